Source: an optimization exercise on an open RTL-to-GDS flow (aim: small area). Production flows keep margins and buffers that such runs may drop. Where RTL was checked, it was by simulation tests only, not by an equivalence proof against the original. Order is by start time. A run may have started before the one above it ended, and the first run may already hold edits. The series may have gaps, and a smaller design here may also do less where the tests do not look. The RTL of run 2 was laid out without a check of its function.

File: config.mk
export PLATFORM = sky130hd
export DESIGN_NAME = FNDCounter
export DESIGN_NICKNAME = FNDCounter
export VERILOG_FILES = /design/flow/design.v
export SDC_FILE = /design/flow/constraint.sdc
export NUM_CORES = 4
export LEC_CHECK = 0
export CAP_MARGIN = 20
export CORE_MARGIN = 2
export CORE_UTILIZATION = 40
export SLEW_MARGIN = 20
File: constraint.sdc
create_clock -name core_clock -period 150.0 [get_ports {clk}]
set_input_delay 30.0000 -clock core_clock [delete_from_list [all_inputs] [get_ports {clk}]]
set_output_delay 30.0000 -clock core_clock [all_outputs]
set_load 0.01 [all_outputs]
File: design.v
`timescale 1ns / 1ps
module BCDDecoder(bcd, seg);
    input [3:0] bcd;
    output reg [6:0] seg;
    always @(bcd) begin
        case (bcd)
            0: seg = 7'b000_0001;
            1: seg = 7'b100_1111;
            2: seg = 7'b001_0010;
            3: seg = 7'b000_0110;
            4: seg = 7'b100_1100;
            5: seg = 7'b010_0100;
            6: seg = 7'b010_0000;
            7: seg = 7'b000_1111;
            8: seg = 7'b000_0000;
            9: seg = 7'b000_0100;
            default: seg = 7'b111_1111;  
        endcase        
    end
endmodule
`timescale 1ns / 1ps
module Counter24 #(parameter RATE = 1000000)(sysclk, rstn, ovf);
    input sysclk;
    input rstn;
    output reg ovf;
    reg [23:0] cnt;
    always @(posedge sysclk or negedge rstn) begin
        if (!rstn) begin
            cnt <= 0;
            ovf <= 0;
        end
        else begin
            if (cnt == RATE) begin
                ovf <= 1;
                cnt <= 0;
            end
            else begin
                ovf <= 0;
                cnt <= cnt + 1;
            end
        end
    end
endmodule
`timescale 1ns / 1ps
module FNDCounter(clk, rstn, clksel, ld, ld_val, seg, an);
    input clk;
    input rstn;
    input clksel;
    input ld;            
    input [31:0] ld_val;
    output [6:0] seg;    
    output reg [7:0] an; 
    reg [31:0] fndcnt;   
    reg [2:0]  fndsel;   
    reg [3:0] bcd;
    wire fndovf;
    wire fndovf1;
    wire fndovf2;
    wire refreshovf;
    Counter24                  fctr1(clk, rstn, fndovf1);    
    Counter24 #(.RATE(500000)) fctr2(clk, rstn, fndovf2);    
    Counter24 #(.RATE(125000)) rctr(clk, rstn, refreshovf);  
    BCDDecoder dec(bcd, seg);
    assign fndovf = (clksel) ? fndovf2 : fndovf1;
    always @(*) begin
        case (fndsel) 
            3'b000: begin
                an = 8'b1111_1110;
                bcd = fndcnt % 10;
            end
            3'b001: begin
                an = 8'b1111_1101;
                bcd = (fndcnt / 10) % 10;
            end
            3'b010: begin
                an = 8'b1111_1011;
                bcd = (fndcnt / 100) % 10;
            end
            3'b011: begin
                an = 8'b1111_0111;
                bcd = (fndcnt / 1000) % 10;
            end
            3'b100: begin
                an = 8'b1110_1111;
                bcd = (fndcnt / 10000) % 10;
            end
            3'b101: begin
                an = 8'b1101_1111;
                bcd = (fndcnt / 100000) % 10;
            end
            3'b110: begin
                an = 8'b1011_1111;
                bcd = (fndcnt / 1000000) % 10;
            end
            3'b111: begin
                an = 8'b0111_1111;
                bcd = (fndcnt / 10000000) % 10;
            end
            default: begin
                an = 8'b1111_1110;
                bcd = fndcnt % 10;
            end
        endcase
    end
    always @(posedge clk or negedge rstn) begin
        if (!rstn) begin
            fndcnt <= 0;
        end
        else begin
            if (ld)
                fndcnt <= ld_val;
            else if (fndovf)
                fndcnt <= fndcnt + 1;
        end
    end
    always @(posedge clk or negedge rstn) begin
        if (!rstn) begin
            fndsel <= 0;
        end
        else begin
            if (refreshovf)
                fndsel <= fndsel + 1;
        end
    end
endmodule
File: run.sh
#!/bin/bash
# synth_recipe.tcl (not shown) runs the flow's synth.tcl, then flattens the netlist and writes it again
# the make line also repeats each setting of config.mk as NAME=value (left out here)
make -C /OpenROAD-flow-scripts/flow DESIGN_CONFIG=/design/flow/config.mk WORK_HOME=/design/flow/orfs CLKGATE_MAP_FILE= SYNTH_SCRIPT=/design/flow/synth_recipe.tcl finish
==> flow_metrics.py, run 1 <==
metrics = {
    "run_status": {
        "status": "complete, no violations",
    },
    "synth": {
        "synth.area.top_cells": "ha_1 17%, dfrtp_1 8.8%, nand2_1 5.4%, xnor2_1 5.3%, nor2_1 4.7%",
        "synth_top_area_cell": "ha_1",
        "synth.net_count": 4785,
        "avgSynthCellArea_um2": 7.291,
        "synth_edf_count": 0,
        "synth-seq-area-share_pct": 8.758,
        "yosysTopAreaCellShare_pct": 17.44,
        "netlist-cell-type-count": 123,
        "synth.ff_latch_count": 110,
        "synthCells": 4311,
        "syn_area_um2": 31430,
        "yosys_warnings": 5,
        "async_reset_ff_share_pct": 100.0,
        "ys.flop_type": "dfrtp_1",
    },
    "floorplan": {
        "die_w_um": 284.3,
        "io_pins": 51,
        "die_h_um": 284.3,
        "core_um2": 77590,
        "start_util_pct": 40.51,
        "die_area_um2": 80840,
        "rows": 102,
    },
    "setup_path": {
        "reg2reg_slack_ns": 146.65,
        "cp-start-kind": "flop",
        "r2r-start": "fndcnt[9]",
        "cp-end-kind": "output port",
        "crit_family": "compound AO/OA/AOI/OAI gates",
        "slowest_stage": "o211a_1",
        "cpMostUsedCell": "o21a_1",
        "timing.rr.end": "fndcnt[31]",
        "timing.critical_path.buf_inv": 22,
        "crit_path_max_fanout": 36,
        "worstPathRequired_ns": 120.00,
        "crit_arrival_ns": 93.71,
        "crit_type": "reg2out",
        "cpPeakStageDelay_ns": 0.86,
        "r2r_cells": 14,
    },
    "layout": {
        "syn_to_final_growth_pct": 5.995,
        "drive_gt1_share_pct": 6.631,
        "nets": 4737,
        "multi_input_area_um2": 27710,
        "num-fill-cells": 8129,
        "register_area_um2": 2753,
        "final_cell_mix": "445 x nand2_1, 438 x ha_1, 388 x nor2_1, 262 x a21oi_1, 245 x nor3_1",
        "layout_commonest_cell": "nand2_1",
    },
    "worst_hold_path": {
        "hold_path_class": "reg2reg",
        "hp-start": "rctr.cnt[23]",
        "whs_path_depth": 1,
        "min_to": "rctr.cnt[23]",
    },
    "grt": {
        "grt_max_degree": 67,
        "antenna_found_initial": 1,
        "gr-total-overflow": 0,
        "grt_pass1_vias": 29230,
        "grtUsageTotal_pct": 22.72,
        "grt_pass1_wl_mm": 154.4,
    },
    "timing": {
        "whs_ns": 0.4810,
        "tns_ns": 0,
        "drv_slew": 0,
        "hold_viol": 0,
        "rsz0062_at_grt": "no",
        "maxSlewHeadroom_pct": 28.54,
        "worst_slew_pin_slew_ns": 1.042,
        "setup_viol": 0,
        "max_freq_mhz": 8.083,
        "post-route-period-util_pct": 82.48,
        "clock_skew_ns": 0.01889,
        "finalCriticalPeriod_ns": 123.71,
    },
    "clocking": {
        "cts_tree": "built",
        "worstSkewPairLatency_ns": 0.38,
        "postCtsSetupBuffers": 0,
        "cts_buffer_depth": 2,
        "clk_pin_slew_worst_paths_ns": 0.09,
        "cts_resized": 0,
        "cts_made_buffers": 9,
        "hold_buffers": 0,
        "root_buffer": "clkbuf_16",
        "cts_max_level": 3,
        "cts.sinks": 110,
    },
    "route": {
        "wl_per_cell_um": 17.89,
        "viasPerCell": 6.016,
        "via_count": 31940,
        "drc": 0,
        "top_layer": "met4",
        "met3_length_mm": 4.206,
        "wl_met2_mm": 41.86,
        "postRouteAntennaNets": 0,
        "drt_iter0_drc": 2433,
        "totalWireLength_mm": 94.99,
        "dr.pass1.iters": 6,
        "wl_met1_mm": 47.30,
    },
    "placement": {
        "io_buffer_count": 50,
        "post-dp-hpwl_mm": 73.60,
        "routabilityCongestion": 0.9152,
    },
    "job": {
        "cap_violations": 0,
    },
}
## metrics by stage
stage | setup WS, ns | area (um2) | util (%) | cells
6_report | 26.29 | 33320 | 42.94 | 5309
3_5_place_dp | 27.84 | 33000 | 42.53 | 5292
2_1_floorplan | 33.22 | 31430 | - | 4311
3_3_place_gp | 30.26 | 33000 | 42.53 | 5292
5_1_grt | 17.79 | 33310 | 42.93 | 5308
4_1_cts | 27.10 | 33310 | 42.93 | 5308
## per-layer routing
layer	vias to the layer above	GRT usage [%]
li1	16180	-
met1	14940	32.99
met2	724	36.80
met3	96	1.958
met4	0	3.789
met5	-	0
## synth_stat cells, types with 38 or more instances
| library cell | count |
|---|---|
| a21o_1 | 121 |
| a21oi_1 | 265 |
| and2_1 | 44 |
| and3_1 | 63 |
| clkbuf_1 | 110 |
| dfrtp_1 | 110 |
| ha_1 | 438 |
| inv_1 | 117 |
| mux2_2 | 91 |
| mux2i_1 | 50 |
| nand2_1 | 448 |
| nand2b_1 | 43 |
| nand3_1 | 109 |
| nand4_1 | 81 |
| nor2_1 | 392 |
| nor2b_1 | 51 |
| nor3_1 | 245 |
| o21a_1 | 193 |
| o21ai_0 | 221 |
| o31ai_1 | 125 |
| or3_1 | 38 |
| xnor2_1 | 190 |
| xor2_1 | 119 |
## flip-flops by register name, summed over array words and instances (netlist names)
| signal | count |
|---|---|
| fctr1.cnt | 24 |
| fndsel | 3 |
| fndcnt | 32 |
| fctr2.cnt | 24 |
| fctr1.ovf | 1 |
| rctr.ovf | 1 |
| fctr2.ovf | 1 |
| rctr.cnt | 24 |
## how the worst max path moves through the flow
| stage | cells past startpoint | start | slack, ns | to |
|---|---|---|---|---|
| 2_1_floorplan | 450 | fndsel[0] | 33.22 | seg[3] |
| 3_3_place_gp | 407 | fndsel[2] | 30.26 | seg[3] |
| 3_5_place_dp | 406 | fndsel[2] | 27.84 | seg[3] |
| 4_1_cts | 406 | fndsel[2] | 27.10 | seg[3] |
| 5_1_grt | 407 | fndsel[2] | 17.79 | seg[3] |
| 6_report | 407 | fndsel[2] | 26.29 | seg[3] |
## layout make-up
type	instances	share of cell area (%)
timing repair buffer	90	2.381
multi-input combinational	3932	83.16
inverter	120	1.352
tap	1040	3.906
sequential	110	8.262
antenna	1	0.007511
clock buffer	9	0.6760
clock inverter	7	0.2554
## kinds of logic (layout without fill, tap and decap cells)
kind of cell               Yosys count  count (layout)  share of synthesized area, %
other                                0               1                             0
adders and majority gates          440             440                         17.50
AOI/OAI and AO/OA                 1363            1363                         30.56
muxes                              148             148                         5.187
DFF                                110             110                         8.758
and+or+nand+nor                   1672            1672                         26.02
buffers and inverters              269             226                         3.364
xor gates and xnor gates           309             309                         8.610
Power of run 1 is left out: the tool's default activity adds up to more than one toggle a clock period on the data nets, which glitch-free logic cannot reach.
==> run 2, diff against run 1 <==
==> design.v (replaced) <==
`timescale 1ns / 1ps
module BCDDecoder(n, an, seg);
    input [31:0] n;
    input [7:0] an;       
    output [6:0] seg;
    wire [2:0] m1_0 = {2'b00, n[31]};
    wire [2:0] m2_0 = {~((m1_0[0]&m1_0[1]&n[30]) | ~((m1_0[0]&n[30])|m1_0[1])), ~((m1_0[0]&n[30]) | ~((m1_0[2]&n[30])|m1_0[0])), ~((m1_0[0]&n[30]) | ~(m1_0[0]|m1_0[2]|n[30]) | m1_0[1])};
    wire [2:0] m3_0 = {~((m2_0[0]&m2_0[1]&n[29]) | ~((m2_0[0]&n[29])|m2_0[1])), ~((m2_0[0]&n[29]) | ~((m2_0[2]&n[29])|m2_0[0])), ~((m2_0[0]&n[29]) | ~(m2_0[0]|m2_0[2]|n[29]) | m2_0[1])};
    wire c3_0 = ((m2_0[1]&n[29])|m2_0[2]);
    wire [2:0] m4_0 = {~((m3_0[0]&m3_0[1]&n[28]) | ~((m3_0[0]&n[28])|m3_0[1])), ~((m3_0[0]&n[28]) | ~((m3_0[2]&n[28])|m3_0[0])), ~((m3_0[0]&n[28]) | ~(m3_0[0]|m3_0[2]|n[28]) | m3_0[1])};
    wire c4_0 = ((m3_0[1]&n[28])|m3_0[2]);
    wire [2:0] m4_1 = {2'b00, c3_0};
    wire [2:0] m5_0 = {~((m4_0[0]&m4_0[1]&n[27]) | ~((m4_0[0]&n[27])|m4_0[1])), ~((m4_0[0]&n[27]) | ~((m4_0[2]&n[27])|m4_0[0])), ~((m4_0[0]&n[27]) | ~(m4_0[0]|m4_0[2]|n[27]) | m4_0[1])};
    wire c5_0 = ((m4_0[1]&n[27])|m4_0[2]);
    wire [2:0] m5_1 = {~((m4_1[0]&m4_1[1]&c4_0) | ~((m4_1[0]&c4_0)|m4_1[1])), ~((m4_1[0]&c4_0) | ~((m4_1[2]&c4_0)|m4_1[0])), ~((m4_1[0]&c4_0) | ~(m4_1[0]|m4_1[2]|c4_0) | m4_1[1])};
    wire [2:0] m6_0 = {~((m5_0[0]&m5_0[1]&n[26]) | ~((m5_0[0]&n[26])|m5_0[1])), ~((m5_0[0]&n[26]) | ~((m5_0[2]&n[26])|m5_0[0])), ~((m5_0[0]&n[26]) | ~(m5_0[0]|m5_0[2]|n[26]) | m5_0[1])};
    wire c6_0 = ((m5_0[1]&n[26])|m5_0[2]);
    wire [2:0] m6_1 = {~((m5_1[0]&m5_1[1]&c5_0) | ~((m5_1[0]&c5_0)|m5_1[1])), ~((m5_1[0]&c5_0) | ~((m5_1[2]&c5_0)|m5_1[0])), ~((m5_1[0]&c5_0) | ~(m5_1[0]|m5_1[2]|c5_0) | m5_1[1])};
    wire c6_1 = ((m5_1[1]&c5_0)|m5_1[2]);
    wire [2:0] m7_0 = {~((m6_0[0]&m6_0[1]&n[25]) | ~((m6_0[0]&n[25])|m6_0[1])), ~((m6_0[0]&n[25]) | ~((m6_0[2]&n[25])|m6_0[0])), ~((m6_0[0]&n[25]) | ~(m6_0[0]|m6_0[2]|n[25]) | m6_0[1])};
    wire c7_0 = ((m6_0[1]&n[25])|m6_0[2]);
    wire [2:0] m7_1 = {~((m6_1[0]&m6_1[1]&c6_0) | ~((m6_1[0]&c6_0)|m6_1[1])), ~((m6_1[0]&c6_0) | ~((m6_1[2]&c6_0)|m6_1[0])), ~((m6_1[0]&c6_0) | ~(m6_1[0]|m6_1[2]|c6_0) | m6_1[1])};
    wire c7_1 = ((m6_1[1]&c6_0)|m6_1[2]);
    wire [2:0] m7_2 = {2'b00, c6_1};
    wire [2:0] m8_0 = {~((m7_0[0]&m7_0[1]&n[24]) | ~((m7_0[0]&n[24])|m7_0[1])), ~((m7_0[0]&n[24]) | ~((m7_0[2]&n[24])|m7_0[0])), ~((m7_0[0]&n[24]) | ~(m7_0[0]|m7_0[2]|n[24]) | m7_0[1])};
    wire c8_0 = ((m7_0[1]&n[24])|m7_0[2]);
    wire [2:0] m8_1 = {~((m7_1[0]&m7_1[1]&c7_0) | ~((m7_1[0]&c7_0)|m7_1[1])), ~((m7_1[0]&c7_0) | ~((m7_1[2]&c7_0)|m7_1[0])), ~((m7_1[0]&c7_0) | ~(m7_1[0]|m7_1[2]|c7_0) | m7_1[1])};
    wire c8_1 = ((m7_1[1]&c7_0)|m7_1[2]);
    wire [2:0] m8_2 = {~((m7_2[0]&m7_2[1]&c7_1) | ~((m7_2[0]&c7_1)|m7_2[1])), ~((m7_2[0]&c7_1) | ~((m7_2[2]&c7_1)|m7_2[0])), ~((m7_2[0]&c7_1) | ~(m7_2[0]|m7_2[2]|c7_1) | m7_2[1])};
    wire [2:0] m9_0 = {~((m8_0[0]&m8_0[1]&n[23]) | ~((m8_0[0]&n[23])|m8_0[1])), ~((m8_0[0]&n[23]) | ~((m8_0[2]&n[23])|m8_0[0])), ~((m8_0[0]&n[23]) | ~(m8_0[0]|m8_0[2]|n[23]) | m8_0[1])};
    wire c9_0 = ((m8_0[1]&n[23])|m8_0[2]);
    wire [2:0] m9_1 = {~((m8_1[0]&m8_1[1]&c8_0) | ~((m8_1[0]&c8_0)|m8_1[1])), ~((m8_1[0]&c8_0) | ~((m8_1[2]&c8_0)|m8_1[0])), ~((m8_1[0]&c8_0) | ~(m8_1[0]|m8_1[2]|c8_0) | m8_1[1])};
    wire c9_1 = ((m8_1[1]&c8_0)|m8_1[2]);
    wire [2:0] m9_2 = {~((m8_2[0]&m8_2[1]&c8_1) | ~((m8_2[0]&c8_1)|m8_2[1])), ~((m8_2[0]&c8_1) | ~((m8_2[2]&c8_1)|m8_2[0])), ~((m8_2[0]&c8_1) | ~(m8_2[0]|m8_2[2]|c8_1) | m8_2[1])};
    wire c9_2 = ((m8_2[1]&c8_1)|m8_2[2]);
    wire [2:0] m10_0 = {~((m9_0[0]&m9_0[1]&n[22]) | ~((m9_0[0]&n[22])|m9_0[1])), ~((m9_0[0]&n[22]) | ~((m9_0[2]&n[22])|m9_0[0])), ~((m9_0[0]&n[22]) | ~(m9_0[0]|m9_0[2]|n[22]) | m9_0[1])};
    wire c10_0 = ((m9_0[1]&n[22])|m9_0[2]);
    wire [2:0] m10_1 = {~((m9_1[0]&m9_1[1]&c9_0) | ~((m9_1[0]&c9_0)|m9_1[1])), ~((m9_1[0]&c9_0) | ~((m9_1[2]&c9_0)|m9_1[0])), ~((m9_1[0]&c9_0) | ~(m9_1[0]|m9_1[2]|c9_0) | m9_1[1])};
    wire c10_1 = ((m9_1[1]&c9_0)|m9_1[2]);
    wire [2:0] m10_2 = {~((m9_2[0]&m9_2[1]&c9_1) | ~((m9_2[0]&c9_1)|m9_2[1])), ~((m9_2[0]&c9_1) | ~((m9_2[2]&c9_1)|m9_2[0])), ~((m9_2[0]&c9_1) | ~(m9_2[0]|m9_2[2]|c9_1) | m9_2[1])};
    wire c10_2 = ((m9_2[1]&c9_1)|m9_2[2]);
    wire [2:0] m10_3 = {2'b00, c9_2};
    wire [2:0] m11_0 = {~((m10_0[0]&m10_0[1]&n[21]) | ~((m10_0[0]&n[21])|m10_0[1])), ~((m10_0[0]&n[21]) | ~((m10_0[2]&n[21])|m10_0[0])), ~((m10_0[0]&n[21]) | ~(m10_0[0]|m10_0[2]|n[21]) | m10_0[1])};
    wire c11_0 = ((m10_0[1]&n[21])|m10_0[2]);
    wire [2:0] m11_1 = {~((m10_1[0]&m10_1[1]&c10_0) | ~((m10_1[0]&c10_0)|m10_1[1])), ~((m10_1[0]&c10_0) | ~((m10_1[2]&c10_0)|m10_1[0])), ~((m10_1[0]&c10_0) | ~(m10_1[0]|m10_1[2]|c10_0) | m10_1[1])};
    wire c11_1 = ((m10_1[1]&c10_0)|m10_1[2]);
    wire [2:0] m11_2 = {~((m10_2[0]&m10_2[1]&c10_1) | ~((m10_2[0]&c10_1)|m10_2[1])), ~((m10_2[0]&c10_1) | ~((m10_2[2]&c10_1)|m10_2[0])), ~((m10_2[0]&c10_1) | ~(m10_2[0]|m10_2[2]|c10_1) | m10_2[1])};
    wire c11_2 = ((m10_2[1]&c10_1)|m10_2[2]);
    wire [2:0] m11_3 = {~((m10_3[0]&m10_3[1]&c10_2) | ~((m10_3[0]&c10_2)|m10_3[1])), ~((m10_3[0]&c10_2) | ~((m10_3[2]&c10_2)|m10_3[0])), ~((m10_3[0]&c10_2) | ~(m10_3[0]|m10_3[2]|c10_2) | m10_3[1])};
    wire [2:0] m12_0 = {~((m11_0[0]&m11_0[1]&n[20]) | ~((m11_0[0]&n[20])|m11_0[1])), ~((m11_0[0]&n[20]) | ~((m11_0[2]&n[20])|m11_0[0])), ~((m11_0[0]&n[20]) | ~(m11_0[0]|m11_0[2]|n[20]) | m11_0[1])};
    wire c12_0 = ((m11_0[1]&n[20])|m11_0[2]);
    wire [2:0] m12_1 = {~((m11_1[0]&m11_1[1]&c11_0) | ~((m11_1[0]&c11_0)|m11_1[1])), ~((m11_1[0]&c11_0) | ~((m11_1[2]&c11_0)|m11_1[0])), ~((m11_1[0]&c11_0) | ~(m11_1[0]|m11_1[2]|c11_0) | m11_1[1])};
    wire c12_1 = ((m11_1[1]&c11_0)|m11_1[2]);
    wire [2:0] m12_2 = {~((m11_2[0]&m11_2[1]&c11_1) | ~((m11_2[0]&c11_1)|m11_2[1])), ~((m11_2[0]&c11_1) | ~((m11_2[2]&c11_1)|m11_2[0])), ~((m11_2[0]&c11_1) | ~(m11_2[0]|m11_2[2]|c11_1) | m11_2[1])};
    wire c12_2 = ((m11_2[1]&c11_1)|m11_2[2]);
    wire [2:0] m12_3 = {~((m11_3[0]&m11_3[1]&c11_2) | ~((m11_3[0]&c11_2)|m11_3[1])), ~((m11_3[0]&c11_2) | ~((m11_3[2]&c11_2)|m11_3[0])), ~((m11_3[0]&c11_2) | ~(m11_3[0]|m11_3[2]|c11_2) | m11_3[1])};
    wire [2:0] m13_0 = {~((m12_0[0]&m12_0[1]&n[19]) | ~((m12_0[0]&n[19])|m12_0[1])), ~((m12_0[0]&n[19]) | ~((m12_0[2]&n[19])|m12_0[0])), ~((m12_0[0]&n[19]) | ~(m12_0[0]|m12_0[2]|n[19]) | m12_0[1])};
    wire c13_0 = ((m12_0[1]&n[19])|m12_0[2]);
    wire [2:0] m13_1 = {~((m12_1[0]&m12_1[1]&c12_0) | ~((m12_1[0]&c12_0)|m12_1[1])), ~((m12_1[0]&c12_0) | ~((m12_1[2]&c12_0)|m12_1[0])), ~((m12_1[0]&c12_0) | ~(m12_1[0]|m12_1[2]|c12_0) | m12_1[1])};
    wire c13_1 = ((m12_1[1]&c12_0)|m12_1[2]);
    wire [2:0] m13_2 = {~((m12_2[0]&m12_2[1]&c12_1) | ~((m12_2[0]&c12_1)|m12_2[1])), ~((m12_2[0]&c12_1) | ~((m12_2[2]&c12_1)|m12_2[0])), ~((m12_2[0]&c12_1) | ~(m12_2[0]|m12_2[2]|c12_1) | m12_2[1])};
    wire c13_2 = ((m12_2[1]&c12_1)|m12_2[2]);
    wire [2:0] m13_3 = {~((m12_3[0]&m12_3[1]&c12_2) | ~((m12_3[0]&c12_2)|m12_3[1])), ~((m12_3[0]&c12_2) | ~((m12_3[2]&c12_2)|m12_3[0])), ~((m12_3[0]&c12_2) | ~(m12_3[0]|m12_3[2]|c12_2) | m12_3[1])};
    wire c13_3 = ((m12_3[1]&c12_2)|m12_3[2]);
    wire [2:0] m14_0 = {~((m13_0[0]&m13_0[1]&n[18]) | ~((m13_0[0]&n[18])|m13_0[1])), ~((m13_0[0]&n[18]) | ~((m13_0[2]&n[18])|m13_0[0])), ~((m13_0[0]&n[18]) | ~(m13_0[0]|m13_0[2]|n[18]) | m13_0[1])};
    wire c14_0 = ((m13_0[1]&n[18])|m13_0[2]);
    wire [2:0] m14_1 = {~((m13_1[0]&m13_1[1]&c13_0) | ~((m13_1[0]&c13_0)|m13_1[1])), ~((m13_1[0]&c13_0) | ~((m13_1[2]&c13_0)|m13_1[0])), ~((m13_1[0]&c13_0) | ~(m13_1[0]|m13_1[2]|c13_0) | m13_1[1])};
    wire c14_1 = ((m13_1[1]&c13_0)|m13_1[2]);
    wire [2:0] m14_2 = {~((m13_2[0]&m13_2[1]&c13_1) | ~((m13_2[0]&c13_1)|m13_2[1])), ~((m13_2[0]&c13_1) | ~((m13_2[2]&c13_1)|m13_2[0])), ~((m13_2[0]&c13_1) | ~(m13_2[0]|m13_2[2]|c13_1) | m13_2[1])};
    wire c14_2 = ((m13_2[1]&c13_1)|m13_2[2]);
    wire [2:0] m14_3 = {~((m13_3[0]&m13_3[1]&c13_2) | ~((m13_3[0]&c13_2)|m13_3[1])), ~((m13_3[0]&c13_2) | ~((m13_3[2]&c13_2)|m13_3[0])), ~((m13_3[0]&c13_2) | ~(m13_3[0]|m13_3[2]|c13_2) | m13_3[1])};
    wire c14_3 = ((m13_3[1]&c13_2)|m13_3[2]);
    wire [2:0] m14_4 = {2'b00, c13_3};
    wire [2:0] m15_0 = {~((m14_0[0]&m14_0[1]&n[17]) | ~((m14_0[0]&n[17])|m14_0[1])), ~((m14_0[0]&n[17]) | ~((m14_0[2]&n[17])|m14_0[0])), ~((m14_0[0]&n[17]) | ~(m14_0[0]|m14_0[2]|n[17]) | m14_0[1])};
    wire c15_0 = ((m14_0[1]&n[17])|m14_0[2]);
    wire [2:0] m15_1 = {~((m14_1[0]&m14_1[1]&c14_0) | ~((m14_1[0]&c14_0)|m14_1[1])), ~((m14_1[0]&c14_0) | ~((m14_1[2]&c14_0)|m14_1[0])), ~((m14_1[0]&c14_0) | ~(m14_1[0]|m14_1[2]|c14_0) | m14_1[1])};
    wire c15_1 = ((m14_1[1]&c14_0)|m14_1[2]);
    wire [2:0] m15_2 = {~((m14_2[0]&m14_2[1]&c14_1) | ~((m14_2[0]&c14_1)|m14_2[1])), ~((m14_2[0]&c14_1) | ~((m14_2[2]&c14_1)|m14_2[0])), ~((m14_2[0]&c14_1) | ~(m14_2[0]|m14_2[2]|c14_1) | m14_2[1])};
    wire c15_2 = ((m14_2[1]&c14_1)|m14_2[2]);
    wire [2:0] m15_3 = {~((m14_3[0]&m14_3[1]&c14_2) | ~((m14_3[0]&c14_2)|m14_3[1])), ~((m14_3[0]&c14_2) | ~((m14_3[2]&c14_2)|m14_3[0])), ~((m14_3[0]&c14_2) | ~(m14_3[0]|m14_3[2]|c14_2) | m14_3[1])};
    wire c15_3 = ((m14_3[1]&c14_2)|m14_3[2]);
    wire [2:0] m15_4 = {~((m14_4[0]&m14_4[1]&c14_3) | ~((m14_4[0]&c14_3)|m14_4[1])), ~((m14_4[0]&c14_3) | ~((m14_4[2]&c14_3)|m14_4[0])), ~((m14_4[0]&c14_3) | ~(m14_4[0]|m14_4[2]|c14_3) | m14_4[1])};
    wire [2:0] m16_0 = {~((m15_0[0]&m15_0[1]&n[16]) | ~((m15_0[0]&n[16])|m15_0[1])), ~((m15_0[0]&n[16]) | ~((m15_0[2]&n[16])|m15_0[0])), ~((m15_0[0]&n[16]) | ~(m15_0[0]|m15_0[2]|n[16]) | m15_0[1])};
    wire c16_0 = ((m15_0[1]&n[16])|m15_0[2]);
    wire [2:0] m16_1 = {~((m15_1[0]&m15_1[1]&c15_0) | ~((m15_1[0]&c15_0)|m15_1[1])), ~((m15_1[0]&c15_0) | ~((m15_1[2]&c15_0)|m15_1[0])), ~((m15_1[0]&c15_0) | ~(m15_1[0]|m15_1[2]|c15_0) | m15_1[1])};
    wire c16_1 = ((m15_1[1]&c15_0)|m15_1[2]);
    wire [2:0] m16_2 = {~((m15_2[0]&m15_2[1]&c15_1) | ~((m15_2[0]&c15_1)|m15_2[1])), ~((m15_2[0]&c15_1) | ~((m15_2[2]&c15_1)|m15_2[0])), ~((m15_2[0]&c15_1) | ~(m15_2[0]|m15_2[2]|c15_1) | m15_2[1])};
    wire c16_2 = ((m15_2[1]&c15_1)|m15_2[2]);
    wire [2:0] m16_3 = {~((m15_3[0]&m15_3[1]&c15_2) | ~((m15_3[0]&c15_2)|m15_3[1])), ~((m15_3[0]&c15_2) | ~((m15_3[2]&c15_2)|m15_3[0])), ~((m15_3[0]&c15_2) | ~(m15_3[0]|m15_3[2]|c15_2) | m15_3[1])};
    wire c16_3 = ((m15_3[1]&c15_2)|m15_3[2]);
    wire [2:0] m16_4 = {~((m15_4[0]&m15_4[1]&c15_3) | ~((m15_4[0]&c15_3)|m15_4[1])), ~((m15_4[0]&c15_3) | ~((m15_4[2]&c15_3)|m15_4[0])), ~((m15_4[0]&c15_3) | ~(m15_4[0]|m15_4[2]|c15_3) | m15_4[1])};
    wire c16_4 = ((m15_4[1]&c15_3)|m15_4[2]);
    wire [2:0] m17_0 = {~((m16_0[0]&m16_0[1]&n[15]) | ~((m16_0[0]&n[15])|m16_0[1])), ~((m16_0[0]&n[15]) | ~((m16_0[2]&n[15])|m16_0[0])), ~((m16_0[0]&n[15]) | ~(m16_0[0]|m16_0[2]|n[15]) | m16_0[1])};
    wire c17_0 = ((m16_0[1]&n[15])|m16_0[2]);
    wire [2:0] m17_1 = {~((m16_1[0]&m16_1[1]&c16_0) | ~((m16_1[0]&c16_0)|m16_1[1])), ~((m16_1[0]&c16_0) | ~((m16_1[2]&c16_0)|m16_1[0])), ~((m16_1[0]&c16_0) | ~(m16_1[0]|m16_1[2]|c16_0) | m16_1[1])};
    wire c17_1 = ((m16_1[1]&c16_0)|m16_1[2]);
    wire [2:0] m17_2 = {~((m16_2[0]&m16_2[1]&c16_1) | ~((m16_2[0]&c16_1)|m16_2[1])), ~((m16_2[0]&c16_1) | ~((m16_2[2]&c16_1)|m16_2[0])), ~((m16_2[0]&c16_1) | ~(m16_2[0]|m16_2[2]|c16_1) | m16_2[1])};
    wire c17_2 = ((m16_2[1]&c16_1)|m16_2[2]);
    wire [2:0] m17_3 = {~((m16_3[0]&m16_3[1]&c16_2) | ~((m16_3[0]&c16_2)|m16_3[1])), ~((m16_3[0]&c16_2) | ~((m16_3[2]&c16_2)|m16_3[0])), ~((m16_3[0]&c16_2) | ~(m16_3[0]|m16_3[2]|c16_2) | m16_3[1])};
    wire c17_3 = ((m16_3[1]&c16_2)|m16_3[2]);
    wire [2:0] m17_4 = {~((m16_4[0]&m16_4[1]&c16_3) | ~((m16_4[0]&c16_3)|m16_4[1])), ~((m16_4[0]&c16_3) | ~((m16_4[2]&c16_3)|m16_4[0])), ~((m16_4[0]&c16_3) | ~(m16_4[0]|m16_4[2]|c16_3) | m16_4[1])};
    wire c17_4 = ((m16_4[1]&c16_3)|m16_4[2]);
    wire [2:0] m17_5 = {2'b00, c16_4};
    wire [2:0] m18_0 = {~((m17_0[0]&m17_0[1]&n[14]) | ~((m17_0[0]&n[14])|m17_0[1])), ~((m17_0[0]&n[14]) | ~((m17_0[2]&n[14])|m17_0[0])), ~((m17_0[0]&n[14]) | ~(m17_0[0]|m17_0[2]|n[14]) | m17_0[1])};
    wire c18_0 = ((m17_0[1]&n[14])|m17_0[2]);
    wire [2:0] m18_1 = {~((m17_1[0]&m17_1[1]&c17_0) | ~((m17_1[0]&c17_0)|m17_1[1])), ~((m17_1[0]&c17_0) | ~((m17_1[2]&c17_0)|m17_1[0])), ~((m17_1[0]&c17_0) | ~(m17_1[0]|m17_1[2]|c17_0) | m17_1[1])};
    wire c18_1 = ((m17_1[1]&c17_0)|m17_1[2]);
    wire [2:0] m18_2 = {~((m17_2[0]&m17_2[1]&c17_1) | ~((m17_2[0]&c17_1)|m17_2[1])), ~((m17_2[0]&c17_1) | ~((m17_2[2]&c17_1)|m17_2[0])), ~((m17_2[0]&c17_1) | ~(m17_2[0]|m17_2[2]|c17_1) | m17_2[1])};
    wire c18_2 = ((m17_2[1]&c17_1)|m17_2[2]);
    wire [2:0] m18_3 = {~((m17_3[0]&m17_3[1]&c17_2) | ~((m17_3[0]&c17_2)|m17_3[1])), ~((m17_3[0]&c17_2) | ~((m17_3[2]&c17_2)|m17_3[0])), ~((m17_3[0]&c17_2) | ~(m17_3[0]|m17_3[2]|c17_2) | m17_3[1])};
    wire c18_3 = ((m17_3[1]&c17_2)|m17_3[2]);
    wire [2:0] m18_4 = {~((m17_4[0]&m17_4[1]&c17_3) | ~((m17_4[0]&c17_3)|m17_4[1])), ~((m17_4[0]&c17_3) | ~((m17_4[2]&c17_3)|m17_4[0])), ~((m17_4[0]&c17_3) | ~(m17_4[0]|m17_4[2]|c17_3) | m17_4[1])};
    wire c18_4 = ((m17_4[1]&c17_3)|m17_4[2]);
    wire [2:0] m18_5 = {~((m17_5[0]&m17_5[1]&c17_4) | ~((m17_5[0]&c17_4)|m17_5[1])), ~((m17_5[0]&c17_4) | ~((m17_5[2]&c17_4)|m17_5[0])), ~((m17_5[0]&c17_4) | ~(m17_5[0]|m17_5[2]|c17_4) | m17_5[1])};
    wire [2:0] m19_0 = {~((m18_0[0]&m18_0[1]&n[13]) | ~((m18_0[0]&n[13])|m18_0[1])), ~((m18_0[0]&n[13]) | ~((m18_0[2]&n[13])|m18_0[0])), ~((m18_0[0]&n[13]) | ~(m18_0[0]|m18_0[2]|n[13]) | m18_0[1])};
    wire c19_0 = ((m18_0[1]&n[13])|m18_0[2]);
    wire [2:0] m19_1 = {~((m18_1[0]&m18_1[1]&c18_0) | ~((m18_1[0]&c18_0)|m18_1[1])), ~((m18_1[0]&c18_0) | ~((m18_1[2]&c18_0)|m18_1[0])), ~((m18_1[0]&c18_0) | ~(m18_1[0]|m18_1[2]|c18_0) | m18_1[1])};
    wire c19_1 = ((m18_1[1]&c18_0)|m18_1[2]);
    wire [2:0] m19_2 = {~((m18_2[0]&m18_2[1]&c18_1) | ~((m18_2[0]&c18_1)|m18_2[1])), ~((m18_2[0]&c18_1) | ~((m18_2[2]&c18_1)|m18_2[0])), ~((m18_2[0]&c18_1) | ~(m18_2[0]|m18_2[2]|c18_1) | m18_2[1])};
    wire c19_2 = ((m18_2[1]&c18_1)|m18_2[2]);
    wire [2:0] m19_3 = {~((m18_3[0]&m18_3[1]&c18_2) | ~((m18_3[0]&c18_2)|m18_3[1])), ~((m18_3[0]&c18_2) | ~((m18_3[2]&c18_2)|m18_3[0])), ~((m18_3[0]&c18_2) | ~(m18_3[0]|m18_3[2]|c18_2) | m18_3[1])};
    wire c19_3 = ((m18_3[1]&c18_2)|m18_3[2]);
    wire [2:0] m19_4 = {~((m18_4[0]&m18_4[1]&c18_3) | ~((m18_4[0]&c18_3)|m18_4[1])), ~((m18_4[0]&c18_3) | ~((m18_4[2]&c18_3)|m18_4[0])), ~((m18_4[0]&c18_3) | ~(m18_4[0]|m18_4[2]|c18_3) | m18_4[1])};
    wire c19_4 = ((m18_4[1]&c18_3)|m18_4[2]);
    wire [2:0] m19_5 = {~((m18_5[0]&m18_5[1]&c18_4) | ~((m18_5[0]&c18_4)|m18_5[1])), ~((m18_5[0]&c18_4) | ~((m18_5[2]&c18_4)|m18_5[0])), ~((m18_5[0]&c18_4) | ~(m18_5[0]|m18_5[2]|c18_4) | m18_5[1])};
    wire c19_5 = ((m18_5[1]&c18_4)|m18_5[2]);
    wire [2:0] m20_0 = {~((m19_0[0]&m19_0[1]&n[12]) | ~((m19_0[0]&n[12])|m19_0[1])), ~((m19_0[0]&n[12]) | ~((m19_0[2]&n[12])|m19_0[0])), ~((m19_0[0]&n[12]) | ~(m19_0[0]|m19_0[2]|n[12]) | m19_0[1])};
    wire c20_0 = ((m19_0[1]&n[12])|m19_0[2]);
    wire [2:0] m20_1 = {~((m19_1[0]&m19_1[1]&c19_0) | ~((m19_1[0]&c19_0)|m19_1[1])), ~((m19_1[0]&c19_0) | ~((m19_1[2]&c19_0)|m19_1[0])), ~((m19_1[0]&c19_0) | ~(m19_1[0]|m19_1[2]|c19_0) | m19_1[1])};
    wire c20_1 = ((m19_1[1]&c19_0)|m19_1[2]);
    wire [2:0] m20_2 = {~((m19_2[0]&m19_2[1]&c19_1) | ~((m19_2[0]&c19_1)|m19_2[1])), ~((m19_2[0]&c19_1) | ~((m19_2[2]&c19_1)|m19_2[0])), ~((m19_2[0]&c19_1) | ~(m19_2[0]|m19_2[2]|c19_1) | m19_2[1])};
    wire c20_2 = ((m19_2[1]&c19_1)|m19_2[2]);
    wire [2:0] m20_3 = {~((m19_3[0]&m19_3[1]&c19_2) | ~((m19_3[0]&c19_2)|m19_3[1])), ~((m19_3[0]&c19_2) | ~((m19_3[2]&c19_2)|m19_3[0])), ~((m19_3[0]&c19_2) | ~(m19_3[0]|m19_3[2]|c19_2) | m19_3[1])};
    wire c20_3 = ((m19_3[1]&c19_2)|m19_3[2]);
    wire [2:0] m20_4 = {~((m19_4[0]&m19_4[1]&c19_3) | ~((m19_4[0]&c19_3)|m19_4[1])), ~((m19_4[0]&c19_3) | ~((m19_4[2]&c19_3)|m19_4[0])), ~((m19_4[0]&c19_3) | ~(m19_4[0]|m19_4[2]|c19_3) | m19_4[1])};
    wire c20_4 = ((m19_4[1]&c19_3)|m19_4[2]);
    wire [2:0] m20_5 = {~((m19_5[0]&m19_5[1]&c19_4) | ~((m19_5[0]&c19_4)|m19_5[1])), ~((m19_5[0]&c19_4) | ~((m19_5[2]&c19_4)|m19_5[0])), ~((m19_5[0]&c19_4) | ~(m19_5[0]|m19_5[2]|c19_4) | m19_5[1])};
    wire c20_5 = ((m19_5[1]&c19_4)|m19_5[2]);
    wire [2:0] m20_6 = {2'b00, c19_5};
    wire [2:0] m21_0 = {~((m20_0[0]&m20_0[1]&n[11]) | ~((m20_0[0]&n[11])|m20_0[1])), ~((m20_0[0]&n[11]) | ~((m20_0[2]&n[11])|m20_0[0])), ~((m20_0[0]&n[11]) | ~(m20_0[0]|m20_0[2]|n[11]) | m20_0[1])};
    wire c21_0 = ((m20_0[1]&n[11])|m20_0[2]);
    wire [2:0] m21_1 = {~((m20_1[0]&m20_1[1]&c20_0) | ~((m20_1[0]&c20_0)|m20_1[1])), ~((m20_1[0]&c20_0) | ~((m20_1[2]&c20_0)|m20_1[0])), ~((m20_1[0]&c20_0) | ~(m20_1[0]|m20_1[2]|c20_0) | m20_1[1])};
    wire c21_1 = ((m20_1[1]&c20_0)|m20_1[2]);
    wire [2:0] m21_2 = {~((m20_2[0]&m20_2[1]&c20_1) | ~((m20_2[0]&c20_1)|m20_2[1])), ~((m20_2[0]&c20_1) | ~((m20_2[2]&c20_1)|m20_2[0])), ~((m20_2[0]&c20_1) | ~(m20_2[0]|m20_2[2]|c20_1) | m20_2[1])};
    wire c21_2 = ((m20_2[1]&c20_1)|m20_2[2]);
    wire [2:0] m21_3 = {~((m20_3[0]&m20_3[1]&c20_2) | ~((m20_3[0]&c20_2)|m20_3[1])), ~((m20_3[0]&c20_2) | ~((m20_3[2]&c20_2)|m20_3[0])), ~((m20_3[0]&c20_2) | ~(m20_3[0]|m20_3[2]|c20_2) | m20_3[1])};
    wire c21_3 = ((m20_3[1]&c20_2)|m20_3[2]);
    wire [2:0] m21_4 = {~((m20_4[0]&m20_4[1]&c20_3) | ~((m20_4[0]&c20_3)|m20_4[1])), ~((m20_4[0]&c20_3) | ~((m20_4[2]&c20_3)|m20_4[0])), ~((m20_4[0]&c20_3) | ~(m20_4[0]|m20_4[2]|c20_3) | m20_4[1])};
    wire c21_4 = ((m20_4[1]&c20_3)|m20_4[2]);
    wire [2:0] m21_5 = {~((m20_5[0]&m20_5[1]&c20_4) | ~((m20_5[0]&c20_4)|m20_5[1])), ~((m20_5[0]&c20_4) | ~((m20_5[2]&c20_4)|m20_5[0])), ~((m20_5[0]&c20_4) | ~(m20_5[0]|m20_5[2]|c20_4) | m20_5[1])};
    wire c21_5 = ((m20_5[1]&c20_4)|m20_5[2]);
    wire [2:0] m21_6 = {~((m20_6[0]&m20_6[1]&c20_5) | ~((m20_6[0]&c20_5)|m20_6[1])), ~((m20_6[0]&c20_5) | ~((m20_6[2]&c20_5)|m20_6[0])), ~((m20_6[0]&c20_5) | ~(m20_6[0]|m20_6[2]|c20_5) | m20_6[1])};
    wire [2:0] m22_0 = {~((m21_0[0]&m21_0[1]&n[10]) | ~((m21_0[0]&n[10])|m21_0[1])), ~((m21_0[0]&n[10]) | ~((m21_0[2]&n[10])|m21_0[0])), ~((m21_0[0]&n[10]) | ~(m21_0[0]|m21_0[2]|n[10]) | m21_0[1])};
    wire c22_0 = ((m21_0[1]&n[10])|m21_0[2]);
    wire [2:0] m22_1 = {~((m21_1[0]&m21_1[1]&c21_0) | ~((m21_1[0]&c21_0)|m21_1[1])), ~((m21_1[0]&c21_0) | ~((m21_1[2]&c21_0)|m21_1[0])), ~((m21_1[0]&c21_0) | ~(m21_1[0]|m21_1[2]|c21_0) | m21_1[1])};
    wire c22_1 = ((m21_1[1]&c21_0)|m21_1[2]);
    wire [2:0] m22_2 = {~((m21_2[0]&m21_2[1]&c21_1) | ~((m21_2[0]&c21_1)|m21_2[1])), ~((m21_2[0]&c21_1) | ~((m21_2[2]&c21_1)|m21_2[0])), ~((m21_2[0]&c21_1) | ~(m21_2[0]|m21_2[2]|c21_1) | m21_2[1])};
    wire c22_2 = ((m21_2[1]&c21_1)|m21_2[2]);
    wire [2:0] m22_3 = {~((m21_3[0]&m21_3[1]&c21_2) | ~((m21_3[0]&c21_2)|m21_3[1])), ~((m21_3[0]&c21_2) | ~((m21_3[2]&c21_2)|m21_3[0])), ~((m21_3[0]&c21_2) | ~(m21_3[0]|m21_3[2]|c21_2) | m21_3[1])};
    wire c22_3 = ((m21_3[1]&c21_2)|m21_3[2]);
    wire [2:0] m22_4 = {~((m21_4[0]&m21_4[1]&c21_3) | ~((m21_4[0]&c21_3)|m21_4[1])), ~((m21_4[0]&c21_3) | ~((m21_4[2]&c21_3)|m21_4[0])), ~((m21_4[0]&c21_3) | ~(m21_4[0]|m21_4[2]|c21_3) | m21_4[1])};
    wire c22_4 = ((m21_4[1]&c21_3)|m21_4[2]);
    wire [2:0] m22_5 = {~((m21_5[0]&m21_5[1]&c21_4) | ~((m21_5[0]&c21_4)|m21_5[1])), ~((m21_5[0]&c21_4) | ~((m21_5[2]&c21_4)|m21_5[0])), ~((m21_5[0]&c21_4) | ~(m21_5[0]|m21_5[2]|c21_4) | m21_5[1])};
    wire c22_5 = ((m21_5[1]&c21_4)|m21_5[2]);
    wire [2:0] m22_6 = {~((m21_6[0]&m21_6[1]&c21_5) | ~((m21_6[0]&c21_5)|m21_6[1])), ~((m21_6[0]&c21_5) | ~((m21_6[2]&c21_5)|m21_6[0])), ~((m21_6[0]&c21_5) | ~(m21_6[0]|m21_6[2]|c21_5) | m21_6[1])};
    wire [2:0] m23_0 = {~((m22_0[0]&m22_0[1]&n[9]) | ~((m22_0[0]&n[9])|m22_0[1])), ~((m22_0[0]&n[9]) | ~((m22_0[2]&n[9])|m22_0[0])), ~((m22_0[0]&n[9]) | ~(m22_0[0]|m22_0[2]|n[9]) | m22_0[1])};
    wire c23_0 = ((m22_0[1]&n[9])|m22_0[2]);
    wire [2:0] m23_1 = {~((m22_1[0]&m22_1[1]&c22_0) | ~((m22_1[0]&c22_0)|m22_1[1])), ~((m22_1[0]&c22_0) | ~((m22_1[2]&c22_0)|m22_1[0])), ~((m22_1[0]&c22_0) | ~(m22_1[0]|m22_1[2]|c22_0) | m22_1[1])};
    wire c23_1 = ((m22_1[1]&c22_0)|m22_1[2]);
    wire [2:0] m23_2 = {~((m22_2[0]&m22_2[1]&c22_1) | ~((m22_2[0]&c22_1)|m22_2[1])), ~((m22_2[0]&c22_1) | ~((m22_2[2]&c22_1)|m22_2[0])), ~((m22_2[0]&c22_1) | ~(m22_2[0]|m22_2[2]|c22_1) | m22_2[1])};
    wire c23_2 = ((m22_2[1]&c22_1)|m22_2[2]);
    wire [2:0] m23_3 = {~((m22_3[0]&m22_3[1]&c22_2) | ~((m22_3[0]&c22_2)|m22_3[1])), ~((m22_3[0]&c22_2) | ~((m22_3[2]&c22_2)|m22_3[0])), ~((m22_3[0]&c22_2) | ~(m22_3[0]|m22_3[2]|c22_2) | m22_3[1])};
    wire c23_3 = ((m22_3[1]&c22_2)|m22_3[2]);
    wire [2:0] m23_4 = {~((m22_4[0]&m22_4[1]&c22_3) | ~((m22_4[0]&c22_3)|m22_4[1])), ~((m22_4[0]&c22_3) | ~((m22_4[2]&c22_3)|m22_4[0])), ~((m22_4[0]&c22_3) | ~(m22_4[0]|m22_4[2]|c22_3) | m22_4[1])};
    wire c23_4 = ((m22_4[1]&c22_3)|m22_4[2]);
    wire [2:0] m23_5 = {~((m22_5[0]&m22_5[1]&c22_4) | ~((m22_5[0]&c22_4)|m22_5[1])), ~((m22_5[0]&c22_4) | ~((m22_5[2]&c22_4)|m22_5[0])), ~((m22_5[0]&c22_4) | ~(m22_5[0]|m22_5[2]|c22_4) | m22_5[1])};
    wire c23_5 = ((m22_5[1]&c22_4)|m22_5[2]);
    wire [2:0] m23_6 = {~((m22_6[0]&m22_6[1]&c22_5) | ~((m22_6[0]&c22_5)|m22_6[1])), ~((m22_6[0]&c22_5) | ~((m22_6[2]&c22_5)|m22_6[0])), ~((m22_6[0]&c22_5) | ~(m22_6[0]|m22_6[2]|c22_5) | m22_6[1])};
    wire c23_6 = ((m22_6[1]&c22_5)|m22_6[2]);
    wire [2:0] m24_0 = {~((m23_0[0]&m23_0[1]&n[8]) | ~((m23_0[0]&n[8])|m23_0[1])), ~((m23_0[0]&n[8]) | ~((m23_0[2]&n[8])|m23_0[0])), ~((m23_0[0]&n[8]) | ~(m23_0[0]|m23_0[2]|n[8]) | m23_0[1])};
    wire c24_0 = ((m23_0[1]&n[8])|m23_0[2]);
    wire [2:0] m24_1 = {~((m23_1[0]&m23_1[1]&c23_0) | ~((m23_1[0]&c23_0)|m23_1[1])), ~((m23_1[0]&c23_0) | ~((m23_1[2]&c23_0)|m23_1[0])), ~((m23_1[0]&c23_0) | ~(m23_1[0]|m23_1[2]|c23_0) | m23_1[1])};
    wire c24_1 = ((m23_1[1]&c23_0)|m23_1[2]);
    wire [2:0] m24_2 = {~((m23_2[0]&m23_2[1]&c23_1) | ~((m23_2[0]&c23_1)|m23_2[1])), ~((m23_2[0]&c23_1) | ~((m23_2[2]&c23_1)|m23_2[0])), ~((m23_2[0]&c23_1) | ~(m23_2[0]|m23_2[2]|c23_1) | m23_2[1])};
    wire c24_2 = ((m23_2[1]&c23_1)|m23_2[2]);
    wire [2:0] m24_3 = {~((m23_3[0]&m23_3[1]&c23_2) | ~((m23_3[0]&c23_2)|m23_3[1])), ~((m23_3[0]&c23_2) | ~((m23_3[2]&c23_2)|m23_3[0])), ~((m23_3[0]&c23_2) | ~(m23_3[0]|m23_3[2]|c23_2) | m23_3[1])};
    wire c24_3 = ((m23_3[1]&c23_2)|m23_3[2]);
    wire [2:0] m24_4 = {~((m23_4[0]&m23_4[1]&c23_3) | ~((m23_4[0]&c23_3)|m23_4[1])), ~((m23_4[0]&c23_3) | ~((m23_4[2]&c23_3)|m23_4[0])), ~((m23_4[0]&c23_3) | ~(m23_4[0]|m23_4[2]|c23_3) | m23_4[1])};
    wire c24_4 = ((m23_4[1]&c23_3)|m23_4[2]);
    wire [2:0] m24_5 = {~((m23_5[0]&m23_5[1]&c23_4) | ~((m23_5[0]&c23_4)|m23_5[1])), ~((m23_5[0]&c23_4) | ~((m23_5[2]&c23_4)|m23_5[0])), ~((m23_5[0]&c23_4) | ~(m23_5[0]|m23_5[2]|c23_4) | m23_5[1])};
    wire c24_5 = ((m23_5[1]&c23_4)|m23_5[2]);
    wire [2:0] m24_6 = {~((m23_6[0]&m23_6[1]&c23_5) | ~((m23_6[0]&c23_5)|m23_6[1])), ~((m23_6[0]&c23_5) | ~((m23_6[2]&c23_5)|m23_6[0])), ~((m23_6[0]&c23_5) | ~(m23_6[0]|m23_6[2]|c23_5) | m23_6[1])};
    wire c24_6 = ((m23_6[1]&c23_5)|m23_6[2]);
    wire [2:0] m24_7 = {2'b00, c23_6};
    wire [2:0] m25_0 = {~((m24_0[0]&m24_0[1]&n[7]) | ~((m24_0[0]&n[7])|m24_0[1])), ~((m24_0[0]&n[7]) | ~((m24_0[2]&n[7])|m24_0[0])), ~((m24_0[0]&n[7]) | ~(m24_0[0]|m24_0[2]|n[7]) | m24_0[1])};
    wire c25_0 = ((m24_0[1]&n[7])|m24_0[2]);
    wire [2:0] m25_1 = {~((m24_1[0]&m24_1[1]&c24_0) | ~((m24_1[0]&c24_0)|m24_1[1])), ~((m24_1[0]&c24_0) | ~((m24_1[2]&c24_0)|m24_1[0])), ~((m24_1[0]&c24_0) | ~(m24_1[0]|m24_1[2]|c24_0) | m24_1[1])};
    wire c25_1 = ((m24_1[1]&c24_0)|m24_1[2]);
    wire [2:0] m25_2 = {~((m24_2[0]&m24_2[1]&c24_1) | ~((m24_2[0]&c24_1)|m24_2[1])), ~((m24_2[0]&c24_1) | ~((m24_2[2]&c24_1)|m24_2[0])), ~((m24_2[0]&c24_1) | ~(m24_2[0]|m24_2[2]|c24_1) | m24_2[1])};
    wire c25_2 = ((m24_2[1]&c24_1)|m24_2[2]);
    wire [2:0] m25_3 = {~((m24_3[0]&m24_3[1]&c24_2) | ~((m24_3[0]&c24_2)|m24_3[1])), ~((m24_3[0]&c24_2) | ~((m24_3[2]&c24_2)|m24_3[0])), ~((m24_3[0]&c24_2) | ~(m24_3[0]|m24_3[2]|c24_2) | m24_3[1])};
    wire c25_3 = ((m24_3[1]&c24_2)|m24_3[2]);
    wire [2:0] m25_4 = {~((m24_4[0]&m24_4[1]&c24_3) | ~((m24_4[0]&c24_3)|m24_4[1])), ~((m24_4[0]&c24_3) | ~((m24_4[2]&c24_3)|m24_4[0])), ~((m24_4[0]&c24_3) | ~(m24_4[0]|m24_4[2]|c24_3) | m24_4[1])};
    wire c25_4 = ((m24_4[1]&c24_3)|m24_4[2]);
    wire [2:0] m25_5 = {~((m24_5[0]&m24_5[1]&c24_4) | ~((m24_5[0]&c24_4)|m24_5[1])), ~((m24_5[0]&c24_4) | ~((m24_5[2]&c24_4)|m24_5[0])), ~((m24_5[0]&c24_4) | ~(m24_5[0]|m24_5[2]|c24_4) | m24_5[1])};
    wire c25_5 = ((m24_5[1]&c24_4)|m24_5[2]);
    wire [2:0] m25_6 = {~((m24_6[0]&m24_6[1]&c24_5) | ~((m24_6[0]&c24_5)|m24_6[1])), ~((m24_6[0]&c24_5) | ~((m24_6[2]&c24_5)|m24_6[0])), ~((m24_6[0]&c24_5) | ~(m24_6[0]|m24_6[2]|c24_5) | m24_6[1])};
    wire c25_6 = ((m24_6[1]&c24_5)|m24_6[2]);
    wire [2:0] m25_7 = {~((m24_7[0]&m24_7[1]&c24_6) | ~((m24_7[0]&c24_6)|m24_7[1])), ~((m24_7[0]&c24_6) | ~((m24_7[2]&c24_6)|m24_7[0])), ~((m24_7[0]&c24_6) | ~(m24_7[0]|m24_7[2]|c24_6) | m24_7[1])};
    wire [2:0] m26_0 = {~((m25_0[0]&m25_0[1]&n[6]) | ~((m25_0[0]&n[6])|m25_0[1])), ~((m25_0[0]&n[6]) | ~((m25_0[2]&n[6])|m25_0[0])), ~((m25_0[0]&n[6]) | ~(m25_0[0]|m25_0[2]|n[6]) | m25_0[1])};
    wire c26_0 = ((m25_0[1]&n[6])|m25_0[2]);
    wire [2:0] m26_1 = {~((m25_1[0]&m25_1[1]&c25_0) | ~((m25_1[0]&c25_0)|m25_1[1])), ~((m25_1[0]&c25_0) | ~((m25_1[2]&c25_0)|m25_1[0])), ~((m25_1[0]&c25_0) | ~(m25_1[0]|m25_1[2]|c25_0) | m25_1[1])};
    wire c26_1 = ((m25_1[1]&c25_0)|m25_1[2]);
    wire [2:0] m26_2 = {~((m25_2[0]&m25_2[1]&c25_1) | ~((m25_2[0]&c25_1)|m25_2[1])), ~((m25_2[0]&c25_1) | ~((m25_2[2]&c25_1)|m25_2[0])), ~((m25_2[0]&c25_1) | ~(m25_2[0]|m25_2[2]|c25_1) | m25_2[1])};
    wire c26_2 = ((m25_2[1]&c25_1)|m25_2[2]);
    wire [2:0] m26_3 = {~((m25_3[0]&m25_3[1]&c25_2) | ~((m25_3[0]&c25_2)|m25_3[1])), ~((m25_3[0]&c25_2) | ~((m25_3[2]&c25_2)|m25_3[0])), ~((m25_3[0]&c25_2) | ~(m25_3[0]|m25_3[2]|c25_2) | m25_3[1])};
    wire c26_3 = ((m25_3[1]&c25_2)|m25_3[2]);
    wire [2:0] m26_4 = {~((m25_4[0]&m25_4[1]&c25_3) | ~((m25_4[0]&c25_3)|m25_4[1])), ~((m25_4[0]&c25_3) | ~((m25_4[2]&c25_3)|m25_4[0])), ~((m25_4[0]&c25_3) | ~(m25_4[0]|m25_4[2]|c25_3) | m25_4[1])};
    wire c26_4 = ((m25_4[1]&c25_3)|m25_4[2]);
    wire [2:0] m26_5 = {~((m25_5[0]&m25_5[1]&c25_4) | ~((m25_5[0]&c25_4)|m25_5[1])), ~((m25_5[0]&c25_4) | ~((m25_5[2]&c25_4)|m25_5[0])), ~((m25_5[0]&c25_4) | ~(m25_5[0]|m25_5[2]|c25_4) | m25_5[1])};
    wire c26_5 = ((m25_5[1]&c25_4)|m25_5[2]);
    wire [2:0] m26_6 = {~((m25_6[0]&m25_6[1]&c25_5) | ~((m25_6[0]&c25_5)|m25_6[1])), ~((m25_6[0]&c25_5) | ~((m25_6[2]&c25_5)|m25_6[0])), ~((m25_6[0]&c25_5) | ~(m25_6[0]|m25_6[2]|c25_5) | m25_6[1])};
    wire c26_6 = ((m25_6[1]&c25_5)|m25_6[2]);
    wire [2:0] m26_7 = {~((m25_7[0]&m25_7[1]&c25_6) | ~((m25_7[0]&c25_6)|m25_7[1])), ~((m25_7[0]&c25_6) | ~((m25_7[2]&c25_6)|m25_7[0])), ~((m25_7[0]&c25_6) | ~(m25_7[0]|m25_7[2]|c25_6) | m25_7[1])};
    wire c26_7 = ((m25_7[1]&c25_6)|m25_7[2]);
    wire [2:0] m27_0 = {~((m26_0[0]&m26_0[1]&n[5]) | ~((m26_0[0]&n[5])|m26_0[1])), ~((m26_0[0]&n[5]) | ~((m26_0[2]&n[5])|m26_0[0])), ~((m26_0[0]&n[5]) | ~(m26_0[0]|m26_0[2]|n[5]) | m26_0[1])};
    wire c27_0 = ((m26_0[1]&n[5])|m26_0[2]);
    wire [2:0] m27_1 = {~((m26_1[0]&m26_1[1]&c26_0) | ~((m26_1[0]&c26_0)|m26_1[1])), ~((m26_1[0]&c26_0) | ~((m26_1[2]&c26_0)|m26_1[0])), ~((m26_1[0]&c26_0) | ~(m26_1[0]|m26_1[2]|c26_0) | m26_1[1])};
    wire c27_1 = ((m26_1[1]&c26_0)|m26_1[2]);
    wire [2:0] m27_2 = {~((m26_2[0]&m26_2[1]&c26_1) | ~((m26_2[0]&c26_1)|m26_2[1])), ~((m26_2[0]&c26_1) | ~((m26_2[2]&c26_1)|m26_2[0])), ~((m26_2[0]&c26_1) | ~(m26_2[0]|m26_2[2]|c26_1) | m26_2[1])};
    wire c27_2 = ((m26_2[1]&c26_1)|m26_2[2]);
    wire [2:0] m27_3 = {~((m26_3[0]&m26_3[1]&c26_2) | ~((m26_3[0]&c26_2)|m26_3[1])), ~((m26_3[0]&c26_2) | ~((m26_3[2]&c26_2)|m26_3[0])), ~((m26_3[0]&c26_2) | ~(m26_3[0]|m26_3[2]|c26_2) | m26_3[1])};
    wire c27_3 = ((m26_3[1]&c26_2)|m26_3[2]);
    wire [2:0] m27_4 = {~((m26_4[0]&m26_4[1]&c26_3) | ~((m26_4[0]&c26_3)|m26_4[1])), ~((m26_4[0]&c26_3) | ~((m26_4[2]&c26_3)|m26_4[0])), ~((m26_4[0]&c26_3) | ~(m26_4[0]|m26_4[2]|c26_3) | m26_4[1])};
    wire c27_4 = ((m26_4[1]&c26_3)|m26_4[2]);
    wire [2:0] m27_5 = {~((m26_5[0]&m26_5[1]&c26_4) | ~((m26_5[0]&c26_4)|m26_5[1])), ~((m26_5[0]&c26_4) | ~((m26_5[2]&c26_4)|m26_5[0])), ~((m26_5[0]&c26_4) | ~(m26_5[0]|m26_5[2]|c26_4) | m26_5[1])};
    wire c27_5 = ((m26_5[1]&c26_4)|m26_5[2]);
    wire [2:0] m27_6 = {~((m26_6[0]&m26_6[1]&c26_5) | ~((m26_6[0]&c26_5)|m26_6[1])), ~((m26_6[0]&c26_5) | ~((m26_6[2]&c26_5)|m26_6[0])), ~((m26_6[0]&c26_5) | ~(m26_6[0]|m26_6[2]|c26_5) | m26_6[1])};
    wire c27_6 = ((m26_6[1]&c26_5)|m26_6[2]);
    wire [2:0] m27_7 = {~((m26_7[0]&m26_7[1]&c26_6) | ~((m26_7[0]&c26_6)|m26_7[1])), ~((m26_7[0]&c26_6) | ~((m26_7[2]&c26_6)|m26_7[0])), ~((m26_7[0]&c26_6) | ~(m26_7[0]|m26_7[2]|c26_6) | m26_7[1])};
    wire c27_7 = ((m26_7[1]&c26_6)|m26_7[2]);
    wire [2:0] m28_0 = {~((m27_0[0]&m27_0[1]&n[4]) | ~((m27_0[0]&n[4])|m27_0[1])), ~((m27_0[0]&n[4]) | ~((m27_0[2]&n[4])|m27_0[0])), ~((m27_0[0]&n[4]) | ~(m27_0[0]|m27_0[2]|n[4]) | m27_0[1])};
    wire c28_0 = ((m27_0[1]&n[4])|m27_0[2]);
    wire [2:0] m28_1 = {~((m27_1[0]&m27_1[1]&c27_0) | ~((m27_1[0]&c27_0)|m27_1[1])), ~((m27_1[0]&c27_0) | ~((m27_1[2]&c27_0)|m27_1[0])), ~((m27_1[0]&c27_0) | ~(m27_1[0]|m27_1[2]|c27_0) | m27_1[1])};
    wire c28_1 = ((m27_1[1]&c27_0)|m27_1[2]);
    wire [2:0] m28_2 = {~((m27_2[0]&m27_2[1]&c27_1) | ~((m27_2[0]&c27_1)|m27_2[1])), ~((m27_2[0]&c27_1) | ~((m27_2[2]&c27_1)|m27_2[0])), ~((m27_2[0]&c27_1) | ~(m27_2[0]|m27_2[2]|c27_1) | m27_2[1])};
    wire c28_2 = ((m27_2[1]&c27_1)|m27_2[2]);
    wire [2:0] m28_3 = {~((m27_3[0]&m27_3[1]&c27_2) | ~((m27_3[0]&c27_2)|m27_3[1])), ~((m27_3[0]&c27_2) | ~((m27_3[2]&c27_2)|m27_3[0])), ~((m27_3[0]&c27_2) | ~(m27_3[0]|m27_3[2]|c27_2) | m27_3[1])};
    wire c28_3 = ((m27_3[1]&c27_2)|m27_3[2]);
    wire [2:0] m28_4 = {~((m27_4[0]&m27_4[1]&c27_3) | ~((m27_4[0]&c27_3)|m27_4[1])), ~((m27_4[0]&c27_3) | ~((m27_4[2]&c27_3)|m27_4[0])), ~((m27_4[0]&c27_3) | ~(m27_4[0]|m27_4[2]|c27_3) | m27_4[1])};
    wire c28_4 = ((m27_4[1]&c27_3)|m27_4[2]);
    wire [2:0] m28_5 = {~((m27_5[0]&m27_5[1]&c27_4) | ~((m27_5[0]&c27_4)|m27_5[1])), ~((m27_5[0]&c27_4) | ~((m27_5[2]&c27_4)|m27_5[0])), ~((m27_5[0]&c27_4) | ~(m27_5[0]|m27_5[2]|c27_4) | m27_5[1])};
    wire c28_5 = ((m27_5[1]&c27_4)|m27_5[2]);
    wire [2:0] m28_6 = {~((m27_6[0]&m27_6[1]&c27_5) | ~((m27_6[0]&c27_5)|m27_6[1])), ~((m27_6[0]&c27_5) | ~((m27_6[2]&c27_5)|m27_6[0])), ~((m27_6[0]&c27_5) | ~(m27_6[0]|m27_6[2]|c27_5) | m27_6[1])};
    wire c28_6 = ((m27_6[1]&c27_5)|m27_6[2]);
    wire [2:0] m28_7 = {~((m27_7[0]&m27_7[1]&c27_6) | ~((m27_7[0]&c27_6)|m27_7[1])), ~((m27_7[0]&c27_6) | ~((m27_7[2]&c27_6)|m27_7[0])), ~((m27_7[0]&c27_6) | ~(m27_7[0]|m27_7[2]|c27_6) | m27_7[1])};
    wire c28_7 = ((m27_7[1]&c27_6)|m27_7[2]);
    wire [2:0] m29_0 = {~((m28_0[0]&m28_0[1]&n[3]) | ~((m28_0[0]&n[3])|m28_0[1])), ~((m28_0[0]&n[3]) | ~((m28_0[2]&n[3])|m28_0[0])), ~((m28_0[0]&n[3]) | ~(m28_0[0]|m28_0[2]|n[3]) | m28_0[1])};
    wire c29_0 = ((m28_0[1]&n[3])|m28_0[2]);
    wire [2:0] m29_1 = {~((m28_1[0]&m28_1[1]&c28_0) | ~((m28_1[0]&c28_0)|m28_1[1])), ~((m28_1[0]&c28_0) | ~((m28_1[2]&c28_0)|m28_1[0])), ~((m28_1[0]&c28_0) | ~(m28_1[0]|m28_1[2]|c28_0) | m28_1[1])};
    wire c29_1 = ((m28_1[1]&c28_0)|m28_1[2]);
    wire [2:0] m29_2 = {~((m28_2[0]&m28_2[1]&c28_1) | ~((m28_2[0]&c28_1)|m28_2[1])), ~((m28_2[0]&c28_1) | ~((m28_2[2]&c28_1)|m28_2[0])), ~((m28_2[0]&c28_1) | ~(m28_2[0]|m28_2[2]|c28_1) | m28_2[1])};
    wire c29_2 = ((m28_2[1]&c28_1)|m28_2[2]);
    wire [2:0] m29_3 = {~((m28_3[0]&m28_3[1]&c28_2) | ~((m28_3[0]&c28_2)|m28_3[1])), ~((m28_3[0]&c28_2) | ~((m28_3[2]&c28_2)|m28_3[0])), ~((m28_3[0]&c28_2) | ~(m28_3[0]|m28_3[2]|c28_2) | m28_3[1])};
    wire c29_3 = ((m28_3[1]&c28_2)|m28_3[2]);
    wire [2:0] m29_4 = {~((m28_4[0]&m28_4[1]&c28_3) | ~((m28_4[0]&c28_3)|m28_4[1])), ~((m28_4[0]&c28_3) | ~((m28_4[2]&c28_3)|m28_4[0])), ~((m28_4[0]&c28_3) | ~(m28_4[0]|m28_4[2]|c28_3) | m28_4[1])};
    wire c29_4 = ((m28_4[1]&c28_3)|m28_4[2]);
    wire [2:0] m29_5 = {~((m28_5[0]&m28_5[1]&c28_4) | ~((m28_5[0]&c28_4)|m28_5[1])), ~((m28_5[0]&c28_4) | ~((m28_5[2]&c28_4)|m28_5[0])), ~((m28_5[0]&c28_4) | ~(m28_5[0]|m28_5[2]|c28_4) | m28_5[1])};
    wire c29_5 = ((m28_5[1]&c28_4)|m28_5[2]);
    wire [2:0] m29_6 = {~((m28_6[0]&m28_6[1]&c28_5) | ~((m28_6[0]&c28_5)|m28_6[1])), ~((m28_6[0]&c28_5) | ~((m28_6[2]&c28_5)|m28_6[0])), ~((m28_6[0]&c28_5) | ~(m28_6[0]|m28_6[2]|c28_5) | m28_6[1])};
    wire c29_6 = ((m28_6[1]&c28_5)|m28_6[2]);
    wire [2:0] m29_7 = {~((m28_7[0]&m28_7[1]&c28_6) | ~((m28_7[0]&c28_6)|m28_7[1])), ~((m28_7[0]&c28_6) | ~((m28_7[2]&c28_6)|m28_7[0])), ~((m28_7[0]&c28_6) | ~(m28_7[0]|m28_7[2]|c28_6) | m28_7[1])};
    wire c29_7 = ((m28_7[1]&c28_6)|m28_7[2]);
    wire [2:0] m30_0 = {~((m29_0[0]&m29_0[1]&n[2]) | ~((m29_0[0]&n[2])|m29_0[1])), ~((m29_0[0]&n[2]) | ~((m29_0[2]&n[2])|m29_0[0])), ~((m29_0[0]&n[2]) | ~(m29_0[0]|m29_0[2]|n[2]) | m29_0[1])};
    wire c30_0 = ((m29_0[1]&n[2])|m29_0[2]);
    wire [2:0] m30_1 = {~((m29_1[0]&m29_1[1]&c29_0) | ~((m29_1[0]&c29_0)|m29_1[1])), ~((m29_1[0]&c29_0) | ~((m29_1[2]&c29_0)|m29_1[0])), ~((m29_1[0]&c29_0) | ~(m29_1[0]|m29_1[2]|c29_0) | m29_1[1])};
    wire c30_1 = ((m29_1[1]&c29_0)|m29_1[2]);
    wire [2:0] m30_2 = {~((m29_2[0]&m29_2[1]&c29_1) | ~((m29_2[0]&c29_1)|m29_2[1])), ~((m29_2[0]&c29_1) | ~((m29_2[2]&c29_1)|m29_2[0])), ~((m29_2[0]&c29_1) | ~(m29_2[0]|m29_2[2]|c29_1) | m29_2[1])};
    wire c30_2 = ((m29_2[1]&c29_1)|m29_2[2]);
    wire [2:0] m30_3 = {~((m29_3[0]&m29_3[1]&c29_2) | ~((m29_3[0]&c29_2)|m29_3[1])), ~((m29_3[0]&c29_2) | ~((m29_3[2]&c29_2)|m29_3[0])), ~((m29_3[0]&c29_2) | ~(m29_3[0]|m29_3[2]|c29_2) | m29_3[1])};
    wire c30_3 = ((m29_3[1]&c29_2)|m29_3[2]);
    wire [2:0] m30_4 = {~((m29_4[0]&m29_4[1]&c29_3) | ~((m29_4[0]&c29_3)|m29_4[1])), ~((m29_4[0]&c29_3) | ~((m29_4[2]&c29_3)|m29_4[0])), ~((m29_4[0]&c29_3) | ~(m29_4[0]|m29_4[2]|c29_3) | m29_4[1])};
    wire c30_4 = ((m29_4[1]&c29_3)|m29_4[2]);
    wire [2:0] m30_5 = {~((m29_5[0]&m29_5[1]&c29_4) | ~((m29_5[0]&c29_4)|m29_5[1])), ~((m29_5[0]&c29_4) | ~((m29_5[2]&c29_4)|m29_5[0])), ~((m29_5[0]&c29_4) | ~(m29_5[0]|m29_5[2]|c29_4) | m29_5[1])};
    wire c30_5 = ((m29_5[1]&c29_4)|m29_5[2]);
    wire [2:0] m30_6 = {~((m29_6[0]&m29_6[1]&c29_5) | ~((m29_6[0]&c29_5)|m29_6[1])), ~((m29_6[0]&c29_5) | ~((m29_6[2]&c29_5)|m29_6[0])), ~((m29_6[0]&c29_5) | ~(m29_6[0]|m29_6[2]|c29_5) | m29_6[1])};
    wire c30_6 = ((m29_6[1]&c29_5)|m29_6[2]);
    wire [2:0] m30_7 = {~((m29_7[0]&m29_7[1]&c29_6) | ~((m29_7[0]&c29_6)|m29_7[1])), ~((m29_7[0]&c29_6) | ~((m29_7[2]&c29_6)|m29_7[0])), ~((m29_7[0]&c29_6) | ~(m29_7[0]|m29_7[2]|c29_6) | m29_7[1])};
    wire c30_7 = ((m29_7[1]&c29_6)|m29_7[2]);
    wire [2:0] m31_0 = {~((m30_0[0]&m30_0[1]&n[1]) | ~((m30_0[0]&n[1])|m30_0[1])), ~((m30_0[0]&n[1]) | ~((m30_0[2]&n[1])|m30_0[0])), ~((m30_0[0]&n[1]) | ~(m30_0[0]|m30_0[2]|n[1]) | m30_0[1])};
    wire c31_0 = ((m30_0[1]&n[1])|m30_0[2]);
    wire [2:0] m31_1 = {~((m30_1[0]&m30_1[1]&c30_0) | ~((m30_1[0]&c30_0)|m30_1[1])), ~((m30_1[0]&c30_0) | ~((m30_1[2]&c30_0)|m30_1[0])), ~((m30_1[0]&c30_0) | ~(m30_1[0]|m30_1[2]|c30_0) | m30_1[1])};
    wire c31_1 = ((m30_1[1]&c30_0)|m30_1[2]);
    wire [2:0] m31_2 = {~((m30_2[0]&m30_2[1]&c30_1) | ~((m30_2[0]&c30_1)|m30_2[1])), ~((m30_2[0]&c30_1) | ~((m30_2[2]&c30_1)|m30_2[0])), ~((m30_2[0]&c30_1) | ~(m30_2[0]|m30_2[2]|c30_1) | m30_2[1])};
    wire c31_2 = ((m30_2[1]&c30_1)|m30_2[2]);
    wire [2:0] m31_3 = {~((m30_3[0]&m30_3[1]&c30_2) | ~((m30_3[0]&c30_2)|m30_3[1])), ~((m30_3[0]&c30_2) | ~((m30_3[2]&c30_2)|m30_3[0])), ~((m30_3[0]&c30_2) | ~(m30_3[0]|m30_3[2]|c30_2) | m30_3[1])};
    wire c31_3 = ((m30_3[1]&c30_2)|m30_3[2]);
    wire [2:0] m31_4 = {~((m30_4[0]&m30_4[1]&c30_3) | ~((m30_4[0]&c30_3)|m30_4[1])), ~((m30_4[0]&c30_3) | ~((m30_4[2]&c30_3)|m30_4[0])), ~((m30_4[0]&c30_3) | ~(m30_4[0]|m30_4[2]|c30_3) | m30_4[1])};
    wire c31_4 = ((m30_4[1]&c30_3)|m30_4[2]);
    wire [2:0] m31_5 = {~((m30_5[0]&m30_5[1]&c30_4) | ~((m30_5[0]&c30_4)|m30_5[1])), ~((m30_5[0]&c30_4) | ~((m30_5[2]&c30_4)|m30_5[0])), ~((m30_5[0]&c30_4) | ~(m30_5[0]|m30_5[2]|c30_4) | m30_5[1])};
    wire c31_5 = ((m30_5[1]&c30_4)|m30_5[2]);
    wire [2:0] m31_6 = {~((m30_6[0]&m30_6[1]&c30_5) | ~((m30_6[0]&c30_5)|m30_6[1])), ~((m30_6[0]&c30_5) | ~((m30_6[2]&c30_5)|m30_6[0])), ~((m30_6[0]&c30_5) | ~(m30_6[0]|m30_6[2]|c30_5) | m30_6[1])};
    wire c31_6 = ((m30_6[1]&c30_5)|m30_6[2]);
    wire [2:0] m31_7 = {~((m30_7[0]&m30_7[1]&c30_6) | ~((m30_7[0]&c30_6)|m30_7[1])), ~((m30_7[0]&c30_6) | ~((m30_7[2]&c30_6)|m30_7[0])), ~((m30_7[0]&c30_6) | ~(m30_7[0]|m30_7[2]|c30_6) | m30_7[1])};
    wire c31_7 = ((m30_7[1]&c30_6)|m30_7[2]);
    wire [3:0] dsel;
    assign dsel[0] = (~an[0] & m31_0[0]) | (~an[1] & m31_1[0]) | (~an[2] & m31_2[0]) | (~an[3] & m31_3[0]) | (~an[4] & m31_4[0]) | (~an[5] & m31_5[0]) | (~an[6] & m31_6[0]) | (~an[7] & m31_7[0]);
    assign dsel[1] = (~an[0] & m31_0[1]) | (~an[1] & m31_1[1]) | (~an[2] & m31_2[1]) | (~an[3] & m31_3[1]) | (~an[4] & m31_4[1]) | (~an[5] & m31_5[1]) | (~an[6] & m31_6[1]) | (~an[7] & m31_7[1]);
    assign dsel[2] = (~an[0] & m31_0[2]) | (~an[1] & m31_1[2]) | (~an[2] & m31_2[2]) | (~an[3] & m31_3[2]) | (~an[4] & m31_4[2]) | (~an[5] & m31_5[2]) | (~an[6] & m31_6[2]) | (~an[7] & m31_7[2]);
    assign dsel[3] = (~an[0] & n[0]) | (~an[1] & c31_0) | (~an[2] & c31_1) | (~an[3] & c31_2) | (~an[4] & c31_3) | (~an[5] & c31_4) | (~an[6] & c31_5) | (~an[7] & c31_6);
    reg [6:0] segr;
    assign seg = segr;
    always @(*) begin
        case ({dsel[3], dsel[2:0]})
            4'd0: segr = 7'b0000001;
            4'd1: segr = 7'b0010010;
            4'd2: segr = 7'b1001001;
            4'd3: segr = 7'b1001100;
            4'd4: segr = 7'b0100000;
            4'd5: segr = 7'b0110010;
            4'd6: segr = 7'b0000000;
            4'd7: segr = 7'b0000100;
            4'd8: segr = 7'b1001111;
            4'd9: segr = 7'b0000110;
            4'd10: segr = 7'b1101101;
            4'd11: segr = 7'b0100100;
            4'd12: segr = 7'b0001111;
            4'd13: segr = 7'b0000111;
            4'd14: segr = 7'b0000100;
            4'd15: segr = 7'b0000100;
        endcase
    end
endmodule
`timescale 1ns / 1ps
module Counter24 #(
    parameter W    = 20,
    parameter TAP  = 17,
    parameter JBIT = 19,
    parameter [W-1:0] TVAL = 0,
    parameter [W-1:0] IVAL = 0
)(sysclk, rstn, ovf);
    input sysclk;
    input rstn;
    output ovf;
    reg [W-1:0] cnt;
    assign ovf = (cnt == TVAL);
    wire [W-1:0] nxt = {cnt[W-2:0], cnt[W-1] ^ cnt[TAP-1]};
    always @(posedge sysclk or negedge rstn) begin
        if (!rstn)
            cnt <= IVAL;
        else
            cnt <= nxt ^ ({{(W-1){1'b0}}, ovf} << JBIT);
    end
endmodule
`timescale 1ns / 1ps
module FNDCounter(clk, rstn, clksel, ld, ld_val, seg, an);
    input clk;
    input rstn;
    input clksel;
    input ld;            
    input [31:0] ld_val;
    output [6:0] seg;    
    output [7:0] an;     
    reg [31:0] fndcnt;   
    reg [2:0]  fndsel;   
    wire fndovf1, fndovf2, refreshovf;
    Counter24 #(.W(20), .TAP(17), .JBIT(19), .TVAL(20'h71d94), .IVAL(20'h31d94)) fctr1(clk, rstn, fndovf1);
    Counter24 #(.W(19), .TAP(7),  .JBIT(3),  .TVAL(19'h28284), .IVAL(19'h28280)) fctr2(clk, rstn, fndovf2);
    Counter24 #(.W(17), .TAP(14), .JBIT(0),  .TVAL(17'h15c38), .IVAL(17'h05c38)) rctr(clk, rstn, refreshovf);
    BCDDecoder dec(.n(fndcnt), .an(an), .seg(seg));
    wire fndovf = clksel ? fndovf2 : fndovf1;
    assign an = ~(8'b1 << fndsel);
    always @(posedge clk or negedge rstn) begin
        if (!rstn)
            fndcnt <= 0;
        else if (ld)
            fndcnt <= ld_val;
        else if (fndovf)
            fndcnt <= fndcnt + 1;
    end
    always @(posedge clk or negedge rstn) begin
        if (!rstn)
            fndsel <= 0;
        else if (refreshovf)
            fndsel <= fndsel + 1;
    end
endmodule
==> flow/run.sh (new file) <==
#!/bin/bash
bash standard.sh > standard.log 2>&1
==> standard.sh (new file) <==
#!/bin/bash
# synth_recipe.tcl (not shown) runs the flow's synth.tcl, then flattens the netlist and writes it again
# the make line also repeats each setting of config.mk as NAME=value (left out here)
make -C /OpenROAD-flow-scripts/flow DESIGN_CONFIG=/design/flow/config.mk WORK_HOME=/design/flow/orfs CLKGATE_MAP_FILE= SYNTH_SCRIPT=/design/flow/synth_recipe.tcl "${@:-finish}"
--- a/config.mk
+++ b/config.mk
@@ -5,6 +5,7 @@
 export SDC_FILE = /design/flow/constraint.sdc
 export NUM_CORES = 4
 export LEC_CHECK = 0
+export ABC_AREA = 1
 export CAP_MARGIN = 20
 export CORE_MARGIN = 2
 export CORE_UTILIZATION = 40
removed: run.sh
==> run 2 against run 1 <==
Net effect: core utilization increased by 1.3 points; worst hold slack got worse by 0.11 ns; critical path depth decreased by 328; via count decreased by 53%; critical path type unchanged; maximum frequency increased to 3.0 times the previous value; still clean on timing, DRC and antenna; synthesized area decreased by 53%; sequential share of layout area increased by 5.9 points; sequential cell count decreased by 19; highest routed layer unchanged; final cell count decreased by 41%; routed wire length decreased by 68%; first-iteration DRC count decreased by 79%.
==> flow_metrics.py, run 2 <==
metrics = {
    "run_status": {
        "status": "complete, no violations",
    },
    "synth": {
        "synthCells": 2601,
        "synth.area.top_cells": "nand2_1 19%, nand3_1 15%, dfrtp_1 12%, nand2_2 8.2%, inv_1 8.0%",
        "synth_edf_count": 0,
        "synth-seq-area-share_pct": 15.43,
        "synth.net_count": 2676,
        "netlist-cell-type-count": 45,
        "synth_top_area_cell": "nand2_1",
        "synth_common_cells": "764 x nand2_1, 459 x nand3_1, 317 x inv_1",
        "synth.ff_latch_count": 91,
        "yosys_warnings": 5,
        "async_reset_ff_share_pct": 100.0,
        "yosysTopAreaCellShare_pct": 19.22,
        "yosysMostFrequentCell": "nand2_1",
        "avgSynthCellArea_um2": 5.738,
        "ys.flop_type": "dfrtp_1",
        "syn_area_um2": 14920,
    },
    "floorplan": {
        "die_w_um": 197.2,
        "start_util_pct": 40.67,
        "core_um2": 36700,
        "rows": 70,
        "die_area_um2": 38870,
        "die_h_um": 197.2,
        "io_pins": 51,
    },
    "grt": {
        "grtUsageTotal_pct": 16.37,
        "grt_pass1_vias": 13850,
        "grt_pass1_wl_mm": 56.70,
        "grt_max_degree": 65,
        "gr-total-overflow": 0,
        "antenna_found_initial": 0,
    },
    "timing": {
        "max_freq_mhz": 24.64,
        "clock_skew_ns": 0.01564,
        "setup_viol": 0,
        "post-route-period-util_pct": 27.06,
        "drv_slew": 0,
        "maxSlewHeadroom_pct": 29.65,
        "finalCriticalPeriod_ns": 40.59,
        "rsz0062_at_grt": "no",
        "tns_ns": 0,
        "worst_slew_pin_slew_ns": 1.052,
        "hold_viol": 0,
    },
    "layout": {
        "antennaDiodeCount": 0,
        "drive_gt1_share_pct": 22.16,
        "nets": 2715,
        "final_cell_mix": "763 x nand2_1, 459 x nand3_1, 316 x inv_1, 197 x nand2_2, 145 x inv_2",
        "reg_top3": "fndcnt x32, fctr1.cnt x20, fctr2.cnt x19",
        "fin_cells": 3113,
        "syn_to_final_growth_pct": 8.711,
        "layout_commonest_cell": "nand2_1",
        "largest_reg_flops": 32,
        "regMostFlops": "fndcnt",
        "num-fill-cells": 3919,
    },
    "clocking": {
        "worstSkewPairLatency_ns": 0.36,
        "cts.sinks": 91,
        "cts_tree": "built",
        "root_buffer": "clkbuf_16",
        "cts_resized": 0,
        "cts_max_level": 3,
        "cts_buffer_depth": 2,
        "postCtsSetupBuffers": 0,
        "hold_buffers": 0,
        "clk_pin_slew_worst_paths_ns": 0.08,
        "cts_made_buffers": 9,
    },
    "route": {
        "drt_iter0_drc": 504,
        "drc": 0,
        "postRouteAntennaNets": 0,
        "dr.pass1.iters": 5,
        "totalWireLength_mm": 30.71,
        "via_count": 15050,
        "wl_per_cell_um": 9.866,
        "viasPerCell": 4.833,
    },
    "setup_path": {
        "crit_path_max_fanout": 4,
        "cp-end-kind": "output port",
        "crit_type": "reg2out",
        "cp-start-kind": "flop",
        "crit_arrival_ns": 10.59,
        "cpMostUsedCell": "nand2_1",
        "slowest_stage": "clkdlybuf4s50_1",
        "cpPeakStageDelay_ns": 0.53,
        "reg2reg_slack_ns": 145.93,
        "worstPathRequired_ns": 120.00,
    },
    "worst_hold_path": {
        "hold_path_class": "reg2reg",
    },
    "placement": {
        "post-dp-hpwl_mm": 25.89,
        "placed_cells": 3097,
        "routabilityCongestion": 0.7987,
        "io_buffer_count": 50,
    },
    "job": {
        "cap_violations": 0,
    },
}
[run 2: cell types whose count changed in the layout (fill, tap and decap cells not counted), moves of 123 or more]
cell / previous run / this run
nor2_1: 388 / 114
o21a_1: 193 / 2
a21oi_1: 262 / 35
nand2_2: 3 / 197
inv_2: 5 / 145
o31ai_1: 125 / 2
nand2_1: 445 / 763
nor3_1: 245 / 10
ha_1: 438 / 39
nand3_1: 109 / 459
inv_1: 115 / 316
xnor2_1: 190 / 2
o21ai_0: 220 / 42
[run 2: layout make-up]
| class | count | area (um2) | share of cell area [%] |
|---|---|---|---|
| Tap cell | 468 | 585.6 | 3.609 |
| Inverter | 466 | 1752 | 10.80 |
| Sequential cell | 91 | 2302 | 14.19 |
| Clock inverter | 7 | 80.08 | 0.4936 |
| Multi-Input combinational cell | 2020 | 10770 | 66.36 |
| Timing Repair Buffer | 52 | 513.0 | 3.162 |
| Clock buffer | 9 | 225.2 | 1.388 |
[run 2: cells by family after synthesis]
family	share of synthesized area [%]
simple gates	60.97
buf+inv	12.45
compound gates	6.581
flops	15.43
fa+ha+maj	3.270
xor+xnor	1.232
mux	0.07545
[run 2: through the flow]
stage	instance area (um2)	setup slack (ns)	hold slack, ns	utilization [%]
after detailed placement	15920	109.75	0.3571	43.38
after CTS	16220	109.32	0.3655	44.21
after global placement	15920	110.12	0.3552	43.38
final	16220	109.41	0.3666	44.21
after floorplan	14920	111.37	0.3464	-
after global routing	16220	107.85	0.3696	44.21
[run 2: worst paths after layout]
path	start	endpoint	cells past startpoint
max	fndcnt[31]	seg[6]	79
min	fctr1.cnt[7]	fctr1.cnt[8]	0
max reg2reg	fndcnt[1]	fndcnt[30]	16
min reg2reg	fctr1.cnt[7]	fctr1.cnt[8]	0
max in group asynchronous	rstn	fndcnt[19]	2
min in group asynchronous	rstn	rctr.cnt[15]	1
[run 2: worst max-delay path: cells and delay by family (launching register included)]
family                   cells  cell delay [ns]
adder cells (fa/ha/maj)      8             2.41
flip-flops                   1             0.41
buffers and inverters       18             1.79
AO/OA/AOI/OAI                6             1.47
AND/OR/NAND/NOR             47             4.11
[run 2: layer usage]
metal	global-route usage, %	wire, um	up-vias
met2	30.56	14980	121
met1	20.46	14870	6553
met4	2.785	376	0
met3	1.759	487	29
met5	0	0	-
li1	-	-	8342
Power of run 2 is left out for the same reason.
==> run 3, diff against run 2 <==
==> design.v (replaced) <==
`timescale 1ns / 1ps
module BCDDecoder(n, an, seg);
    input [31:0] n;
    input [7:0] an;       
    output [6:0] seg;
    function [3:0] f;
        input [2:0] m;
        input l;
        begin
            f[0] = ~((m[0] & l) | ~(m[0] | m[2] | l) | m[1]);
            f[1] = ~((m[0] & l) | ~((m[2] & l) | m[0]));
            f[2] = ~((m[0] & m[1] & l) | ~((m[0] & l) | m[1]));
            f[3] = (m[1] & l) | m[2];
        end
    endfunction
    wire [2:0] m1_0 = {2'b00, n[31]};
    wire [2:0] m2_0;
    wire m2_0_h;
    assign {m2_0_h, m2_0} = f(m1_0, n[30]);
    wire [2:0] m3_0;
    wire c3_0;
    assign {c3_0, m3_0} = f(m2_0, n[29]);
    wire [2:0] m4_0;
    wire c4_0;
    assign {c4_0, m4_0} = f(m3_0, n[28]);
    wire [2:0] m4_1 = {2'b00, c3_0};
    wire [2:0] m5_0;
    wire c5_0;
    assign {c5_0, m5_0} = f(m4_0, n[27]);
    wire [2:0] m5_1;
    wire m5_1_h;
    assign {m5_1_h, m5_1} = f(m4_1, c4_0);
    wire [2:0] m6_0;
    wire c6_0;
    assign {c6_0, m6_0} = f(m5_0, n[26]);
    wire [2:0] m6_1;
    wire c6_1;
    assign {c6_1, m6_1} = f(m5_1, c5_0);
    wire [2:0] m7_0;
    wire c7_0;
    assign {c7_0, m7_0} = f(m6_0, n[25]);
    wire [2:0] m7_1;
    wire c7_1;
    assign {c7_1, m7_1} = f(m6_1, c6_0);
    wire [2:0] m7_2 = {2'b00, c6_1};
    wire [2:0] m8_0;
    wire c8_0;
    assign {c8_0, m8_0} = f(m7_0, n[24]);
    wire [2:0] m8_1;
    wire c8_1;
    assign {c8_1, m8_1} = f(m7_1, c7_0);
    wire [2:0] m8_2;
    wire m8_2_h;
    assign {m8_2_h, m8_2} = f(m7_2, c7_1);
    wire [2:0] m9_0;
    wire c9_0;
    assign {c9_0, m9_0} = f(m8_0, n[23]);
    wire [2:0] m9_1;
    wire c9_1;
    assign {c9_1, m9_1} = f(m8_1, c8_0);
    wire [2:0] m9_2;
    wire c9_2;
    assign {c9_2, m9_2} = f(m8_2, c8_1);
    wire [2:0] m10_0;
    wire c10_0;
    assign {c10_0, m10_0} = f(m9_0, n[22]);
    wire [2:0] m10_1;
    wire c10_1;
    assign {c10_1, m10_1} = f(m9_1, c9_0);
    wire [2:0] m10_2;
    wire c10_2;
    assign {c10_2, m10_2} = f(m9_2, c9_1);
    wire [2:0] m10_3 = {2'b00, c9_2};
    wire [2:0] m11_0;
    wire c11_0;
    assign {c11_0, m11_0} = f(m10_0, n[21]);
    wire [2:0] m11_1;
    wire c11_1;
    assign {c11_1, m11_1} = f(m10_1, c10_0);
    wire [2:0] m11_2;
    wire c11_2;
    assign {c11_2, m11_2} = f(m10_2, c10_1);
    wire [2:0] m11_3;
    wire m11_3_h;
    assign {m11_3_h, m11_3} = f(m10_3, c10_2);
    wire [2:0] m12_0;
    wire c12_0;
    assign {c12_0, m12_0} = f(m11_0, n[20]);
    wire [2:0] m12_1;
    wire c12_1;
    assign {c12_1, m12_1} = f(m11_1, c11_0);
    wire [2:0] m12_2;
    wire c12_2;
    assign {c12_2, m12_2} = f(m11_2, c11_1);
    wire [2:0] m12_3;
    wire m12_3_h;
    assign {m12_3_h, m12_3} = f(m11_3, c11_2);
    wire [2:0] m13_0;
    wire c13_0;
    assign {c13_0, m13_0} = f(m12_0, n[19]);
    wire [2:0] m13_1;
    wire c13_1;
    assign {c13_1, m13_1} = f(m12_1, c12_0);
    wire [2:0] m13_2;
    wire c13_2;
    assign {c13_2, m13_2} = f(m12_2, c12_1);
    wire [2:0] m13_3;
    wire c13_3;
    assign {c13_3, m13_3} = f(m12_3, c12_2);
    wire [2:0] m14_0;
    wire c14_0;
    assign {c14_0, m14_0} = f(m13_0, n[18]);
    wire [2:0] m14_1;
    wire c14_1;
    assign {c14_1, m14_1} = f(m13_1, c13_0);
    wire [2:0] m14_2;
    wire c14_2;
    assign {c14_2, m14_2} = f(m13_2, c13_1);
    wire [2:0] m14_3;
    wire c14_3;
    assign {c14_3, m14_3} = f(m13_3, c13_2);
    wire [2:0] m14_4 = {2'b00, c13_3};
    wire [2:0] m15_0;
    wire c15_0;
    assign {c15_0, m15_0} = f(m14_0, n[17]);
    wire [2:0] m15_1;
    wire c15_1;
    assign {c15_1, m15_1} = f(m14_1, c14_0);
    wire [2:0] m15_2;
    wire c15_2;
    assign {c15_2, m15_2} = f(m14_2, c14_1);
    wire [2:0] m15_3;
    wire c15_3;
    assign {c15_3, m15_3} = f(m14_3, c14_2);
    wire [2:0] m15_4;
    wire m15_4_h;
    assign {m15_4_h, m15_4} = f(m14_4, c14_3);
    wire [2:0] m16_0;
    wire c16_0;
    assign {c16_0, m16_0} = f(m15_0, n[16]);
    wire [2:0] m16_1;
    wire c16_1;
    assign {c16_1, m16_1} = f(m15_1, c15_0);
    wire [2:0] m16_2;
    wire c16_2;
    assign {c16_2, m16_2} = f(m15_2, c15_1);
    wire [2:0] m16_3;
    wire c16_3;
    assign {c16_3, m16_3} = f(m15_3, c15_2);
    wire [2:0] m16_4;
    wire c16_4;
    assign {c16_4, m16_4} = f(m15_4, c15_3);
    wire [2:0] m17_0;
    wire c17_0;
    assign {c17_0, m17_0} = f(m16_0, n[15]);
    wire [2:0] m17_1;
    wire c17_1;
    assign {c17_1, m17_1} = f(m16_1, c16_0);
    wire [2:0] m17_2;
    wire c17_2;
    assign {c17_2, m17_2} = f(m16_2, c16_1);
    wire [2:0] m17_3;
    wire c17_3;
    assign {c17_3, m17_3} = f(m16_3, c16_2);
    wire [2:0] m17_4;
    wire c17_4;
    assign {c17_4, m17_4} = f(m16_4, c16_3);
    wire [2:0] m17_5 = {2'b00, c16_4};
    wire [2:0] m18_0;
    wire c18_0;
    assign {c18_0, m18_0} = f(m17_0, n[14]);
    wire [2:0] m18_1;
    wire c18_1;
    assign {c18_1, m18_1} = f(m17_1, c17_0);
    wire [2:0] m18_2;
    wire c18_2;
    assign {c18_2, m18_2} = f(m17_2, c17_1);
    wire [2:0] m18_3;
    wire c18_3;
    assign {c18_3, m18_3} = f(m17_3, c17_2);
    wire [2:0] m18_4;
    wire c18_4;
    assign {c18_4, m18_4} = f(m17_4, c17_3);
    wire [2:0] m18_5;
    wire m18_5_h;
    assign {m18_5_h, m18_5} = f(m17_5, c17_4);
    wire [2:0] m19_0;
    wire c19_0;
    assign {c19_0, m19_0} = f(m18_0, n[13]);
    wire [2:0] m19_1;
    wire c19_1;
    assign {c19_1, m19_1} = f(m18_1, c18_0);
    wire [2:0] m19_2;
    wire c19_2;
    assign {c19_2, m19_2} = f(m18_2, c18_1);
    wire [2:0] m19_3;
    wire c19_3;
    assign {c19_3, m19_3} = f(m18_3, c18_2);
    wire [2:0] m19_4;
    wire c19_4;
    assign {c19_4, m19_4} = f(m18_4, c18_3);
    wire [2:0] m19_5;
    wire c19_5;
    assign {c19_5, m19_5} = f(m18_5, c18_4);
    wire [2:0] m20_0;
    wire c20_0;
    assign {c20_0, m20_0} = f(m19_0, n[12]);
    wire [2:0] m20_1;
    wire c20_1;
    assign {c20_1, m20_1} = f(m19_1, c19_0);
    wire [2:0] m20_2;
    wire c20_2;
    assign {c20_2, m20_2} = f(m19_2, c19_1);
    wire [2:0] m20_3;
    wire c20_3;
    assign {c20_3, m20_3} = f(m19_3, c19_2);
    wire [2:0] m20_4;
    wire c20_4;
    assign {c20_4, m20_4} = f(m19_4, c19_3);
    wire [2:0] m20_5;
    wire c20_5;
    assign {c20_5, m20_5} = f(m19_5, c19_4);
    wire [2:0] m20_6 = {2'b00, c19_5};
    wire [2:0] m21_0;
    wire c21_0;
    assign {c21_0, m21_0} = f(m20_0, n[11]);
    wire [2:0] m21_1;
    wire c21_1;
    assign {c21_1, m21_1} = f(m20_1, c20_0);
    wire [2:0] m21_2;
    wire c21_2;
    assign {c21_2, m21_2} = f(m20_2, c20_1);
    wire [2:0] m21_3;
    wire c21_3;
    assign {c21_3, m21_3} = f(m20_3, c20_2);
    wire [2:0] m21_4;
    wire c21_4;
    assign {c21_4, m21_4} = f(m20_4, c20_3);
    wire [2:0] m21_5;
    wire c21_5;
    assign {c21_5, m21_5} = f(m20_5, c20_4);
    wire [2:0] m21_6;
    wire m21_6_h;
    assign {m21_6_h, m21_6} = f(m20_6, c20_5);
    wire [2:0] m22_0;
    wire c22_0;
    assign {c22_0, m22_0} = f(m21_0, n[10]);
    wire [2:0] m22_1;
    wire c22_1;
    assign {c22_1, m22_1} = f(m21_1, c21_0);
    wire [2:0] m22_2;
    wire c22_2;
    assign {c22_2, m22_2} = f(m21_2, c21_1);
    wire [2:0] m22_3;
    wire c22_3;
    assign {c22_3, m22_3} = f(m21_3, c21_2);
    wire [2:0] m22_4;
    wire c22_4;
    assign {c22_4, m22_4} = f(m21_4, c21_3);
    wire [2:0] m22_5;
    wire c22_5;
    assign {c22_5, m22_5} = f(m21_5, c21_4);
    wire [2:0] m22_6;
    wire m22_6_h;
    assign {m22_6_h, m22_6} = f(m21_6, c21_5);
    wire [2:0] m23_0;
    wire c23_0;
    assign {c23_0, m23_0} = f(m22_0, n[9]);
    wire [2:0] m23_1;
    wire c23_1;
    assign {c23_1, m23_1} = f(m22_1, c22_0);
    wire [2:0] m23_2;
    wire c23_2;
    assign {c23_2, m23_2} = f(m22_2, c22_1);
    wire [2:0] m23_3;
    wire c23_3;
    assign {c23_3, m23_3} = f(m22_3, c22_2);
    wire [2:0] m23_4;
    wire c23_4;
    assign {c23_4, m23_4} = f(m22_4, c22_3);
    wire [2:0] m23_5;
    wire c23_5;
    assign {c23_5, m23_5} = f(m22_5, c22_4);
    wire [2:0] m23_6;
    wire c23_6;
    assign {c23_6, m23_6} = f(m22_6, c22_5);
    wire [2:0] m24_0;
    wire c24_0;
    assign {c24_0, m24_0} = f(m23_0, n[8]);
    wire [2:0] m24_1;
    wire c24_1;
    assign {c24_1, m24_1} = f(m23_1, c23_0);
    wire [2:0] m24_2;
    wire c24_2;
    assign {c24_2, m24_2} = f(m23_2, c23_1);
    wire [2:0] m24_3;
    wire c24_3;
    assign {c24_3, m24_3} = f(m23_3, c23_2);
    wire [2:0] m24_4;
    wire c24_4;
    assign {c24_4, m24_4} = f(m23_4, c23_3);
    wire [2:0] m24_5;
    wire c24_5;
    assign {c24_5, m24_5} = f(m23_5, c23_4);
    wire [2:0] m24_6;
    wire c24_6;
    assign {c24_6, m24_6} = f(m23_6, c23_5);
    wire [2:0] m24_7 = {2'b00, c23_6};
    wire [2:0] m25_0;
    wire c25_0;
    assign {c25_0, m25_0} = f(m24_0, n[7]);
    wire [2:0] m25_1;
    wire c25_1;
    assign {c25_1, m25_1} = f(m24_1, c24_0);
    wire [2:0] m25_2;
    wire c25_2;
    assign {c25_2, m25_2} = f(m24_2, c24_1);
    wire [2:0] m25_3;
    wire c25_3;
    assign {c25_3, m25_3} = f(m24_3, c24_2);
    wire [2:0] m25_4;
    wire c25_4;
    assign {c25_4, m25_4} = f(m24_4, c24_3);
    wire [2:0] m25_5;
    wire c25_5;
    assign {c25_5, m25_5} = f(m24_5, c24_4);
    wire [2:0] m25_6;
    wire c25_6;
    assign {c25_6, m25_6} = f(m24_6, c24_5);
    wire [2:0] m25_7;
    wire m25_7_h;
    assign {m25_7_h, m25_7} = f(m24_7, c24_6);
    wire [2:0] m26_0;
    wire c26_0;
    assign {c26_0, m26_0} = f(m25_0, n[6]);
    wire [2:0] m26_1;
    wire c26_1;
    assign {c26_1, m26_1} = f(m25_1, c25_0);
    wire [2:0] m26_2;
    wire c26_2;
    assign {c26_2, m26_2} = f(m25_2, c25_1);
    wire [2:0] m26_3;
    wire c26_3;
    assign {c26_3, m26_3} = f(m25_3, c25_2);
    wire [2:0] m26_4;
    wire c26_4;
    assign {c26_4, m26_4} = f(m25_4, c25_3);
    wire [2:0] m26_5;
    wire c26_5;
    assign {c26_5, m26_5} = f(m25_5, c25_4);
    wire [2:0] m26_6;
    wire c26_6;
    assign {c26_6, m26_6} = f(m25_6, c25_5);
    wire [2:0] m26_7;
    wire c26_7;
    assign {c26_7, m26_7} = f(m25_7, c25_6);
    wire [2:0] m27_0;
    wire c27_0;
    assign {c27_0, m27_0} = f(m26_0, n[5]);
    wire [2:0] m27_1;
    wire c27_1;
    assign {c27_1, m27_1} = f(m26_1, c26_0);
    wire [2:0] m27_2;
    wire c27_2;
    assign {c27_2, m27_2} = f(m26_2, c26_1);
    wire [2:0] m27_3;
    wire c27_3;
    assign {c27_3, m27_3} = f(m26_3, c26_2);
    wire [2:0] m27_4;
    wire c27_4;
    assign {c27_4, m27_4} = f(m26_4, c26_3);
    wire [2:0] m27_5;
    wire c27_5;
    assign {c27_5, m27_5} = f(m26_5, c26_4);
    wire [2:0] m27_6;
    wire c27_6;
    assign {c27_6, m27_6} = f(m26_6, c26_5);
    wire [2:0] m27_7;
    wire c27_7;
    assign {c27_7, m27_7} = f(m26_7, c26_6);
    wire [2:0] m28_0;
    wire c28_0;
    assign {c28_0, m28_0} = f(m27_0, n[4]);
    wire [2:0] m28_1;
    wire c28_1;
    assign {c28_1, m28_1} = f(m27_1, c27_0);
    wire [2:0] m28_2;
    wire c28_2;
    assign {c28_2, m28_2} = f(m27_2, c27_1);
    wire [2:0] m28_3;
    wire c28_3;
    assign {c28_3, m28_3} = f(m27_3, c27_2);
    wire [2:0] m28_4;
    wire c28_4;
    assign {c28_4, m28_4} = f(m27_4, c27_3);
    wire [2:0] m28_5;
    wire c28_5;
    assign {c28_5, m28_5} = f(m27_5, c27_4);
    wire [2:0] m28_6;
    wire c28_6;
    assign {c28_6, m28_6} = f(m27_6, c27_5);
    wire [2:0] m28_7;
    wire c28_7;
    assign {c28_7, m28_7} = f(m27_7, c27_6);
    wire [2:0] m29_0;
    wire c29_0;
    assign {c29_0, m29_0} = f(m28_0, n[3]);
    wire [2:0] m29_1;
    wire c29_1;
    assign {c29_1, m29_1} = f(m28_1, c28_0);
    wire [2:0] m29_2;
    wire c29_2;
    assign {c29_2, m29_2} = f(m28_2, c28_1);
    wire [2:0] m29_3;
    wire c29_3;
    assign {c29_3, m29_3} = f(m28_3, c28_2);
    wire [2:0] m29_4;
    wire c29_4;
    assign {c29_4, m29_4} = f(m28_4, c28_3);
    wire [2:0] m29_5;
    wire c29_5;
    assign {c29_5, m29_5} = f(m28_5, c28_4);
    wire [2:0] m29_6;
    wire c29_6;
    assign {c29_6, m29_6} = f(m28_6, c28_5);
    wire [2:0] m29_7;
    wire c29_7;
    assign {c29_7, m29_7} = f(m28_7, c28_6);
    wire [2:0] m30_0;
    wire c30_0;
    assign {c30_0, m30_0} = f(m29_0, n[2]);
    wire [2:0] m30_1;
    wire c30_1;
    assign {c30_1, m30_1} = f(m29_1, c29_0);
    wire [2:0] m30_2;
    wire c30_2;
    assign {c30_2, m30_2} = f(m29_2, c29_1);
    wire [2:0] m30_3;
    wire c30_3;
    assign {c30_3, m30_3} = f(m29_3, c29_2);
    wire [2:0] m30_4;
    wire c30_4;
    assign {c30_4, m30_4} = f(m29_4, c29_3);
    wire [2:0] m30_5;
    wire c30_5;
    assign {c30_5, m30_5} = f(m29_5, c29_4);
    wire [2:0] m30_6;
    wire c30_6;
    assign {c30_6, m30_6} = f(m29_6, c29_5);
    wire [2:0] m30_7;
    wire c30_7;
    assign {c30_7, m30_7} = f(m29_7, c29_6);
    wire [2:0] m31_0;
    wire c31_0;
    assign {c31_0, m31_0} = f(m30_0, n[1]);
    wire [2:0] m31_1;
    wire c31_1;
    assign {c31_1, m31_1} = f(m30_1, c30_0);
    wire [2:0] m31_2;
    wire c31_2;
    assign {c31_2, m31_2} = f(m30_2, c30_1);
    wire [2:0] m31_3;
    wire c31_3;
    assign {c31_3, m31_3} = f(m30_3, c30_2);
    wire [2:0] m31_4;
    wire c31_4;
    assign {c31_4, m31_4} = f(m30_4, c30_3);
    wire [2:0] m31_5;
    wire c31_5;
    assign {c31_5, m31_5} = f(m30_5, c30_4);
    wire [2:0] m31_6;
    wire c31_6;
    assign {c31_6, m31_6} = f(m30_6, c30_5);
    wire [2:0] m31_7;
    wire c31_7;
    assign {c31_7, m31_7} = f(m30_7, c30_6);
    wire [3:0] dsel;
    assign dsel[0] = (~an[0] & m31_0[0]) | (~an[1] & m31_1[0]) | (~an[2] & m31_2[0]) | (~an[3] & m31_3[0]) | (~an[4] & m31_4[0]) | (~an[5] & m31_5[0]) | (~an[6] & m31_6[0]) | (~an[7] & m31_7[0]);
    assign dsel[1] = (~an[0] & m31_0[1]) | (~an[1] & m31_1[1]) | (~an[2] & m31_2[1]) | (~an[3] & m31_3[1]) | (~an[4] & m31_4[1]) | (~an[5] & m31_5[1]) | (~an[6] & m31_6[1]) | (~an[7] & m31_7[1]);
    assign dsel[2] = (~an[0] & m31_0[2]) | (~an[1] & m31_1[2]) | (~an[2] & m31_2[2]) | (~an[3] & m31_3[2]) | (~an[4] & m31_4[2]) | (~an[5] & m31_5[2]) | (~an[6] & m31_6[2]) | (~an[7] & m31_7[2]);
    assign dsel[3] = (~an[0] & n[0]) | (~an[1] & c31_0) | (~an[2] & c31_1) | (~an[3] & c31_2) | (~an[4] & c31_3) | (~an[5] & c31_4) | (~an[6] & c31_5) | (~an[7] & c31_6);
    reg [6:0] segr;
    assign seg = segr;
    always @(*) begin
        case ({dsel[3], dsel[2:0]})
            4'd0: segr = 7'b0000001;
            4'd1: segr = 7'b0010010;
            4'd2: segr = 7'b1001001;
            4'd3: segr = 7'b1001100;
            4'd4: segr = 7'b0100000;
            4'd5: segr = 7'b0110010;
            4'd6: segr = 7'b0000000;
            4'd7: segr = 7'b0000100;
            4'd8: segr = 7'b1001111;
            4'd9: segr = 7'b0000110;
            4'd10: segr = 7'b1101101;
            4'd11: segr = 7'b0100100;
            4'd12: segr = 7'b0001111;
            4'd13: segr = 7'b0000111;
            4'd14: segr = 7'b0000100;
            4'd15: segr = 7'b0000100;
        endcase
    end
endmodule
`timescale 1ns / 1ps
module Counter24 #(
    parameter W    = 20,
    parameter TAP  = 17,
    parameter JBIT = 19,
    parameter [W-1:0] TVAL = 0,
    parameter [W-1:0] IVAL = 0
)(sysclk, rstn, ovf);
    input sysclk;
    input rstn;
    output ovf;
    reg [W-1:0] cnt;
    assign ovf = (cnt == TVAL);
    wire [W-1:0] nxt = {cnt[W-2:0], cnt[W-1] ^ cnt[TAP-1]};
    always @(posedge sysclk or negedge rstn) begin
        if (!rstn)
            cnt <= IVAL;
        else
            cnt <= nxt ^ ({{(W-1){1'b0}}, ovf} << JBIT);
    end
endmodule
`timescale 1ns / 1ps
module FNDCounter(clk, rstn, clksel, ld, ld_val, seg, an);
    input clk;
    input rstn;
    input clksel;
    input ld;            
    input [31:0] ld_val;
    output [6:0] seg;    
    output [7:0] an;     
    reg [31:0] fndcnt;   
    reg [2:0]  fndsel;   
    wire fndovf1, fndovf2, refreshovf;
    Counter24 #(.W(20), .TAP(17), .JBIT(19), .TVAL(20'h71d94), .IVAL(20'h31d94)) fctr1(clk, rstn, fndovf1);
    Counter24 #(.W(19), .TAP(7),  .JBIT(3),  .TVAL(19'h28284), .IVAL(19'h28280)) fctr2(clk, rstn, fndovf2);
    Counter24 #(.W(17), .TAP(14), .JBIT(0),  .TVAL(17'h15c38), .IVAL(17'h05c38)) rctr(clk, rstn, refreshovf);
    BCDDecoder dec(.n(fndcnt), .an(an), .seg(seg));
    wire fndovf = clksel ? fndovf2 : fndovf1;
    assign an = ~(8'b1 << fndsel);
    always @(posedge clk or negedge rstn) begin
        if (!rstn)
            fndcnt <= 0;
        else if (ld)
            fndcnt <= ld_val;
        else if (fndovf)
            fndcnt <= fndcnt + 1;
    end
    always @(posedge clk or negedge rstn) begin
        if (!rstn)
            fndsel <= 0;
        else if (refreshovf)
            fndsel <= fndsel + 1;
    end
endmodule
==> flow/run.sh (replaced) <==
#!/bin/bash
# Layout flow: the standard flow, except that
#  - synthesis maps the logic with an area-only ABC script (flow/abc_area.script)
#    in place of ORFS's abc_area.script, which sizes cells up for speed;
#  - ports are buffered with sky130_fd_sc_hd__buf_1.
# Synthesis itself is ORFS's (synth_recipe.tcl), so registers keep their names and cells.
set -euo pipefail
W=$(pwd)
rm -rf "$W/scripts_custom"
cp -r "$FLOW_HOME/scripts" "$W/scripts_custom"
cp "$W/flow/abc_area.script" "$W/scripts_custom/abc_area.script"
bash standard.sh synth "SCRIPTS_DIR=$W/scripts_custom" > "$W/synth.log" 2>&1
bash standard.sh finish "BUFFER_PORTS_ARGS=-buffer_cell sky130_fd_sc_hd__buf_1" > "$W/finish.log" 2>&1
==> flow/abc_area.script (new file) <==
strash
dc2
dch -f
amap
topo
--- a/config.mk
+++ b/config.mk
@@ -9,4 +9,5 @@
 export CAP_MARGIN = 20
 export CORE_MARGIN = 2
 export CORE_UTILIZATION = 40
+export CTS_BUF_LIST = sky130_fd_sc_hd__clkbuf_8
 export SLEW_MARGIN = 20
==> run 3 against run 2 <==
Net effect: still clean; worst setup slack lost 3.4 ns; routed wire length shrank 27%; final area shrank 34%; worst hold slack lost 0.0035 ns; sequential share of layout area grew 7.5 points; non-clock buffer count grew 2; sequential cell count is the same; final cell count shrank 35%.
==> flow_metrics.py, run 3 <==
metrics = {
    "layout": {
        "drive_gt1_share_pct": 2.549,
        "final_area_um2": 10640,
        "final_cell_mix": "427 x nor2_1, 244 x o21ai_0, 213 x a21oi_1, 189 x clkinv_1, 150 x nand2_1",
        "largest_reg_flops": 32,
        "antennaDiodeCount": 0,
        "syn_to_final_growth_pct": 8.472,
        "reg_top3": "fndcnt x32, fctr1.cnt x20, fctr2.cnt x19",
        "regMostFlops": "fndcnt",
        "nets": 1757,
        "layout_commonest_cell": "nor2_1",
    },
    "timing": {
        "rsz0062_at_grt": "no",
        "clock_skew_ns": 0.01206,
        "maxSlewHeadroom_pct": 41.64,
        "post-route-period-util_pct": 29.31,
        "hold_viol": 0,
        "fin_ws_ns": 106.03,
        "tns_ns": 0,
        "drv_slew": 0,
        "finalCriticalPeriod_ns": 43.97,
        "max_freq_mhz": 22.74,
        "setup_viol": 0,
        "worst_slew_pin_slew_ns": 0.8700,
    },
    "setup_path": {
        "cp-start-kind": "flop",
        "cpMostUsedCell": "o21ai_0",
        "cp-end-kind": "output port",
        "crit_arrival_ns": 13.97,
        "crit_path_max_fanout": 5,
        "r2r_cells": 23,
        "reg2reg_slack_ns": 145.76,
        "slowest_stage": "a2111oi_0",
        "cpPeakStageDelay_ns": 0.44,
        "worstPathRequired_ns": 120.00,
        "crit_type": "reg2out",
    },
    "grt": {
        "grtUsageTotal_pct": 17.62,
        "grt_pass1_wl_mm": 39.66,
        "gr-total-overflow": 0,
        "grt_max_degree": 55,
        "antenna_found_initial": 0,
        "grt_pass1_vias": 9485,
    },
    "synth": {
        "synth_common_cells": "427 x nor2_1, 244 x o21ai_0, 213 x a21oi_1",
        "avgSynthCellArea_um2": 6.065,
        "ys.flop_type": "dfrtp_1",
        "netlist-cell-type-count": 45,
        "yosys_warnings": 5,
        "syn_area_um2": 9807,
        "async_reset_ff_share_pct": 100.0,
        "synth_edf_count": 0,
        "synth.net_count": 1692,
        "synth.ff_latch_count": 91,
        "yosysMostFrequentCell": "nor2_1",
        "synth-seq-area-share_pct": 23.48,
        "synth.area.top_cells": "dfrtp_1 18%, nor2_1 16%, o21ai_0 12%, a21oi_1 11%, clkinv_1 7.2%",
        "yosysTopAreaCellShare_pct": 18.12,
        "synthCells": 1617,
        "synth_top_area_cell": "dfrtp_1",
    },
    "clocking": {
        "cts_resized": 0,
        "hold_buffers": 0,
        "cts.sinks": 91,
        "cts_tree": "built",
        "cts_max_level": 3,
        "clk_pin_slew_worst_paths_ns": 0.09,
        "cts_buffer_depth": 2,
        "root_buffer": "clkbuf_8",
        "postCtsSetupBuffers": 0,
        "cts_made_buffers": 9,
        "worstSkewPairLatency_ns": 0.37,
    },
    "route": {
        "viasPerCell": 5.164,
        "totalWireLength_mm": 22.29,
        "via_count": 10380,
        "dr.pass1.iters": 5,
        "wl_per_cell_um": 11.08,
        "drt_iter0_drc": 558,
        "postRouteAntennaNets": 0,
        "drc": 0,
    },
    "worst_hold_path": {
        "hold_path_class": "reg2reg",
        "whs_path_depth": 0,
    },
    "floorplan": {
        "core_um2": 24180,
        "die_h_um": 160.6,
        "io_pins": 51,
        "rows": 57,
        "die_area_um2": 25790,
        "start_util_pct": 40.56,
        "die_w_um": 160.6,
    },
    "placement": {
        "dp_slack_ns": 106.58,
        "placed_area_um2": 10440,
        "io_buffer_count": 50,
        "routabilityCongestion": 0.8204,
        "post-dp-hpwl_mm": 17.87,
    },
    "run_status": {
        "status": "complete, no violations",
    },
    "job": {
        "cap_violations": 0,
    },
}
[run 3: cell types whose count changed in the layout (fill, tap and decap cells not counted), sizes merged, moves of 170 or more]
cell and delta:
nand2 -857, inv -462, a21oi +170, clkinv +184, nor2 +230, o21ai +174
nand3 -483
[run 3: final cells by class]
class                   count  area [um2]
fillers                  2561       13540
clock buffers              10       137.6
multi-input cells        1337        6802
clock inverters             6       58.81
repair buffers             54       222.7
flip-flops and latches     91        2302
well taps                 324       405.4
inverters                 189       709.4
[run 3: path summary, 6_finish.rpt]
check | start | endpoint
worst max-delay path | fndcnt[31] | seg[3]
worst min-delay path | rctr.cnt[4] | rctr.cnt[5]
worst max register to register | fndcnt[4] | fndcnt[31]
worst min register to register | rctr.cnt[4] | rctr.cnt[5]
max in group asynchronous | rstn | fctr2.cnt[4]
min in group asynchronous | rstn | fctr1.cnt[1]
[run 3: critical path, delay by kind of cell, from the launching register on]
kind,cells,cell delay (ns)
AO/OA/AOI/OAI,29,7.65
adder cells (fa/ha/maj),2,0.61
buffers and inverters,11,1.34
flip-flops,1,0.43
AND/OR/NAND/NOR,28,3.56
[run 3: cell families (layout without fill, tap and decap cells)]
family | Yosys count | after routing | share of synthesized area, %
and+or+nand+nor | 687 | 687 | 28.85
AOI/OAI and AO/OA | 611 | 611 | 35.47
buffers and inverters | 189 | 259 | 7.234
DFF | 91 | 91 | 23.48
adders and majority gates | 39 | 39 | 4.976
[run 3: per-layer routing]
metal,vias to the layer above,GRT usage [%],wire [um]
li1,5723,-,-
met1,4545,22.56,11060
met2,99,32.27,10510
met3,17,2.144,536
met4,0,2.826,184
met5,-,0,0
[run 3: metrics by stage]
stage	instances	util, %	hold slack [ns]
2_1_floorplan	1617	-	0.3464
3_3_place_gp	1995	43.19	0.3552
3_5_place_dp	1995	43.19	0.3538
4_1_cts	2011	44.00	0.3679
5_1_grt	2011	44.00	0.3715
6_report	2011	44.00	0.3631
Power of run 3 is left out for the same reason.
==> run 4, diff against run 3 <==
==> design.v (replaced) <==
`timescale 1ns / 1ps
module BCDDecoder(n, an, seg);
    input [31:0] n;
    input [7:0] an;
    output [6:0] seg;
    function [3:0] fa;
        input [2:0] m;
        input l;
        begin
            fa[0] = ~((m[0] | l) & ~((m[0] & m[2] & l) | m[1]));
            fa[1] = ~(l ? m[0] : m[2]);
            fa[2] = ~(~(m[0] | l) ^ m[1]);
            fa[3] = ~((m[0] | m[1]) & ~((m[0] | l) & m[2]));
        end
    endfunction
    function [3:0] fb;
        input [2:0] m;
        input l;
        begin
            fb[0] = ~((m[0] | l) & ~((m[0] & m[2] & l) | m[1]));
            fb[1] = ~(l ? m[0] : m[2]);
            fb[2] = ~(~(m[0] | l) ^ m[1]);
            fb[3] = ~((m[0] | m[1]) & ~((m[0] | l) & m[2]));
        end
    endfunction
    wire [2:0] m1_0;
    wire m1_0_h;
    assign {m1_0_h, m1_0} = fb(3'd3, n[31]);
    wire [2:0] m2_0;
    wire m2_0_h;
    assign {m2_0_h, m2_0} = fa(m1_0, n[30]);
    wire [2:0] m3_0;
    wire c3_0;
    assign {c3_0, m3_0} = fb(m2_0, n[29]);
    wire [2:0] m4_0;
    wire c4_0;
    assign {c4_0, m4_0} = fa(m3_0, n[28]);
    wire [2:0] m4_1;
    wire m4_1_h;
    assign {m4_1_h, m4_1} = fa(3'd3, c3_0);
    wire [2:0] m5_0;
    wire c5_0;
    assign {c5_0, m5_0} = fb(m4_0, n[27]);
    wire [2:0] m5_1;
    wire m5_1_h;
    assign {m5_1_h, m5_1} = fb(m4_1, c4_0);
    wire [2:0] m6_0;
    wire c6_0;
    assign {c6_0, m6_0} = fa(m5_0, n[26]);
    wire [2:0] m6_1;
    wire c6_1;
    assign {c6_1, m6_1} = fa(m5_1, c5_0);
    wire [2:0] m7_0;
    wire c7_0;
    assign {c7_0, m7_0} = fb(m6_0, n[25]);
    wire [2:0] m7_1;
    wire c7_1;
    assign {c7_1, m7_1} = fb(m6_1, c6_0);
    wire [2:0] m7_2;
    wire m7_2_h;
    assign {m7_2_h, m7_2} = fb(3'd3, c6_1);
    wire [2:0] m8_0;
    wire c8_0;
    assign {c8_0, m8_0} = fa(m7_0, n[24]);
    wire [2:0] m8_1;
    wire c8_1;
    assign {c8_1, m8_1} = fa(m7_1, c7_0);
    wire [2:0] m8_2;
    wire m8_2_h;
    assign {m8_2_h, m8_2} = fa(m7_2, c7_1);
    wire [2:0] m9_0;
    wire c9_0;
    assign {c9_0, m9_0} = fb(m8_0, n[23]);
    wire [2:0] m9_1;
    wire c9_1;
    assign {c9_1, m9_1} = fb(m8_1, c8_0);
    wire [2:0] m9_2;
    wire c9_2;
    assign {c9_2, m9_2} = fb(m8_2, c8_1);
    wire [2:0] m10_0;
    wire c10_0;
    assign {c10_0, m10_0} = fa(m9_0, n[22]);
    wire [2:0] m10_1;
    wire c10_1;
    assign {c10_1, m10_1} = fa(m9_1, c9_0);
    wire [2:0] m10_2;
    wire c10_2;
    assign {c10_2, m10_2} = fa(m9_2, c9_1);
    wire [2:0] m10_3;
    wire m10_3_h;
    assign {m10_3_h, m10_3} = fa(3'd3, c9_2);
    wire [2:0] m11_0;
    wire c11_0;
    assign {c11_0, m11_0} = fb(m10_0, n[21]);
    wire [2:0] m11_1;
    wire c11_1;
    assign {c11_1, m11_1} = fb(m10_1, c10_0);
    wire [2:0] m11_2;
    wire c11_2;
    assign {c11_2, m11_2} = fb(m10_2, c10_1);
    wire [2:0] m11_3;
    wire m11_3_h;
    assign {m11_3_h, m11_3} = fb(m10_3, c10_2);
    wire [2:0] m12_0;
    wire c12_0;
    assign {c12_0, m12_0} = fa(m11_0, n[20]);
    wire [2:0] m12_1;
    wire c12_1;
    assign {c12_1, m12_1} = fa(m11_1, c11_0);
    wire [2:0] m12_2;
    wire c12_2;
    assign {c12_2, m12_2} = fa(m11_2, c11_1);
    wire [2:0] m12_3;
    wire m12_3_h;
    assign {m12_3_h, m12_3} = fa(m11_3, c11_2);
    wire [2:0] m13_0;
    wire c13_0;
    assign {c13_0, m13_0} = fb(m12_0, n[19]);
    wire [2:0] m13_1;
    wire c13_1;
    assign {c13_1, m13_1} = fb(m12_1, c12_0);
    wire [2:0] m13_2;
    wire c13_2;
    assign {c13_2, m13_2} = fb(m12_2, c12_1);
    wire [2:0] m13_3;
    wire c13_3;
    assign {c13_3, m13_3} = fb(m12_3, c12_2);
    wire [2:0] m14_0;
    wire c14_0;
    assign {c14_0, m14_0} = fa(m13_0, n[18]);
    wire [2:0] m14_1;
    wire c14_1;
    assign {c14_1, m14_1} = fa(m13_1, c13_0);
    wire [2:0] m14_2;
    wire c14_2;
    assign {c14_2, m14_2} = fa(m13_2, c13_1);
    wire [2:0] m14_3;
    wire c14_3;
    assign {c14_3, m14_3} = fa(m13_3, c13_2);
    wire [2:0] m14_4;
    wire m14_4_h;
    assign {m14_4_h, m14_4} = fa(3'd3, c13_3);
    wire [2:0] m15_0;
    wire c15_0;
    assign {c15_0, m15_0} = fb(m14_0, n[17]);
    wire [2:0] m15_1;
    wire c15_1;
    assign {c15_1, m15_1} = fb(m14_1, c14_0);
    wire [2:0] m15_2;
    wire c15_2;
    assign {c15_2, m15_2} = fb(m14_2, c14_1);
    wire [2:0] m15_3;
    wire c15_3;
    assign {c15_3, m15_3} = fb(m14_3, c14_2);
    wire [2:0] m15_4;
    wire m15_4_h;
    assign {m15_4_h, m15_4} = fb(m14_4, c14_3);
    wire [2:0] m16_0;
    wire c16_0;
    assign {c16_0, m16_0} = fa(m15_0, n[16]);
    wire [2:0] m16_1;
    wire c16_1;
    assign {c16_1, m16_1} = fa(m15_1, c15_0);
    wire [2:0] m16_2;
    wire c16_2;
    assign {c16_2, m16_2} = fa(m15_2, c15_1);
    wire [2:0] m16_3;
    wire c16_3;
    assign {c16_3, m16_3} = fa(m15_3, c15_2);
    wire [2:0] m16_4;
    wire c16_4;
    assign {c16_4, m16_4} = fa(m15_4, c15_3);
    wire [2:0] m17_0;
    wire c17_0;
    assign {c17_0, m17_0} = fb(m16_0, n[15]);
    wire [2:0] m17_1;
    wire c17_1;
    assign {c17_1, m17_1} = fb(m16_1, c16_0);
    wire [2:0] m17_2;
    wire c17_2;
    assign {c17_2, m17_2} = fb(m16_2, c16_1);
    wire [2:0] m17_3;
    wire c17_3;
    assign {c17_3, m17_3} = fb(m16_3, c16_2);
    wire [2:0] m17_4;
    wire c17_4;
    assign {c17_4, m17_4} = fb(m16_4, c16_3);
    wire [2:0] m17_5;
    wire m17_5_h;
    assign {m17_5_h, m17_5} = fb(3'd3, c16_4);
    wire [2:0] m18_0;
    wire c18_0;
    assign {c18_0, m18_0} = fa(m17_0, n[14]);
    wire [2:0] m18_1;
    wire c18_1;
    assign {c18_1, m18_1} = fa(m17_1, c17_0);
    wire [2:0] m18_2;
    wire c18_2;
    assign {c18_2, m18_2} = fa(m17_2, c17_1);
    wire [2:0] m18_3;
    wire c18_3;
    assign {c18_3, m18_3} = fa(m17_3, c17_2);
    wire [2:0] m18_4;
    wire c18_4;
    assign {c18_4, m18_4} = fa(m17_4, c17_3);
    wire [2:0] m18_5;
    wire m18_5_h;
    assign {m18_5_h, m18_5} = fa(m17_5, c17_4);
    wire [2:0] m19_0;
    wire c19_0;
    assign {c19_0, m19_0} = fb(m18_0, n[13]);
    wire [2:0] m19_1;
    wire c19_1;
    assign {c19_1, m19_1} = fb(m18_1, c18_0);
    wire [2:0] m19_2;
    wire c19_2;
    assign {c19_2, m19_2} = fb(m18_2, c18_1);
    wire [2:0] m19_3;
    wire c19_3;
    assign {c19_3, m19_3} = fb(m18_3, c18_2);
    wire [2:0] m19_4;
    wire c19_4;
    assign {c19_4, m19_4} = fb(m18_4, c18_3);
    wire [2:0] m19_5;
    wire c19_5;
    assign {c19_5, m19_5} = fb(m18_5, c18_4);
    wire [2:0] m20_0;
    wire c20_0;
    assign {c20_0, m20_0} = fa(m19_0, n[12]);
    wire [2:0] m20_1;
    wire c20_1;
    assign {c20_1, m20_1} = fa(m19_1, c19_0);
    wire [2:0] m20_2;
    wire c20_2;
    assign {c20_2, m20_2} = fa(m19_2, c19_1);
    wire [2:0] m20_3;
    wire c20_3;
    assign {c20_3, m20_3} = fa(m19_3, c19_2);
    wire [2:0] m20_4;
    wire c20_4;
    assign {c20_4, m20_4} = fa(m19_4, c19_3);
    wire [2:0] m20_5;
    wire c20_5;
    assign {c20_5, m20_5} = fa(m19_5, c19_4);
    wire [2:0] m20_6;
    wire m20_6_h;
    assign {m20_6_h, m20_6} = fa(3'd3, c19_5);
    wire [2:0] m21_0;
    wire c21_0;
    assign {c21_0, m21_0} = fb(m20_0, n[11]);
    wire [2:0] m21_1;
    wire c21_1;
    assign {c21_1, m21_1} = fb(m20_1, c20_0);
    wire [2:0] m21_2;
    wire c21_2;
    assign {c21_2, m21_2} = fb(m20_2, c20_1);
    wire [2:0] m21_3;
    wire c21_3;
    assign {c21_3, m21_3} = fb(m20_3, c20_2);
    wire [2:0] m21_4;
    wire c21_4;
    assign {c21_4, m21_4} = fb(m20_4, c20_3);
    wire [2:0] m21_5;
    wire c21_5;
    assign {c21_5, m21_5} = fb(m20_5, c20_4);
    wire [2:0] m21_6;
    wire m21_6_h;
    assign {m21_6_h, m21_6} = fb(m20_6, c20_5);
    wire [2:0] m22_0;
    wire c22_0;
    assign {c22_0, m22_0} = fa(m21_0, n[10]);
    wire [2:0] m22_1;
    wire c22_1;
    assign {c22_1, m22_1} = fa(m21_1, c21_0);
    wire [2:0] m22_2;
    wire c22_2;
    assign {c22_2, m22_2} = fa(m21_2, c21_1);
    wire [2:0] m22_3;
    wire c22_3;
    assign {c22_3, m22_3} = fa(m21_3, c21_2);
    wire [2:0] m22_4;
    wire c22_4;
    assign {c22_4, m22_4} = fa(m21_4, c21_3);
    wire [2:0] m22_5;
    wire c22_5;
    assign {c22_5, m22_5} = fa(m21_5, c21_4);
    wire [2:0] m22_6;
    wire m22_6_h;
    assign {m22_6_h, m22_6} = fa(m21_6, c21_5);
    wire [2:0] m23_0;
    wire c23_0;
    assign {c23_0, m23_0} = fb(m22_0, n[9]);
    wire [2:0] m23_1;
    wire c23_1;
    assign {c23_1, m23_1} = fb(m22_1, c22_0);
    wire [2:0] m23_2;
    wire c23_2;
    assign {c23_2, m23_2} = fb(m22_2, c22_1);
    wire [2:0] m23_3;
    wire c23_3;
    assign {c23_3, m23_3} = fb(m22_3, c22_2);
    wire [2:0] m23_4;
    wire c23_4;
    assign {c23_4, m23_4} = fb(m22_4, c22_3);
    wire [2:0] m23_5;
    wire c23_5;
    assign {c23_5, m23_5} = fb(m22_5, c22_4);
    wire [2:0] m23_6;
    wire c23_6;
    assign {c23_6, m23_6} = fb(m22_6, c22_5);
    wire [2:0] m24_0;
    wire c24_0;
    assign {c24_0, m24_0} = fa(m23_0, n[8]);
    wire [2:0] m24_1;
    wire c24_1;
    assign {c24_1, m24_1} = fa(m23_1, c23_0);
    wire [2:0] m24_2;
    wire c24_2;
    assign {c24_2, m24_2} = fa(m23_2, c23_1);
    wire [2:0] m24_3;
    wire c24_3;
    assign {c24_3, m24_3} = fa(m23_3, c23_2);
    wire [2:0] m24_4;
    wire c24_4;
    assign {c24_4, m24_4} = fa(m23_4, c23_3);
    wire [2:0] m24_5;
    wire c24_5;
    assign {c24_5, m24_5} = fa(m23_5, c23_4);
    wire [2:0] m24_6;
    wire c24_6;
    assign {c24_6, m24_6} = fa(m23_6, c23_5);
    wire [2:0] m24_7;
    wire m24_7_h;
    assign {m24_7_h, m24_7} = fa(3'd3, c23_6);
    wire [2:0] m25_0;
    wire c25_0;
    assign {c25_0, m25_0} = fb(m24_0, n[7]);
    wire [2:0] m25_1;
    wire c25_1;
    assign {c25_1, m25_1} = fb(m24_1, c24_0);
    wire [2:0] m25_2;
    wire c25_2;
    assign {c25_2, m25_2} = fb(m24_2, c24_1);
    wire [2:0] m25_3;
    wire c25_3;
    assign {c25_3, m25_3} = fb(m24_3, c24_2);
    wire [2:0] m25_4;
    wire c25_4;
    assign {c25_4, m25_4} = fb(m24_4, c24_3);
    wire [2:0] m25_5;
    wire c25_5;
    assign {c25_5, m25_5} = fb(m24_5, c24_4);
    wire [2:0] m25_6;
    wire c25_6;
    assign {c25_6, m25_6} = fb(m24_6, c24_5);
    wire [2:0] m25_7;
    wire m25_7_h;
    assign {m25_7_h, m25_7} = fb(m24_7, c24_6);
    wire [2:0] m26_0;
    wire c26_0;
    assign {c26_0, m26_0} = fa(m25_0, n[6]);
    wire [2:0] m26_1;
    wire c26_1;
    assign {c26_1, m26_1} = fa(m25_1, c25_0);
    wire [2:0] m26_2;
    wire c26_2;
    assign {c26_2, m26_2} = fa(m25_2, c25_1);
    wire [2:0] m26_3;
    wire c26_3;
    assign {c26_3, m26_3} = fa(m25_3, c25_2);
    wire [2:0] m26_4;
    wire c26_4;
    assign {c26_4, m26_4} = fa(m25_4, c25_3);
    wire [2:0] m26_5;
    wire c26_5;
    assign {c26_5, m26_5} = fa(m25_5, c25_4);
    wire [2:0] m26_6;
    wire c26_6;
    assign {c26_6, m26_6} = fa(m25_6, c25_5);
    wire [2:0] m26_7;
    wire c26_7;
    assign {c26_7, m26_7} = fa(m25_7, c25_6);
    wire [2:0] m27_0;
    wire c27_0;
    assign {c27_0, m27_0} = fb(m26_0, n[5]);
    wire [2:0] m27_1;
    wire c27_1;
    assign {c27_1, m27_1} = fb(m26_1, c26_0);
    wire [2:0] m27_2;
    wire c27_2;
    assign {c27_2, m27_2} = fb(m26_2, c26_1);
    wire [2:0] m27_3;
    wire c27_3;
    assign {c27_3, m27_3} = fb(m26_3, c26_2);
    wire [2:0] m27_4;
    wire c27_4;
    assign {c27_4, m27_4} = fb(m26_4, c26_3);
    wire [2:0] m27_5;
    wire c27_5;
    assign {c27_5, m27_5} = fb(m26_5, c26_4);
    wire [2:0] m27_6;
    wire c27_6;
    assign {c27_6, m27_6} = fb(m26_6, c26_5);
    wire [2:0] m27_7;
    wire c27_7;
    assign {c27_7, m27_7} = fb(m26_7, c26_6);
    wire [2:0] m28_0;
    wire c28_0;
    assign {c28_0, m28_0} = fa(m27_0, n[4]);
    wire [2:0] m28_1;
    wire c28_1;
    assign {c28_1, m28_1} = fa(m27_1, c27_0);
    wire [2:0] m28_2;
    wire c28_2;
    assign {c28_2, m28_2} = fa(m27_2, c27_1);
    wire [2:0] m28_3;
    wire c28_3;
    assign {c28_3, m28_3} = fa(m27_3, c27_2);
    wire [2:0] m28_4;
    wire c28_4;
    assign {c28_4, m28_4} = fa(m27_4, c27_3);
    wire [2:0] m28_5;
    wire c28_5;
    assign {c28_5, m28_5} = fa(m27_5, c27_4);
    wire [2:0] m28_6;
    wire c28_6;
    assign {c28_6, m28_6} = fa(m27_6, c27_5);
    wire [2:0] m28_7;
    wire c28_7;
    assign {c28_7, m28_7} = fa(m27_7, c27_6);
    wire [2:0] m29_0;
    wire c29_0;
    assign {c29_0, m29_0} = fb(m28_0, n[3]);
    wire [2:0] m29_1;
    wire c29_1;
    assign {c29_1, m29_1} = fb(m28_1, c28_0);
    wire [2:0] m29_2;
    wire c29_2;
    assign {c29_2, m29_2} = fb(m28_2, c28_1);
    wire [2:0] m29_3;
    wire c29_3;
    assign {c29_3, m29_3} = fb(m28_3, c28_2);
    wire [2:0] m29_4;
    wire c29_4;
    assign {c29_4, m29_4} = fb(m28_4, c28_3);
    wire [2:0] m29_5;
    wire c29_5;
    assign {c29_5, m29_5} = fb(m28_5, c28_4);
    wire [2:0] m29_6;
    wire c29_6;
    assign {c29_6, m29_6} = fb(m28_6, c28_5);
    wire [2:0] m29_7;
    wire c29_7;
    assign {c29_7, m29_7} = fb(m28_7, c28_6);
    wire [2:0] m30_0;
    wire c30_0;
    assign {c30_0, m30_0} = fa(m29_0, n[2]);
    wire [2:0] m30_1;
    wire c30_1;
    assign {c30_1, m30_1} = fa(m29_1, c29_0);
    wire [2:0] m30_2;
    wire c30_2;
    assign {c30_2, m30_2} = fa(m29_2, c29_1);
    wire [2:0] m30_3;
    wire c30_3;
    assign {c30_3, m30_3} = fa(m29_3, c29_2);
    wire [2:0] m30_4;
    wire c30_4;
    assign {c30_4, m30_4} = fa(m29_4, c29_3);
    wire [2:0] m30_5;
    wire c30_5;
    assign {c30_5, m30_5} = fa(m29_5, c29_4);
    wire [2:0] m30_6;
    wire c30_6;
    assign {c30_6, m30_6} = fa(m29_6, c29_5);
    wire [2:0] m30_7;
    wire c30_7;
    assign {c30_7, m30_7} = fa(m29_7, c29_6);
    wire [2:0] m31_0;
    wire c31_0;
    assign {c31_0, m31_0} = fb(m30_0, n[1]);
    wire [2:0] m31_1;
    wire c31_1;
    assign {c31_1, m31_1} = fb(m30_1, c30_0);
    wire [2:0] m31_2;
    wire c31_2;
    assign {c31_2, m31_2} = fb(m30_2, c30_1);
    wire [2:0] m31_3;
    wire c31_3;
    assign {c31_3, m31_3} = fb(m30_3, c30_2);
    wire [2:0] m31_4;
    wire c31_4;
    assign {c31_4, m31_4} = fb(m30_4, c30_3);
    wire [2:0] m31_5;
    wire c31_5;
    assign {c31_5, m31_5} = fb(m30_5, c30_4);
    wire [2:0] m31_6;
    wire c31_6;
    assign {c31_6, m31_6} = fb(m30_6, c30_5);
    wire [2:0] m31_7;
    wire c31_7;
    assign {c31_7, m31_7} = fb(m30_7, c30_6);
    wire [3:0] dsel;   
    assign dsel[0] = (~an[0] & m31_0[0]) | (~an[1] & m31_1[0]) | (~an[2] & m31_2[0]) | (~an[3] & m31_3[0]) | (~an[4] & m31_4[0]) | (~an[5] & m31_5[0]) | (~an[6] & m31_6[0]) | (~an[7] & m31_7[0]);
    assign dsel[1] = (~an[0] & m31_0[1]) | (~an[1] & m31_1[1]) | (~an[2] & m31_2[1]) | (~an[3] & m31_3[1]) | (~an[4] & m31_4[1]) | (~an[5] & m31_5[1]) | (~an[6] & m31_6[1]) | (~an[7] & m31_7[1]);
    assign dsel[2] = (~an[0] & m31_0[2]) | (~an[1] & m31_1[2]) | (~an[2] & m31_2[2]) | (~an[3] & m31_3[2]) | (~an[4] & m31_4[2]) | (~an[5] & m31_5[2]) | (~an[6] & m31_6[2]) | (~an[7] & m31_7[2]);
    assign dsel[3] = (~an[0] & n[0]) | (~an[1] & c31_0) | (~an[2] & c31_1) | (~an[3] & c31_2) | (~an[4] & c31_3) | (~an[5] & c31_4) | (~an[6] & c31_5) | (~an[7] & c31_6);
    reg [6:0] segr;
    assign seg = segr;
    always @(*) begin
        case (dsel)
            4'd0: segr = 7'b0110010;
            4'd1: segr = 7'b0010010;
            4'd2: segr = 7'b0001000;
            4'd3: segr = 7'b0000001;
            4'd4: segr = 7'b0100000;
            4'd5: segr = 7'b0000000;
            4'd6: segr = 7'b1001100;
            4'd7: segr = 7'b1000101;
            4'd8: segr = 7'b0001111;
            4'd9: segr = 7'b0000110;
            4'd10: segr = 7'b1000110;
            4'd11: segr = 7'b1001111;
            4'd12: segr = 7'b0001111;
            4'd13: segr = 7'b0000100;
            4'd14: segr = 7'b0100100;
            4'd15: segr = 7'b0101101;
        endcase
    end
endmodule
`timescale 1ns / 1ps
module Counter24 #(
    parameter W    = 20,
    parameter TAP  = 17,
    parameter JBIT = 19,
    parameter [W-1:0] TVAL = 0,
    parameter [W-1:0] IVAL = 0
)(sysclk, rstn, ovf);
    input sysclk;
    input rstn;
    output ovf;
    reg [W-1:0] cnt;
    assign ovf = (cnt == TVAL);
    wire [W-1:0] nxt = {cnt[W-2:0], cnt[W-1] ^ cnt[TAP-1]};
    always @(posedge sysclk or negedge rstn) begin
        if (!rstn)
            cnt <= IVAL;
        else
            cnt <= nxt ^ ({{(W-1){1'b0}}, ovf} << JBIT);
    end
endmodule
`timescale 1ns / 1ps
module FNDCounter(clk, rstn, clksel, ld, ld_val, seg, an);
    input clk;
    input rstn;
    input clksel;
    input ld;            
    input [31:0] ld_val;
    output [6:0] seg;    
    output [7:0] an;     
    reg [31:0] fndcnt;   
    reg [2:0]  fndsel;   
    wire fndovf1, fndovf2, refreshovf;
    Counter24 #(.W(20), .TAP(17), .JBIT(19), .TVAL(20'h71d94), .IVAL(20'h31d94)) fctr1(clk, rstn, fndovf1);
    Counter24 #(.W(19), .TAP(7),  .JBIT(3),  .TVAL(19'h28284), .IVAL(19'h28280)) fctr2(clk, rstn, fndovf2);
    Counter24 #(.W(17), .TAP(14), .JBIT(0),  .TVAL(17'h15c38), .IVAL(17'h05c38)) rctr(clk, rstn, refreshovf);
    BCDDecoder dec(.n(fndcnt), .an(an), .seg(seg));
    wire fndovf = clksel ? fndovf2 : fndovf1;
    assign an = ~(8'b1 << fndsel);
    always @(posedge clk or negedge rstn) begin
        if (!rstn)
            fndcnt <= 0;
        else if (ld)
            fndcnt <= ld_val;
        else if (fndovf)
            fndcnt <= fndcnt + 1;
    end
    always @(posedge clk or negedge rstn) begin
        if (!rstn)
            fndsel <= 0;
        else if (refreshovf)
            fndsel <= fndsel + 1;
    end
endmodule
==> flow/abc_area.script (replaced) <==
strash
dc2
&get -n
&deepsyn -T 30
&put
dc2
dch -f
amap
topo
==> run 4 against run 3 <==
Net effect: critical path type unchanged; largest cell class unchanged; register-to-register slack better by 0.26 ns; via count is 7.8% lower; final area is 5.9% lower.
==> flow_metrics.py, run 4 <==
metrics = {
    "timing": {
        "post-route-period-util_pct": 29.23,
        "drv_slew": 0,
        "tns_ns": 0,
        "hold_viol": 0,
        "finalCriticalPeriod_ns": 43.85,
        "clock_skew_ns": 0.01883,
        "fin_ws_ns": 106.16,
        "maxSlewHeadroom_pct": 43.35,
        "setup_viol": 0,
        "max_freq_mhz": 22.81,
        "rsz0062_at_grt": "no",
        "worst_slew_pin_slew_ns": 0.8498,
    },
    "route": {
        "viasPerCell": 5.376,
        "wl_per_cell_um": 11.68,
        "postRouteAntennaNets": 0,
        "drc": 0,
        "dr.pass1.iters": 5,
        "drt_iter0_drc": 412,
        "via_count": 9575,
        "totalWireLength_mm": 20.81,
    },
    "setup_path": {
        "cp-start-kind": "flop",
        "crit_type": "reg2out",
        "slowest_stage": "dfrtp_1",
        "worstPathRequired_ns": 120.00,
        "crit_arrival_ns": 13.85,
        "cpPeakStageDelay_ns": 0.45,
        "crit_path_max_fanout": 5,
        "cp-end-kind": "output port",
    },
    "clocking": {
        "postCtsSetupBuffers": 0,
        "worstSkewPairLatency_ns": 0.39,
        "cts_resized": 0,
        "cts_max_level": 3,
        "cts_made_buffers": 9,
        "cts_tree": "built",
        "cts.sinks": 91,
        "cts_buffer_depth": 2,
        "clk_pin_slew_worst_paths_ns": 0.11,
        "root_buffer": "clkbuf_8",
        "hold_buffers": 0,
    },
    "synth": {
        "yosysTopAreaCellShare_pct": 19.30,
        "synth.net_count": 1501,
        "synth_top_area_cell": "dfrtp_1",
        "synth.area.top_cells": "dfrtp_1 19%, o21ai_0 14%, nor2_1 13%, o21a_1 10%, nor3_1 7.1%",
        "synthCells": 1425,
        "synth.ff_latch_count": 91,
        "ys.flop_type": "dfrtp_1",
        "synth-seq-area-share_pct": 25.01,
        "avgSynthCellArea_um2": 6.460,
        "async_reset_ff_share_pct": 100.0,
        "synth_edf_count": 0,
        "yosysMostFrequentCell": "nor2_1",
        "synth_common_cells": "316 x nor2_1, 253 x o21ai_0, 157 x nand2_1",
        "yosys_warnings": 5,
        "netlist-cell-type-count": 39,
        "syn_area_um2": 9205,
    },
    "placement": {
        "dp_slack_ns": 106.68,
        "post-dp-hpwl_mm": 16.96,
        "routabilityCongestion": 0.8753,
        "io_buffer_count": 50,
    },
    "layout": {
        "largest_reg_flops": 32,
        "antennaDiodeCount": 0,
        "reg_top3": "fndcnt x32, fctr1.cnt x20, fctr2.cnt x19",
        "nets": 1567,
        "syn_to_final_growth_pct": 8.781,
        "drive_gt1_share_pct": 2.807,
        "final_cell_mix": "316 x nor2_1, 253 x o21ai_0, 157 x nand2_1, 130 x nor3_1, 126 x o21a_1",
        "layout_commonest_cell": "nor2_1",
        "regMostFlops": "fndcnt",
    },
    "grt": {
        "antenna_found_initial": 0,
        "grt_max_degree": 69,
        "gr-total-overflow": 0,
        "grt_pass1_wl_mm": 37.20,
        "grtUsageTotal_pct": 17.91,
        "grt_pass1_vias": 8761,
    },
    "floorplan": {
        "io_pins": 51,
        "die_area_um2": 24240,
        "rows": 55,
        "core_um2": 22640,
        "die_w_um": 155.7,
        "die_h_um": 155.7,
        "start_util_pct": 40.66,
    },
    "job": {
        "cap_violations": 0,
    },
    "run_status": {
        "status": "complete, no violations",
    },
    "worst_hold_path": {
        "hold_path_class": "reg2reg",
    },
}
==> run 4: through the flow <==
| stage | instances | hold slack [ns] | cell area, um2 | utilization (%) |
|---|---|---|---|---|
| 5_1_grt | 1781 | 0.3792 | 10010 | 44.23 |
| 3_5_place_dp | 1764 | 0.3547 | 9783 | 43.21 |
| 2_1_floorplan | 1425 | 0.3456 | 9205 | - |
| 6_report | 1781 | 0.3710 | 10010 | 44.23 |
| 3_3_place_gp | 1764 | 0.3498 | 9783 | 43.21 |
| 4_1_cts | 1780 | 0.3721 | 9986 | 44.11 |
==> run 4: path summary, 6_finish.rpt <==
path                         startpoint       endpoint  slack [ns]  cells after the start
setup / recovery             fndcnt[29]         seg[0]      106.16                     77
hold / removal             rctr.cnt[11]   rctr.cnt[12]        0.37                      0
setup reg to reg              fndcnt[4]     fndcnt[30]      146.02                     15
hold reg to reg            rctr.cnt[11]   rctr.cnt[12]        0.37                      0
max in group asynchronous          rstn  fctr2.cnt[16]      119.28                      2
min in group asynchronous          rstn     fndcnt[31]       29.53                      1
==> run 4: cell type report <==
class                   instances  area, um2
flip-flops and latches         91       2302
multi-input cells            1230       6513
clock inverters                 7      78.83
well taps                     285      356.6
inverters                     104      390.4
repair buffers                 55      249.0
fillers                      2351      12630
clock buffers                   9      123.9
==> run 4: worst max-delay path: cells and delay by family, from the launching register on <==
family          cells  cell delay (ns)
compound gates     22             5.51
simple gates       35             4.96
buf+inv            13             1.21
fa+ha+maj           7             1.36
flops               1             0.45
==> run 4: cells by family (layout without fill, tap and decap cells) <==
kind of cell / count (synthesis) / after routing / synth area share, %
AO/OA/AOI/OAI: 502 / 502 / 32.93
adder cells (fa/ha/maj): 40 / 40 / 5.437
buffers and inverters: 104 / 175 / 4.241
flip-flops: 91 / 91 / 25.01
AND/OR/NAND/NOR: 687 / 687 / 32.28
XOR/XNOR: 1 / 1 / 0.09516
==> run 4: routing by layer <==
metal / up-vias / GRT usage [%] / wire length [um]
met5: - / 0 / 0
met4: 0 / 3.495 / 179
met3: 17 / 2.389 / 452
met2: 76 / 31.21 / 9408
met1: 4224 / 23.84 / 10770
li1: 5258 / - / -
Power of run 4 is left out for the same reason.
==> run 5, diff against run 4 <==
--- a/design.v
+++ b/design.v
@@ -567,13 +567,19 @@
     BCDDecoder dec(.n(fndcnt), .an(an), .seg(seg));
     wire fndovf = clksel ? fndovf2 : fndovf1;
     assign an = ~(8'b1 << fndsel);
+    wire [32:0] carry;
+    assign carry[0] = fndovf;
+    genvar i;
+    generate
+        for (i = 0; i < 32; i = i + 1) begin : inc
+            assign carry[i+1] = carry[i] & fndcnt[i];
+        end
+    endgenerate
     always @(posedge clk or negedge rstn) begin
         if (!rstn)
             fndcnt <= 0;
-        else if (ld)
-            fndcnt <= ld_val;
-        else if (fndovf)
-            fndcnt <= fndcnt + 1;
+        else
+            fndcnt <= ld ? ld_val : (fndcnt ^ carry[31:0]);
     end
     always @(posedge clk or negedge rstn) begin
         if (!rstn)
==> flow/run.sh (replaced) <==
#!/bin/bash
# Layout flow: the standard flow, except that
#  - synthesis maps the logic with an area-only ABC script (flow/abc_area.script)
#    in place of ORFS's abc_area.script, which sizes cells up for speed, and
#    without mapping adders to sky130 half/full adder cells (ADDER_MAP_FILE empty),
#    so that ABC optimizes that logic with the rest;
#  - ports are buffered with sky130_fd_sc_hd__buf_1.
# Synthesis itself is ORFS's (synth_recipe.tcl), so registers keep their names and cells.
set -euo pipefail
W=$(pwd)
rm -rf "$W/scripts_custom"
cp -r "$FLOW_HOME/scripts" "$W/scripts_custom"
cp "$W/flow/abc_area.script" "$W/scripts_custom/abc_area.script"
bash standard.sh synth "SCRIPTS_DIR=$W/scripts_custom" "ADDER_MAP_FILE=" > "$W/synth.log" 2>&1
bash standard.sh finish "BUFFER_PORTS_ARGS=-buffer_cell sky130_fd_sc_hd__buf_1" > "$W/finish.log" 2>&1
==> run 5 against run 4 <==
Net effect: still clean on timing, DRC and antenna; final cell count fell by 8.3%; register-to-register slack worse by 2.3 ns; die area fell by 10%; critical endpoint is now seg[6].
==> flow_metrics.py, run 5 <==
metrics = {
    "run_status": {
        "status": "complete, no violations",
    },
    "synth": {
        "ys.flop_type": "dfrtp_1",
        "synth_top_area_cell": "dfrtp_1",
        "synth_common_cells": "335 x nor2_1, 247 x o21ai_0, 172 x nand2_1",
        "avgSynthCellArea_um2": 6.362,
        "synth.area.top_cells": "dfrtp_1 22%, nor2_1 15%, o21ai_0 15%, o21a_1 12%, nor3_1 8.2%",
        "netlist-cell-type-count": 38,
        "synth.ff_latch_count": 91,
        "yosysMostFrequentCell": "nor2_1",
        "synth-seq-area-share_pct": 27.92,
        "synthCells": 1296,
        "yosys_warnings": 5,
        "synth.net_count": 1332,
        "syn_area_um2": 8245,
        "yosysTopAreaCellShare_pct": 21.55,
        "synth_edf_count": 0,
        "async_reset_ff_share_pct": 100.0,
    },
    "timing": {
        "worst_slew_pin_slew_ns": 0.8029,
        "finalCriticalPeriod_ns": 43.91,
        "rsz0062_at_grt": "no",
        "clock_skew_ns": 0.01714,
        "drv_slew": 0,
        "post-route-period-util_pct": 29.27,
        "setup_viol": 0,
        "max_freq_mhz": 22.78,
        "maxSlewHeadroom_pct": 45.79,
        "fin_ws_ns": 106.10,
        "hold_viol": 0,
        "tns_ns": 0,
    },
    "setup_path": {
        "cp-end-kind": "output port",
        "crit_family": "compound AO/OA/AOI/OAI gates",
        "timing.critical_path.buf_inv": 6,
        "r2r-start": "fctr2.cnt[9]",
        "crit_path_max_fanout": 6,
        "crit_arrival_ns": 13.91,
        "slowest_stage": "a2111oi_0",
        "timing.rr.end": "fndcnt[31]",
        "cpMostUsedCell": "o21ai_0",
        "crit_type": "reg2out",
        "cp-start-kind": "flop",
        "worstPathRequired_ns": 120.00,
        "r2r_cells": 27,
        "cpPeakStageDelay_ns": 0.60,
        "reg2reg_slack_ns": 143.69,
    },
    "route": {
        "postRouteAntennaNets": 0,
        "viasPerCell": 5.280,
        "drt_iter0_drc": 334,
        "wl_per_cell_um": 10.63,
        "via_count": 8627,
        "drc": 0,
        "dr.pass1.iters": 5,
        "totalWireLength_mm": 17.36,
    },
    "layout": {
        "reg_top3": "fndcnt x32, fctr1.cnt x20, fctr2.cnt x19",
        "syn_to_final_growth_pct": 9.150,
        "largest_reg_flops": 32,
        "regMostFlops": "fndcnt",
        "antennaDiodeCount": 0,
        "nets": 1395,
        "num-fill-cells": 2101,
        "drive_gt1_share_pct": 2.933,
        "final_cell_mix": "335 x nor2_1, 247 x o21ai_0, 172 x nand2_1, 135 x nor3_1, 131 x o21a_1",
        "layout_commonest_cell": "nor2_1",
        "final_area_um2": 9000,
    },
    "floorplan": {
        "io_pins": 51,
        "die_area_um2": 21780,
        "die_w_um": 147.6,
        "core_um2": 20230,
        "die_h_um": 147.6,
        "rows": 52,
        "start_util_pct": 40.75,
    },
    "placement": {
        "dp_slack_ns": 106.60,
        "placed_area_um2": 8791,
        "post-dp-hpwl_mm": 13.52,
        "routabilityCongestion": 0.8648,
        "io_buffer_count": 50,
    },
    "clocking": {
        "postCtsSetupBuffers": 0,
        "worstSkewPairLatency_ns": 0.38,
        "cts.sinks": 91,
        "root_buffer": "clkbuf_8",
        "cts_max_level": 3,
        "hold_buffers": 0,
        "cts_made_buffers": 9,
        "cts_tree": "built",
        "cts_resized": 0,
        "cts_buffer_depth": 2,
        "clk_pin_slew_worst_paths_ns": 0.12,
    },
    "grt": {
        "grt_pass1_wl_mm": 31.33,
        "grt_pass1_vias": 7613,
        "gr-total-overflow": 0,
        "grt_max_degree": 61,
        "antenna_found_initial": 0,
        "grtUsageTotal_pct": 16.49,
    },
    "worst_hold_path": {
        "hp-start": "rctr.cnt[10]",
        "whs_path_depth": 0,
        "min_to": "rctr.cnt[11]",
        "hold_path_class": "reg2reg",
    },
    "job": {
        "cap_violations": 0,
    },
}
-- run 5: cell count changes after synthesis, sizes merged, moves of 7 or more --
cell    previous run  this run
ha                40         0
clkinv           104        35
or4               10         3
or3               12         1
and3               6        26
or2               19         8
o31ai              2        27
a21oi             46        16
nor2             316       335
nand2            157       172
-- run 5: how the worst max path moves through the flow --
stage / start / depth (start not counted) / endpoint / slack, ns
floorplan: fndcnt[31] / 74 / seg[6] / 108.31
global placement: fndcnt[31] / 75 / seg[6] / 106.75
detailed placement: fndcnt[31] / 76 / seg[6] / 106.60
CTS: fndcnt[31] / 76 / seg[6] / 106.12
global route: fndcnt[31] / 69 / seg[6] / 103.45
finish: fndcnt[31] / 76 / seg[6] / 106.10
-- run 5: kinds of logic (layout without fill, tap and decap cells) --
family | count (synthesis) | count (layout) | synth area share (%)
and+or+nand+nor | 709 | 709 | 36.51
AOI/OAI and AO/OA | 461 | 461 | 33.98
DFF | 91 | 91 | 27.92
buffers and inverters | 35 | 103 | 1.593
-- run 5: per-stage QoR --
stage / utilization (%) / cells / hold WS [ns]
finish: 44.48 / 1634 / 0.3640
CTS: 44.48 / 1634 / 0.3583
global placement: 43.45 / 1618 / 0.3525
detailed placement: 43.45 / 1618 / 0.3530
floorplan: - / 1296 / 0.3456
global route: 44.48 / 1634 / 0.3669
-- run 5: layout make-up --
cell class              count  area (um2)  area share [%]
clock inverters             7       85.08          0.9454
flip-flops and latches     91        2302           25.58
repair buffers             52       207.7           2.308
clock buffers               9       123.9           1.376
inverters                  35       131.4           1.460
multi-input cells        1170        5812           64.58
well taps                 270       337.8           3.754
-- run 5: per-layer routing --
metal  track usage [%]  up-vias  part of all wire (%)
met1             23.19     3736                    55
met3             2.469        6                   2.5
met2             27.07       69                    42
li1                  -     4816                     -
met4             3.269        0                  0.66
met5                 0        -                     0
-- run 5: worst register-to-register path, cell delays in order (launching register included) --
cell and delay (ns):
dfstp_2 0.54, or4b_1 0.43, or4b_1 0.52, nor4_1 0.31, o22ai_1 0.21, nor2_1 0.38
and3_1 0.28, and3_1 0.21, and3_1 0.20, and3_1 0.20, and3_1 0.20, and3_1 0.21
and3_1 0.22, and3_1 0.22, and3_1 0.21, and3_1 0.22, and3_1 0.22, and3_1 0.21
and3_1 0.22, nand2_1 0.10, nor2_1 0.15, clkinv_1 0.10, nor2_1 0.13, clkinv_1 0.09
nor2_1 0.15, nor2_1 0.06, a21oi_1 0.13, o22a_1 0.13
Power of run 5 is left out for the same reason.
==> run 6, diff against run 5 <==
--- a/config.mk
+++ b/config.mk
@@ -6,8 +6,8 @@
 export NUM_CORES = 4
 export LEC_CHECK = 0
 export ABC_AREA = 1
-export CAP_MARGIN = 20
+export CAP_MARGIN = 10
 export CORE_MARGIN = 2
 export CORE_UTILIZATION = 40
-export CTS_BUF_LIST = sky130_fd_sc_hd__clkbuf_8
-export SLEW_MARGIN = 20
+export CTS_BUF_LIST = sky130_fd_sc_hd__clkbuf_4 sky130_fd_sc_hd__clkbuf_8
+export SLEW_MARGIN = 10
==> run 6 against run 5 <==
Net effect: still clean on timing, DRC and antenna; worst hold slack unchanged; die area unchanged; maximum frequency unchanged; clock skew unchanged; critical path type unchanged.
==> flow_metrics.py, run 6 <==
metrics = {
    "clocking": {
        "cts_made_buffers": 9,
        "postCtsSetupBuffers": 0,
        "worstSkewPairLatency_ns": 0.38,
        "cts_resized": 0,
        "cts_buffer_depth": 2,
        "hold_buffers": 0,
        "root_buffer": "clkbuf_8",
        "clk_pin_slew_worst_paths_ns": 0.12,
        "cts_max_level": 3,
        "cts.sinks": 91,
        "cts_tree": "built",
    },
    "synth": {
        "synthCells": 1296,
        "synth-seq-area-share_pct": 27.92,
        "syn_area_um2": 8245,
        "synth.ff_latch_count": 91,
        "yosysMostFrequentCell": "nor2_1",
        "netlist-cell-type-count": 38,
        "synth.net_count": 1332,
        "avgSynthCellArea_um2": 6.362,
        "async_reset_ff_share_pct": 100.0,
        "ys.flop_type": "dfrtp_1",
        "synth.area.top_cells": "dfrtp_1 22%, nor2_1 15%, o21ai_0 15%, o21a_1 12%, nor3_1 8.2%",
        "yosys_warnings": 5,
        "yosysTopAreaCellShare_pct": 21.55,
        "synth_common_cells": "335 x nor2_1, 247 x o21ai_0, 172 x nand2_1",
        "synth_top_area_cell": "dfrtp_1",
        "synth_edf_count": 0,
    },
    "route": {
        "postRouteAntennaNets": 0,
        "totalWireLength_mm": 17.36,
        "viasPerCell": 5.280,
        "drc": 0,
        "via_count": 8627,
        "dr.pass1.iters": 5,
        "wl_per_cell_um": 10.63,
        "drt_iter0_drc": 334,
    },
    "floorplan": {
        "die_h_um": 147.6,
        "rows": 52,
        "die_w_um": 147.6,
        "die_area_um2": 21780,
        "core_um2": 20230,
        "io_pins": 51,
        "start_util_pct": 40.75,
    },
    "timing": {
        "fin_ws_ns": 106.10,
        "worst_slew_pin_slew_ns": 0.8029,
        "max_freq_mhz": 22.78,
        "setup_viol": 0,
        "hold_viol": 0,
        "rsz0062_at_grt": "no",
        "whs_ns": 0.3640,
        "clock_skew_ns": 0.01714,
        "finalCriticalPeriod_ns": 43.91,
        "maxSlewHeadroom_pct": 45.79,
        "tns_ns": 0,
        "drv_slew": 0,
        "post-route-period-util_pct": 29.27,
    },
    "placement": {
        "io_buffer_count": 50,
        "post-dp-hpwl_mm": 13.52,
        "routabilityCongestion": 0.8648,
        "dp_slack_ns": 106.60,
    },
    "setup_path": {
        "crit_path_max_fanout": 6,
        "worstPathRequired_ns": 120.00,
        "crit_type": "reg2out",
        "cpPeakStageDelay_ns": 0.60,
        "cpMostUsedCell": "o21ai_0",
        "slowest_stage": "a2111oi_0",
        "crit_arrival_ns": 13.91,
        "reg2reg_slack_ns": 143.69,
        "cp-end-kind": "output port",
        "cp-start-kind": "flop",
    },
    "layout": {
        "syn_to_final_growth_pct": 9.150,
        "regMostFlops": "fndcnt",
        "drive_gt1_share_pct": 2.933,
        "layout_commonest_cell": "nor2_1",
        "largest_reg_flops": 32,
        "final_cell_mix": "335 x nor2_1, 247 x o21ai_0, 172 x nand2_1, 135 x nor3_1, 131 x o21a_1",
        "reg_top3": "fndcnt x32, fctr1.cnt x20, fctr2.cnt x19",
        "antennaDiodeCount": 0,
        "nets": 1395,
    },
    "grt": {
        "grt_pass1_wl_mm": 31.33,
        "grtUsageTotal_pct": 16.49,
        "grt_max_degree": 61,
        "gr-total-overflow": 0,
        "grt_pass1_vias": 7613,
        "antenna_found_initial": 0,
    },
    "job": {
        "cap_violations": 0,
    },
    "worst_hold_path": {
        "hold_path_class": "reg2reg",
    },
    "run_status": {
        "status": "complete, no violations",
    },
}
-- run 6: cell counts after synthesis --
No cell type changed its count.
-- run 6: worst paths after layout --
kind                       depth (start not counted)           end          from
max                                               76        seg[6]    fndcnt[31]
max in group asynchronous                          2  fctr1.cnt[2]          rstn
min in group asynchronous                          1    fndcnt[24]          rstn
min reg2reg                                        0  rctr.cnt[11]  rctr.cnt[10]
min                                                0  rctr.cnt[11]  rctr.cnt[10]
max reg2reg                                       27    fndcnt[31]  fctr2.cnt[9]
-- run 6: worst max-delay path, delay by kind of cell (launching register included) --
kind,cells,cell delay [ns]
AOI/OAI and AO/OA,30,6.43
buffers and inverters,6,0.87
DFF,1,0.46
and+or+nand+nor,40,5.72
-- run 6: cells by family after synthesis --
logic type      count (synthesis)  share of synthesized area [%]
simple gates                  709                          36.51
compound gates                461                          33.98
flops                          91                          27.92
buf+inv                        35                          1.593
-- run 6: stage by stage --
stage                     std cells  utilization [%]  instance area (um2)
after floorplan                1296                -                 8245
after global placement         1618            43.45                 8791
after detailed placement       1618            43.45                 8791
after CTS                      1634            44.48                 9000
after global routing           1634            44.48                 9000
final                          1634            44.48                 9000
-- run 6: area by class of cell --
cell class                 count  area, um2
fill                        2101      11230
multi-input combinational   1170       5812
sequential                    91       2302
tap                          270      337.8
timing repair buffer          52      207.7
inverter                      35      131.4
clock buffer                   9      123.9
clock inverter                 7      85.08
-- run 6: routing by layer --
| metal | GRT usage [%] | part of all wire (%) | up-vias |
|---|---|---|---|
| met2 | 27.07 | 42 | 69 |
| li1 | - | - | 4816 |
| met5 | 0 | 0 | - |
| met1 | 23.19 | 55 | 3736 |
| met3 | 2.469 | 2.5 | 6 |
| met4 | 3.269 | 0.66 | 0 |
Power of run 6 is left out for the same reason.
==> run 7, diff against run 6 <==
--- a/design.v
+++ b/design.v
@@ -476,35 +476,21 @@
     wire [2:0] m30_7;
     wire c30_7;
     assign {c30_7, m30_7} = fa(m29_7, c29_6);
-    wire [2:0] m31_0;
-    wire c31_0;
-    assign {c31_0, m31_0} = fb(m30_0, n[1]);
-    wire [2:0] m31_1;
-    wire c31_1;
-    assign {c31_1, m31_1} = fb(m30_1, c30_0);
-    wire [2:0] m31_2;
-    wire c31_2;
-    assign {c31_2, m31_2} = fb(m30_2, c30_1);
-    wire [2:0] m31_3;
-    wire c31_3;
-    assign {c31_3, m31_3} = fb(m30_3, c30_2);
-    wire [2:0] m31_4;
-    wire c31_4;
-    assign {c31_4, m31_4} = fb(m30_4, c30_3);
-    wire [2:0] m31_5;
-    wire c31_5;
-    assign {c31_5, m31_5} = fb(m30_5, c30_4);
-    wire [2:0] m31_6;
-    wire c31_6;
-    assign {c31_6, m31_6} = fb(m30_6, c30_5);
-    wire [2:0] m31_7;
-    wire c31_7;
-    assign {c31_7, m31_7} = fb(m30_7, c30_6);
-    wire [3:0] dsel;   
-    assign dsel[0] = (~an[0] & m31_0[0]) | (~an[1] & m31_1[0]) | (~an[2] & m31_2[0]) | (~an[3] & m31_3[0]) | (~an[4] & m31_4[0]) | (~an[5] & m31_5[0]) | (~an[6] & m31_6[0]) | (~an[7] & m31_7[0]);
-    assign dsel[1] = (~an[0] & m31_0[1]) | (~an[1] & m31_1[1]) | (~an[2] & m31_2[1]) | (~an[3] & m31_3[1]) | (~an[4] & m31_4[1]) | (~an[5] & m31_5[1]) | (~an[6] & m31_6[1]) | (~an[7] & m31_7[1]);
-    assign dsel[2] = (~an[0] & m31_0[2]) | (~an[1] & m31_1[2]) | (~an[2] & m31_2[2]) | (~an[3] & m31_3[2]) | (~an[4] & m31_4[2]) | (~an[5] & m31_5[2]) | (~an[6] & m31_6[2]) | (~an[7] & m31_7[2]);
-    assign dsel[3] = (~an[0] & n[0]) | (~an[1] & c31_0) | (~an[2] & c31_1) | (~an[3] & c31_2) | (~an[4] & c31_3) | (~an[5] & c31_4) | (~an[6] & c31_5) | (~an[7] & c31_6);
+    wire [2:0] ms;    
+    wire ls;          
+    wire [2:0] mb;    
+    wire lb;          
+    assign ms[0] = (~an[0] & m30_0[0]) | (~an[1] & m30_1[0]) | (~an[2] & m30_2[0]) | (~an[3] & m30_3[0]) | (~an[4] & m30_4[0]) | (~an[5] & m30_5[0]) | (~an[6] & m30_6[0]) | (~an[7] & m30_7[0]);
+    assign mb[0] = (~an[1] & m30_0[0]) | (~an[2] & m30_1[0]) | (~an[3] & m30_2[0]) | (~an[4] & m30_3[0]) | (~an[5] & m30_4[0]) | (~an[6] & m30_5[0]) | (~an[7] & m30_6[0]);
+    assign ms[1] = (~an[0] & m30_0[1]) | (~an[1] & m30_1[1]) | (~an[2] & m30_2[1]) | (~an[3] & m30_3[1]) | (~an[4] & m30_4[1]) | (~an[5] & m30_5[1]) | (~an[6] & m30_6[1]) | (~an[7] & m30_7[1]);
+    assign mb[1] = (~an[1] & m30_0[1]) | (~an[2] & m30_1[1]) | (~an[3] & m30_2[1]) | (~an[4] & m30_3[1]) | (~an[5] & m30_4[1]) | (~an[6] & m30_5[1]) | (~an[7] & m30_6[1]);
+    assign ms[2] = (~an[0] & m30_0[2]) | (~an[1] & m30_1[2]) | (~an[2] & m30_2[2]) | (~an[3] & m30_3[2]) | (~an[4] & m30_4[2]) | (~an[5] & m30_5[2]) | (~an[6] & m30_6[2]) | (~an[7] & m30_7[2]);
+    assign mb[2] = (~an[1] & m30_0[2]) | (~an[2] & m30_1[2]) | (~an[3] & m30_2[2]) | (~an[4] & m30_3[2]) | (~an[5] & m30_4[2]) | (~an[6] & m30_5[2]) | (~an[7] & m30_6[2]);
+    assign ls = (~an[0] & n[1]) | (~an[1] & c30_0) | (~an[2] & c30_1) | (~an[3] & c30_2) | (~an[4] & c30_3) | (~an[5] & c30_4) | (~an[6] & c30_5) | (~an[7] & c30_6);
+    assign lb = (~an[1] & n[1]) | (~an[2] & c30_0) | (~an[3] & c30_1) | (~an[4] & c30_2) | (~an[5] & c30_3) | (~an[6] & c30_4) | (~an[7] & c30_5);
+    wire [3:0] sa = fb(ms, ls);
+    wire [3:0] sb = fb(mb, lb);
+    wire [3:0] dsel = {(~an[0] & n[0]) | (an[0] & sb[3]), sa[2:0]};   
     reg [6:0] segr;
     assign seg = segr;
     always @(*) begin
--- a/config.mk
+++ b/config.mk
@@ -6,8 +6,8 @@
 export NUM_CORES = 4
 export LEC_CHECK = 0
 export ABC_AREA = 1
-export CAP_MARGIN = 10
+export CAP_MARGIN = 20
 export CORE_MARGIN = 2
 export CORE_UTILIZATION = 40
-export CTS_BUF_LIST = sky130_fd_sc_hd__clkbuf_4 sky130_fd_sc_hd__clkbuf_8
-export SLEW_MARGIN = 10
+export CTS_BUF_LIST = sky130_fd_sc_hd__clkbuf_8
+export SLEW_MARGIN = 20
==> run 7 against run 6 <==
Net effect: clock skew is 0.0020 ns lower; die area is 1.2% lower; final cell count is 1.2% lower; final area is 1.3% lower; largest cell class unchanged; first-iteration DRC count is 50% higher; sequential share of layout area is 0.35 points higher; worst hold slack better by 0.0077 ns; worst setup slack better by 0.094 ns; highest routed layer unchanged; core utilization is 0.31 points lower; still clean on timing, DRC and antenna.
==> flow_metrics.py, run 7 <==
metrics = {
    "layout": {
        "antennaDiodeCount": 0,
        "final_cell_mix": "324 x nor2_1, 245 x o21ai_0, 164 x nand2_1, 124 x nor3_1, 123 x o21a_1",
        "layout_commonest_cell": "nor2_1",
        "largest_reg_flops": 32,
        "reg_top3": "fndcnt x32, fctr1.cnt x20, fctr2.cnt x19",
        "syn_to_final_growth_pct": 9.000,
        "nets": 1375,
        "drive_gt1_share_pct": 3.051,
        "regMostFlops": "fndcnt",
    },
    "route": {
        "dr.pass1.iters": 7,
        "wl_per_cell_um": 11.10,
        "drc": 0,
        "postRouteAntennaNets": 0,
        "viasPerCell": 5.364,
        "totalWireLength_mm": 17.92,
        "via_count": 8657,
        "drt_iter0_drc": 500,
    },
    "clocking": {
        "cts.sinks": 91,
        "postCtsSetupBuffers": 0,
        "clk_pin_slew_worst_paths_ns": 0.10,
        "cts_resized": 0,
        "cts_buffer_depth": 2,
        "hold_buffers": 0,
        "cts_made_buffers": 9,
        "worstSkewPairLatency_ns": 0.37,
        "cts_max_level": 3,
        "root_buffer": "clkbuf_8",
        "cts_tree": "built",
    },
    "grt": {
        "gr-total-overflow": 0,
        "grt_pass1_vias": 7789,
        "grt_max_degree": 74,
        "grtUsageTotal_pct": 17.27,
        "antenna_found_initial": 0,
        "grt_pass1_wl_mm": 32.34,
    },
    "synth": {
        "synth_top_area_cell": "dfrtp_1",
        "synth.area.top_cells": "dfrtp_1 22%, o21ai_0 15%, nor2_1 15%, o21a_1 11%, nor3_1 7.6%",
        "synth_edf_count": 0,
        "yosysMostFrequentCell": "nor2_1",
        "synth.ff_latch_count": 91,
        "ys.flop_type": "dfrtp_1",
        "avgSynthCellArea_um2": 6.389,
        "synthCells": 1275,
        "synth_common_cells": "324 x nor2_1, 245 x o21ai_0, 164 x nand2_1",
        "synth.net_count": 1311,
        "synth-seq-area-share_pct": 28.26,
        "syn_area_um2": 8147,
        "netlist-cell-type-count": 32,
        "async_reset_ff_share_pct": 100.0,
        "yosys_warnings": 5,
        "yosysTopAreaCellShare_pct": 21.81,
    },
    "setup_path": {
        "r2r-start": "fctr2.cnt[9]",
        "timing.critical_path.buf_inv": 4,
        "slowest_stage": "dfrtp_1",
        "cp-start-kind": "flop",
        "r2r_cells": 29,
        "cpMostUsedCell": "o21ai_0",
        "cp-end-kind": "output port",
        "crit_arrival_ns": 13.81,
        "worstPathRequired_ns": 120.00,
        "crit_cells": 73,
        "crit_path_max_fanout": 7,
        "crit_family": "compound AO/OA/AOI/OAI gates",
        "cpPeakStageDelay_ns": 0.39,
        "timing.rr.end": "fndcnt[31]",
        "crit_type": "reg2out",
        "reg2reg_slack_ns": 143.31,
    },
    "floorplan": {
        "rows": 52,
        "core_um2": 20100,
        "die_w_um": 146.7,
        "start_util_pct": 40.52,
        "die_h_um": 146.7,
        "io_pins": 51,
        "die_area_um2": 21520,
    },
    "worst_hold_path": {
        "min_to": "rctr.cnt[11]",
        "hold_path_class": "reg2reg",
        "hp-start": "rctr.cnt[10]",
        "whs_path_depth": 0,
    },
    "timing": {
        "worst_slew_pin_slew_ns": 0.8684,
        "setup_viol": 0,
        "hold_viol": 0,
        "max_freq_mhz": 22.83,
        "tns_ns": 0,
        "maxSlewHeadroom_pct": 42.11,
        "finalCriticalPeriod_ns": 43.81,
        "post-route-period-util_pct": 29.21,
        "rsz0062_at_grt": "no",
        "drv_slew": 0,
        "clock_skew_ns": 0.01511,
    },
    "placement": {
        "post-dp-hpwl_mm": 14.45,
        "routabilityCongestion": 0.8418,
        "io_buffer_count": 50,
    },
    "run_status": {
        "status": "complete, no violations",
    },
    "job": {
        "cap_violations": 0,
    },
}
[run 7: changes by cell type after synthesis, moves of 5 or more]
cell     change
a21oi_1      +5
nor2_1      -11
o21a_1       -8
or2_0        +7
o22ai_1      +9
nor3_1      -11
nand3_1      +5
nand2_1      -8
[run 7: how the worst max path moves through the flow]
stage | from | end | slack, ns
global route | fndcnt[29] | seg[5] | 103.77
global placement | fndcnt[29] | seg[5] | 107.10
CTS | fndcnt[29] | seg[5] | 106.23
detailed placement | fndcnt[29] | seg[5] | 106.70
finish | fndcnt[29] | seg[5] | 106.19
floorplan | fndcnt[29] | seg[3] | 108.17
[run 7: cell families (layout without fill, tap and decap cells)]
family	count (synthesis)	after routing	synth area share [%]
compound gates	459	459	33.91
flops	91	91	28.26
simple gates	692	692	36.31
buf+inv	33	102	1.521
[run 7: per-layer routing]
layer  GRT usage (%)  vias up  part of all wire, %
li1                -     4735                    -
met1           24.81     3780                   54
met2           27.82      117                   41
met5               0        -                    0
met3           1.925       25                  3.2
met4           4.417        0                  1.6
[run 7: metrics by stage]
stage | util (%) | hold WS, ns | instance area, um2 | worst slack [ns] | std cells
global route | 44.17 | 0.3778 | 8880 | 103.77 | 1614
floorplan | - | 0.3456 | 8147 | 108.17 | 1275
finish | 44.17 | 0.3717 | 8880 | 106.19 | 1614
detailed placement | 43.27 | 0.3501 | 8700 | 106.70 | 1598
global placement | 43.27 | 0.3540 | 8700 | 107.10 | 1598
CTS | 44.17 | 0.3745 | 8880 | 106.23 | 1614
[run 7: final cells by class]
cell class / count / area, um2
inverter: 33 / 123.9
timing repair buffer: 53 / 215.2
clock inverter: 7 / 56.30
tap: 270 / 337.8
fill: 2072 / 11220
multi-input combinational: 1151 / 5720
sequential: 91 / 2302
clock buffer: 9 / 123.9
[run 7: worst reg2reg max path, delay by kind of cell (launching register included)]
kind                   cells  cell delay, ns
AOI/OAI and AO/OA          3            0.72
buffers and inverters      3            0.36
DFF                        1            0.53
and+or+nand+nor           23            5.03
Power of run 7 is left out for the same reason.
==> run 8, diff against run 7 <==
--- a/design.v
+++ b/design.v
@@ -478,19 +478,21 @@
     assign {c30_7, m30_7} = fa(m29_7, c29_6);
     wire [2:0] ms;    
     wire ls;          
-    wire [2:0] mb;    
-    wire lb;          
+    wire lf;          
+    wire [3:0] t0 = fb(m30_0, n[1]);   
+    wire [3:0] t1 = fb(m30_1, c30_0);   
+    wire [3:0] t2 = fb(m30_2, c30_1);   
+    wire [3:0] t3 = fb(m30_3, c30_2);   
+    wire [3:0] t4 = fb(m30_4, c30_3);   
+    wire [3:0] t5 = fb(m30_5, c30_4);   
+    wire [3:0] t6 = fb(m30_6, c30_5);   
     assign ms[0] = (~an[0] & m30_0[0]) | (~an[1] & m30_1[0]) | (~an[2] & m30_2[0]) | (~an[3] & m30_3[0]) | (~an[4] & m30_4[0]) | (~an[5] & m30_5[0]) | (~an[6] & m30_6[0]) | (~an[7] & m30_7[0]);
-    assign mb[0] = (~an[1] & m30_0[0]) | (~an[2] & m30_1[0]) | (~an[3] & m30_2[0]) | (~an[4] & m30_3[0]) | (~an[5] & m30_4[0]) | (~an[6] & m30_5[0]) | (~an[7] & m30_6[0]);
     assign ms[1] = (~an[0] & m30_0[1]) | (~an[1] & m30_1[1]) | (~an[2] & m30_2[1]) | (~an[3] & m30_3[1]) | (~an[4] & m30_4[1]) | (~an[5] & m30_5[1]) | (~an[6] & m30_6[1]) | (~an[7] & m30_7[1]);
-    assign mb[1] = (~an[1] & m30_0[1]) | (~an[2] & m30_1[1]) | (~an[3] & m30_2[1]) | (~an[4] & m30_3[1]) | (~an[5] & m30_4[1]) | (~an[6] & m30_5[1]) | (~an[7] & m30_6[1]);
     assign ms[2] = (~an[0] & m30_0[2]) | (~an[1] & m30_1[2]) | (~an[2] & m30_2[2]) | (~an[3] & m30_3[2]) | (~an[4] & m30_4[2]) | (~an[5] & m30_5[2]) | (~an[6] & m30_6[2]) | (~an[7] & m30_7[2]);
-    assign mb[2] = (~an[1] & m30_0[2]) | (~an[2] & m30_1[2]) | (~an[3] & m30_2[2]) | (~an[4] & m30_3[2]) | (~an[5] & m30_4[2]) | (~an[6] & m30_5[2]) | (~an[7] & m30_6[2]);
     assign ls = (~an[0] & n[1]) | (~an[1] & c30_0) | (~an[2] & c30_1) | (~an[3] & c30_2) | (~an[4] & c30_3) | (~an[5] & c30_4) | (~an[6] & c30_5) | (~an[7] & c30_6);
-    assign lb = (~an[1] & n[1]) | (~an[2] & c30_0) | (~an[3] & c30_1) | (~an[4] & c30_2) | (~an[5] & c30_3) | (~an[6] & c30_4) | (~an[7] & c30_5);
+    assign lf = (~an[0] & n[0]) | (~an[1] & t0[3]) | (~an[2] & t1[3]) | (~an[3] & t2[3]) | (~an[4] & t3[3]) | (~an[5] & t4[3]) | (~an[6] & t5[3]) | (~an[7] & t6[3]);
     wire [3:0] sa = fb(ms, ls);
-    wire [3:0] sb = fb(mb, lb);
-    wire [3:0] dsel = {(~an[0] & n[0]) | (an[0] & sb[3]), sa[2:0]};   
+    wire [3:0] dsel = {lf, sa[2:0]};   
     reg [6:0] segr;
     assign seg = segr;
     always @(*) begin
==> run 8 against run 7 <==
Net effect: global-route usage increased by 0.25 points; sequential share of layout area increased by 0.084 points; final cell count decreased by 0.74%; clock skew increased by 0.0032 ns; critical path depth increased by 2; final area decreased by 0.32%; die area decreased by 0.70%; largest cell class unchanged.
==> flow_metrics.py, run 8 <==
metrics = {
    "setup_path": {
        "crit_family": "compound AO/OA/AOI/OAI gates",
        "crit_type": "reg2out",
        "r2r_cells": 28,
        "cp-start-kind": "flop",
        "cpMostUsedCell": "o21ai_0",
        "crit_path_max_fanout": 4,
        "slowest_stage": "nor4_1",
        "reg2reg_slack_ns": 143.57,
        "timing.rr.end": "fndcnt[31]",
        "crit_arrival_ns": 14.18,
        "timing.critical_path.buf_inv": 5,
        "worstPathRequired_ns": 120.00,
        "cpPeakStageDelay_ns": 0.52,
        "cp-end-kind": "output port",
        "worstSetupStartpoint": "fndcnt[31]",
        "r2r-start": "fctr2.cnt[9]",
    },
    "timing": {
        "clock_skew_ns": 0.01831,
        "setup_viol": 0,
        "hold_viol": 0,
        "fin_ws_ns": 105.83,
        "drv_slew": 0,
        "rsz0062_at_grt": "no",
        "maxSlewHeadroom_pct": 53.56,
        "whs_ns": 0.3493,
        "tns_ns": 0,
        "post-route-period-util_pct": 29.45,
        "worst_slew_pin_slew_ns": 0.6966,
        "max_freq_mhz": 22.64,
        "finalCriticalPeriod_ns": 44.18,
    },
    "route": {
        "drc": 0,
        "totalWireLength_mm": 17.76,
        "postRouteAntennaNets": 0,
        "drt_iter0_drc": 313,
        "viasPerCell": 5.325,
        "via_count": 8531,
        "wl_per_cell_um": 11.09,
        "dr.pass1.iters": 5,
    },
    "layout": {
        "layout_commonest_cell": "nor2_1",
        "final_cell_mix": "329 x nor2_1, 242 x o21ai_0, 162 x nand2_1, 133 x nor3_1, 127 x o21a_1",
        "antennaDiodeCount": 0,
        "syn_to_final_growth_pct": 9.437,
        "drive_gt1_share_pct": 3.003,
        "reg_top3": "fndcnt x32, fctr1.cnt x20, fctr2.cnt x19",
        "largest_reg_flops": 32,
        "regMostFlops": "fndcnt",
        "nets": 1363,
    },
    "grt": {
        "grt_max_degree": 61,
        "grt_pass1_wl_mm": 32.38,
        "antenna_found_initial": 0,
        "gr-total-overflow": 0,
        "grt_pass1_vias": 7791,
        "grtUsageTotal_pct": 17.52,
    },
    "clocking": {
        "root_buffer": "clkbuf_8",
        "hold_buffers": 0,
        "cts_made_buffers": 9,
        "cts.sinks": 91,
        "cts_resized": 0,
        "worstSkewPairLatency_ns": 0.39,
        "cts_max_level": 3,
        "cts_buffer_depth": 2,
        "postCtsSetupBuffers": 0,
        "clk_pin_slew_worst_paths_ns": 0.11,
        "cts_tree": "built",
    },
    "placement": {
        "dp_slack_ns": 106.34,
        "io_buffer_count": 50,
        "routabilityCongestion": 0.8367,
        "post-dp-hpwl_mm": 14.15,
    },
    "floorplan": {
        "rows": 52,
        "start_util_pct": 40.36,
        "io_pins": 51,
        "core_um2": 20040,
        "die_w_um": 146.2,
        "die_h_um": 146.2,
        "die_area_um2": 21370,
    },
    "synth": {
        "synthCells": 1264,
        "yosysTopAreaCellShare_pct": 21.97,
        "synth.area.top_cells": "dfrtp_1 22%, nor2_1 15%, o21ai_0 15%, o21a_1 12%, nor3_1 8.2%",
        "synth-seq-area-share_pct": 28.47,
        "syn_area_um2": 8088,
        "netlist-cell-type-count": 33,
        "ys.flop_type": "dfrtp_1",
        "synth_edf_count": 0,
        "yosys_warnings": 5,
        "async_reset_ff_share_pct": 100.0,
        "avgSynthCellArea_um2": 6.399,
        "synth_common_cells": "329 x nor2_1, 242 x o21ai_0, 162 x nand2_1",
        "synth.ff_latch_count": 91,
        "synth_top_area_cell": "dfrtp_1",
        "synth.net_count": 1300,
        "yosysMostFrequentCell": "nor2_1",
    },
    "job": {
        "cap_violations": 0,
    },
    "worst_hold_path": {
        "hold_path_class": "reg2reg",
        "hp-start": "rctr.cnt[10]",
        "whs_path_depth": 0,
        "min_to": "rctr.cnt[11]",
    },
    "run_status": {
        "status": "complete, no violations",
    },
}
-- run 8: how the worst max path moves through the flow --
| stage | end | slack, ns | cells after the start |
|---|---|---|---|
| 3_3_place_gp | seg[5] | 106.70 | 67 |
| 5_1_grt | seg[5] | 103.34 | 79 |
| 2_1_floorplan | seg[5] | 107.89 | 75 |
| 6_report | seg[5] | 105.83 | 75 |
| 3_5_place_dp | seg[5] | 106.34 | 67 |
| 4_1_cts | seg[5] | 105.82 | 67 |
-- run 8: cell families after synthesis --
group	after synthesis	share of synthesized area (%)
AND/OR/NAND/NOR	690	36.29
flip-flops	91	28.47
buffers and inverters	35	1.624
AO/OA/AOI/OAI	448	33.62
-- run 8: per-stage QoR --
stage / cells / instance area [um2] / util, %
after floorplan: 1264 / 8088 / -
after global placement: 1586 / 8633 / 43.08
after detailed placement: 1586 / 8633 / 43.08
after CTS: 1602 / 8851 / 44.17
after global routing: 1602 / 8851 / 44.17
final: 1602 / 8851 / 44.17
-- run 8: area by class of cell --
cell class | instances | area, um2
repair buffers | 52 | 207.7
flip-flops and latches | 91 | 2302
well taps | 270 | 337.8
clock inverters | 6 | 80.08
inverters | 35 | 131.4
fillers | 2149 | 11190
clock buffers | 10 | 137.6
multi-input cells | 1138 | 5654
-- run 8: worst reg2reg max path: cells and delay by family, from the launching register on --
kind / cells / cell delay, ns
AND/OR/NAND/NOR: 23 / 5.18
buffers and inverters: 2 / 0.20
AO/OA/AOI/OAI: 3 / 0.46
flip-flops: 1 / 0.54
-- run 8: per-layer routing --
metal  wire length, um  up-vias  track usage [%]
met5                 0        -                0
met4               198        0            4.660
met3               453       11            2.625
met2              7806       66            29.69
met1              9305     3755            23.44
li1                  -     4699                -
Power of run 8 is left out for the same reason.
==> run 9, diff against run 8 <==
--- a/flow/run.sh
+++ b/flow/run.sh
@@ -12,4 +12,4 @@
 cp -r "$FLOW_HOME/scripts" "$W/scripts_custom"
 cp "$W/flow/abc_area.script" "$W/scripts_custom/abc_area.script"
 bash standard.sh synth "SCRIPTS_DIR=$W/scripts_custom" "ADDER_MAP_FILE=" > "$W/synth.log" 2>&1
-bash standard.sh finish "BUFFER_PORTS_ARGS=-buffer_cell sky130_fd_sc_hd__buf_1" > "$W/finish.log" 2>&1
+bash standard.sh finish "BUFFER_PORTS_ARGS=-buffer_cell sky130_fd_sc_hd__buf_1" "CTS_ARGS=-sink_clustering_enable -repair_clock_nets -buf_list sky130_fd_sc_hd__clkbuf_8 -dont_use_dummy_load" > "$W/finish.log" 2>&1
==> run 9 against run 8 <==
Net effect: still clean on timing, DRC and antenna; die area did not move; clock skew rose by 0.0062 ns; sequential cell count did not move; sequential share of layout area rose by 0.28 points; worst hold slack got worse by 0.0047 ns; routed wire length barely moved; first-iteration DRC count rose by 25%; maximum frequency barely moved; via count barely moved; critical path depth did not move; non-clock buffer count did not move; worst setup slack improved by 0.026 ns; critical path type unchanged; critical endpoint unchanged.
==> flow_metrics.py, run 9 <==
metrics = {
    "route": {
        "via_count": 8525,
        "drc": 0,
        "postRouteAntennaNets": 0,
        "totalWireLength_mm": 17.75,
        "wl_per_cell_um": 11.13,
        "viasPerCell": 5.345,
        "dr.pass1.iters": 5,
        "drt_iter0_drc": 392,
    },
    "timing": {
        "finalCriticalPeriod_ns": 44.15,
        "tns_ns": 0,
        "hold_viol": 0,
        "worst_slew_pin_slew_ns": 0.6988,
        "max_freq_mhz": 22.65,
        "fin_ws_ns": 105.85,
        "maxSlewHeadroom_pct": 53.41,
        "drv_slew": 0,
        "post-route-period-util_pct": 29.43,
        "clock_skew_ns": 0.02452,
        "rsz0062_at_grt": "no",
        "setup_viol": 0,
    },
    "floorplan": {
        "start_util_pct": 40.36,
        "io_pins": 51,
        "core_um2": 20040,
        "rows": 52,
        "die_area_um2": 21370,
        "die_w_um": 146.2,
        "die_h_um": 146.2,
    },
    "setup_path": {
        "cp-start-kind": "flop",
        "cpPeakStageDelay_ns": 0.53,
        "slowest_stage": "nor4_1",
        "crit_type": "reg2out",
        "worstPathRequired_ns": 120.00,
        "cp-end-kind": "output port",
        "crit_path_max_fanout": 4,
        "timing.critical_path.buf_inv": 5,
        "crit_family": "compound AO/OA/AOI/OAI gates",
        "crit_arrival_ns": 14.15,
        "cpMostUsedCell": "o21ai_0",
    },
    "placement": {
        "io_buffer_count": 50,
        "routabilityCongestion": 0.8367,
        "placed_cells": 1586,
        "dp_slack_ns": 106.34,
        "post-dp-hpwl_mm": 14.15,
    },
    "clocking": {
        "cts_max_level": 3,
        "cts.sinks": 91,
        "worstSkewPairLatency_ns": 0.38,
        "cts_made_buffers": 9,
        "cts_buffer_depth": 2,
        "hold_buffers": 0,
        "root_buffer": "clkbuf_8",
        "cts_tree": "built",
        "clk_pin_slew_worst_paths_ns": 0.10,
        "postCtsSetupBuffers": 0,
        "cts_resized": 0,
    },
    "layout": {
        "regMostFlops": "fndcnt",
        "largest_reg_flops": 32,
        "drive_gt1_share_pct": 2.491,
        "num-fill-cells": 2152,
        "nets": 1363,
        "final_cell_mix": "329 x nor2_1, 242 x o21ai_0, 162 x nand2_1, 133 x nor3_1, 127 x o21a_1",
        "reg_top3": "fndcnt x32, fctr1.cnt x20, fctr2.cnt x19",
        "syn_to_final_growth_pct": 8.277,
        "fin_cells": 1595,
        "antennaDiodeCount": 0,
        "layout_commonest_cell": "nor2_1",
    },
    "grt": {
        "grtUsageTotal_pct": 17.45,
        "grt_max_degree": 61,
        "antenna_found_initial": 0,
        "grt_pass1_vias": 7776,
        "grt_pass1_wl_mm": 32.29,
        "gr-total-overflow": 0,
    },
    "synth": {
        "synth.ff_latch_count": 91,
        "synthXorXnorAreaFrac_pct": 0,
        "muxShareOfSynthArea_pct": 0,
        "synthCells": 1264,
        "syn_area_um2": 8088,
        "yosysMostFrequentCell": "nor2_1",
        "synth_common_cells": "329 x nor2_1, 242 x o21ai_0, 162 x nand2_1",
        "synth_top_family_by_area": "simple AND/OR/NAND/NOR gates",
        "synth_compound_area_share_pct": 33.62,
        "yosys.area_share.simple_pct": 36.29,
        "synth.net_count": 1300,
        "synth_edf_count": 0,
        "yosys_warnings": 5,
        "yosysTopAreaCellShare_pct": 21.97,
        "synth.area.top_cells": "dfrtp_1 22%, nor2_1 15%, o21ai_0 15%, o21a_1 12%, nor3_1 8.2%",
        "async_reset_ff_share_pct": 100.0,
        "ys.flop_type": "dfrtp_1",
        "netlist-cell-type-count": 33,
        "synth_top_area_cell": "dfrtp_1",
        "avgSynthCellArea_um2": 6.399,
        "synth_adder_area_share_pct": 0,
        "synth-seq-area-share_pct": 28.47,
    },
    "run_status": {
        "status": "complete, no violations",
    },
    "job": {
        "cap_violations": 0,
    },
    "worst_hold_path": {
        "hold_path_class": "reg2reg",
    },
}
==> run 9: cell families (layout without fill, tap and decap cells) <==
family,after synthesis,count (layout)
flip-flops,91,91
buffers and inverters,35,96
AO/OA/AOI/OAI,448,448
AND/OR/NAND/NOR,690,690
==> run 9: worst paths after layout <==
check                                    from            end  slack, ns  cells after the start
worst max-delay path               fndcnt[31]         seg[5]     105.85                     75
worst min-delay path            fctr2.cnt[10]  fctr2.cnt[11]       0.34                      0
worst max register to register   fctr2.cnt[9]     fndcnt[31]     143.56                     28
worst min register to register  fctr2.cnt[10]  fctr2.cnt[11]       0.34                      0
max in group asynchronous                rstn      fndcnt[5]     119.28                      2
min in group asynchronous                rstn   fctr1.cnt[9]      29.61                      1
==> run 9: through the flow <==
stage / utilization [%] / cell area, um2 / hold WS (ns)
after floorplan: - / 8088 / 0.3456
after global placement: 43.08 / 8633 / 0.3533
after detailed placement: 43.08 / 8633 / 0.3537
after CTS: 43.70 / 8757 / 0.3531
after global routing: 43.70 / 8757 / 0.3612
final: 43.70 / 8757 / 0.3447
==> run 9: layout make-up <==
cell class | count | area (um2) | share of cell area, %
flip-flops and latches | 91 | 2302 | 26.29
clock buffers | 9 | 123.9 | 1.414
multi-input cells | 1138 | 5654 | 64.57
repair buffers | 52 | 207.7 | 2.372
well taps | 270 | 337.8 | 3.858
inverters | 35 | 131.4 | 1.500
==> run 9: per-layer routing <==
layer / global-route usage (%) / share of wire, %
met1: 23.50 / 53
met2: 29.58 / 44
met3: 2.625 / 2.7
met4: 4.223 / 1.2
met5: 0 / 0
==> run 9: worst register-to-register path: cells and delay by family, from the launching register on <==
kind                   cells  cell delay, ns
AND/OR/NAND/NOR           23            5.18
flip-flops                 1            0.53
AO/OA/AOI/OAI              3            0.46
buffers and inverters      2            0.20
Power of run 9 is left out for the same reason.
==> run 10, diff against run 9 <==
--- a/flow/run.sh
+++ b/flow/run.sh
@@ -4,7 +4,8 @@
 #    in place of ORFS's abc_area.script, which sizes cells up for speed, and
 #    without mapping adders to sky130 half/full adder cells (ADDER_MAP_FILE empty),
 #    so that ABC optimizes that logic with the rest;
-#  - ports are buffered with sky130_fd_sc_hd__buf_1.
+#  - ports are buffered with sky130_fd_sc_hd__buf_1;
+#  - clock tree synthesis uses clkbuf_8 and adds no dummy loads.
 # Synthesis itself is ORFS's (synth_recipe.tcl), so registers keep their names and cells.
 set -euo pipefail
 W=$(pwd)
==> run 10 against run 9 <==
Net effect: synthesized cell count is the same; critical path depth is the same; clock skew did not move; final cell count unchanged; core utilization did not move; critical endpoint unchanged.
==> flow_metrics.py, run 10 <==
metrics = {
    "route": {
        "postRouteAntennaNets": 0,
        "totalWireLength_mm": 17.75,
        "wl_per_cell_um": 11.13,
        "viasPerCell": 5.345,
        "via_count": 8525,
        "dr.pass1.iters": 5,
        "drt_iter0_drc": 392,
        "drc": 0,
    },
    "layout": {
        "reg_top3": "fndcnt x32, fctr1.cnt x20, fctr2.cnt x19",
        "final_cell_mix": "329 x nor2_1, 242 x o21ai_0, 162 x nand2_1, 133 x nor3_1, 127 x o21a_1",
        "nets": 1363,
        "drive_gt1_share_pct": 2.491,
        "largest_reg_flops": 32,
        "antennaDiodeCount": 0,
        "regMostFlops": "fndcnt",
        "syn_to_final_growth_pct": 8.277,
        "final_area_um2": 8757,
        "layout_commonest_cell": "nor2_1",
    },
    "timing": {
        "worst_slew_pin_slew_ns": 0.6988,
        "clock_skew_ns": 0.02452,
        "tns_ns": 0,
        "whs_ns": 0.3447,
        "hold_viol": 0,
        "drv_slew": 0,
        "finalCriticalPeriod_ns": 44.15,
        "rsz0062_at_grt": "no",
        "maxSlewHeadroom_pct": 53.41,
        "post-route-period-util_pct": 29.43,
        "max_freq_mhz": 22.65,
        "setup_viol": 0,
    },
    "grt": {
        "grt_pass1_wl_mm": 32.29,
        "grtUsageTotal_pct": 17.45,
        "gr-total-overflow": 0,
        "grt_max_degree": 61,
        "antenna_found_initial": 0,
        "grt_pass1_vias": 7776,
    },
    "synth": {
        "avgSynthCellArea_um2": 6.399,
        "synth.net_count": 1300,
        "yosysMostFrequentCell": "nor2_1",
        "yosysTopAreaCellShare_pct": 21.97,
        "synth_top_area_cell": "dfrtp_1",
        "ys.flop_type": "dfrtp_1",
        "synth.ff_latch_count": 91,
        "synth-seq-area-share_pct": 28.47,
        "synth_edf_count": 0,
        "syn_area_um2": 8088,
        "synthCells": 1264,
        "synth.area.top_cells": "dfrtp_1 22%, nor2_1 15%, o21ai_0 15%, o21a_1 12%, nor3_1 8.2%",
        "yosys_warnings": 5,
        "synth_common_cells": "329 x nor2_1, 242 x o21ai_0, 162 x nand2_1",
        "netlist-cell-type-count": 33,
        "async_reset_ff_share_pct": 100.0,
    },
    "clocking": {
        "hold_buffers": 0,
        "clk_pin_slew_worst_paths_ns": 0.10,
        "postCtsSetupBuffers": 0,
        "cts.sinks": 91,
        "root_buffer": "clkbuf_8",
        "cts_buffer_depth": 2,
        "cts_resized": 0,
        "cts_tree": "built",
        "cts_made_buffers": 9,
        "worstSkewPairLatency_ns": 0.38,
        "cts_max_level": 3,
    },
    "placement": {
        "placed_area_um2": 8633,
        "routabilityCongestion": 0.8367,
        "io_buffer_count": 50,
        "post-dp-hpwl_mm": 14.15,
    },
    "setup_path": {
        "cp-start-kind": "flop",
        "crit_path_end": "seg[5]",
        "worstSetupStartpoint": "fndcnt[31]",
        "r2r_cells": 28,
        "cp-end-kind": "output port",
        "crit_arrival_ns": 14.15,
        "cpMostUsedCell": "o21ai_0",
        "cpPeakStageDelay_ns": 0.53,
        "crit_type": "reg2out",
        "worstPathRequired_ns": 120.00,
        "slowest_stage": "nor4_1",
        "crit_path_max_fanout": 4,
        "reg2reg_slack_ns": 143.56,
        "r2r-start": "fctr2.cnt[9]",
        "timing.rr.end": "fndcnt[31]",
    },
    "worst_hold_path": {
        "hold_path_class": "reg2reg",
        "whs_path_depth": 0,
    },
    "floorplan": {
        "die_w_um": 146.2,
        "die_h_um": 146.2,
        "rows": 52,
        "die_area_um2": 21370,
        "core_um2": 20040,
        "start_util_pct": 40.36,
        "io_pins": 51,
    },
    "job": {
        "cap_violations": 0,
    },
    "run_status": {
        "status": "complete, no violations",
    },
}
==> run 10: cell counts in the layout (fill, tap and decap cells not counted) <==
Identical to the previous run, type by type.
==> run 10: worst max-delay path: cells and delay by family (launching register included) <==
family / cells / cell delay, ns
flip-flops: 1 / 0.39
AO/OA/AOI/OAI: 30 / 6.87
AND/OR/NAND/NOR: 40 / 5.95
buffers and inverters: 5 / 0.58
==> run 10: kinds of logic (layout without fill, tap and decap cells) <==
kind of cell / after synthesis / in the layout / share of synthesized area [%]
buffers and inverters: 35 / 96 / 1.624
flip-flops: 91 / 91 / 28.47
AO/OA/AOI/OAI: 448 / 448 / 33.62
AND/OR/NAND/NOR: 690 / 690 / 36.29
==> run 10: metrics by stage <==
step                instances  utilization, %  worst slack, ns
floorplan                1264               -           107.89
global placement         1586           43.08           106.70
detailed placement       1586           43.08           106.34
CTS                      1595           43.70           105.86
global route             1595           43.70           103.37
finish                   1595           43.70           105.85
==> run 10: layout make-up <==
type / count / area [um2]
sequential: 91 / 2302
multi-input combinational: 1138 / 5654
timing repair buffer: 52 / 207.7
tap: 270 / 337.8
fill: 2152 / 11280
clock buffer: 9 / 123.9
inverter: 35 / 131.4
==> run 10: worst min path at each step <==
stage                        from       endpoint  slack [ns]
floorplan             rctr.cnt[8]    rctr.cnt[9]        0.35
global placement    fctr2.cnt[10]  fctr2.cnt[11]        0.35
detailed placement    rctr.cnt[2]    rctr.cnt[3]        0.35
CTS                 fctr2.cnt[10]  fctr2.cnt[11]        0.35
global route        fctr2.cnt[10]  fctr2.cnt[11]        0.36
finish              fctr2.cnt[10]  fctr2.cnt[11]        0.34
==> run 10: layer usage <==
| layer | vias to the layer above | wire length (um) | global-route usage, % |
|---|---|---|---|
| li1 | 4690 | - | - |
| met3 | 13 | 476 | 2.625 |
| met5 | - | 0 | 0 |
| met1 | 3749 | 9321 | 23.50 |
| met2 | 73 | 7737 | 29.58 |
| met4 | 0 | 212 | 4.223 |
Power of run 10 is left out for the same reason.
==> run 11, diff against run 10 <==
--- a/config.mk
+++ b/config.mk
@@ -8,6 +8,6 @@
 export ABC_AREA = 1
 export CAP_MARGIN = 20
 export CORE_MARGIN = 2
-export CORE_UTILIZATION = 40
-export CTS_BUF_LIST = sky130_fd_sc_hd__clkbuf_8
+export CORE_UTILIZATION = 65
+export PLACE_DENSITY = 0.75
 export SLEW_MARGIN = 20
==> run 11 against run 10 <==
Net effect: still clean; count of clock-buffer cells in the layout unchanged; die area down 38%; final cell count down 6.4%; worst hold slack better by 0.0062 ns.
==> flow_metrics.py, run 11 <==
metrics = {
    "run_status": {
        "status": "complete, no violations",
    },
    "clocking": {
        "clk_pin_slew_worst_paths_ns": 0.10,
        "postCtsSetupBuffers": 0,
        "cts_made_buffers": 9,
        "cts.sinks": 91,
        "cts_buffer_depth": 2,
        "cts_tree": "built",
        "hold_buffers": 0,
        "cts_max_level": 3,
        "worstSkewPairLatency_ns": 0.39,
        "cts_resized": 0,
        "root_buffer": "clkbuf_8",
    },
    "synth": {
        "synth.net_count": 1300,
        "yosysMostFrequentCell": "nor2_1",
        "synth.ff_latch_count": 91,
        "yosysTopAreaCellShare_pct": 21.97,
        "yosys_warnings": 5,
        "synth_top_area_cell": "dfrtp_1",
        "muxShareOfSynthArea_pct": 0,
        "synth_compound_area_share_pct": 33.62,
        "synth_common_cells": "329 x nor2_1, 242 x o21ai_0, 162 x nand2_1",
        "synth_edf_count": 0,
        "avgSynthCellArea_um2": 6.399,
        "yosys.area_share.simple_pct": 36.29,
        "synth_adder_area_share_pct": 0,
        "async_reset_ff_share_pct": 100.0,
        "syn_area_um2": 8088,
        "synth-seq-area-share_pct": 28.47,
        "ys.flop_type": "dfrtp_1",
        "synthCells": 1264,
        "synth_top_family_by_area": "simple AND/OR/NAND/NOR gates",
        "synthXorXnorAreaFrac_pct": 0,
        "netlist-cell-type-count": 33,
        "synth.area.top_cells": "dfrtp_1 22%, nor2_1 15%, o21ai_0 15%, o21a_1 12%, nor3_1 8.2%",
    },
    "layout": {
        "num-fill-cells": 1073,
        "layout_commonest_cell": "nor2_1",
        "reg_top3": "fndcnt x32, fctr1.cnt x20, fctr2.cnt x19",
        "largest_reg_flops": 32,
        "regMostFlops": "fndcnt",
        "syn_to_final_growth_pct": 6.699,
        "drive_gt1_share_pct": 2.491,
        "nets": 1363,
        "final_cell_mix": "329 x nor2_1, 242 x o21ai_0, 162 x nand2_1, 133 x nor3_1, 127 x o21a_1",
        "antennaDiodeCount": 0,
    },
    "setup_path": {
        "slowest_stage": "dfrtp_1",
        "worstPathRequired_ns": 120.00,
        "crit_path_max_fanout": 4,
        "cpPeakStageDelay_ns": 0.38,
        "r2r-start": "fctr2.cnt[9]",
        "r2r_cells": 27,
        "cp-end-kind": "output port",
        "cp-start-kind": "flop",
        "crit_arrival_ns": 14.18,
        "cpMostUsedCell": "o21ai_0",
        "crit_type": "reg2out",
        "reg2reg_slack_ns": 143.54,
        "timing.rr.end": "fndcnt[30]",
    },
    "route": {
        "wl_per_cell_um": 11.64,
        "dr.pass1.iters": 5,
        "drt_iter0_drc": 611,
        "drc": 0,
        "totalWireLength_mm": 17.37,
        "viasPerCell": 5.787,
        "via_count": 8640,
        "postRouteAntennaNets": 0,
    },
    "floorplan": {
        "die_h_um": 115.5,
        "rows": 40,
        "die_area_um2": 13350,
        "core_um2": 12060,
        "start_util_pct": 67.05,
        "io_pins": 51,
        "die_w_um": 115.5,
    },
    "timing": {
        "post-route-period-util_pct": 29.46,
        "hold_viol": 0,
        "setup_viol": 0,
        "finalCriticalPeriod_ns": 44.18,
        "worst_slew_pin_slew_ns": 0.8068,
        "tns_ns": 0,
        "maxSlewHeadroom_pct": 46.22,
        "drv_slew": 0,
        "clock_skew_ns": 0.03115,
        "rsz0062_at_grt": "no",
        "max_freq_mhz": 22.63,
    },
    "grt": {
        "grtUsageTotal_pct": 27.50,
        "antenna_found_initial": 0,
        "grt_pass1_vias": 7648,
        "gr-total-overflow": 0,
        "grt_pass1_wl_mm": 30.78,
        "grt_max_degree": 68,
    },
    "placement": {
        "routabilityCongestion": 0.9061,
        "io_buffer_count": 50,
        "post-dp-hpwl_mm": 13.82,
    },
    "worst_hold_path": {
        "min_to": "fctr2.cnt[1]",
        "whs_path_depth": 0,
        "hold_path_class": "reg2reg",
        "hp-start": "fctr2.cnt[0]",
    },
    "job": {
        "cap_violations": 0,
    },
}
## run 11: cell counts after synthesis
No cell type changed its count.
## run 11: logic make-up after synthesis
group                  after synthesis
flip-flops                          91
AND/OR/NAND/NOR                    690
buffers and inverters               35
AO/OA/AOI/OAI                      448
## run 11: layer usage
layer / global-route usage (%) / vias up / part of all wire, %
li1: - / 4701 / -
met2: 47.88 / 133 / 45
met5: 0 / - / 0
met1: 35.70 / 3785 / 50
met3: 4.393 / 21 / 3.4
met4: 7.068 / 0 / 1.4
## run 11: layout make-up
| cell class | instances | area [um2] | area share (%) |
|---|---|---|---|
| Tap cell | 168 | 210.2 | 2.436 |
| Sequential cell | 91 | 2302 | 26.68 |
| Inverter | 35 | 131.4 | 1.522 |
| Multi-Input combinational cell | 1138 | 5654 | 65.52 |
| Timing Repair Buffer | 52 | 207.7 | 2.407 |
| Clock buffer | 9 | 123.9 | 1.435 |
## run 11: how the worst max path moves through the flow
stage	from	end	cells after the start	slack, ns
floorplan	fndcnt[31]	seg[5]	75	107.89
global placement	fndcnt[31]	seg[5]	77	106.68
detailed placement	fndcnt[31]	seg[5]	79	106.38
CTS	fndcnt[31]	seg[5]	79	105.91
global route	fndcnt[31]	seg[5]	70	103.51
finish	fndcnt[31]	seg[5]	79	105.82
## run 11: critical path: cells and delay by family, from the launching register on
kind / cells / cell delay [ns]
buffers and inverters: 5 / 0.55
flip-flops: 1 / 0.38
AND/OR/NAND/NOR: 40 / 5.46
AO/OA/AOI/OAI: 34 / 7.44
## run 11: through the flow
step / instances / util (%) / hold slack [ns] / instance area (um2) / setup WS (ns)
floorplan: 1264 / - / 0.3456 / 8088 / 107.89
global placement: 1484 / 70.52 / 0.3523 / 8506 / 106.68
detailed placement: 1484 / 70.52 / 0.3557 / 8506 / 106.38
CTS: 1493 / 71.55 / 0.3530 / 8630 / 105.91
global route: 1493 / 71.55 / 0.3578 / 8630 / 103.51
finish: 1493 / 71.55 / 0.3508 / 8630 / 105.82
Power of run 11 is left out for the same reason.
==> run 12, diff against run 11 <==
--- a/design.v
+++ b/design.v
@@ -556,7 +556,7 @@
     wire fndovf = clksel ? fndovf2 : fndovf1;
     assign an = ~(8'b1 << fndsel);
     wire [32:0] carry;
-    assign carry[0] = fndovf;
+    assign carry[0] = fndovf & ~ld;
     genvar i;
     generate
         for (i = 0; i < 32; i = i + 1) begin : inc
@@ -567,7 +567,7 @@
         if (!rstn)
             fndcnt <= 0;
         else
-            fndcnt <= ld ? ld_val : (fndcnt ^ carry[31:0]);
+            fndcnt <= (ld ? ld_val : fndcnt) ^ carry[31:0];
     end
     always @(posedge clk or negedge rstn) begin
         if (!rstn)
--- a/config.mk
+++ b/config.mk
@@ -8,6 +8,6 @@
 export ABC_AREA = 1
 export CAP_MARGIN = 20
 export CORE_MARGIN = 2
-export CORE_UTILIZATION = 65
-export PLACE_DENSITY = 0.75
+export CORE_UTILIZATION = 40
+export CTS_BUF_LIST = sky130_fd_sc_hd__clkbuf_8
 export SLEW_MARGIN = 20
==> run 12 against run 11 <==
Net effect: register-to-register slack better by 0.31 ns; final cell count rose by 6.0%; final area increased by 0.67%; non-clock buffer count is 2 higher; routed wire length rose by 2.8%; synthesized cell count decreased by 0.71%; sequential cell count is the same; sequential share of layout area down 0.18 points; critical path type unchanged.
==> flow_metrics.py, run 12 <==
metrics = {
    "run_status": {
        "status": "complete, no violations",
    },
    "setup_path": {
        "cpMostUsedCell": "o21ai_0",
        "cp-start-kind": "flop",
        "cp-end-kind": "output port",
        "cpPeakStageDelay_ns": 0.44,
        "crit_path_max_fanout": 6,
        "crit_arrival_ns": 14.07,
        "crit_type": "reg2out",
        "slowest_stage": "o21ai_0",
        "reg2reg_slack_ns": 143.85,
        "worstPathRequired_ns": 120.00,
    },
    "timing": {
        "fin_ws_ns": 105.93,
        "worst_slew_pin_slew_ns": 0.9324,
        "setup_viol": 0,
        "hold_viol": 0,
        "whs_ns": 0.3392,
        "max_freq_mhz": 22.69,
        "maxSlewHeadroom_pct": 37.84,
        "clock_skew_ns": 0.04618,
        "rsz0062_at_grt": "no",
        "tns_ns": 0,
        "drv_slew": 0,
        "finalCriticalPeriod_ns": 44.07,
        "post-route-period-util_pct": 29.38,
    },
    "grt": {
        "grtUsageTotal_pct": 16.92,
        "grt_pass1_vias": 7591,
        "use_met3_pct": 2.069,
        "use_met1_pct": 24.22,
        "grt_util_met2_pct": 27.58,
        "grt_pass1_wl_mm": 31.74,
        "grt_max_degree": 79,
        "grt.busiest_layer": "met2",
        "gr-total-overflow": 0,
        "antenna_found_initial": 0,
    },
    "synth": {
        "synth_common_cells": "325 x nor2_1, 247 x o21ai_0, 152 x nand2_1",
        "yosysMostFrequentCell": "nor2_1",
        "yosysTopAreaCellShare_pct": 22.18,
        "synth.net_count": 1291,
        "synth.ff_latch_count": 91,
        "async_reset_ff_share_pct": 100.0,
        "synth-seq-area-share_pct": 28.74,
        "synth_top_area_cell": "dfrtp_1",
        "synthCells": 1255,
        "muxShareOfSynthArea_pct": 0,
        "synth.area.top_cells": "dfrtp_1 22%, o21ai_0 15%, nor2_1 15%, o21a_1 12%, nor3_1 8.4%",
        "avgSynthCellArea_um2": 6.383,
        "synth_edf_count": 0,
        "syn_area_um2": 8010,
        "synth_compound_area_share_pct": 34.74,
        "ys.flop_type": "dfrtp_1",
        "synth_adder_area_share_pct": 0,
        "yosys_warnings": 5,
        "yosys.area_share.simple_pct": 34.83,
        "synthXorXnorAreaFrac_pct": 0,
        "netlist-cell-type-count": 35,
        "synth_top_family_by_area": "simple AND/OR/NAND/NOR gates",
    },
    "floorplan": {
        "die_w_um": 145.5,
        "io_pins": 51,
        "start_util_pct": 41.02,
        "die_h_um": 145.5,
        "core_um2": 19530,
        "rows": 51,
        "die_area_um2": 21170,
    },
    "route": {
        "viasPerCell": 5.448,
        "drc": 0,
        "drt_iter0_drc": 404,
        "wl_per_cell_um": 11.28,
        "totalWireLength_mm": 17.86,
        "postRouteAntennaNets": 0,
        "via_count": 8624,
        "dr.pass1.iters": 5,
    },
    "clocking": {
        "cts_made_buffers": 9,
        "postCtsSetupBuffers": 0,
        "hold_buffers": 0,
        "cts.sinks": 91,
        "cts_buffer_depth": 2,
        "cts_max_level": 3,
        "cts_resized": 0,
        "cts_tree": "built",
        "worstSkewPairLatency_ns": 0.37,
        "clk_pin_slew_worst_paths_ns": 0.11,
        "root_buffer": "clkbuf_8",
    },
    "layout": {
        "largest_reg_flops": 32,
        "final_cell_mix": "325 x nor2_1, 247 x o21ai_0, 152 x nand2_1, 134 x nor3_1, 123 x o21a_1",
        "reg_top3": "fndcnt x32, fctr1.cnt x20, fctr2.cnt x19",
        "antennaDiodeCount": 0,
        "nets": 1356,
        "drive_gt1_share_pct": 2.580,
        "regMostFlops": "fndcnt",
        "syn_to_final_growth_pct": 8.450,
        "final_area_um2": 8687,
        "layout_commonest_cell": "nor2_1",
    },
    "placement": {
        "io_buffer_count": 50,
        "placed_area_um2": 8563,
        "routabilityCongestion": 0.8568,
        "dp_slack_ns": 106.50,
        "post-dp-hpwl_mm": 14.38,
    },
    "worst_hold_path": {
        "hold_path_class": "reg2reg",
    },
    "job": {
        "cap_violations": 0,
    },
}
==> run 12: cell types whose count changed in the layout (fill, tap and decap cells not counted), moves of 8 or more <==
cell / previous run / this run
and3_1: 26 / 8
a21oi_1: 19 / 35
a221oi_1: 4 / 12
o31ai_1: 27 / 1
o22ai_1: 11 / 32
nand2_1: 162 / 152
==> run 12: kinds of logic (layout without fill, tap and decap cells) <==
| group | after synthesis | in the layout |
|---|---|---|
| buffers and inverters | 36 | 99 |
| AOI/OAI and AO/OA | 466 | 466 |
| DFF | 91 | 91 |
| and+or+nand+nor | 662 | 662 |
==> run 12: through the flow <==
step | utilization [%] | instances
2_1_floorplan | - | 1255
3_3_place_gp | 43.85 | 1574
3_5_place_dp | 43.85 | 1574
4_1_cts | 44.49 | 1583
5_1_grt | 44.49 | 1583
6_report | 44.49 | 1583
==> run 12: final cells by class <==
class | count | area (um2)
Sequential cell | 91 | 2302
Clock buffer | 9 | 123.9
Multi-Input combinational cell | 1128 | 5573
Inverter | 36 | 135.1
Timing Repair Buffer | 54 | 221.5
Fill cell | 2073 | 10840
Tap cell | 265 | 331.6
==> run 12: per-layer routing <==
layer,wire length [um],vias up
li1,-,4703
met4,155,0
met1,9715,3817
met2,7519,95
met3,469,9
met5,0,-
==> run 12: worst max-delay path, delay by kind of cell (launching register included) <==
kind	cells	cell delay, ns
buffers and inverters	5	0.75
AND/OR/NAND/NOR	42	6.23
flip-flops	1	0.42
AO/OA/AOI/OAI	24	6.31
==> run 12: path summary, 6_finish.rpt <==
kind / startpoint / cells past startpoint / endpoint
min: fctr1.cnt[16] / 0 / fctr1.cnt[17]
min in group asynchronous: rstn / 1 / fctr1.cnt[9]
max reg2reg: fctr2.cnt[9] / 27 / fndcnt[31]
max in group asynchronous: rstn / 2 / rctr.cnt[2]
min reg2reg: fctr1.cnt[16] / 0 / fctr1.cnt[17]
max: fndcnt[29] / 71 / seg[5]
Power of run 12 is left out for the same reason.
==> run 13, diff against run 12 <==
--- a/config.mk
+++ b/config.mk
@@ -9,5 +9,6 @@
 export CAP_MARGIN = 20
 export CORE_MARGIN = 2
 export CORE_UTILIZATION = 40
-export CTS_BUF_LIST = sky130_fd_sc_hd__clkbuf_8
+export GPL_ROUTABILITY_DRIVEN = 0
+export GPL_TIMING_DRIVEN = 0
 export SLEW_MARGIN = 20
==> run 13 against run 12 <==
Net effect: highest routed layer unchanged; critical endpoint unchanged; register-to-register slack got worse by 0.15 ns; maximum frequency fell by 0.57%; via count fell by 0.50%; worst hold slack improved by 0.0088 ns; critical path depth rose by 2; still clean; final area rose by 0.42%.
==> flow_metrics.py, run 13 <==
metrics = {
    "synth": {
        "synth.area.top_cells": "dfrtp_1 22%, o21ai_0 15%, nor2_1 15%, o21a_1 12%, nor3_1 8.4%",
        "synth_top_area_cell": "dfrtp_1",
        "yosys.area_share.simple_pct": 34.83,
        "synthCells": 1255,
        "async_reset_ff_share_pct": 100.0,
        "synth_top_family_by_area": "simple AND/OR/NAND/NOR gates",
        "synth_adder_area_share_pct": 0,
        "synthXorXnorAreaFrac_pct": 0,
        "synth_edf_count": 0,
        "ys.flop_type": "dfrtp_1",
        "syn_area_um2": 8010,
        "muxShareOfSynthArea_pct": 0,
        "synth_common_cells": "325 x nor2_1, 247 x o21ai_0, 152 x nand2_1",
        "netlist-cell-type-count": 35,
        "synth_compound_area_share_pct": 34.74,
        "avgSynthCellArea_um2": 6.383,
        "synth.net_count": 1291,
        "synth-seq-area-share_pct": 28.74,
        "yosysTopAreaCellShare_pct": 22.18,
        "synth.ff_latch_count": 91,
        "yosys_warnings": 5,
        "yosysMostFrequentCell": "nor2_1",
    },
    "setup_path": {
        "crit_type": "reg2out",
        "timing.critical_path.buf_inv": 5,
        "crit_path_max_fanout": 6,
        "cp-start-kind": "flop",
        "crit_family": "simple AND/OR/NAND/NOR gates",
        "cpPeakStageDelay_ns": 0.46,
        "cpMostUsedCell": "nor2_1",
        "crit_arrival_ns": 14.32,
        "worstSetupStartpoint": "fndcnt[29]",
        "slowest_stage": "dfrtp_1",
        "r2r-start": "fctr2.cnt[9]",
        "cp-end-kind": "output port",
        "worstPathRequired_ns": 120.00,
    },
    "floorplan": {
        "rows": 51,
        "io_pins": 51,
        "die_h_um": 145.5,
        "core_um2": 19530,
        "die_area_um2": 21170,
        "die_w_um": 145.5,
        "start_util_pct": 41.02,
    },
    "clocking": {
        "cts_made_buffers": 9,
        "worstSkewPairLatency_ns": 0.35,
        "cts_max_level": 3,
        "clk_pin_slew_worst_paths_ns": 0.08,
        "postCtsSetupBuffers": 0,
        "cts_resized": 0,
        "hold_buffers": 0,
        "cts_buffer_depth": 2,
        "cts_tree": "built",
        "cts.sinks": 91,
        "root_buffer": "clkbuf_8",
    },
    "route": {
        "met3_length_um": 421,
        "wl_per_cell_um": 11.09,
        "via_count": 8581,
        "drc": 0,
        "dr.pass1.iters": 5,
        "viasPerCell": 5.424,
        "wl_met2_mm": 7.422,
        "postRouteAntennaNets": 0,
        "wl_met1_mm": 9.562,
        "totalWireLength_mm": 17.54,
        "top_layer": "met4",
        "drt_iter0_drc": 448,
    },
    "grt": {
        "grt_pass1_vias": 7730,
        "gr-total-overflow": 0,
        "grt_max_degree": 34,
        "grt_pass1_wl_mm": 31.99,
        "grtUsageTotal_pct": 17.03,
        "antenna_found_initial": 0,
    },
    "placement": {
        "io_buffer_count": 50,
        "placed_cells": 1573,
        "post-dp-hpwl_mm": 14.33,
    },
    "layout": {
        "layout_commonest_cell": "nor2_1",
        "num-fill-cells": 2072,
        "nets": 1355,
        "reg_top3": "fndcnt x32, fctr1.cnt x20, fctr2.cnt x19",
        "fin_cells": 1582,
        "multi_input_area_um2": 5573,
        "largest_reg_flops": 32,
        "final_cell_mix": "325 x nor2_1, 247 x o21ai_0, 152 x nand2_1, 134 x nor3_1, 123 x o21a_1",
        "register_area_um2": 2302,
        "regMostFlops": "fndcnt",
        "antennaDiodeCount": 0,
        "syn_to_final_growth_pct": 8.904,
        "drive_gt1_share_pct": 2.582,
    },
    "timing": {
        "rsz0062_at_grt": "no",
        "post-route-period-util_pct": 29.55,
        "finalCriticalPeriod_ns": 44.32,
        "maxSlewHeadroom_pct": 34.18,
        "clock_skew_ns": 0.03404,
        "hold_viol": 0,
        "worst_slew_pin_slew_ns": 0.9813,
        "setup_viol": 0,
        "drv_slew": 0,
        "whs_ns": 0.3480,
        "tns_ns": 0,
        "max_freq_mhz": 22.56,
    },
    "job": {
        "cap_violations": 0,
    },
    "worst_hold_path": {
        "hold_path_class": "reg2reg",
        "hp-start": "rctr.cnt[10]",
    },
    "run_status": {
        "status": "complete, no violations",
    },
}
run 13: cell count changes in the layout (fill, tap and decap cells not counted), sizes merged:
cell    change
clkbuf      -1
run 13: final timing paths:
check | end | slack (ns) | depth (start not counted)
max reg2reg | fndcnt[31] | 143.70 | 27
min reg2reg | rctr.cnt[11] | 0.35 | 0
min | rctr.cnt[11] | 0.35 | 0
min in group asynchronous | fctr1.cnt[9] | 29.57 | 1
max in group asynchronous | rctr.cnt[10] | 119.42 | 4
max | seg[5] | 105.68 | 73
run 13: routing by layer:
metal | global-route usage, % | vias to the layer above
met5 | 0 | -
met4 | 3.382 | 0
li1 | - | 4710
met3 | 1.881 | 9
met1 | 24.40 | 3790
met2 | 27.96 | 72
run 13: layout make-up:
cell class	count	area share, %
multi-input cells	1128	63.88
flip-flops and latches	91	26.39
inverters	36	1.549
repair buffers	53	2.955
clock buffers	9	1.420
well taps	265	3.801
run 13: logic make-up after synthesis:
kind of cell | Yosys count
AOI/OAI and AO/OA | 466
buffers and inverters | 36
DFF | 91
and+or+nand+nor | 662
run 13: metrics by stage:
step	area, um2	setup WS (ns)	util (%)
floorplan	8010	108.17	-
global placement	8529	106.44	43.68
detailed placement	8600	106.23	44.04
CTS	8723	105.82	44.68
global route	8723	103.23	44.68
finish	8723	105.68	44.68
run 13: worst reg2reg max path: stages (launching register included):
cell	delay, ns
dfstp_2	0.53
or4b_1	0.43
nor4_1	0.45
o221ai_1	0.29
nor2_1	0.35
and3_1	0.30
and3_1	0.20
nand2_1	0.09
nor2_1	0.22
and3_1	0.24
and3_1	0.23
nand2_1	0.09
nor2_1	0.23
and3_1	0.26
nand2_1	0.08
nor2_1	0.31
nand4_1	0.21
nor2b_1	0.23
and3_1	0.27
and3_1	0.23
nand2_1	0.08
nor2_1	0.24
nand2_1	0.10
nor2_1	0.17
nand2_1	0.10
nor2_1	0.13
nand2_1	0.06
o21ai_0	0.08
Power of run 13 is left out for the same reason.

==> what the ideal ports hide <==
In the flow no input, the clock included, has a driving cell. The finished layouts below were timed again as built, in two steps. Step 1, drivers: a clkbuf_16 drives clk and a buf_2 each remaining input, both assumed. Step 2, shift: input delay + t, output delay - t, t = (earliest + latest rising clock arrival at the registers) / 2. This alone moves slack from input paths to output paths. Three values: ideal, step 1, step 2; two values: the first two.
| run | shift t [ns] | setup WS [ns] | slew at the worst register clock pin (ns) | worst data-port slew with drivers (ns) |
|---|---|---|---|---|
| run 1 | 0.427 | 26.287 / 26.229 / 26.656 | 0.09 / 0.09 | 0.05 |
| run 2 | 0.391 | 109.411 / 109.369 / 109.759 | 0.08 / 0.08 | 0.06 |
| run 3 | 0.403 | 106.032 / 105.999 / 106.402 | 0.10 / 0.10 | 0.04 |
| run 4 | 0.420 | 106.155 / 106.115 / 106.536 | 0.11 / 0.11 | 0.04 |
| run 5 | 0.416 | 106.095 / 106.053 / 106.469 | 0.12 / 0.12 | 0.03 |
| run 6 | 0.416 | 106.095 / 106.053 / 106.469 | 0.12 / 0.12 | 0.03 |
| run 7 | 0.396 | 106.189 / 106.151 / 106.547 | 0.10 / 0.10 | 0.03 |
| run 8 | 0.426 | 105.825 / 105.780 / 106.207 | 0.11 / 0.11 | 0.04 |
| run 9 | 0.408 | 105.851 / 105.806 / 106.214 | 0.10 / 0.10 | 0.04 |
| run 10 | 0.408 | 105.851 / 105.806 / 106.214 | 0.10 / 0.10 | 0.04 |
| run 11 | 0.405 | 105.817 / 105.781 / 106.186 | 0.10 / 0.10 | 0.04 |
| run 12 | 0.384 | 105.930 / 105.891 / 106.276 | 0.11 / 0.11 | 0.04 |
| run 13 | 0.371 | 105.679 / 105.646 / 106.017 | 0.10 / 0.10 | 0.04 |
After both steps setup and hold are still met in every run listed.
